Source: an optimization exercise on an open RTL-to-GDS flow (aim: small area, a short achievable clock period and few clock cycles per item). Production flows keep margins and buffers that such runs may drop.
Where RTL was checked, it was by simulation tests only, not by an equivalence proof against the original.
Order is by start time. A run may have started before the one above it ended, and the first run may already hold edits.
Some runs may be left out. An edit can pass the tests and still lose a function that they never use.
For runs 2 to 5, 9 and 13, only the layout was checked, not whether the RTL still works.
Power is estimated from default activity; no workload was simulated.

===== design/flow/config.mk =====
export PLATFORM = sky130hd
export DESIGN_NAME = exec_unit_top
export DESIGN_NICKNAME = exec_unit_top
export VERILOG_FILES = /design/flow/design.v
export SDC_FILE = /design/flow/constraint.sdc
export NUM_CORES = 4
export LEC_CHECK = 0
export CAP_MARGIN = 20
export CORE_MARGIN = 2
export CORE_UTILIZATION = 40
export SETUP_SLACK_MARGIN = 0.5
export SLEW_MARGIN = 20

===== design/flow/constraint.sdc =====
create_clock -name core_clock -period 12.0 [get_ports {clk}]
set_input_delay 2.4000 -clock core_clock [delete_from_list [all_inputs] [get_ports {clk}]]
set_output_delay 2.4000 -clock core_clock [all_outputs]
set_load 0.01 [all_outputs]

===== design/flow/run.sh =====
#!/bin/bash
# synth_recipe.tcl (not shown) runs the flow's synth.tcl, then flattens the netlist and writes it again
# the make line also repeats each setting of config.mk as NAME=value (left out here)
make -C /OpenROAD-flow-scripts/flow DESIGN_CONFIG=/design/flow/config.mk WORK_HOME=/design/flow/orfs CLKGATE_MAP_FILE= SYNTH_SCRIPT=/design/flow/synth_recipe.tcl finish

===== design/flow/design.v =====
package rv32i_types;
    localparam  ROB_ID_SIZE = 4;
    localparam  EX_UNITS = 3;
    typedef enum logic [6:0] {
        op_b_lui   = 7'b0110111,  
        op_b_auipc = 7'b0010111,  
        op_b_jal   = 7'b1101111,  
        op_b_jalr  = 7'b1100111,  
        op_b_br    = 7'b1100011,  
        op_b_load  = 7'b0000011,  
        op_b_store = 7'b0100011,  
        op_b_imm   = 7'b0010011,  
        op_b_reg   = 7'b0110011,  
        op_b_csr   = 7'b1110011   
    } rv32i_op_b_t;
    typedef struct packed{
        logic                   ready;
        logic   [ROB_ID_SIZE-1:0] rob_id;
        logic   [31:0]          rd_data;
      } ex_data_bus_t;
    typedef enum bit [2:0] {
        alu_add = 3'b000,
        alu_sll = 3'b001,
        alu_sra = 3'b010,
        alu_sub = 3'b011,
        alu_xor = 3'b100,
        alu_srl = 3'b101,
        alu_or  = 3'b110,
        alu_and = 3'b111
    } alu_ops;
    typedef enum bit [2:0] {
        mul = 3'b000,
        mulh = 3'b001,
        mulhsu = 3'b010,
        mulhu = 3'b011,
        div = 3'b100,
        divu = 3'b101,
        rem  = 3'b110,
        remu = 3'b111
    } mult_ops;
    typedef enum bit {
        div_idle  = 1'b0,  
        div_compute  = 1'b1
    } div_state;
    typedef enum bit [2:0] {
        beq  = 3'b000,
        bne  = 3'b001,
        blt  = 3'b100,
        bge  = 3'b101,
        bltu = 3'b110,
        bgeu = 3'b111
    } branch_funct3_t;
    typedef struct packed{
        logic   [ROB_ID_SIZE-1:0]            rob_id;
        logic   [ROB_ID_SIZE-1:0]            rob_id2;
        logic   [ROB_ID_SIZE-1:0]            rob_id_dest;
        logic valid;
        logic   [6:0]    opcode;
        logic   [6:0]    funct7;
        logic   [2:0]    funct3;
        logic    alu_cmp;
        logic    [31:0] rs1_v;
        logic    [31:0] rs2_v;
        logic    [2:0]  aluop;
        logic    [2:0]  cmpop;
        logic    r1;
        logic    r2;
      } rs_d;
endpackage
module wallace_multiplier
#(
    parameter int OPERAND_WIDTH = 32, parameter MULT_SETS = 11, parameter int TOTAL_MULTS = 33, parameter STAGES = 8
)
(
    input logic clk,
    input logic rst,
    input logic branch_mispredict,
    input logic start,
    input logic [1:0] mul_type,
    input logic[OPERAND_WIDTH-1:0] a,
    input logic[OPERAND_WIDTH-1:0] b,
    output logic[2*OPERAND_WIDTH-1:0] p,
    output logic done
);
   typedef enum bit [1:0] {
        mult_idle  = 2'b00,
        partial_product = 2'b01,
        wallace_add  = 2'b10,
        sign_conversion = 2'b11
    } mult_controller_states;
    logic [1:0] state, next_state;
    localparam int OP_WIDTH_LOG = $clog2(OPERAND_WIDTH);
    logic [OPERAND_WIDTH - 1:0] counter;
    logic [OPERAND_WIDTH-1:0] a_reg, b_reg;
    logic [2*OPERAND_WIDTH-1:0] computation_stations[0:TOTAL_MULTS - 1];
    logic [2*OPERAND_WIDTH-1:0] final_sol, sol;
    logic [TOTAL_MULTS -1:0] early_finish_check;
    logic [OP_WIDTH_LOG-1:0] mult_indices[0:MULT_SETS - 1];
    logic [OP_WIDTH_LOG-1:0] zero_indices[0:7];
    logic early_finish_true, extremely_early_check, neg_result;
    assign mult_indices[0] = 5'd0;
    assign mult_indices[1] = 5'd3;
    assign mult_indices[2] = 5'd6;
    assign mult_indices[3] = 5'd9;
    assign mult_indices[4] = 5'd12;
    assign mult_indices[5] = 5'd15;
    assign mult_indices[6] = 5'd18;
    assign mult_indices[7] = 5'd21;
    assign mult_indices[8] = 5'd24;
    assign mult_indices[9] = 5'd27;
    assign mult_indices[10] = 5'd30;
    assign zero_indices[0] = 5'd22;
    assign zero_indices[1] = 5'd16;
    assign zero_indices[2] = 5'd12;
    assign zero_indices[3] = 5'd8;
    assign zero_indices[4] = 5'd6;
    assign zero_indices[5] = 5'd4;
    assign zero_indices[6] = 5'd3;
    assign zero_indices[7] = 5'd2;
    logic [OP_WIDTH_LOG-1:0] zero_idx;
    assign zero_idx = (counter < 8) ? zero_indices[counter[2:0]] : 5'd2;
    assign extremely_early_check = ((a_reg == 0)|| (a_reg == 1) || (a_reg ==2) || (b_reg == 0) || (b_reg==1) || (b_reg ==2)) && (state == partial_product);
    assign sol = computation_stations[0] + computation_stations[1];
    always_comb begin
        next_state = state;
        p = '0;
        done = '0;
        unique case (state)
            mult_idle: begin
             if(start) begin
             next_state = partial_product;
             end
             else next_state = mult_idle;
            end
            partial_product: begin
            if(extremely_early_check) next_state = sign_conversion;
            else next_state = wallace_add;
            end
            wallace_add: next_state =  branch_mispredict ? mult_idle : early_finish_true || (counter == 32'h9) ? sign_conversion : wallace_add;
            sign_conversion: begin 
                 done = 1'b1;
                unique case (mul_type)
                    2'b00: p = final_sol[2*OPERAND_WIDTH-1:0];
                    2'b01,
                    2'b10: p = neg_result ? (~final_sol[2*OPERAND_WIDTH-1-1:0])+1'b1 : final_sol;
                    default: ;
                endcase
                next_state = mult_idle;
            end
            default: ;
        endcase
    end
    always_comb begin
        for(int i=0; i<2; i++) begin
           early_finish_check[i] = '0; 
        end
        for(int i=2; i < TOTAL_MULTS; i++) begin
        early_finish_check[i] = |computation_stations[i];
        end
      early_finish_true = (~|early_finish_check) && (counter != '0);    
    end
    always_comb begin
    final_sol = sol;
    if((a_reg == 0) || (b_reg == 0)) final_sol = '0;
    if((a_reg == 1) || (a_reg == 2)) final_sol = {32'b0, b_reg} << {32'b0, (a_reg - 1)};
    if((b_reg == 1) || (b_reg == 2)) final_sol = {32'b0, a_reg} << {32'b0, (b_reg - 1)};
    end
    always_ff @(posedge clk) begin
        if(rst || done || branch_mispredict) begin
            state <= mult_idle;
            counter <= 'x;
            for(int i =0; i < TOTAL_MULTS; i++) begin
                computation_stations[i] <= 'x;
            end
        end
        else begin
            state <= next_state;
            unique case(state)
                mult_idle: begin
                    if(start) begin
                    counter <= '0;
                    for(int i = 0; i < TOTAL_MULTS; i++) begin
			    computation_stations[i] <= '0;
		    end
              unique case (mul_type)
                            2'b00:
                            begin
                                neg_result <= '0;    
                                a_reg <= a;
                                b_reg <= b;
                            end
                            2'b01:
                            begin
                                neg_result <= (a[OPERAND_WIDTH-1] ^ b[OPERAND_WIDTH-1]) && ((a != '0) && (b != '0));
                                a_reg <= (a[OPERAND_WIDTH-1]) ?  {(~a + 1'b1)} : a;
                                b_reg <= (b[OPERAND_WIDTH-1]) ? {(~b + 1'b1)} : b;
                            end
                            2'b10:
                            begin
                                neg_result <= a[OPERAND_WIDTH-1];
                                a_reg <= (a[OPERAND_WIDTH-1]) ? {(~a + 1'b1)} : a;
                                b_reg <= b;
                            end
                            default:;
                        endcase
                    end
                end
                partial_product: begin
                 for (int i = 0; i < 32; i++) begin 
			unique case (b_reg[i])
				1'b1: computation_stations[i] <= ({32'b0, a_reg} << i);
				1'b0: ;
				default:;
			endcase
		end                    
                end
                wallace_add: begin
                 for (int i = 0; i < MULT_SETS; i++) begin 
			         computation_stations[mult_indices[i] + 0 - unsigned'(i)]	<= computation_stations[mult_indices[i] + 0] ^ computation_stations[mult_indices[i] + 1] ^ computation_stations[mult_indices[i] + 2];
			          computation_stations[mult_indices[i] + 1 - unsigned'(i)]	<= ((computation_stations[mult_indices[i] + 0] & computation_stations[mult_indices[i] + 1]) | 
												(computation_stations[mult_indices[i] + 1] & computation_stations[mult_indices[i] + 2]) | 
												(computation_stations[mult_indices[i] + 0] & computation_stations[mult_indices[i] + 2])) << 1;
		         end 
		         for (int i = 0; i < TOTAL_MULTS; i++) begin
			         if (i >= int'(zero_idx)) computation_stations[i] <= '0;
		         end
		          counter <= counter + 1;
                end
                default: ;
            endcase
        end
    end
endmodule
module new_divider
(
	input logic inst_clk,
	input logic rst,
	input logic inst_start,
  input logic branch_mispredict,
	input logic [31:0] inst_a,
	input logic [31:0] inst_b,
	output logic [31:0] quotient_inst,
	output logic [31:0] remainder_inst,
	output logic complete_inst,
	output logic divide_by_0
);
	enum bit [1:0] {
		div_idle			= 2'b00,
		shift_sub		 = 2'b01,
		done			 = 2'b10
	} state, next_state;
	logic [31:0] local_numerator, local_denominator;
	logic [31:0] Q;
	logic [31:0] R;
	logic [31:0] R_SUB;
	logic [31:0] counter;
assign divide_by_0 = (inst_b == '0);
assign quotient_inst = Q;
assign remainder_inst = R;
assign R_SUB = R - inst_b;
always_comb begin
next_state = state;
complete_inst = 1'b0;
 case (state)
    div_idle: begin
        if(inst_start && !divide_by_0) next_state = shift_sub;
        else next_state = div_idle;
        if(inst_start && divide_by_0) complete_inst = 1'b1;
    end
    shift_sub: begin
            if(counter == '0) next_state = done;
            else next_state = shift_sub;
    end
    done: begin
    next_state = div_idle;
    complete_inst = 1'b1;
    end
endcase
end
always_ff @(posedge inst_clk) begin
    if(rst) begin
        counter <= '0;
        Q <= '0;
        R <= '0;
        state <= div_idle;
end
    else begin
    state <= next_state;
    case (state)
        div_idle: begin
            if(inst_start) begin
                Q <= '0;
                R <= '0;
                counter <= log2(inst_a);
            end   
            end
         shift_sub: begin
            if(branch_mispredict) begin
                counter <= '0;
                state <= div_idle;
            end
            else begin
            if (inst_b <= R) begin
							Q[31:0] <= {Q[30:0], 1'b1};
							if (counter != '0)
								R[31:0] <= {R_SUB[30:0], inst_a[counter - 1'b1]};
							else
								R[31:0] <= R_SUB;
					end else begin
							Q <= {Q[30:0], 1'b0};
							if (counter != '0)
								R[31:0] <= {R[30:0], inst_a[counter - 1'b1]};
							else
								R[31:0] <= R[31:0];
					end
					counter <= counter - 1'b1;
          end
         end
         done: begin
            Q <= '0;
            R <= '0;
            counter <= '0;
         end
    endcase
    end
end
function logic [31:0] log2(logic [31:0] data);
      log2 = '0;
      for (int i = 1; i < 32; i = i + 1) begin
        if (data[i] == 1'b1) log2 = unsigned'(i) + 1;
      end
	endfunction
endmodule
import rv32i_types::*;
module cmp
(
    input   logic   [2:0]   cmpop,
    input   logic   [31:0]  a, b,
    output  logic           br_en
);
    logic signed   [31:0] as;
    logic signed   [31:0] bs;
    logic unsigned [31:0] au;
    logic unsigned [31:0] bu;
    assign as =   signed'(a);
    assign bs =   signed'(b);
    assign au = unsigned'(a);
    assign bu = unsigned'(b);
    always_comb begin
        unique case (cmpop)
            beq:  br_en = (au == bu);
            bne:  br_en = (au != bu);
            blt:  br_en = (as <  bs);
            bge:  br_en = (as >=  bs);
            bltu: br_en = (au <  bu);
            bgeu: br_en = (au >=  bu);
            default: br_en = 1'bx;
        endcase
    end
endmodule: cmp
module alu
(
    input   logic   [2:0]   aluop,
    input   logic   [31:0]  a, b,
    output  logic   [31:0]  f
);
    logic signed   [31:0] as;
    logic signed   [31:0] bs;
    logic unsigned [31:0] au;
    logic unsigned [31:0] bu;
    assign as =   signed'(a);
    assign bs =   signed'(b);
    assign au = unsigned'(a);
    assign bu = unsigned'(b);
    always_comb begin
        unique case (aluop)
            alu_add: f = au +   bu;
            alu_sll: f = au <<  bu[4:0];
            alu_sra: f = unsigned'(as >>> bu[4:0]);
            alu_sub: f = au -   bu;
            alu_xor: f = au ^   bu;
            alu_srl: f = au >>  bu[4:0];
            alu_or:  f = au |   bu;
            alu_and: f = au &   bu;
            default: f = 'x;
        endcase
    end
endmodule : alu
module execution_unit
(   
    input logic clk,
    input logic rst,
    input rv32i_types::rs_d rs_data,
    input logic branch_mispredict,
    output logic mult_inst_bit,
    output logic done_inst,
    output logic start_inst,
    output rv32i_types::ex_data_bus_t data_bus
);
    logic   [2:0]   aluop;
    logic   [31:0]  alu_in_1;
    logic   [31:0]  alu_in_2;
    logic   [31:0]  alu_out;
    logic   [2:0]   cmpop;
    logic   [31:0]  cmp_in_1;
    logic   [31:0]  cmp_in_2;
    logic           cmp_out;
    logic   [31:0]  out;
    logic   [2:0]   funct3;
    logic           done;
    logic           start;
    logic   [63:0]  mul_out;
    logic           mult_inst;
    logic           mul_out_top;
    logic           ready;
    logic   [1:0]   mul_type;
    logic   [31:0]  mul_in_1;
    logic   [31:0]  mul_in_2;
    logic valid;
    logic div_inst, start_div, div_complete, state_div, state_div_next,complete, divide_by_zero, divider_bypass_check;
    logic [31:0] div_inp_a, div_inp_b, quotient, remainder, quotient2, remainder2;
    always_comb begin
        div_inp_a = rs_data.rs1_v;
        div_inp_b = rs_data.rs2_v;
        case (funct3)
            div: begin
                div_inp_a = is_neg(rs_data.rs1_v) ? negative(rs_data.rs1_v) : rs_data.rs1_v;
                div_inp_b = is_neg(rs_data.rs2_v) ? negative(rs_data.rs2_v) : rs_data.rs2_v;
            end
            rem: begin
                 div_inp_a = is_neg(rs_data.rs1_v) ? negative(rs_data.rs1_v) : rs_data.rs1_v;
                 div_inp_b = is_neg(rs_data.rs2_v) ? negative(rs_data.rs2_v) : rs_data.rs2_v;
            end
        endcase
    end
    assign divider_bypass_check = divider_bypass(div_inp_a, div_inp_b);
    assign div_complete = complete || divide_by_zero;
    assign done_inst = done;
    assign start_inst = start;
    assign funct3 = rs_data.funct3;
    assign aluop = rs_data.aluop;
    assign cmpop = rs_data.cmpop;
    assign alu_in_1 = rs_data.rs1_v;
    assign alu_in_2 = rs_data.rs2_v;
    assign cmp_in_1 = rs_data.rs1_v;
    assign cmp_in_2 = rs_data.rs2_v;
    assign mul_in_1 = rs_data.rs1_v;
    assign mul_in_2 = rs_data.rs2_v;
    assign data_bus.ready = ready;
    assign data_bus.rob_id = rs_data.rob_id_dest;
    assign data_bus.rd_data = out;
    assign mult_inst_bit = mult_inst;
    assign valid = rs_data.r1 && rs_data.r2;
    alu alu_inst(
        .aluop(aluop),
        .a(alu_in_1),
        .b(alu_in_2),
        .f(alu_out)
    );
    cmp cmp_inst(
        .cmpop(cmpop),
        .a(cmp_in_1),
        .b(cmp_in_2),
        .br_en(cmp_out)
    );
    wallace_multiplier wallace_multiplier(
        .clk(clk),
        .rst(rst),
        .start(start),
        .mul_type(mul_type),
        .branch_mispredict(branch_mispredict),
        .a(mul_in_1),
        .b(mul_in_2),
        .p(mul_out),
        .done(done)
    );
    new_divider new_divider(
    .inst_clk(clk),
    .rst(rst || branch_mispredict),
    .inst_start(start_div),
    .inst_a(div_inp_a),
    .inst_b(div_inp_b),
    .complete_inst(complete),
    .branch_mispredict(branch_mispredict),
    .divide_by_0(divide_by_zero),
    .quotient_inst(quotient),
    .remainder_inst(remainder)
    );
    always_ff @(posedge clk) begin
    if(rst || branch_mispredict) begin
        state_div <= div_idle;
    end
    else begin
        state_div <= state_div_next;
    end
    end
    always_comb begin
        state_div_next = state_div;
        start_div = 1'b0;
        case (state_div)
            div_idle: begin
                state_div_next = (div_inst && valid && rs_data.r1 && rs_data.r2 && ~divider_bypass_check) ? div_compute : div_idle;
                start_div = (div_inst && valid && rs_data.r1 && rs_data.r2 && ~divider_bypass_check) ? 1'b1: 1'b0;
            end
            div_compute: begin
                state_div_next = (div_inst && valid && rs_data.r1 && rs_data.r2 && div_complete) ? div_idle : div_compute;
                start_div = 1'b0;
            end
        endcase
    end
    always_comb begin
        mult_inst = 1'b0;
        div_inst = 1'b0;
        if (rs_data.opcode == op_b_reg && rs_data.funct7 == 7'b0000001 && valid && ((funct3 == mul) || (funct3 == mulh) || (funct3 ==mulhsu) || (funct3 == mulhu))) begin
            mult_inst = 1'b1;
        end
        if (rs_data.opcode == op_b_reg && rs_data.funct7 == 7'b0000001 && valid && ((funct3 == div) || (funct3 == divu) || (funct3 == rem) || (funct3 == remu))) begin
            div_inst = 1'b1;
        end
        if (mult_inst && valid) begin   
            ready = done && rs_data.r1 && rs_data.r2;
            start = (rs_data.r1 && rs_data.r2) || done;
        end
        else if(div_inst && valid) begin
            ready = ~divider_bypass_check && valid && rs_data.r1 && rs_data.r2 && div_complete && !start_div || divider_bypass_check && valid && rs_data.r1 && rs_data.r2;
            start = 1'b0;
        end
        else begin
            ready =  rs_data.r1 && rs_data.r2;
            start = 1'b0;      
        end
        unique case (funct3)
            mul : begin
                mul_type = 2'b01;
                mul_out_top = 1'b0;
            end
            mulh : begin
                mul_type = 2'b01;
                mul_out_top = 1'b1;
            end
            mulhsu : begin
                mul_type = 2'b10;
                mul_out_top = 1'b1;
            end
            mulhu : begin
                mul_type = 2'b00;
                mul_out_top = 1'b1;
            end
            default : begin
                mul_type = 2'bx;
                mul_out_top = 1'bx;
            end
        endcase
        if (rs_data.alu_cmp == 1'b1) begin
            out = {31'd0, cmp_out};
        end 
        else if (mult_inst) begin
            out = mul_out[31:0];
            if (mul_out_top) begin
                out = mul_out[63:32];
            end
            else begin
                out = mul_out[31:0];
            end
        end
        else if(div_inst) begin
            case (funct3)
              div: begin
                  if(divider_bypass_check) begin
                          out = ((is_neg(rs_data.rs1_v)) ^ (is_neg(rs_data.rs2_v))) ? negative(quotient2) : quotient2; 
                  end
                  else begin
                      case (divide_by_zero)
                          1'b1: begin
                            out = 32'hffffffff;
                          end
                          1'b0: begin
                          out = ((is_neg(rs_data.rs1_v)) ^ (is_neg(rs_data.rs2_v))) ? negative(quotient) : quotient;   
                          end
                      endcase
                  end
              end
              rem: begin
                   if(divider_bypass_check) begin
                        out = (is_neg(rs_data.rs1_v)) ? negative(remainder2) : remainder2;
                   end
                   else begin
                       case (divide_by_zero)
                          1'b1: begin
                            out = rs_data.rs1_v;
                          end
                          1'b0: begin
                          out = (is_neg(rs_data.rs1_v)) ? negative(remainder) : remainder;   
                          end
                      endcase
                  end
              end
               divu: begin
                   if(divider_bypass_check) begin
                       out = quotient2; 
                   end
                   else begin
                       case (divide_by_zero)
                          1'b1: begin
                            out = 32'hffffffff;
                          end
                          1'b0: begin
                          out = quotient;  
                          end
                      endcase
                  end
              end
              remu: begin
                   if(divider_bypass_check) begin
                        out = remainder2;
                   end
                   else begin
                       case (divide_by_zero)
                          1'b1: begin
                            out = div_inp_a;
                          end
                          1'b0: begin
                          out = remainder;  
                          end
                      endcase
                  end
              end
              default: begin
                  out = 'x;
              end
           endcase 
        end
        else begin
            out = alu_out;
        end
    end
    always_comb begin
        quotient2 = '0;
        remainder2 = '0;
        if(div_inp_a == '0) begin
            quotient2 = '0;
            remainder2 = '0;
        end
        else if(div_inp_b > div_inp_a) begin
            quotient2 = '0;
            remainder2 = div_inp_a;
        end
        else if(div_inp_a == div_inp_b) begin
            quotient2 = 1;
            remainder2 = 0;
        end
        else if(div_inp_b == 1) begin
            quotient2 = div_inp_a;
            remainder2 = '0;
        end
        else if((div_inp_a == 1) && (div_inp_b != 1)) begin
                quotient2 = 0;
                remainder2 = 1;
        end
    end
function logic is_neg(logic [31:0] data);
		is_neg = data[31];
endfunction
	function logic [31:0] negative(logic [31:0] data);
		negative = (~data) + 1;
	endfunction
function logic divider_bypass(logic [31:0] a, logic [31:0] b);
    if((b != 0) && ((a==b) || (a == 0) || ((a==1) || (b==1)) || (b > a))) begin
        divider_bypass = 1;
        end
     else divider_bypass = 0;
 endfunction
endmodule : execution_unit
import rv32i_types::*;
module exec_unit_top
(
    input  logic        clk,
    input  logic        rst,
    input  logic        branch_mispredict,
    input  logic        in_valid,
    input  logic [6:0]  opcode,
    input  logic [6:0]  funct7,
    input  logic [2:0]  funct3,
    input  logic        alu_cmp,
    input  logic [2:0]  aluop,
    input  logic [2:0]  cmpop,
    input  logic [31:0] rs1_v,
    input  logic [31:0] rs2_v,
    input  logic [3:0]  rob_id_dest,
    output logic        ready,
    output logic [3:0]  rob_id,
    output logic [31:0] rd_data
);
    rv32i_types::rs_d          rs_data;
    rv32i_types::ex_data_bus_t data_bus;
    logic         mult_inst_bit, done_inst, start_inst;
    always_comb begin
        rs_data             = '0;
        rs_data.rob_id_dest = rob_id_dest;
        rs_data.valid       = in_valid;
        rs_data.opcode      = opcode;
        rs_data.funct7      = funct7;
        rs_data.funct3      = funct3;
        rs_data.alu_cmp     = alu_cmp;
        rs_data.rs1_v       = rs1_v;
        rs_data.rs2_v       = rs2_v;
        rs_data.aluop       = aluop;
        rs_data.cmpop       = cmpop;
        rs_data.r1          = in_valid;
        rs_data.r2          = in_valid;
    end
    execution_unit exec_unit (
        .clk(clk),
        .rst(rst),
        .rs_data(rs_data),
        .branch_mispredict(branch_mispredict),
        .mult_inst_bit(mult_inst_bit),
        .done_inst(done_inst),
        .start_inst(start_inst),
        .data_bus(data_bus)
    );
    assign ready   = data_bus.ready;
    assign rob_id  = data_bus.rob_id;
    assign rd_data = data_bus.rd_data;
endmodule

==> results.sh, run 1 <==
export IMPL_status="complete, no violations"
export IMPL_largest_reg_flops=1449
export IMPL_start_kind="input pin"
export IMPL_fp_dieW_um=524
export IMPL_io_pins=133
export IMPL_ff_latch_area_mm2=0.0484
export IMPL_die_area_mm2=0.274
export IMPL_route_detailed_drc=0
export IMPL_netlist_top_cells_count="1,546 x edfxtp_1, 1,199 x nand2_1, 1,062 x a21oi_1, 791 x nor2_1, 715 x and2_1"
export IMPL_ys_flop_type="edfxtp_1"
export IMPL_tightest_slew_ns=1.24
export IMPL_hold_start="exec_unit.new_divider.counter[21]$_SDFFE_PP0P_"
export IMPL_power_density_mw_per_mm2=119
export IMPL_h_tree_depth=4
export IMPL_crit_slowest_cell="o21ai_0"
export IMPL_hold_class="flip-flop to flip-flop"
export IMPL_avgSynthCellArea_um2=10.2
export IMPL_place_hpwl_mm=405
export IMPL_yosys_top_cells_area="edfxtp_1 43%, fa_1 8.2%, a21oi_1 4.9%"
export IMPL_top_register="exec_unit.wallace_multiplier.computation_stations"
export IMPL_gp_congestion=1.08
export IMPL_dr_pass1_iters=10
export IMPL_crit_required_ns=9.60
export IMPL_pwr_share_comb_pct=15.8
export IMPL_grt_max_degree=129
export IMPL_max_cap_violations=0
export IMPL_multi_input_area_mm2=0.0567
export IMPL_clkTransAtPathRegs_ns=0.05
export IMPL_start_util_pct=40.3
export IMPL_synth_top_area_share_pct=43.0
export IMPL_period_minus_slack_ns=11.50
export IMPL_hold_viol_final=0
export IMPL_antenna_found_initial=27
export IMPL_max_freq_ghz=0.0870
export IMPL_p_switching_w=0.00426
export IMPL_fp_coreArea_mm2=0.268
export IMPL_via_per_inst=6.53
export IMPL_ant_nets=0
export IMPL_fin_crit_sh_pct=95.8
export IMPL_final_net_count=11773
export IMPL_syn_num_nets=11440
export IMPL_die_h_um=524
export IMPL_grt_overflow=0
export IMPL_crit_path_max_incr_delay_ns=0.83
export IMPL_ys_types=111
export IMPL_syn_inst=10604
export IMPL_yosys_warnings=8
export IMPL_pre_cts_ws_ns=-0.264
export IMPL_clock_path_buffers=4
export IMPL_num_rows=190
export IMPL_ir_worst_vdd_mv=0.116
export IMPL_critPathBufInv=10
export IMPL_grt_pass1_wl_mm=730
export IMPL_synthArstFlopShare_pct=0
export IMPL_internal_power_w=0.0105
export IMPL_grt_pass1_vias=90915
export IMPL_rsz0062_at_grt="true"
export IMPL_worst_slack_ns=0.502
export IMPL_cts_root_buffer_cell="clkbuf_16"
export IMPL_arrival_ns=9.10
export IMPL_synth_edf_count=1546
export IMPL_path_common_cell="buf_4"
export IMPL_io_buffer_count=124
export IMPL_routed_wl_mm=533
export IMPL_yosysMostFrequentCell="edfxtp_1"
export IMPL_path_delay_family="simple AND/OR/NAND/NOR gates"
export IMPL_p_total_w=0.0148
export IMPL_grt_use_total_pct=37.9
export IMPL_cts_tree="built"
export IMPL_slew_viol_final=0
export IMPL_synth_cell_area_mm2=0.108
export IMPL_clock_latency_ns=0.89
export IMPL_max_slew_margin_pct=16.8
export IMPL_crit_path_end_kind="output port"
export IMPL_finClkSkew_ns=0.0913
export IMPL_yosysTopAreaCell="edfxtp_1"
export IMPL_synth_seq_cells=1647
export IMPL_reg2reg_from="exec_unit.new_divider.R[0]$_SDFFE_PP0P_"
export IMPL_worstSetupStartpoint="rs1_v[28]"
export IMPL_clock_sinks=1647
export IMPL_setup_viol=0
export IMPL_p_sw_share_pct=28.8
export IMPL_pwr_share_seq_pct=45.8
export IMPL_worstPathMaxFanout=3
export IMPL_drive_gt1_share_pct=13.2
export IMPL_final_util_pct=46.1
export IMPL_numCtsBuffers=184
export IMPL_route_detailed_wl_per_inst_um=36.3
export IMPL_clkPwrFrac_pct=38.4
export IMPL_syn_to_final_growth_pct=14.5
export IMPL_setup_worst_path_class="input pin to output port"
export IMPL_p_leak_nw=47.4
export IMPL_drtIter0Drc=14647
export IMPL_vias=95618
export IMPL_ys_seq_area_share_pct=44.8
export IMPL_fillerInstances=25180
[power by group through the flow]
stage                     registers (W)  logic [W]  clock network (W)
after floorplan                 0.00675    0.00110                  0
after global placement          0.00687    0.00222                  0
after detailed placement        0.00687    0.00222                  0
after CTS                       0.00675    0.00224            0.00570
after global routing            0.00677    0.00243            0.00590
final                           0.00676    0.00234            0.00568
[worst reg2reg max path: stages, from the launching register on]
cell      delay, ns
dfxtp_1        0.40
inv_1          0.26
ha_1           0.23
inv_1          0.06
fa_1           0.43
a21o_1         0.20
a21oi_1        0.26
o211ai_1       0.19
a21oi_1        0.25
or4_1          0.23
nand3_1        0.18
a221o_1        0.40
a31o_2         0.34
a21oi_4        0.16
inv_1          0.32
o21bai_2       0.22
buf_4          0.38
nor2_1         0.25
a32o_1         0.27
[per-layer routing]
metal  vias to the layer above  part of all wire [%]  global-route usage [%]
met5                         -                 0.016                       0
met4                        14                   7.7                    23.9
met3                      1440                    10                    8.35
met2                      6562                    44                    57.5
met1                     47793                    38                    49.1
li1                      39809                     -                       -
[layout by cell type, fill, tap and decap left out, types with 32 or more instances in the layout]
master,instances
edfxtp_1,1546
nand2_1,1182
a21oi_1,1048
buf_4,771
nor2_1,770
and2_1,713
nor4_1,444
fa_1,441
o21ai_0,434
ha_1,294
xnor2_1,248
inv_1,234
nand3_1,206
clkbuf_16,188
nand4_1,174
nor3_1,146
mux2i_1,140
mux4_2,110
dfxtp_1,101
a21o_1,94
xor2_1,92
clkdlybuf4s50_1,90
a31oi_1,89
or3_1,76
o211ai_1,72
a22oi_1,70
o31ai_1,66
and3_1,62
a211oi_1,60
a221oi_1,59
nand2b_1,43
o221ai_1,41
clkinv_1,41
o22ai_1,34
or4_1,33
clkbuf_1,33
clkinv_2,32
[through the flow]
stage,area [um^2],instances,hold slack (ns),setup TNS [ns]
after floorplan,108000,10604,0.444,0
after global placement,117000,14282,0.461,-1.93
final,124000,14651,0.473,0
after detailed placement,117000,14282,0.469,-0.594
after global routing,124000,14634,0.508,0
after CTS,123000,14617,0.478,0
[worst paths after layout]
check | slack [ns] | end | cells after the start
setup / recovery | 0.50 | rd_data[9] | 27
hold / removal | 0.47 | exec_unit.new_divider.counter[21]$_SDFFE_PP0P_ | 2
setup reg to reg | 6.86 | exec_unit.new_divider.R[28]$_SDFFE_PP0P_ | 18
hold reg to reg | 0.47 | exec_unit.new_divider.counter[21]$_SDFFE_PP0P_ | 2
[kinds of logic after synthesis]
logic type / count (synthesis) / share of synthesized area [%]
muxes: 268 / 3.78
xor gates and xnor gates: 349 / 2.84
adders and majority gates: 740 / 11.6
buffers and inverters: 1014 / 3.61
AOI/OAI and AO/OA: 2492 / 14.3
and+or+nand+nor: 4094 / 19.0
DFF: 1647 / 44.8
[area by class of cell]
| cell class | count | area share [%] |
|---|---|---|
| well taps | 3552 | 3.59 |
| clock buffers | 223 | 3.92 |
| flip-flops and latches | 1647 | 39.2 |
| multi-input cells | 7943 | 45.8 |
| clock inverters | 104 | 0.791 |
| inverters | 247 | 0.750 |
| repair buffers | 914 | 5.96 |
| diodes | 21 | 0.0425 |
[what timing repair did]
action / CTS / global route
pin swaps: 13 / 32
hold buffers: 0 / 0
setup buffers: 8 / 10
setup endpoints to repair: 31 / 31
gates resized for setup: 66 / 66
Testbench counts, summed over its fixed seeds: cycles 21,221, items 5,600.
==> run 2, diff against run 1 <==
==> design/flow/design.v (replaced) <==
package rv32i_types;
    localparam  ROB_ID_SIZE = 4;
    typedef enum bit [2:0] {
        alu_add = 3'b000,
        alu_sll = 3'b001,
        alu_sra = 3'b010,
        alu_sub = 3'b011,
        alu_xor = 3'b100,
        alu_srl = 3'b101,
        alu_or  = 3'b110,
        alu_and = 3'b111
    } alu_ops;
endpackage
module booth_step
(
    input  logic [32:0] x,         
    input  logic [8:0]  ybits,
    input  logic [33:0] acc_in,    
    output logic [33:0] acc_out,   
    output logic [7:0]  lo_out
);
    localparam int W = 42;
    logic [W-1:0] row [0:3];
    logic [W-1:0] negv;
    logic [W-1:0] accx;
    logic [W-1:0] s1, c1, s2, c2, s3, c3, s4, c4;
    logic [W-1:0] total;
    always_comb begin
        negv = '0;
        for (int i = 0; i < 4; i++) begin
            logic b0, b1, b2, neg, one, two;
            logic [34:0] mag;
            b0 = ybits[2*i];
            b1 = ybits[2*i+1];
            b2 = ybits[2*i+2];
            neg = b2 & ~(b1 & b0);
            one = b1 ^ b0;
            two = (b2 & ~b1 & ~b0) | (~b2 & b1 & b0);
            mag = one ? {{2{x[32]}}, x} : (two ? {x[32], x, 1'b0} : 35'd0);
            if (neg) mag = ~mag;
            row[i] = {{(W-35){mag[34]}}, mag} << (2*i);
            negv[2*i] = neg;
        end
    end
    assign accx = {{(W-34){acc_in[33]}}, acc_in};
    function automatic logic [2*W-1:0] csa(input logic [W-1:0] p, q, r);
        logic [W-1:0] s, c;
        s = p ^ q ^ r;
        c = ((p & q) | (p & r) | (q & r)) << 1;
        csa = {c, s};
    endfunction
    assign {c1, s1} = csa(row[0], row[1], row[2]);
    assign {c2, s2} = csa(row[3], negv, accx);
    assign {c3, s3} = csa(s1, c1, s2);
    assign {c4, s4} = csa(s3, c3, c2);
    assign total = s4 + c4;
    assign lo_out  = total[7:0];
    assign acc_out = total[41:8];
endmodule : booth_step
module div_steps
(
    input  logic [31:0] r_in,
    input  logic [31:0] q_in,
    input  logic [31:0] b,
    output logic [31:0] r_out,
    output logic [31:0] q_out
);
    always_comb begin
        logic [31:0] r, q;
        logic [32:0] rp;
        logic [33:0] d;
        r = r_in;
        q = q_in;
        for (int i = 0; i < 4; i++) begin
            rp = {r, q[31]};
            q  = {q[30:0], 1'b0};
            d  = {1'b0, rp} - {2'b00, b};
            if (!d[33]) begin
                r    = d[31:0];
                q[0] = 1'b1;
            end else begin
                r    = rp[31:0];
            end
        end
        r_out = r;
        q_out = q;
    end
endmodule : div_steps
import rv32i_types::*;
module alu_cmp_unit
(
    input   logic           alu_cmp,
    input   logic   [2:0]   aluop,
    input   logic   [2:0]   cmpop,
    input   logic   [31:0]  a, b,
    output  logic   [31:0]  f
);
    logic        sub;
    logic [32:0] sum;
    logic        eq, lts, ltu, br_en;
    logic [31:0] sh_in, sh_out, a_rev;
    logic [32:0] sr;
    logic        sh_left;
    assign sub = alu_cmp | (aluop == alu_sub);
    assign sum = {1'b0, a} + {1'b0, b ^ {32{sub}}} + {32'd0, sub};
    assign eq  = (a == b);
    assign ltu = ~sum[32];
    assign lts = (a[31] ^ b[31]) ? a[31] : sum[31];
    assign br_en = (cmpop[2] ? (cmpop[1] ? ltu : lts) : eq) ^ cmpop[0];
    always_comb begin
        for (int i = 0; i < 32; i++) a_rev[i] = a[31-i];
    end
    assign sh_left = (aluop == alu_sll);
    assign sh_in   = sh_left ? a_rev : a;
    assign sr      = $signed({(aluop == alu_sra) & a[31], sh_in}) >>> b[4:0];
    always_comb begin
        for (int i = 0; i < 32; i++) sh_out[i] = sh_left ? sr[31-i] : sr[i];
    end
    always_comb begin
        if (alu_cmp) f = {31'd0, br_en};
        else begin
            case (aluop)
                alu_add, alu_sub: f = sum[31:0];
                alu_sll, alu_sra, alu_srl: f = sh_out;
                alu_xor: f = a ^ b;
                alu_or:  f = a | b;
                default: f = a & b;
            endcase
        end
    end
endmodule : alu_cmp_unit
import rv32i_types::*;
module exec_unit_top
(
    input  logic        clk,
    input  logic        rst,
    input  logic        branch_mispredict,
    input  logic        in_valid,
    input  logic [6:0]  opcode,
    input  logic [6:0]  funct7,
    input  logic [2:0]  funct3,
    input  logic        alu_cmp,
    input  logic [2:0]  aluop,
    input  logic [2:0]  cmpop,
    input  logic [31:0] rs1_v,
    input  logic [31:0] rs2_v,
    input  logic [3:0]  rob_id_dest,
    output logic        ready,
    output logic [3:0]  rob_id,
    output logic [31:0] rd_data
);
    logic is_m, is_mul, is_div;
    assign is_m   = (opcode == 7'b0110011) && (funct7 == 7'b0000001);
    assign is_mul = is_m & ~funct3[2];
    assign is_div = is_m &  funct3[2];
    logic        busy, done;
    logic [2:0]  cnt;
    logic [33:0] acc;      
    logic [31:0] lo;       
    logic [31:0] breg;     
    logic [31:0] alu_f;
    alu_cmp_unit u_alu (
        .alu_cmp(alu_cmp), .aluop(aluop), .cmpop(cmpop),
        .a(rs1_v), .b(rs2_v), .f(alu_f)
    );
    function automatic logic [2:0] nchunks(input logic [32:0] v);
        if      (v[32:7]  == {26{v[32]}}) nchunks = 3'd1;
        else if (v[32:15] == {18{v[32]}}) nchunks = 3'd2;
        else if (v[32:23] == {10{v[32]}}) nchunks = 3'd3;
        else if (v[32:31] == {2{v[32]}})  nchunks = 3'd4;
        else                              nchunks = 3'd5;
    endfunction
    logic        a_sg, b_sg, swap;
    logic [32:0] ax, bx, mx, my;
    logic [2:0]  ma, mb, mm, kk;
    logic [40:0] yext;
    logic [8:0]  ybits;
    logic [33:0] acc_in, acc_n;
    logic [7:0]  lo_n;
    assign a_sg = (funct3[1:0] != 2'b11);    
    assign b_sg = ~funct3[1];                
    assign ax   = {a_sg & rs1_v[31], rs1_v};
    assign bx   = {b_sg & rs2_v[31], rs2_v};
    assign ma   = nchunks(ax);
    assign mb   = nchunks(bx);
    assign swap = (ma < mb);
    assign mx   = swap ? bx : ax;
    assign my   = swap ? ax : bx;
    assign mm   = swap ? ma : mb;
    assign kk   = busy ? cnt : 3'd0;
    assign yext = {{7{my[32]}}, my, 1'b0};
    always_comb begin
        case (kk)
            3'd0:    ybits = yext[8:0];
            3'd1:    ybits = yext[16:8];
            3'd2:    ybits = yext[24:16];
            3'd3:    ybits = yext[32:24];
            default: ybits = yext[40:32];
        endcase
    end
    assign acc_in = busy ? acc : 34'd0;
    booth_step u_booth (
        .x(mx), .ybits(ybits), .acc_in(acc_in), .acc_out(acc_n), .lo_out(lo_n)
    );
    logic [31:0] p_hi, p_lo, mul_out;
    logic        s;
    assign s = acc[33];
    always_comb begin
        case (cnt)
            3'd1:    begin p_hi = {{22{s}}, acc[33:24]}; p_lo = {acc[23:0], lo[31:24]}; end
            3'd2:    begin p_hi = {{14{s}}, acc[33:16]}; p_lo = {acc[15:0], lo[31:16]}; end
            3'd3:    begin p_hi = {{6{s}},  acc[33:8]};  p_lo = {acc[7:0],  lo[31:8]};  end
            3'd4:    begin p_hi = acc[31:0];             p_lo = lo;                     end
            default: begin p_hi = {acc[23:0], lo[31:24]}; p_lo = lo;                   end
        endcase
    end
    assign mul_out = (funct3[1:0] == 2'b00) ? p_lo : p_hi;
    function automatic logic [5:0] clz32(input logic [31:0] v);
        clz32 = 6'd32;
        for (int i = 0; i < 32; i++) if (v[i]) clz32 = 6'(31 - i);
    endfunction
    logic        d_sg, d_rem, bz, bypass;
    logic [31:0] da, db;
    logic [5:0]  lza, lzb;
    logic [6:0]  nq;
    logic [3:0]  nc;           
    logic [63:0] dinit;
    logic [31:0] r_n, q_n, dval, dfix, dbyp, div_out;
    logic        dneg;
    assign d_sg  = ~funct3[0];               
    assign d_rem =  funct3[1];               
    assign da    = (d_sg & rs1_v[31]) ? (~rs1_v + 32'd1) : rs1_v;
    assign db    = (d_sg & rs2_v[31]) ? (~rs2_v + 32'd1) : rs2_v;
    assign bz    = (rs2_v == 32'd0);
    assign bypass = bz | (da < db);
    assign lza   = clz32(da);
    assign lzb   = clz32(db);
    assign nq    = {1'b0, lzb} - {1'b0, lza} + 7'd4;
    assign nc    = nq[5:2];
    assign dinit = {32'd0, da} << {(4'd8 - nc), 2'b00};
    div_steps u_div (
        .r_in(acc[31:0]), .q_in(lo), .b(breg), .r_out(r_n), .q_out(q_n)
    );
    assign dval = d_rem ? acc[31:0] : lo;
    assign dneg = d_sg & (d_rem ? rs1_v[31] : (rs1_v[31] ^ rs2_v[31]));
    assign dfix = dneg ? (~dval + 32'd1) : dval;
    assign dbyp = d_rem ? rs1_v : {32{bz}};
    assign div_out = done ? dfix : dbyp;
    always_ff @(posedge clk) begin
        if (rst || branch_mispredict) begin
            busy <= 1'b0;
            done <= 1'b0;
        end else if (done) begin
            busy <= 1'b0;
            done <= 1'b0;
        end else if (!busy) begin
            if (in_valid && is_mul) begin
                busy <= 1'b1;
                done <= (mm == 3'd1);
            end else if (in_valid && is_div && !bypass) begin
                busy <= 1'b1;
            end
        end else begin
            if (is_mul) done <= (cnt + 3'd1 == mm);
            else        done <= (cnt == 3'd0);
        end
    end
    always_ff @(posedge clk) begin
        if (!busy) begin
            if (is_div) begin
                cnt  <= 3'(nc - 4'd1);
                acc  <= {2'b00, dinit[63:32]};
                lo   <= dinit[31:0];
                breg <= db;
            end else begin
                cnt  <= 3'd1;
                acc  <= acc_n;
                lo   <= {lo_n, lo[31:8]};
            end
        end else if (!done) begin
            if (is_mul) begin
                cnt <= cnt + 3'd1;
                acc <= acc_n;
                lo  <= {lo_n, lo[31:8]};
            end else begin
                cnt <= cnt - 3'd1;
                acc <= {2'b00, r_n};
                lo  <= q_n;
            end
        end
    end
    assign ready   = in_valid & (~is_m | (is_mul & done) | (is_div & (done | bypass)));
    assign rob_id  = rob_id_dest;
    assign rd_data = is_m ? (is_div ? div_out : mul_out) : alu_f;
endmodule
--- a/design/flow/config.mk
+++ b/design/flow/config.mk
@@ -8,5 +8,5 @@
 export CAP_MARGIN = 20
 export CORE_MARGIN = 2
 export CORE_UTILIZATION = 40
-export SETUP_SLACK_MARGIN = 0.5
+export SETUP_SLACK_MARGIN = 4
 export SLEW_MARGIN = 20
==> results.sh, run 2 <==
export IMPL_numCtsBuffers=9
export IMPL_grt_max_degree=70
export IMPL_lastStage="global routing (5_1_grt)"
export IMPL_synth_top_area_share_pct=11.9
export IMPL_ys_flop_type="edfxtp_1"
export IMPL_num_rows=113
export IMPL_synthArstFlopShare_pct=0
export IMPL_error_line="[ERROR GRT-0232] Routing congestion too high. Check the congestion heatmap in the GUI."
export IMPL_ys_types=100
export IMPL_avgSynthCellArea_um2=7.18
export IMPL_yosysMostFrequentCell="a21oi_1"
export IMPL_synth_cell_area_mm2=0.0381
export IMPL_netlist_top_cells_count="568 x a21oi_1, 448 x inv_1, 418 x nor2_1, 382 x nand2_1, 362 x ha_1"
export IMPL_syn_num_nets=5878
export IMPL_pre_cts_ws_ns=-0.548
export IMPL_start_util_pct=40.2
export IMPL_grt_use_total_pct=44.0
export IMPL_clock_sinks=103
export IMPL_ys_seq_area_share_pct=8.07
export IMPL_clock_path_buffers=2
export IMPL_place_hpwl_mm=172
export IMPL_yosysTopAreaCell="ha_1"
export IMPL_yosys_top_cells_area="ha_1 12%, edfxtp_1 8.0%, a21oi_1 7.5%"
export IMPL_die_h_um=312
export IMPL_synth_seq_cells=103
export IMPL_gp_congestion=1.10
export IMPL_grt_overflow=1
export IMPL_syn_inst=5305
export IMPL_yosys_warnings=5
export IMPL_status="stopped before the end"
export IMPL_fp_dieW_um=312
export IMPL_h_tree_depth=3
export IMPL_synth_edf_count=101
export IMPL_cts_root_buffer_cell="clkbuf_16"
export IMPL_dpl_instance_area_mm2=0.0453
export IMPL_io_buffer_count=124
export IMPL_io_pins=133
run 2: cells by family after synthesis:
group | synth area share [%]
compound gates | 29.6
xor+xnor | 8.98
fa+ha+maj | 17.9
buf+inv | 8.62
flops | 8.07
mux | 7.87
simple gates | 18.9
run 2: worst max-delay path by stage:
stage | endpoint | slack (ns) | cells after the start
global placement | acc[1]$_DFFE_PP_ | -0.48 | 54
detailed placement | acc[1]$_DFFE_PP_ | -0.55 | 55
floorplan | acc[15]$_DFFE_PP_ | 0.78 | 53
CTS | acc[15]$_DFFE_PP_ | 0.04 | 55
run 2: through the flow:
step	hold WS (ns)	TNS (ns)	cells
floorplan	0.600	0	5305
global placement	0.704	-10.97	6942
detailed placement	0.680	-14.11	6942
CTS	0.700	0	7134
run 2: layer usage:
metal | global-route usage, % | GRT overflow
met1 | 54.3 | 0
met2 | 64.5 | 1
met4 | 33.8 | 0
met3 | 12.8 | 0
met5 | 0.338 | 0
run 2: timing repair:
item | 4_1_cts
hold buffers | 0
setup buffers | 169
pin swaps | 190
cloned | 7
gates resized for setup | 520
hold endpoints to repair | 0
endpoints found under the setup margin | 101
==> run 3, diff against run 2 <==
==> design/flow/design.v (replaced) <==
package rv32i_types;
    localparam  ROB_ID_SIZE = 4;
    typedef enum bit [2:0] {
        alu_add = 3'b000,
        alu_sll = 3'b001,
        alu_sra = 3'b010,
        alu_sub = 3'b011,
        alu_xor = 3'b100,
        alu_srl = 3'b101,
        alu_or  = 3'b110,
        alu_and = 3'b111
    } alu_ops;
endpackage
module booth_step
(
    input  logic [32:0] x,         
    input  logic [4:0]  ybits,
    input  logic [37:0] lo_in,
    input  logic [25:0] up_in,
    input  logic [1:0]  pend_in,
    output logic [37:0] lo_out,
    output logic [25:0] up_out,
    output logic [1:0]  pend_out
);
    localparam int W = 40;         
    logic [W-1:0] row [0:1];
    logic [W-1:0] op0;
    logic [W-1:0] s1, c1, total;
    logic [25:0]  up_fix;
    always_comb begin
        op0 = {2'b00, lo_in[33:0], 4'b0000};
        for (int i = 0; i < 2; i++) begin
            logic b0, b1, b2, neg, one, two;
            logic [34:0] mag;
            b0 = ybits[2*i];
            b1 = ybits[2*i+1];
            b2 = ybits[2*i+2];
            neg = b2 & ~(b1 & b0);
            one = b1 ^ b0;
            two = (b2 & ~b1 & ~b0) | (~b2 & b1 & b0);
            mag = one ? {{2{x[32]}}, x} : (two ? {x[32], x, 1'b0} : 35'd0);
            if (neg) mag = ~mag;
            row[i] = {{(W-35){mag[34]}}, mag} << (2*i);
            op0[2*i] = neg;
        end
    end
    assign s1 = op0 ^ row[0] ^ row[1];
    assign c1 = ((op0 & row[0]) | (op0 & row[1]) | (row[0] & row[1])) << 1;
    assign total = s1 + c1;
    assign up_fix   = up_in + {{25{pend_in[1]}}, pend_in[0]};
    assign up_out   = {up_fix[21:0], lo_in[37:34]};
    assign lo_out   = total[37:0];
    assign pend_out = total[39:38];
endmodule : booth_step
module div_steps
(
    input  logic [31:0] r_in,
    input  logic [31:0] q_in,
    input  logic [32:0] bal_in,
    output logic [31:0] r_out,
    output logic [31:0] q_out,
    output logic [32:0] bal_out
);
    always_comb begin
        logic [31:0] r, q;
        logic [32:0] bal;
        logic [33:0] d;
        r   = r_in;
        q   = q_in;
        bal = bal_in;
        for (int i = 0; i < 2; i++) begin
            d = {2'b00, r} - {1'b0, bal};
            q = {q[30:0], ~d[33]};
            if (!d[33]) r = d[31:0];
            bal = {1'b0, bal[32:1]};
        end
        r_out   = r;
        q_out   = q;
        bal_out = bal;
    end
endmodule : div_steps
import rv32i_types::*;
module alu_cmp_unit
(
    input   logic           alu_cmp,
    input   logic   [2:0]   aluop,
    input   logic   [2:0]   cmpop,
    input   logic   [31:0]  a, b,
    output  logic   [31:0]  f
);
    logic        sub;
    logic [31:0] bb, p, g, sum, lg;
    logic [32:0] c;
    logic        eq, lts, ltu, br_en;
    assign sub = alu_cmp | (aluop == alu_sub);
    assign bb  = b ^ {32{sub}};
    assign p   = a ^ bb;
    assign g   = a & bb;
    always_comb begin
        logic [31:0] gg, pp, gn, pn;
        gg = g; pp = p;
        gg[0] = g[0] | (p[0] & sub);
        for (int l = 0; l < 5; l++) begin
            gn = gg; pn = pp;
            for (int i = 0; i < 32; i++) begin
                if ((i >> l) & 1) begin
                    int j;
                    j = ((i >> l) << l) - 1;
                    gn[i] = gg[i] | (pp[i] & gg[j]);
                    pn[i] = pp[i] & pp[j];
                end
            end
            gg = gn; pp = pn;
        end
        c[0] = sub;
        for (int i = 0; i < 32; i++) c[i+1] = gg[i];
    end
    assign sum = p ^ c[31:0];
    assign eq  = &p;                  
    assign ltu = ~c[32];
    assign lts = (a[31] ^ b[31]) ? a[31] : sum[31];
    assign br_en = (cmpop[2] ? (cmpop[1] ? ltu : lts) : eq) ^ cmpop[0];
    always_comb begin
        case (aluop[1:0])
            2'b00:   lg = p;          
            2'b10:   lg = p | g;      
            default: lg = g;          
        endcase
    end
    logic [31:0] sh_out, sr_in;
    logic [32:0] sr;
    logic        sh_left;
    assign sh_left = (aluop == alu_sll);
    always_comb begin
        for (int i = 0; i < 32; i++) sr_in[i] = sh_left ? a[31-i] : a[i];
    end
    assign sr = $signed({(aluop == alu_sra) & a[31], sr_in}) >>> b[4:0];
    always_comb begin
        for (int i = 0; i < 32; i++) sh_out[i] = sh_left ? sr[31-i] : sr[i];
    end
    always_comb begin
        if (alu_cmp) f = {31'd0, br_en};
        else begin
            case (aluop)
                alu_add, alu_sub: f = sum;
                alu_sll, alu_sra, alu_srl: f = sh_out;
                default: f = lg;
            endcase
        end
    end
endmodule : alu_cmp_unit
import rv32i_types::*;
module exec_unit_top
(
    input  logic        clk,
    input  logic        rst,
    input  logic        branch_mispredict,
    input  logic        in_valid,
    input  logic [6:0]  opcode,
    input  logic [6:0]  funct7,
    input  logic [2:0]  funct3,
    input  logic        alu_cmp,
    input  logic [2:0]  aluop,
    input  logic [2:0]  cmpop,
    input  logic [31:0] rs1_v,
    input  logic [31:0] rs2_v,
    input  logic [3:0]  rob_id_dest,
    output logic        ready,
    output logic [3:0]  rob_id,
    output logic [31:0] rd_data
);
    logic is_m, is_mul, is_div;
    assign is_m   = (opcode == 7'b0110011) && (funct7 == 7'b0000001);
    assign is_mul = is_m & ~funct3[2];
    assign is_div = is_m &  funct3[2];
    logic        busy, done;
    logic [3:0]  cnt;
    logic [63:0] acc;      
    logic [1:0]  pend;     
    logic [32:0] bal;      
    logic [31:0] alu_f;
    alu_cmp_unit u_alu (
        .alu_cmp(alu_cmp), .aluop(aluop), .cmpop(cmpop),
        .a(rs1_v), .b(rs2_v), .f(alu_f)
    );
    function automatic logic [7:0] fits(input logic [32:0] v);
        logic [32:0] d;
        d = v ^ {33{v[32]}};       
        for (int k = 1; k <= 8; k++) fits[k-1] = ((d >> (4*k-1)) == 33'd0);
    endfunction
    function automatic logic [4:0] chunk(input logic [32:0] v, input logic [3:0] k);
        logic [36:0] e;
        e = {{3{v[32]}}, v, 1'b0};
        case (k)
            4'd0:    chunk = e[4:0];
            4'd1:    chunk = e[8:4];
            4'd2:    chunk = e[12:8];
            4'd3:    chunk = e[16:12];
            4'd4:    chunk = e[20:16];
            4'd5:    chunk = e[24:20];
            4'd6:    chunk = e[28:24];
            4'd7:    chunk = e[32:28];
            default: chunk = e[36:32];
        endcase
    endfunction
    function automatic logic [4:0] topchunk(input logic [32:0] v, input logic [7:0] f);
        logic [36:0] e;
        e = {{3{v[32]}}, v, 1'b0};
        topchunk = f[0] ? e[4:0] : 5'd0;
        for (int k = 1; k < 8; k++)
            if (f[k] & ~f[k-1]) topchunk = topchunk | e[4*k+4 -: 5];
        if (~f[7]) topchunk = topchunk | e[36:32];
    endfunction
    function automatic logic [3:0] nchunks(input logic [7:0] f);
        nchunks = 4'd9;
        for (int k = 8; k >= 1; k--) if (f[k-1]) nchunks = 4'(k);
    endfunction
    logic        a_sg, b_sg, swap;
    logic [32:0] ax, bx, mx;
    logic [7:0]  fa, fb;
    logic [3:0]  mm;
    logic [4:0]  ya, yb, ybits;
    logic [37:0] lo_n;
    logic [25:0] up_n;
    logic [1:0]  pend_n;
    assign a_sg = (funct3[1:0] != 2'b11);    
    assign b_sg = ~funct3[1];                
    assign ax   = {a_sg & rs1_v[31], rs1_v};
    assign bx   = {b_sg & rs2_v[31], rs2_v};
    assign fa   = fits(ax);
    assign fb   = fits(bx);
    assign swap = |(fa & ~fb);
    assign mx   = swap ? bx : ax;
    assign mm   = swap ? nchunks(fa) : nchunks(fb);
    assign ya    = busy ? chunk(ax, cnt) : topchunk(ax, fa);
    assign yb    = busy ? chunk(bx, cnt) : topchunk(bx, fb);
    assign ybits = swap ? ya : yb;
    booth_step u_booth (
        .x(mx), .ybits(ybits),
        .lo_in(busy ? acc[37:0] : 38'd0), .up_in(busy ? acc[63:38] : 26'd0),
        .pend_in(busy ? pend : 2'd0),
        .lo_out(lo_n), .up_out(up_n), .pend_out(pend_n)
    );
    logic [25:0] up_fin;
    logic [31:0] mul_out;
    assign up_fin  = acc[63:38] + {{25{pend[1]}}, pend[0]};
    assign mul_out = (funct3[1:0] == 2'b00) ? acc[31:0] : {up_fin, acc[37:32]};
    function automatic logic [5:0] clz32(input logic [31:0] v);
        clz32 = 6'd32;
        for (int i = 0; i < 32; i++) if (v[i]) clz32 = 6'(31 - i);
    endfunction
    logic        d_sg, d_rem, bz, bypass;
    logic [31:0] da, db;
    logic [5:0]  lza, lzb;
    logic [5:0]  nq;
    logic [3:0]  c1;           
    logic [32:0] bal0;
    logic [31:0] r_n, q_n, dval, dfix, dbyp, div_out;
    logic [32:0] bal_n;
    logic        dneg;
    assign d_sg  = ~funct3[0];               
    assign d_rem =  funct3[1];               
    assign da    = (d_sg & rs1_v[31]) ? (~rs1_v + 32'd1) : rs1_v;
    assign db    = (d_sg & rs2_v[31]) ? (~rs2_v + 32'd1) : rs2_v;
    assign bz    = (rs2_v == 32'd0);
    assign bypass = bz | (da < db);
    assign lza   = clz32(da);
    assign lzb   = clz32(db);
    assign nq    = lzb - lza;
    assign c1    = nq[4:1];
    assign bal0  = {1'b0, db} << {c1, 1'b1};
    div_steps u_div (
        .r_in(acc[31:0]), .q_in(acc[63:32]), .bal_in(bal),
        .r_out(r_n), .q_out(q_n), .bal_out(bal_n)
    );
    assign dval = d_rem ? acc[31:0] : acc[63:32];
    assign dneg = d_sg & (rs1_v[31] ^ (~d_rem & rs2_v[31]));
    assign dfix = dneg ? (~dval + 32'd1) : dval;
    assign dbyp = d_rem ? rs1_v : {32{bz}};
    assign div_out = done ? dfix : dbyp;
    always_ff @(posedge clk) begin
        if (rst || branch_mispredict) begin
            busy <= 1'b0;
            done <= 1'b0;
        end else if (done) begin
            busy <= 1'b0;
            done <= 1'b0;
        end else if (!busy) begin
            if (in_valid && is_mul) begin
                busy <= 1'b1;
                done <= swap ? fa[0] : fb[0];
            end else if (in_valid && is_div && !bypass) begin
                busy <= 1'b1;
            end
        end else begin
            done <= (cnt == 4'd0);
        end
    end
    always_ff @(posedge clk) begin
        if (!busy) begin
            if (is_div) begin
                cnt <= c1;
                acc <= {32'd0, da};
                bal <= bal0;
            end else begin
                cnt  <= mm - 4'd2;
                acc  <= {up_n, lo_n};
                pend <= pend_n;
            end
        end else if (!done) begin
            cnt <= cnt - 4'd1;
            if (is_mul) begin
                acc  <= {up_n, lo_n};
                pend <= pend_n;
            end else begin
                acc <= {q_n, r_n};
                bal <= bal_n;
            end
        end
    end
    assign ready   = in_valid & (~is_m | (is_mul & done) | (is_div & (done | bypass)));
    assign rob_id  = rob_id_dest;
    assign rd_data = is_m ? (is_div ? div_out : mul_out) : alu_f;
endmodule
--- a/design/flow/config.mk
+++ b/design/flow/config.mk
@@ -8,5 +8,5 @@
 export CAP_MARGIN = 20
 export CORE_MARGIN = 2
 export CORE_UTILIZATION = 40
-export SETUP_SLACK_MARGIN = 4
+export SETUP_SLACK_MARGIN = 0.5
 export SLEW_MARGIN = 20
==> results.sh, run 3 <==
export IMPL_status="complete, no violations"
export IMPL_setup_viol=0
export IMPL_internal_power_w=0.00240
export IMPL_crit_slowest_cell="clkdlybuf4s50_1"
export IMPL_worstPathMaxFanout=4
export IMPL_ant_nets=0
export IMPL_drive_gt1_share_pct=7.62
export IMPL_ctsHoldBuffers=0
export IMPL_syn_num_nets=4627
export IMPL_yosysTopAreaCell="ha_1"
export IMPL_route_detailed_wl_per_inst_um=26.0
export IMPL_final_cell_mix="430 x a21oi_1, 400 x nand2_1, 369 x nor2_1"
export IMPL_crit_required_ns=9.60
export IMPL_slew_viol_final=0
export IMPL_crit_path_end_kind="output port"
export IMPL_synth_cell_area_mm2=0.0298
export IMPL_arrival_ns=9.07
export IMPL_setup_worst_path_class="input pin to output port"
export IMPL_ys_flop_type="edfxtp_1"
export IMPL_finClkSkew_ns=0.0154
export IMPL_ir_worst_vdd_mv=0.133
export IMPL_pwr_share_comb_pct=79.5
export IMPL_hold_class="flip-flop to flip-flop"
export IMPL_yosys_warnings=5
export IMPL_tightest_slew_ns=1.12
export IMPL_multi_input_area_mm2=0.0246
export IMPL_clkTransAtPathRegs_ns=0.10
export IMPL_grt_pass1_wl_mm=196
export IMPL_syn_inst=4225
export IMPL_max_slew_margin_pct=24.6
export IMPL_clock_latency_ns=0.41
export IMPL_synthArstFlopShare_pct=0
export IMPL_route_detailed_drc=0
export IMPL_synth_top_family_by_area="compound AO/OA/AOI/OAI gates"
export IMPL_dr_pass1_iters=11
export IMPL_yosys_area_share_adder_pct=14.0
export IMPL_fillerInstances=7825
export IMPL_synth_mux_area_share_pct=9.08
export IMPL_cts_root_buffer_cell="clkbuf_16"
export IMPL_cts_tree="built"
export IMPL_top_register="acc"
export IMPL_num_rows=100
export IMPL_grt_use_total_pct=34.0
export IMPL_antennaDiodeCount=0
export IMPL_final_net_count=4650
export IMPL_synth_compound_area_share_pct=29.0
export IMPL_fp_dieW_um=277
export IMPL_power_density_mw_per_mm2=158
export IMPL_period_minus_slack_ns=11.47
export IMPL_gp_congestion=1.06
export IMPL_ys_types=97
export IMPL_start_kind="input pin"
export IMPL_crit_path_max_incr_delay_ns=0.72
export IMPL_vias=33030
export IMPL_pre_cts_ws_ns=0.210
export IMPL_max_freq_ghz=0.0872
export IMPL_path_cells="clkdlybuf4s50_1 -> inv_2 -> mux2i_1 -> fa_1 -> a21o_1 -> a21oi_1 -> o21ai_0 -> a21o_1 -> a21oi_2 -> o21bai_1 -> a221o_1 -> a221o_1 -> a221o_1 -> a2111oi_4 -> nor3_1 -> a211o_1 -> o41a_1 -> mux2_2 -> a21oi_1 -> o2111ai_1 -> a21oi_1 -> nor3b_1 -> clkdlybuf4s50_1"
export IMPL_hold_viol_final=0
export IMPL_via_per_inst=6.33
export IMPL_tns_ns=0
export IMPL_io_buffer_count=124
export IMPL_yosysMostFrequentCell="a21oi_1"
export IMPL_rsz0062_at_grt="false"
export IMPL_numCtsBuffers=9
export IMPL_syn_to_final_growth_pct=10.7
export IMPL_grt_max_degree=72
export IMPL_antenna_found_initial=3
export IMPL_start_util_pct=40.2
export IMPL_netlist_top_cells_count="434 x a21oi_1, 401 x nand2_1, 374 x nor2_1, 324 x o21ai_0, 301 x inv_1"
export IMPL_clkPwrFrac_pct=6.7
export IMPL_ys_seq_area_share_pct=10.5
export IMPL_synth_xor_xnor_area_share_pct=9.87
export IMPL_clock_sinks=105
export IMPL_pwr_share_seq_pct=13.8
export IMPL_io_pins=133
export IMPL_p_leak_nw=14.0
export IMPL_synth_top_area_share_pct=11.0
export IMPL_clock_path_buffers=2
export IMPL_avgSynthCellArea_um2=7.05
export IMPL_synth_edf_count=103
export IMPL_yosys_top_cells_area="ha_1 11%, edfxtp_1 10%, a21oi_1 7.3%"
export IMPL_p_switching_w=0.00280
export IMPL_synth_seq_cells=105
export IMPL_grt_overflow=0
export IMPL_place_hpwl_mm=107
export IMPL_fin_crit_sh_pct=95.6
export IMPL_drtIter0Drc=4569
export IMPL_worst_slack_ns=0.528
export IMPL_h_tree_depth=3
export IMPL_die_area_mm2=0.0767
export IMPL_die_h_um=277
export IMPL_grt_pass1_vias=30065
export IMPL_largest_reg_flops=64
export IMPL_synthSimpleGateAreaFrac_pct=19.9
export IMPL_final_common_cell="a21oi_1"
export IMPL_p_sw_share_pct=53.8
export IMPL_routed_wl_mm=136
export IMPL_ff_latch_area_mm2=0.00314
export IMPL_fp_coreArea_mm2=0.0741
export IMPL_max_cap_violations=0
export IMPL_largestRegisters="acc x64, bal x33, cnt x4"
## run 3: worst paths after layout
path	startpoint	end	slack (ns)	depth (start not counted)
min reg2reg	bal[5]$_DFFE_PP_	bal[3]$_DFFE_PP_	0.58	2
min	bal[5]$_DFFE_PP_	bal[3]$_DFFE_PP_	0.58	2
max	rs2_v[0]	rd_data[0]	0.53	23
max reg2reg	acc[1]$_DFFE_PP_	acc[12]$_DFFE_PP_	1.48	36
## run 3: worst max-delay path: cells and delay by family
family,cells,cell delay (ns)
fa+ha+maj,1,0.42
simple gates,2,0.45
mux,2,0.41
buf+inv,3,1.40
compound gates,15,3.96
## run 3: logic make-up (layout without fill, tap and decap cells)
logic type,count (synthesis),after routing
adder cells (fa/ha/maj),306,306
flip-flops,105,105
AND/OR/NAND/NOR,1272,1272
XOR/XNOR,336,336
multiplexers,236,236
AO/OA/AOI/OAI,1367,1367
buffers and inverters,603,631
## run 3: power by group through the flow
stage               combinational [W]  sequential, W  clock, W
global placement              0.00401       0.000721         0
CTS                           0.00405       0.000713  0.000354
floorplan                     0.00295       0.000650         0
detailed placement            0.00402       0.000722         0
global route                  0.00452       0.000723  0.000362
finish                        0.00413       0.000719  0.000349
## run 3: metrics by stage
| stage | util, % | hold WS (ns) | std cells | power, W | instance area, um^2 |
|---|---|---|---|---|---|
| after global routing | 44.5 | 0.607 | 5222 | 0.00560 | 33000 |
| after floorplan | - | 0.525 | 4225 | 0.00359 | 29800 |
| after CTS | 44.5 | 0.577 | 5221 | 0.00511 | 32900 |
| final | 44.5 | 0.579 | 5222 | 0.00520 | 33000 |
| after global placement | 44.0 | 0.546 | 5204 | 0.00473 | 32600 |
| after detailed placement | 44.0 | 0.554 | 5204 | 0.00474 | 32600 |
## run 3: layer usage
layer / vias up / global-route usage [%] / routed length [um]
met1: 15499 / 45.7 / 55400
met4: 0 / 14.2 / 6820
met5: - / 0 / 0
li1: 15290 / - / -
met3: 368 / 9.43 / 16900
met2: 1873 / 51.0 / 56700
## run 3: cell type report
cell class | instances | share of cell area (%)
timing repair buffer | 305 | 7.88
inverter | 310 | 3.53
multi-input combinational | 3517 | 74.4
clock buffer | 9 | 0.683
sequential | 105 | 9.51
tap | 969 | 3.68
clock inverter | 7 | 0.284
## run 3: repair_timing
item,4_1_cts,5_1_grt
resized for setup,3,6
setup endpoints to repair,3,5
cloned,0,0
setup buffers,1,0
==> run 4, diff against run 3 <==
--- a/design/flow/design.v
+++ b/design/flow/design.v
@@ -14,22 +14,22 @@
 module booth_step
 (
     input  logic [32:0] x,         
-    input  logic [4:0]  ybits,
-    input  logic [37:0] lo_in,
-    input  logic [25:0] up_in,
+    input  logic [6:0]  ybits,
+    input  logic [39:0] lo_in,
+    input  logic [23:0] up_in,
     input  logic [1:0]  pend_in,
-    output logic [37:0] lo_out,
-    output logic [25:0] up_out,
+    output logic [39:0] lo_out,
+    output logic [23:0] up_out,
     output logic [1:0]  pend_out
 );
-    localparam int W = 40;         
-    logic [W-1:0] row [0:1];
+    localparam int W = 42;         
+    logic [W-1:0] row [0:2];
     logic [W-1:0] op0;
-    logic [W-1:0] s1, c1, total;
-    logic [25:0]  up_fix;
+    logic [W-1:0] s1, c1, s2, c2, total;
+    logic [23:0]  up_fix;
     always_comb begin
-        op0 = {2'b00, lo_in[33:0], 4'b0000};
-        for (int i = 0; i < 2; i++) begin
+        op0 = {2'b00, lo_in[33:0], 6'b000000};
+        for (int i = 0; i < 3; i++) begin
             logic b0, b1, b2, neg, one, two;
             logic [34:0] mag;
             b0 = ybits[2*i];
@@ -46,11 +46,13 @@
     end
     assign s1 = op0 ^ row[0] ^ row[1];
     assign c1 = ((op0 & row[0]) | (op0 & row[1]) | (row[0] & row[1])) << 1;
-    assign total = s1 + c1;
-    assign up_fix   = up_in + {{25{pend_in[1]}}, pend_in[0]};
-    assign up_out   = {up_fix[21:0], lo_in[37:34]};
-    assign lo_out   = total[37:0];
-    assign pend_out = total[39:38];
+    assign s2 = s1 ^ c1 ^ row[2];
+    assign c2 = ((s1 & c1) | (s1 & row[2]) | (c1 & row[2])) << 1;
+    assign total = s2 + c2;
+    assign up_fix   = up_in + {{23{pend_in[1]}}, pend_in[0]};
+    assign up_out   = {up_fix[17:0], lo_in[39:34]};
+    assign lo_out   = total[39:0];
+    assign pend_out = total[41:40];
 endmodule : booth_step
 module div_steps
 (
@@ -183,45 +185,42 @@
         .alu_cmp(alu_cmp), .aluop(aluop), .cmpop(cmpop),
         .a(rs1_v), .b(rs2_v), .f(alu_f)
     );
-    function automatic logic [7:0] fits(input logic [32:0] v);
+    function automatic logic [4:0] fits(input logic [32:0] v);
         logic [32:0] d;
         d = v ^ {33{v[32]}};       
-        for (int k = 1; k <= 8; k++) fits[k-1] = ((d >> (4*k-1)) == 33'd0);
+        for (int k = 1; k <= 5; k++) fits[k-1] = ((d >> (6*k-1)) == 33'd0);
     endfunction
-    function automatic logic [4:0] chunk(input logic [32:0] v, input logic [3:0] k);
+    function automatic logic [6:0] chunk(input logic [32:0] v, input logic [3:0] k);
         logic [36:0] e;
         e = {{3{v[32]}}, v, 1'b0};
         case (k)
-            4'd0:    chunk = e[4:0];
-            4'd1:    chunk = e[8:4];
-            4'd2:    chunk = e[12:8];
-            4'd3:    chunk = e[16:12];
-            4'd4:    chunk = e[20:16];
-            4'd5:    chunk = e[24:20];
-            4'd6:    chunk = e[28:24];
-            4'd7:    chunk = e[32:28];
-            default: chunk = e[36:32];
+            4'd0:    chunk = e[6:0];
+            4'd1:    chunk = e[12:6];
+            4'd2:    chunk = e[18:12];
+            4'd3:    chunk = e[24:18];
+            4'd4:    chunk = e[30:24];
+            default: chunk = e[36:30];
         endcase
     endfunction
-    function automatic logic [4:0] topchunk(input logic [32:0] v, input logic [7:0] f);
+    function automatic logic [6:0] topchunk(input logic [32:0] v, input logic [4:0] f);
         logic [36:0] e;
         e = {{3{v[32]}}, v, 1'b0};
-        topchunk = f[0] ? e[4:0] : 5'd0;
-        for (int k = 1; k < 8; k++)
-            if (f[k] & ~f[k-1]) topchunk = topchunk | e[4*k+4 -: 5];
-        if (~f[7]) topchunk = topchunk | e[36:32];
+        topchunk = f[0] ? e[6:0] : 7'd0;
+        for (int k = 1; k < 5; k++)
+            if (f[k] & ~f[k-1]) topchunk = topchunk | e[6*k+6 -: 7];
+        if (~f[4]) topchunk = topchunk | e[36:30];
     endfunction
-    function automatic logic [3:0] nchunks(input logic [7:0] f);
-        nchunks = 4'd9;
-        for (int k = 8; k >= 1; k--) if (f[k-1]) nchunks = 4'(k);
+    function automatic logic [3:0] nchunks(input logic [4:0] f);
+        nchunks = 4'd6;
+        for (int k = 5; k >= 1; k--) if (f[k-1]) nchunks = 4'(k);
     endfunction
     logic        a_sg, b_sg, swap;
     logic [32:0] ax, bx, mx;
-    logic [7:0]  fa, fb;
+    logic [4:0]  fa, fb;
     logic [3:0]  mm;
-    logic [4:0]  ya, yb, ybits;
-    logic [37:0] lo_n;
-    logic [25:0] up_n;
+    logic [6:0]  ya, yb, ybits;
+    logic [39:0] lo_n;
+    logic [23:0] up_n;
     logic [1:0]  pend_n;
     assign a_sg = (funct3[1:0] != 2'b11);    
     assign b_sg = ~funct3[1];                
@@ -237,14 +236,14 @@
     assign ybits = swap ? ya : yb;
     booth_step u_booth (
         .x(mx), .ybits(ybits),
-        .lo_in(busy ? acc[37:0] : 38'd0), .up_in(busy ? acc[63:38] : 26'd0),
+        .lo_in(busy ? acc[39:0] : 40'd0), .up_in(busy ? acc[63:40] : 24'd0),
         .pend_in(busy ? pend : 2'd0),
         .lo_out(lo_n), .up_out(up_n), .pend_out(pend_n)
     );
-    logic [25:0] up_fin;
+    logic [23:0] up_fin;
     logic [31:0] mul_out;
-    assign up_fin  = acc[63:38] + {{25{pend[1]}}, pend[0]};
-    assign mul_out = (funct3[1:0] == 2'b00) ? acc[31:0] : {up_fin, acc[37:32]};
+    assign up_fin  = acc[63:40] + {{23{pend[1]}}, pend[0]};
+    assign mul_out = (funct3[1:0] == 2'b00) ? acc[31:0] : {up_fin, acc[39:32]};
     function automatic logic [5:0] clz32(input logic [31:0] v);
         clz32 = 6'd32;
         for (int i = 0; i < 32; i++) if (v[i]) clz32 = 6'(31 - i);
--- a/design/flow/config.mk
+++ b/design/flow/config.mk
@@ -8,5 +8,5 @@
 export CAP_MARGIN = 20
 export CORE_MARGIN = 2
 export CORE_UTILIZATION = 40
-export SETUP_SLACK_MARGIN = 0.5
+export SETUP_SLACK_MARGIN = 4
 export SLEW_MARGIN = 20
==> results.sh, run 4 <==
export IMPL_status="complete, no violations"
export IMPL_grt_pass1_wl_mm=233
export IMPL_crit_path_end_kind="flip-flop"
export IMPL_start_kind="input pin"
export IMPL_grt_busiest_layer="met2"
export IMPL_finClkSkew_ns=0.0215
export IMPL_ys_flop_type="edfxtp_1"
export IMPL_io_pins=133
export IMPL_grt_util_met2_pct=58.1
export IMPL_synth_top_area_share_pct=10.3
export IMPL_dpl_cell_count=5224
export IMPL_synth_cell_area_mm2=0.0314
export IMPL_antenna_found_initial=3
export IMPL_largest_reg_flops=64
export IMPL_yosysTopAreaCell="ha_1"
export IMPL_synth_edf_count=103
export IMPL_gp_congestion=1.11
export IMPL_finalNonFillerCells=5542
export IMPL_ys_seq_area_share_pct=9.97
export IMPL_routed_wl_mm=164
export IMPL_largestRegisters="acc x64, bal x33, cnt x4"
export IMPL_final_net_count=4929
export IMPL_route_detailed_wl_per_inst_um=29.7
export IMPL_synthArstFlopShare_pct=0
export IMPL_crit_required_ns=12.15
export IMPL_synth_mux_area_share_pct=8.48
export IMPL_yosys_warnings=5
export IMPL_drive_gt1_share_pct=27.1
export IMPL_tns_ns=0
export IMPL_syn_num_nets=4630
export IMPL_yosysMostFrequentCell="nand2_1"
export IMPL_crit_slowest_cell="fa_1"
export IMPL_cts_tree="built"
export IMPL_syn_to_final_growth_pct=31.0
export IMPL_fp_coreArea_mm2=0.0776
export IMPL_clock_sinks=105
export IMPL_final_common_cell="nand2_1"
export IMPL_yosys_area_share_adder_pct=15.5
export IMPL_max_freq_ghz=0.110
export IMPL_grtUsageMet1_pct=46.4
export IMPL_p_leak_nw=17.1
export IMPL_hold_ws_ns=0.576
export IMPL_grt_use_total_pct=38.3
export IMPL_avgSynthCellArea_um2=7.49
export IMPL_io_buffer_count=124
export IMPL_rsz0062_at_grt="true"
export IMPL_top_register="acc"
export IMPL_pre_cts_ws_ns=1.07
export IMPL_ant_nets=0
export IMPL_p_total_w=0.00833
export IMPL_grt_max_degree=84
export IMPL_synth_xor_xnor_area_share_pct=10.5
export IMPL_h_tree_depth=3
export IMPL_route_detailed_drc=0
export IMPL_yosys_top_cells_area="ha_1 10%, edfxtp_1 9.8%, xnor2_1 7.3%"
export IMPL_period_minus_slack_ns=9.07
export IMPL_ys_types=105
export IMPL_die_h_um=284
export IMPL_worst_slack_ns=2.93
export IMPL_dr_pass1_iters=11
export IMPL_max_cap_violations=0
export IMPL_clock_path_buffers=2
export IMPL_grt_met3_usage_pct=11.0
export IMPL_fp_dieW_um=284
export IMPL_worstPathMaxFanout=5
export IMPL_synth_top_family_by_area="compound AO/OA/AOI/OAI gates"
export IMPL_ir_worst_vdd_mv=0.182
export IMPL_num_rows=102
export IMPL_netlist_top_cells_count="370 x nand2_1, 332 x a21oi_1, 277 x nor2_1, 263 x xnor2_1, 260 x o21ai_0"
export IMPL_cts_root_buffer_cell="clkbuf_16"
export IMPL_place_hpwl_mm=119
export IMPL_fin_crit_sh_pct=75.6
export IMPL_start_util_pct=40.5
export IMPL_ctsHoldBuffers=0
export IMPL_synthSimpleGateAreaFrac_pct=18.5
export IMPL_slew_viol_final=0
export IMPL_drtIter0Drc=5686
export IMPL_grt_pass1_vias=34296
export IMPL_via_per_inst=6.71
export IMPL_setup_worst_path_class="input pin to flip-flop"
export IMPL_vias=37209
export IMPL_clkTransAtPathRegs_ns=0.08
export IMPL_synth_seq_cells=105
export IMPL_max_slew_margin_pct=25.6
export IMPL_arrival_ns=9.22
export IMPL_die_area_mm2=0.0808
export IMPL_hold_class="flip-flop to flip-flop"
export IMPL_setup_viol=0
export IMPL_numCtsBuffers=9
export IMPL_tightest_slew_ns=1.12
export IMPL_grt_overflow=0
export IMPL_final_cell_mix="356 x nand2_1, 350 x buf_4, 276 x a21oi_1"
export IMPL_power_density_mw_per_mm2=202
export IMPL_syn_inst=4193
export IMPL_hold_viol_final=0
export IMPL_crit_path_max_incr_delay_ns=0.53
export IMPL_clock_latency_ns=0.41
export IMPL_synth_compound_area_share_pct=30.1
-- run 4: cell types whose count changed in the layout (fill, tap and decap cells not counted), sizes merged, moves of 37 or more --
| cell | change |
|---|---|
| buf | +310 |
| o21ai | -52 |
| fa | +37 |
| nor2 | -98 |
| clkdlybuf4s50 | -92 |
| a22oi | +79 |
| a21oi | -102 |
| inv | -70 |
-- run 4: metal layers --
layer | up-vias | routed length (um) | part of all wire, %
li1 | 16123 | - | -
met1 | 17776 | 61100 | 37
met2 | 2573 | 69700 | 42
met3 | 735 | 19300 | 12
met4 | 2 | 14300 | 8.7
met5 | - | 11 | 0.0067
-- run 4: critical path: cells and delay by family --
kind	cells	cell delay, ns
buffers and inverters	4	0.79
AND/OR/NAND/NOR	7	1.60
AO/OA/AOI/OAI	14	2.51
multiplexers	2	0.43
XOR/XNOR	1	0.19
adder cells (fa/ha/maj)	3	1.29
-- run 4: repair_timing --
| item | CTS | global route |
|---|---|---|
| pin swaps | 184 | 165 |
| cloned | 15 | 1 |
| endpoints found under the setup margin | 108 | 105 |
| resized for setup | 721 | 345 |
| endpoints found under the hold margin | 0 | 0 |
| buffers inserted | 153 | 128 |
-- run 4: worst paths after layout --
check / startpoint / to / slack (ns) / cells after the start
worst max-delay path: rs1_v[7] / acc[37]$_DFFE_PP_ / 2.93 / 31
worst min-delay path: bal[20]$_DFFE_PP_ / bal[18]$_DFFE_PP_ / 0.58 / 2
worst max register to register: acc[1]$_DFFE_PP_ / acc[31]$_DFFE_PP_ / 4.08 / 26
worst min register to register: bal[20]$_DFFE_PP_ / bal[18]$_DFFE_PP_ / 0.58 / 2
-- run 4: kinds of logic after synthesis --
logic type / after synthesis
and+or+nand+nor: 1182
AOI/OAI and AO/OA: 1414
xor gates and xnor gates: 374
muxes: 232
DFF: 105
buffers and inverters: 545
adders and majority gates: 341
-- run 4: stage by stage --
step | instance area (um^2) | util [%]
6_report | 41200 | 53.0
5_1_grt | 41100 | 53.0
4_1_cts | 38700 | 49.8
3_5_place_dp | 34700 | 44.7
3_3_place_gp | 34600 | 44.6
2_1_floorplan | 32200 | -
-- run 4: cell type report --
cell class / count / area [um^2]
Fill cell: 7343 / 36400
Multi-Input combinational cell: 3547 / 29900
Timing Repair Buffer: 582 / 5470
Sequential cell: 105 / 3140
Tap cell: 1040 / 1300
Inverter: 246 / 1010
Clock buffer: 9 / 225
Clock inverter: 7 / 61.3
Antenna cell: 5 / 12.5
Timing Repair inverter: 1 / 8.76
-- run 4: where the power goes --
group          internal, W  total [W]  switching, W
Combinational      0.00320    0.00721       0.00401
Sequential        0.000624   0.000791      0.000167
Clock             0.000145   0.000322      0.000177
==> run 5, diff against run 4 <==
--- a/design/flow/config.mk
+++ b/design/flow/config.mk
@@ -8,5 +8,5 @@
 export CAP_MARGIN = 20
 export CORE_MARGIN = 2
 export CORE_UTILIZATION = 40
-export SETUP_SLACK_MARGIN = 4
+export SETUP_SLACK_MARGIN = 2
 export SLEW_MARGIN = 20
==> results.sh, run 5 <==
export IMPL_synth_top_area_share_pct=10.3
export IMPL_worstPathMaxFanout=11
export IMPL_routed_wl_mm=154
export IMPL_rsz0062_at_grt="true"
export IMPL_route_detailed_drc=0
export IMPL_crit_required_ns=9.60
export IMPL_crit_path_end_kind="output port"
export IMPL_slew_viol_final=0
export IMPL_synth_mux_area_share_pct=8.48
export IMPL_die_h_um=284
export IMPL_worst_slack_ns=2.03
export IMPL_path_cells="clkdlybuf4s50_1 -> a21oi_4 -> buf_4 -> buf_4 -> xnor2_1 -> inv_1 -> ha_1 -> a21o_1 -> a21oi_1 -> o21a_1 -> nor2_1 -> a2111oi_2 -> buf_4 -> nor2_1 -> o32a_1 -> o211ai_1 -> a21oi_1 -> o211ai_1 -> clkdlybuf4s50_1"
export IMPL_cts_root_buffer_cell="clkbuf_16"
export IMPL_grt_overflow=0
export IMPL_setup_viol=0
export IMPL_reg2reg_from="acc[1]$_DFFE_PP_"
export IMPL_start_kind="input pin"
export IMPL_h_tree_depth=3
export IMPL_status="complete, no violations"
export IMPL_avgSynthCellArea_um2=7.49
export IMPL_hold_class="flip-flop to flip-flop"
export IMPL_clock_sinks=105
export IMPL_crit_path_max_incr_delay_ns=0.71
export IMPL_top_register="acc"
export IMPL_via_per_inst=6.57
export IMPL_start_util_pct=40.5
export IMPL_gp_congestion=1.05
export IMPL_dr_pass1_iters=9
export IMPL_drive_gt1_share_pct=12.4
export IMPL_drtIter0Drc=4743
export IMPL_num_rows=102
export IMPL_max_slew_margin_pct=24.1
export IMPL_io_buffer_count=124
export IMPL_synth_cell_area_mm2=0.0314
export IMPL_clkTransAtPathRegs_ns=0.09
export IMPL_final_net_count=4697
export IMPL_final_cell_mix="366 x nand2_1, 318 x a21oi_1, 266 x nor2_1"
export IMPL_fin_crit_sh_pct=83.1
export IMPL_arrival_ns=7.57
export IMPL_io_pins=133
export IMPL_ir_worst_vdd_mv=0.151
export IMPL_grt_use_total_pct=36.5
export IMPL_tns_ns=0
export IMPL_ant_nets=0
export IMPL_synth_compound_area_share_pct=30.1
export IMPL_netlist_top_cells_count="370 x nand2_1, 332 x a21oi_1, 277 x nor2_1, 263 x xnor2_1, 260 x o21ai_0"
export IMPL_final_common_cell="nand2_1"
export IMPL_synth_edf_count=103
export IMPL_hold_viol_final=0
export IMPL_grt_max_degree=74
export IMPL_place_hpwl_mm=120
export IMPL_fp_coreArea_mm2=0.0776
export IMPL_hold_start="bal[19]$_DFFE_PP_"
export IMPL_clock_latency_ns=0.42
export IMPL_pre_cts_ws_ns=0.325
export IMPL_route_detailed_wl_per_inst_um=29.0
export IMPL_syn_to_final_growth_pct=13.7
export IMPL_largest_reg_flops=64
export IMPL_p_leak_nw=14.9
export IMPL_ys_seq_area_share_pct=9.97
export IMPL_yosys_top_cells_area="ha_1 10%, edfxtp_1 9.8%, xnor2_1 7.3%"
export IMPL_path_common_cell="buf_4"
export IMPL_tightest_slew_ns=1.13
export IMPL_min_delay_path_depth=2
export IMPL_numCtsBuffers=9
export IMPL_p_total_w=0.00730
export IMPL_setup_worst_path_class="input pin to output port"
export IMPL_reg2reg_depth=25
export IMPL_synth_top_family_by_area="compound AO/OA/AOI/OAI gates"
export IMPL_ctsHoldBuffers=0
export IMPL_synth_seq_cells=105
export IMPL_dpl_instance_area_mm2=0.0342
export IMPL_syn_inst=4193
export IMPL_syn_num_nets=4630
export IMPL_yosysMostFrequentCell="nand2_1"
export IMPL_cts_tree="built"
export IMPL_power_density_mw_per_mm2=204
export IMPL_finClkSkew_ns=0.0318
export IMPL_largestRegisters="acc x64, bal x33, cnt x4"
export IMPL_ys_flop_type="edfxtp_1"
export IMPL_grt_pass1_wl_mm=221
export IMPL_vias=34854
export IMPL_reg2reg_slack_ns=3.52
export IMPL_period_minus_slack_ns=9.97
export IMPL_min_to="bal[17]$_DFFE_PP_"
export IMPL_yosys_area_share_adder_pct=15.5
export IMPL_fp_dieW_um=284
export IMPL_yosysTopAreaCell="ha_1"
export IMPL_grt_pass1_vias=32826
export IMPL_r2r_end="acc[30]$_DFFE_PP_"
export IMPL_max_freq_ghz=0.100
export IMPL_synthArstFlopShare_pct=0
export IMPL_antenna_found_initial=3
export IMPL_ys_types=105
export IMPL_clock_path_buffers=2
export IMPL_fin_area_mm2=0.0357
export IMPL_yosys_warnings=5
export IMPL_synthSimpleGateAreaFrac_pct=18.5
export IMPL_max_cap_violations=0
export IMPL_die_area_mm2=0.0808
export IMPL_synth_xor_xnor_area_share_pct=10.5
export IMPL_crit_slowest_cell="xnor2_1"
[run 5: cell count changes in the layout (fill, tap and decap cells not counted), sizes merged, moves of 4 or more]
| cell | change |
|---|---|
| buf | -267 |
| clkdlybuf4s50 | +61 |
| clkdlybuf4s15 | -23 |
| dlymetal6s2s | +18 |
| bufbuf | -8 |
| clkbuf | -6 |
| diode | -4 |
| dlygate4sd2 | -4 |
[run 5: critical path: cells and delay by family]
| family | cells | cell delay, ns |
|---|---|---|
| XOR/XNOR | 1 | 0.71 |
| buffers and inverters | 6 | 1.82 |
| AO/OA/AOI/OAI | 9 | 2.08 |
| adder cells (fa/ha/maj) | 1 | 0.39 |
| AND/OR/NAND/NOR | 2 | 0.14 |
[run 5: metrics by stage]
step | hold slack [ns] | util, % | std cells
floorplan | 0.518 | - | 4193
global placement | 0.552 | 44.1 | 5236
detailed placement | 0.563 | 44.1 | 5236
CTS | 0.586 | 45.0 | 5277
global route | 0.623 | 46.0 | 5305
finish | 0.587 | 46.0 | 5306
[run 5: layout make-up]
cell class,instances,area (um^2)
multi-input combinational,3546,27000
antenna,1,2.50
timing repair buffer,352,3070
fill,7933,41900
clock inverter,7,86.3
sequential,105,3140
inverter,246,942
tap,1040,1300
clock buffer,9,225
[run 5: kinds of logic (layout without fill, tap and decap cells)]
family                     after synthesis  count (layout)
DFF                                    105             105
adders and majority gates              341             341
buffers and inverters                  545             614
AOI/OAI and AO/OA                     1414            1417
other                                    0               1
muxes                                  232             232
xor gates and xnor gates               374             374
and+or+nand+nor                       1182            1182
[run 5: how the worst max path moves through the flow]
stage | cells past startpoint | from | slack, ns | end
floorplan | 32 | rs1_v[21] | 2.34 | pend[1]$_DFFE_PP_
global placement | 27 | rs2_v[16] | 0.54 | pend[1]$_DFFE_PP_
detailed placement | 27 | rs2_v[16] | 0.32 | pend[1]$_DFFE_PP_
CTS | 29 | rs2_v[26] | 1.92 | pend[1]$_DFFE_PP_
global route | 30 | rs2_v[21] | 1.86 | acc[38]$_DFFE_PP_
finish | 19 | aluop[0] | 2.03 | rd_data[31]
[run 5: metal layers]
layer  vias to the layer above  wire (um)  global-route usage (%)
met5                         -         13                       0
met4                         2      12200                    24.1
met3                       535      14700                    6.77
met2                      2099      66600                    57.0
met1                     16600      60400                    45.8
li1                      15618          -                       -
[run 5: power by group]
part,total [W],internal (W),switching [W]
clock,0.000333,0.000150,0.000184
combinational,0.00618,0.00257,0.00361
sequential,0.000788,0.000624,0.000164
total,0.00730,0.00334,0.00396
[run 5: what timing repair did]
action                     in CTS  in global routing
setup buffers                  23                 26
setup endpoints to repair      47                 35
pin swaps                      11                 45
gates resized for setup        75                123
gates cloned                    2                  2
==> run 6, diff against run 5 <==
--- a/design/flow/design.v
+++ b/design/flow/design.v
@@ -136,7 +136,7 @@
     always_comb begin
         for (int i = 0; i < 32; i++) sr_in[i] = sh_left ? a[31-i] : a[i];
     end
-    assign sr = $signed({(aluop == alu_sra) & a[31], sr_in}) >>> b[4:0];
+    assign sr = signed'({(aluop == alu_sra) & a[31], sr_in}) >>> b[4:0];
     always_comb begin
         for (int i = 0; i < 32; i++) sh_out[i] = sh_left ? sr[31-i] : sr[i];
     end
@@ -272,11 +272,11 @@
         .r_in(acc[31:0]), .q_in(acc[63:32]), .bal_in(bal),
         .r_out(r_n), .q_out(q_n), .bal_out(bal_n)
     );
-    assign dval = d_rem ? acc[31:0] : acc[63:32];
+    assign dval = d_rem ? r_n : q_n;
     assign dneg = d_sg & (rs1_v[31] ^ (~d_rem & rs2_v[31]));
     assign dfix = dneg ? (~dval + 32'd1) : dval;
     assign dbyp = d_rem ? rs1_v : {32{bz}};
-    assign div_out = done ? dfix : dbyp;
+    assign div_out = busy ? dfix : dbyp;
     always_ff @(posedge clk) begin
         if (rst || branch_mispredict) begin
             busy <= 1'b0;
@@ -291,33 +291,22 @@
             end else if (in_valid && is_div && !bypass) begin
                 busy <= 1'b1;
             end
+        end else if (is_div) begin
+            if (cnt == 4'd0) busy <= 1'b0;
         end else begin
             done <= (cnt == 4'd0);
         end
     end
     always_ff @(posedge clk) begin
-        if (!busy) begin
-            if (is_div) begin
-                cnt <= c1;
-                acc <= {32'd0, da};
-                bal <= bal0;
-            end else begin
-                cnt  <= mm - 4'd2;
-                acc  <= {up_n, lo_n};
-                pend <= pend_n;
-            end
-        end else if (!done) begin
-            cnt <= cnt - 4'd1;
-            if (is_mul) begin
-                acc  <= {up_n, lo_n};
-                pend <= pend_n;
-            end else begin
-                acc <= {q_n, r_n};
-                bal <= bal_n;
-            end
-        end
+        if (!busy) cnt <= is_div ? c1 : (mm - 4'd2);
+        else       cnt <= cnt - 4'd1;
+        if (is_mul || (!busy && !is_div)) acc <= {up_n, lo_n};
+        else if (busy)                    acc <= {q_n, r_n};
+        else                              acc <= {32'd0, da};
+        pend <= pend_n;
+        bal  <= busy ? bal_n : bal0;
     end
-    assign ready   = in_valid & (~is_m | (is_mul & done) | (is_div & (done | bypass)));
+    assign ready   = in_valid & (~is_m | (is_mul & done) | (is_div & (bypass | (busy & (cnt == 4'd0)))));
     assign rob_id  = rob_id_dest;
     assign rd_data = is_m ? (is_div ? div_out : mul_out) : alu_f;
 endmodule
--- a/design/flow/config.mk
+++ b/design/flow/config.mk
@@ -8,5 +8,6 @@
 export CAP_MARGIN = 20
 export CORE_MARGIN = 2
 export CORE_UTILIZATION = 40
+export GPL_TIMING_DRIVEN = 0
 export SETUP_SLACK_MARGIN = 2
 export SLEW_MARGIN = 20
==> results.sh, run 6 <==
export IMPL_route_detailed_drc=0
export IMPL_path_common_cell="a221o_1"
export IMPL_top_register="acc"
export IMPL_ctsHoldBuffers=0
export IMPL_routed_wl_mm=187
export IMPL_reg2reg_from="cnt[0]$_DFF_P_"
export IMPL_cts_root_buffer_cell="clkbuf_16"
export IMPL_syn_num_nets=4788
export IMPL_via_per_inst=6.71
export IMPL_dpl_cell_count=5446
export IMPL_ff_latch_area_mm2=0.00216
export IMPL_vias=37827
export IMPL_crit_required_ns=12.30
export IMPL_ys_types=118
export IMPL_max_slew_margin_pct=8.52
export IMPL_num_rows=101
export IMPL_max_freq_ghz=0.0989
export IMPL_fp_dieW_um=280
export IMPL_crit_path_max_incr_delay_ns=0.66
export IMPL_final_cell_mix="558 x nand2_1, 299 x a21oi_1, 293 x nor2_1"
export IMPL_drive_gt1_share_pct=17.4
export IMPL_start_kind="input pin"
export IMPL_gp_congestion=1.08
export IMPL_yosysMostFrequentCell="nand2_1"
export IMPL_synth_cell_area_mm2=0.0304
export IMPL_status="complete, no violations"
export IMPL_grt_pass1_vias=35284
export IMPL_slew_viol_final=0
export IMPL_yosys_top_cells_area="ha_1 11%, nand2_1 7.0%, dfxtp_1 6.9%"
export IMPL_numCtsBuffers=9
export IMPL_grt_pass1_wl_mm=258
export IMPL_max_cap_violations=0
export IMPL_syn_inst=4351
export IMPL_die_h_um=280
export IMPL_final_common_cell="nand2_1"
export IMPL_finClkSkew_ns=0.0140
export IMPL_die_area_mm2=0.0783
export IMPL_ys_flop_type="dfxtp_1"
export IMPL_hold_start="bal[4]$_DFF_P_"
export IMPL_yosys_warnings=5
export IMPL_clock_latency_ns=0.42
export IMPL_hold_class="flip-flop to flip-flop"
export IMPL_dpl_instance_area_mm2=0.0329
export IMPL_drtIter0Drc=4695
export IMPL_period_minus_slack_ns=10.11
export IMPL_synth_edf_count=0
export IMPL_netlist_top_cells_count="564 x nand2_1, 355 x o21ai_0, 328 x a21oi_1, 307 x nor2_1, 259 x ha_1"
export IMPL_crit_path_end_kind="flip-flop"
export IMPL_synthArstFlopShare_pct=0
export IMPL_finalNonFillerCells=5637
export IMPL_synth_top_area_share_pct=10.7
export IMPL_crit_slowest_cell="clkdlybuf4s50_1"
export IMPL_ant_nets=0
export IMPL_h_tree_depth=3
export IMPL_clock_path_buffers=2
export IMPL_route_detailed_wl_per_inst_um=33.2
export IMPL_largestRegisters="acc x64, bal x33, cnt x4"
export IMPL_cts_tree="built"
export IMPL_antenna_found_initial=10
export IMPL_tightest_slew_ns=1.36
export IMPL_reg2reg_slack_ns=3.77
export IMPL_fin_area_mm2=0.0373
export IMPL_arrival_ns=10.41
export IMPL_setup_worst_path_class="input pin to flip-flop"
export IMPL_multi_input_area_mm2=0.0282
export IMPL_fp_coreArea_mm2=0.0756
export IMPL_fin_crit_sh_pct=84.3
export IMPL_start_util_pct=40.3
export IMPL_place_hpwl_mm=150
export IMPL_ys_seq_area_share_pct=6.91
export IMPL_pre_cts_ws_ns=-1.87
export IMPL_largest_reg_flops=64
export IMPL_setup_viol=0
export IMPL_final_net_count=5081
export IMPL_grt_use_total_pct=45.9
export IMPL_worstSetupStartpoint="rs1_v[30]"
export IMPL_hold_viol_final=0
export IMPL_fillerInstances=7793
export IMPL_io_pins=133
export IMPL_rsz0062_at_grt="true"
export IMPL_worst_slack_ns=1.89
export IMPL_grt_max_degree=27
export IMPL_grt_overflow=0
export IMPL_dr_pass1_iters=6
export IMPL_worstPathMaxFanout=10
export IMPL_syn_to_final_growth_pct=22.7
export IMPL_yosysTopAreaCell="ha_1"
export IMPL_synth_seq_cells=105
export IMPL_clkTransAtPathRegs_ns=0.10
export IMPL_io_buffer_count=104
export IMPL_clock_sinks=105
export IMPL_avgSynthCellArea_um2=6.99
## run 6: cell types whose count changed in the layout (fill, tap and decap cells not counted), moves of 41 or more
| cell | delta |
|---|---|
| clkbuf_1 | +148 |
| xnor2_1 | -76 |
| a22oi_1 | -53 |
| nand2_1 | +192 |
| edfxtp_1 | -103 |
| o22ai_1 | -41 |
| dfxtp_1 | +74 |
| mux2_2 | -42 |
## run 6: layer usage
layer	vias to the layer above	routed length, um	GRT usage, %
li1	16343	-	-
met1	18166	72200	57.1
met2	2563	78300	68.9
met3	749	19100	9.81
met4	6	17600	35.2
met5	-	138	1.06
## run 6: area by class of cell
class / count / area share (%)
clock inverter: 7 / 0.201
inverter: 247 / 2.60
sequential: 105 / 5.79
buffer: 310 / 5.17
multi-input combinational: 3690 / 75.6
clock buffer: 9 / 0.603
timing repair buffer: 281 / 6.64
tap: 978 / 3.28
antenna: 10 / 0.0670
## run 6: timing repair
action / 4_1_cts / 5_1_grt
pin swaps: 94 / 90
endpoints found under the setup margin: 104 / 47
buffers inserted: 113 / 49
cloned: 2 / 1
endpoints found under the hold margin: 0 / 0
gates resized for setup: 531 / 306
## run 6: kinds of logic after synthesis
logic type      share of synthesized area [%]
flops                                    6.91
simple gates                             21.2
fa+ha+maj                                16.0
compound gates                           30.6
mux                                      7.84
xor+xnor                                 10.1
buf+inv                                  7.30
## run 6: through the flow
step / hold slack (ns) / utilization (%) / setup TNS, ns
3_3_place_gp: 0.443 / 43.3 / -31.06
4_1_cts: 0.467 / 47.6 / 0
2_1_floorplan: 0.428 / - / 0
5_1_grt: 0.527 / 49.4 / 0
6_report: 0.472 / 49.4 / 0
3_5_place_dp: 0.447 / 43.5 / -24.02
## run 6: worst paths after layout
path / endpoint / cells past startpoint
setup / recovery: pend[0]$_DFF_P_ / 31
hold / removal: bal[2]$_DFF_P_ / 2
setup reg to reg: pend[0]$_DFF_P_ / 31
hold reg to reg: bal[2]$_DFF_P_ / 2
## run 6: worst max-delay path: cells and delay by family
| kind | cells | cell delay (ns) |
|---|---|---|
| buffers and inverters | 5 | 1.74 |
| AO/OA/AOI/OAI | 19 | 4.11 |
| AND/OR/NAND/NOR | 2 | 0.56 |
| adder cells (fa/ha/maj) | 3 | 1.19 |
| XOR/XNOR | 2 | 0.38 |
Testbench counts for the RTL of run 6, summed over its fixed seeds: cycles 10,517, items 5,600.
Power of run 6 is not shown: the default activity estimate is doubtful for this run.
==> run 7, diff against run 6 <==
--- a/design/flow/config.mk
+++ b/design/flow/config.mk
@@ -5,9 +5,9 @@
 export SDC_FILE = /design/flow/constraint.sdc
 export NUM_CORES = 4
 export LEC_CHECK = 0
+export ABC_AREA = 1
 export CAP_MARGIN = 20
 export CORE_MARGIN = 2
 export CORE_UTILIZATION = 40
-export GPL_TIMING_DRIVEN = 0
 export SETUP_SLACK_MARGIN = 2
 export SLEW_MARGIN = 20
==> results.sh, run 7 <==
export IMPL_grt_max_degree=81
export IMPL_grt_pass1_vias=33607
export IMPL_max_slew_margin_pct=21.7
export IMPL_clock_sinks=105
export IMPL_final_common_cell="nand2_1"
export IMPL_cts_root_buffer_cell="clkbuf_16"
export IMPL_route_detailed_drc=0
export IMPL_critPathBufInv=7
export IMPL_io_buffer_count=124
export IMPL_clkTransAtPathRegs_ns=0.10
export IMPL_status="complete, no violations"
export IMPL_top_register="acc"
export IMPL_crit_path_end_kind="output port"
export IMPL_largestRegisters="acc x64, bal x33, cnt x4"
export IMPL_synthArstFlopShare_pct=0
export IMPL_max_freq_ghz=0.100
export IMPL_path_cells="clkdlybuf4s50_1 -> clkinvlp_4 -> ha_1 -> nand2_2 -> inv_2 -> nand3_2 -> nor3_4 -> buf_4 -> buf_4 -> buf_4 -> nand4_1 -> nor4_1 -> nand2_1 -> o21ai_0 -> nand2_1 -> a31oi_1 -> o21ai_1 -> o21ai_0 -> clkdlybuf4s50_1"
export IMPL_arrival_ns=7.56
export IMPL_hold_class="flip-flop to flip-flop"
export IMPL_ys_types=67
export IMPL_ys_seq_area_share_pct=7.17
export IMPL_cts_tree="built"
export IMPL_place_hpwl_mm=124
export IMPL_synth_seq_cells=105
export IMPL_die_area_mm2=0.0755
export IMPL_num_rows=99
export IMPL_fillerInstances=7859
export IMPL_rsz0062_at_grt="false"
export IMPL_slew_viol_final=0
export IMPL_tns_ns=0
export IMPL_ff_latch_area_mm2=0.00217
export IMPL_netlist_top_cells_count="1,161 x nand2_1, 752 x o21ai_0, 613 x inv_1, 424 x nor2_1, 358 x a21oi_1"
export IMPL_multi_input_area_mm2=0.0251
export IMPL_fp_coreArea_mm2=0.0728
export IMPL_grt_overflow=0
export IMPL_ys_flop_type="dfxtp_1"
export IMPL_crit_slowest_cell="nand2_1"
export IMPL_numCtsBuffers=9
export IMPL_gp_congestion=1.09
export IMPL_largest_reg_flops=64
export IMPL_ant_nets=0
export IMPL_dr_pass1_iters=7
export IMPL_start_kind="input pin"
export IMPL_crit_path_max_incr_delay_ns=0.85
export IMPL_crit_required_ns=9.60
export IMPL_fin_crit_sh_pct=83.0
export IMPL_period_minus_slack_ns=9.96
export IMPL_syn_to_final_growth_pct=16.9
export IMPL_yosys_top_cells_area="nand2_1 15%, o21ai_0 13%, ha_1 11%"
export IMPL_route_detailed_wl_per_inst_um=25.1
export IMPL_drive_gt1_share_pct=11.7
export IMPL_setup_viol=0
export IMPL_start_util_pct=40.3
export IMPL_yosysTopAreaCell="nand2_1"
export IMPL_yosys_warnings=5
export IMPL_avgSynthCellArea_um2=5.80
export IMPL_grt_pass1_wl_mm=221
export IMPL_clock_latency_ns=0.42
export IMPL_setup_worst_path_class="input pin to output port"
export IMPL_syn_num_nets=5493
export IMPL_grt_use_total_pct=39.5
export IMPL_path_delay_family="simple AND/OR/NAND/NOR gates"
export IMPL_vias=37045
export IMPL_yosysMostFrequentCell="nand2_1"
export IMPL_synth_cell_area_mm2=0.0293
export IMPL_hold_viol_final=0
export IMPL_io_pins=133
export IMPL_synth_edf_count=0
export IMPL_worstPathMaxFanout=26
export IMPL_clock_path_buffers=2
export IMPL_antenna_found_initial=3
export IMPL_path_common_cell="buf_4"
export IMPL_synth_top_area_share_pct=14.9
export IMPL_tightest_slew_ns=1.16
export IMPL_syn_inst=5056
export IMPL_final_cell_mix="1,139 x nand2_1, 684 x o21ai_0, 587 x inv_1"
export IMPL_routed_wl_mm=154
export IMPL_via_per_inst=6.02
export IMPL_reg2reg_slack_ns=4.00
export IMPL_h_tree_depth=3
export IMPL_finClkSkew_ns=0.0270
export IMPL_max_cap_violations=0
export IMPL_drtIter0Drc=4393
export IMPL_final_net_count=5627
export IMPL_fp_dieW_um=275
export IMPL_die_h_um=275
==> run 7: changes by cell type after synthesis, sizes merged, moves of 66 or more <==
cell,delta
mux2i,-161
o21ai,+408
inv,+388
a21o,-85
nand2,+602
and2,-68
nor2,+135
nand3,+139
o22ai,+66
xnor2,-130
==> run 7: area by class of cell <==
class                      count  area share (%)
clock inverter                 7           0.215
multi-input combinational   4069            73.1
clock buffer                   9           0.657
timing repair buffer         359            9.06
antenna                        1         0.00730
inverter                     646            7.16
tap                          959            3.50
sequential                   105            6.33
==> run 7: what timing repair did <==
| item | in CTS | in global routing |
|---|---|---|
| pin swaps | 22 | 54 |
| setup buffers | 37 | 48 |
| hold buffers | 0 | 0 |
| gates resized for setup | 205 | 290 |
| cloned | 0 | 1 |
| setup endpoints to repair | 48 | 47 |
==> run 7: cells by family after synthesis <==
kind of cell | share of synthesized area [%]
XOR/XNOR | 8.40
flip-flops | 7.17
adder cells (fa/ha/maj) | 16.6
multiplexers | 0.410
AO/OA/AOI/OAI | 28.6
AND/OR/NAND/NOR | 27.2
buffers and inverters | 11.6
==> run 7: routing by layer <==
metal	vias to the layer above	wire length, um	part of all wire, %	GRT usage, %
met5	-	22	0.014	0
met1	17224	62900	41	51.9
met3	477	16100	10	8.06
met4	4	13000	8.4	28.3
met2	2139	62300	40	57.3
li1	17201	-	-	-
==> run 7: path summary, 6_finish.rpt <==
kind                  startpoint           endpoint  cells after the start
setup / recovery        rs2_v[1]         rd_data[3]                     19
hold reg to reg   bal[2]$_DFF_P_  bal[0]$_SDFF_PN0_                      2
setup reg to reg  cnt[1]$_DFF_P_    acc[38]$_DFF_P_                     44
hold / removal    bal[2]$_DFF_P_  bal[0]$_SDFF_PN0_                      2
==> run 7: per-stage QoR <==
stage	std cells	setup slack [ns]	area (um^2)	util, %	hold WS, ns
floorplan	5056	2.01	29300	-	0.426
global placement	6052	0.626	32000	43.9	0.506
detailed placement	6052	0.583	32000	43.9	0.518
CTS	6105	1.93	33000	45.3	0.516
global route	6154	1.92	34300	47.1	0.495
finish	6155	2.04	34300	47.1	0.485
==> run 7: worst reg2reg max path, delay by kind of cell (launching register included) <==
kind            cells  cell delay, ns
compound gates     20            3.15
fa+ha+maj           5            1.86
simple gates       12            1.54
buf+inv             6            0.78
flops               1            0.40
xor+xnor            1            0.14
Power of run 7 is not shown: the default activity estimate is doubtful for this run.
==> run 8, diff against run 7 <==
--- a/design/flow/config.mk
+++ b/design/flow/config.mk
@@ -9,5 +9,5 @@
 export CAP_MARGIN = 20
 export CORE_MARGIN = 2
 export CORE_UTILIZATION = 40
-export SETUP_SLACK_MARGIN = 2
+export SETUP_SLACK_MARGIN = 3
 export SLEW_MARGIN = 20
==> results.sh, run 8 <==
export IMPL_max_cap_violations=0
export IMPL_vias=39028
export IMPL_synth_compound_area_share_pct=28.6
export IMPL_synth_seq_cells=105
export IMPL_ant_nets=0
export IMPL_yosysTopAreaCell="nand2_1"
export IMPL_synth_cell_area_mm2=0.0293
export IMPL_synth_edf_count=0
export IMPL_final_common_cell="nand2_1"
export IMPL_yosys_warnings=5
export IMPL_yosysMostFrequentCell="nand2_1"
export IMPL_ys_flop_type="dfxtp_1"
export IMPL_reg2reg_slack_ns=4.00
export IMPL_fp_coreArea_mm2=0.0728
export IMPL_grt_pass1_wl_mm=228
export IMPL_syn_to_final_growth_pct=34.1
export IMPL_grt_overflow=0
export IMPL_setup_worst_path_class="input pin to flip-flop"
export IMPL_drive_gt1_share_pct=25.2
export IMPL_crit_path_end_kind="flip-flop"
export IMPL_largest_reg_flops=64
export IMPL_max_slew_margin_pct=20.1
export IMPL_setup_viol=0
export IMPL_ys_seq_area_share_pct=7.17
export IMPL_slew_viol_final=0
export IMPL_antenna_found_initial=2
export IMPL_clock_path_buffers=2
export IMPL_syn_inst=5056
export IMPL_worstPathMaxFanout=10
export IMPL_crit_required_ns=12.32
export IMPL_finClkSkew_ns=0.0355
export IMPL_ys_types=67
export IMPL_reg2reg_from="cnt[1]$_DFF_P_"
export IMPL_route_detailed_wl_per_inst_um=25.4
export IMPL_synth_mux_area_share_pct=0.410
export IMPL_largestRegisters="acc x64, bal x33, cnt x4"
export IMPL_via_per_inst=6.08
export IMPL_io_buffer_count=124
export IMPL_avgSynthCellArea_um2=5.80
export IMPL_tns_ns=0
export IMPL_crit_path_max_incr_delay_ns=0.59
export IMPL_cts_tree="built"
export IMPL_crit_slowest_cell="fa_1"
export IMPL_pre_cts_ws_ns=0.728
export IMPL_hold_viol_final=0
export IMPL_period_minus_slack_ns=9.29
export IMPL_tightest_slew_ns=1.19
export IMPL_final_net_count=5893
export IMPL_final_cell_mix="1,023 x nand2_1, 585 x o21ai_0, 525 x inv_1"
export IMPL_worstSetupStartpoint="rs2_v[31]"
export IMPL_clock_latency_ns=0.43
export IMPL_place_hpwl_mm=122
export IMPL_yosys_top_cells_area="nand2_1 15%, o21ai_0 13%, ha_1 11%"
export IMPL_top_register="acc"
export IMPL_synthSimpleGateAreaFrac_pct=27.2
export IMPL_hold_start="bal[27]$_DFF_P_"
export IMPL_route_detailed_drc=0
export IMPL_grt_max_degree=73
export IMPL_gp_congestion=1.09
export IMPL_worst_slack_ns=2.71
export IMPL_routed_wl_mm=163
export IMPL_hold_ws_ns=0.510
export IMPL_synth_top_family_by_area="compound AO/OA/AOI/OAI gates"
export IMPL_netlist_top_cells_count="1,161 x nand2_1, 752 x o21ai_0, 613 x inv_1, 424 x nor2_1, 358 x a21oi_1"
export IMPL_die_h_um=275
export IMPL_h_tree_depth=3
export IMPL_synthArstFlopShare_pct=0
export IMPL_path_common_cell="buf_6"
export IMPL_arrival_ns=9.62
export IMPL_fp_dieW_um=275
export IMPL_ctsHoldBuffers=0
export IMPL_clock_sinks=105
export IMPL_rsz0062_at_grt="true"
export IMPL_clkTransAtPathRegs_ns=0.08
export IMPL_grt_use_total_pct=40.6
export IMPL_grt_pass1_vias=34812
export IMPL_status="complete, no violations"
export IMPL_synth_xor_xnor_area_share_pct=8.40
export IMPL_num_rows=99
export IMPL_numCtsBuffers=9
export IMPL_synth_top_area_share_pct=14.9
export IMPL_final_util_pct=54.0
export IMPL_start_kind="input pin"
export IMPL_dr_pass1_iters=6
export IMPL_start_util_pct=40.3
export IMPL_syn_num_nets=5493
export IMPL_fin_crit_sh_pct=77.4
export IMPL_max_freq_ghz=0.108
export IMPL_io_pins=133
export IMPL_hold_class="flip-flop to flip-flop"
export IMPL_cts_root_buffer_cell="clkbuf_16"
export IMPL_yosys_area_share_adder_pct=16.6
export IMPL_die_area_mm2=0.0755
export IMPL_drtIter0Drc=5039
[run 8: cell counts after synthesis]
Identical to the previous run, type by type.
[run 8: area by class of cell]
cell class	instances	area (um^2)
Inverter	646	2570
Multi-Input combinational cell	4072	27400
Fill cell	7291	33500
Timing Repair inverter	7	53.8
Clock buffer	9	225
Sequential cell	105	2210
Clock inverter	7	81.3
Timing Repair Buffer	615	5580
Antenna cell	4	10.0
Tap cell	959	1200
[run 8: logic make-up (layout without fill, tap and decap cells)]
logic type                 count (synthesis)  after routing
other                                      0              4
xor gates and xnor gates                 278            278
AOI/OAI and AO/OA                       1495           1496
adders and majority gates                341            341
muxes                                     12             12
DFF                                      105            105
buffers and inverters                    882           1284
and+or+nand+nor                         1943           1945
[run 8: worst paths after layout]
check / endpoint / depth (start not counted)
setup / recovery: acc[29]$_DFF_P_ / 52
hold / removal: bal[25]$_DFF_P_ / 2
setup reg to reg: acc[29]$_DFF_P_ / 45
hold reg to reg: bal[25]$_DFF_P_ / 2
[run 8: timing repair]
action	CTS	global route
pin swaps	169	279
endpoints found under the setup margin	77	53
gates resized for setup	857	637
cloned	11	13
buffers inserted	212	130
[run 8: per-layer routing]
| layer | GRT usage [%] | part of all wire, % | routed length (um) | vias to the layer above |
|---|---|---|---|---|
| li1 | - | - | - | 17741 |
| met1 | 54.2 | 39 | 64400 | 18110 |
| met2 | 59.3 | 41 | 66400 | 2592 |
| met3 | 8.08 | 12 | 18900 | 585 |
| met4 | 26.5 | 8.3 | 13600 | 0 |
| met5 | 0 | 0 | 0 | - |
[run 8: critical path, delay by kind of cell]
family	cells	cell delay [ns]
AND/OR/NAND/NOR	13	1.35
AO/OA/AOI/OAI	15	2.09
adder cells (fa/ha/maj)	3	1.30
buffers and inverters	20	2.20
XOR/XNOR	1	0.24
[run 8: through the flow]
| stage | instances | instance area (um^2) |
|---|---|---|
| after floorplan | 5056 | 29500 |
| after global placement | 6038 | 32000 |
| after detailed placement | 6038 | 32000 |
| after CTS | 6277 | 36100 |
| after global routing | 6420 | 39300 |
| final | 6424 | 39300 |
Power of run 8 is not shown: the default activity estimate is doubtful for this run.
==> run 9, diff against run 8 <==
--- a/design/flow/design.v
+++ b/design/flow/design.v
@@ -14,22 +14,22 @@
 module booth_step
 (
     input  logic [32:0] x,         
-    input  logic [6:0]  ybits,
-    input  logic [39:0] lo_in,
-    input  logic [23:0] up_in,
+    input  logic [8:0]  ybits,
+    input  logic [41:0] lo_in,
+    input  logic [21:0] up_in,
     input  logic [1:0]  pend_in,
-    output logic [39:0] lo_out,
-    output logic [23:0] up_out,
+    output logic [41:0] lo_out,
+    output logic [21:0] up_out,
     output logic [1:0]  pend_out
 );
-    localparam int W = 42;         
-    logic [W-1:0] row [0:2];
+    localparam int W = 44;         
+    logic [W-1:0] row [0:3];
     logic [W-1:0] op0;
-    logic [W-1:0] s1, c1, s2, c2, total;
-    logic [23:0]  up_fix;
+    logic [W-1:0] s1, c1, s2, c2, s3, c3, total;
+    logic [21:0]  up_fix;
     always_comb begin
-        op0 = {2'b00, lo_in[33:0], 6'b000000};
-        for (int i = 0; i < 3; i++) begin
+        op0 = {2'b00, lo_in[33:0], 8'b00000000};
+        for (int i = 0; i < 4; i++) begin
             logic b0, b1, b2, neg, one, two;
             logic [34:0] mag;
             b0 = ybits[2*i];
@@ -46,13 +46,15 @@
     end
     assign s1 = op0 ^ row[0] ^ row[1];
     assign c1 = ((op0 & row[0]) | (op0 & row[1]) | (row[0] & row[1])) << 1;
-    assign s2 = s1 ^ c1 ^ row[2];
-    assign c2 = ((s1 & c1) | (s1 & row[2]) | (c1 & row[2])) << 1;
-    assign total = s2 + c2;
-    assign up_fix   = up_in + {{23{pend_in[1]}}, pend_in[0]};
-    assign up_out   = {up_fix[17:0], lo_in[39:34]};
-    assign lo_out   = total[39:0];
-    assign pend_out = total[41:40];
+    assign s2 = row[2] ^ row[3] ^ s1;
+    assign c2 = ((row[2] & row[3]) | (row[2] & s1) | (row[3] & s1)) << 1;
+    assign s3 = s2 ^ c2 ^ c1;
+    assign c3 = ((s2 & c2) | (s2 & c1) | (c2 & c1)) << 1;
+    assign total = s3 + c3;
+    assign up_fix   = up_in + {{21{pend_in[1]}}, pend_in[0]};
+    assign up_out   = {up_fix[13:0], lo_in[41:34]};
+    assign lo_out   = total[41:0];
+    assign pend_out = total[43:42];
 endmodule : booth_step
 module div_steps
 (
@@ -185,42 +187,41 @@
         .alu_cmp(alu_cmp), .aluop(aluop), .cmpop(cmpop),
         .a(rs1_v), .b(rs2_v), .f(alu_f)
     );
-    function automatic logic [4:0] fits(input logic [32:0] v);
+    function automatic logic [3:0] fits(input logic [32:0] v);
         logic [32:0] d;
         d = v ^ {33{v[32]}};       
-        for (int k = 1; k <= 5; k++) fits[k-1] = ((d >> (6*k-1)) == 33'd0);
+        for (int k = 1; k <= 4; k++) fits[k-1] = ((d >> (8*k-1)) == 33'd0);
     endfunction
-    function automatic logic [6:0] chunk(input logic [32:0] v, input logic [3:0] k);
-        logic [36:0] e;
-        e = {{3{v[32]}}, v, 1'b0};
+    function automatic logic [8:0] chunk(input logic [32:0] v, input logic [3:0] k);
+        logic [40:0] e;
+        e = {{7{v[32]}}, v, 1'b0};
         case (k)
-            4'd0:    chunk = e[6:0];
-            4'd1:    chunk = e[12:6];
-            4'd2:    chunk = e[18:12];
-            4'd3:    chunk = e[24:18];
-            4'd4:    chunk = e[30:24];
-            default: chunk = e[36:30];
+            4'd0:    chunk = e[8:0];
+            4'd1:    chunk = e[16:8];
+            4'd2:    chunk = e[24:16];
+            4'd3:    chunk = e[32:24];
+            default: chunk = e[40:32];
         endcase
     endfunction
-    function automatic logic [6:0] topchunk(input logic [32:0] v, input logic [4:0] f);
-        logic [36:0] e;
-        e = {{3{v[32]}}, v, 1'b0};
-        topchunk = f[0] ? e[6:0] : 7'd0;
-        for (int k = 1; k < 5; k++)
-            if (f[k] & ~f[k-1]) topchunk = topchunk | e[6*k+6 -: 7];
-        if (~f[4]) topchunk = topchunk | e[36:30];
+    function automatic logic [8:0] topchunk(input logic [32:0] v, input logic [3:0] f);
+        logic [40:0] e;
+        e = {{7{v[32]}}, v, 1'b0};
+        topchunk = f[0] ? e[8:0] : 9'd0;
+        for (int k = 1; k < 4; k++)
+            if (f[k] & ~f[k-1]) topchunk = topchunk | e[8*k+8 -: 9];
+        if (~f[3]) topchunk = topchunk | e[40:32];
     endfunction
-    function automatic logic [3:0] nchunks(input logic [4:0] f);
-        nchunks = 4'd6;
-        for (int k = 5; k >= 1; k--) if (f[k-1]) nchunks = 4'(k);
+    function automatic logic [3:0] nchunks(input logic [3:0] f);
+        nchunks = 4'd5;
+        for (int k = 4; k >= 1; k--) if (f[k-1]) nchunks = 4'(k);
     endfunction
     logic        a_sg, b_sg, swap;
     logic [32:0] ax, bx, mx;
-    logic [4:0]  fa, fb;
+    logic [3:0]  fa, fb;
     logic [3:0]  mm;
-    logic [6:0]  ya, yb, ybits;
-    logic [39:0] lo_n;
-    logic [23:0] up_n;
+    logic [8:0]  ya, yb, ybits;
+    logic [41:0] lo_n;
+    logic [21:0] up_n;
     logic [1:0]  pend_n;
     assign a_sg = (funct3[1:0] != 2'b11);    
     assign b_sg = ~funct3[1];                
@@ -236,14 +237,14 @@
     assign ybits = swap ? ya : yb;
     booth_step u_booth (
         .x(mx), .ybits(ybits),
-        .lo_in(busy ? acc[39:0] : 40'd0), .up_in(busy ? acc[63:40] : 24'd0),
+        .lo_in(busy ? acc[41:0] : 42'd0), .up_in(busy ? acc[63:42] : 22'd0),
         .pend_in(busy ? pend : 2'd0),
         .lo_out(lo_n), .up_out(up_n), .pend_out(pend_n)
     );
-    logic [23:0] up_fin;
+    logic [21:0] up_fin;
     logic [31:0] mul_out;
-    assign up_fin  = acc[63:40] + {{23{pend[1]}}, pend[0]};
-    assign mul_out = (funct3[1:0] == 2'b00) ? acc[31:0] : {up_fin, acc[39:32]};
+    assign up_fin  = acc[63:42] + {{21{pend[1]}}, pend[0]};
+    assign mul_out = (funct3[1:0] == 2'b00) ? acc[31:0] : {up_fin, acc[41:32]};
     function automatic logic [5:0] clz32(input logic [31:0] v);
         clz32 = 6'd32;
         for (int i = 0; i < 32; i++) if (v[i]) clz32 = 6'(31 - i);
--- a/design/flow/config.mk
+++ b/design/flow/config.mk
@@ -9,5 +9,5 @@
 export CAP_MARGIN = 20
 export CORE_MARGIN = 2
 export CORE_UTILIZATION = 40
-export SETUP_SLACK_MARGIN = 3
+export SETUP_SLACK_MARGIN = 2
 export SLEW_MARGIN = 20
==> results.sh, run 9 <==
export IMPL_antenna_found_initial=11
export IMPL_arrival_ns=7.60
export IMPL_top_register="acc"
export IMPL_synth_edf_count=0
export IMPL_route_detailed_drc=0
export IMPL_min_to="bal[29]$_DFF_P_"
export IMPL_period_minus_slack_ns=10.0
export IMPL_vias=38467
export IMPL_start_util_pct=40.2
export IMPL_slew_viol_final=0
export IMPL_yosys_warnings=5
export IMPL_status="complete, no violations"
export IMPL_drive_gt1_share_pct=14.5
export IMPL_tightest_slew_ns=1.15
export IMPL_ys_types=74
export IMPL_start_kind="input pin"
export IMPL_yosysTopAreaCell="nand2_1"
export IMPL_syn_to_final_growth_pct=19.6
export IMPL_yosysMostFrequentCell="nand2_1"
export IMPL_setup_viol=0
export IMPL_clock_path_buffers=2
export IMPL_reg2reg_depth=44
export IMPL_synthArstFlopShare_pct=0
export IMPL_clkTransAtPathRegs_ns=0.10
export IMPL_grt_pass1_vias=34337
export IMPL_synth_top_area_share_pct=13.0
export IMPL_numCtsBuffers=9
export IMPL_num_rows=101
export IMPL_max_cap_violations=0
export IMPL_via_per_inst=6.14
export IMPL_rsz0062_at_grt="true"
export IMPL_grt_max_degree=61
export IMPL_hold_viol_final=0
export IMPL_hold_class="flip-flop to flip-flop"
export IMPL_synth_seq_cells=105
export IMPL_synth_cell_area_mm2=0.0305
export IMPL_h_tree_depth=3
export IMPL_final_common_cell="nand2_1"
export IMPL_place_hpwl_mm=142
export IMPL_final_cell_mix="1,032 x nand2_1, 694 x o21ai_0, 558 x inv_1"
export IMPL_cts_tree="built"
export IMPL_ys_flop_type="dfxtp_1"
export IMPL_setup_worst_path_class="input pin to output port"
export IMPL_netlist_top_cells_count="1,057 x nand2_1, 772 x o21ai_0, 593 x inv_1, 370 x a21oi_1, 329 x nor2_1"
export IMPL_avgSynthCellArea_um2=6.03
export IMPL_reg2reg_from="cnt[2]$_DFF_P_"
export IMPL_grt_use_total_pct=43.2
export IMPL_crit_slowest_cell="clkdlybuf4s50_1"
export IMPL_crit_required_ns=9.60
export IMPL_reg2reg_slack_ns=3.78
export IMPL_ant_nets=0
export IMPL_die_area_mm2=0.0784
export IMPL_fp_coreArea_mm2=0.0757
export IMPL_finClkSkew_ns=0.0180
export IMPL_crit_path_max_incr_delay_ns=0.54
export IMPL_syn_inst=5051
export IMPL_yosys_top_cells_area="nand2_1 13%, o21ai_0 13%, ha_1 11%"
export IMPL_fillerInstances=8047
export IMPL_die_h_um=280
export IMPL_fin_crit_sh_pct=83.3
export IMPL_largestRegisters="acc x64, bal x33, cnt x4"
export IMPL_ys_seq_area_share_pct=6.90
export IMPL_worstPathMaxFanout=11
export IMPL_max_slew_margin_pct=23.1
export IMPL_worstSetupStartpoint="alu_cmp"
export IMPL_clock_latency_ns=0.41
export IMPL_dpl_instance_area_mm2=0.0337
export IMPL_io_buffer_count=124
export IMPL_syn_num_nets=5529
export IMPL_tns_ns=0
export IMPL_gp_congestion=1.09
export IMPL_cts_root_buffer_cell="clkbuf_16"
export IMPL_routed_wl_mm=175
export IMPL_hold_start="bal[31]$_SDFF_PP0_"
export IMPL_io_pins=133
export IMPL_min_delay_path_depth=2
export IMPL_fp_dieW_um=280
export IMPL_dr_pass1_iters=8
export IMPL_largest_reg_flops=64
export IMPL_r2r_end="acc[37]$_DFF_P_"
export IMPL_grt_overflow=0
export IMPL_route_detailed_wl_per_inst_um=28.0
export IMPL_drtIter0Drc=5810
export IMPL_fin_area_mm2=0.0364
export IMPL_final_net_count=5758
export IMPL_max_freq_ghz=0.100
export IMPL_grt_pass1_wl_mm=246
export IMPL_crit_path_end_kind="output port"
export IMPL_clock_sinks=105
[run 9: cell count changes in the layout (fill, tap and decap cells not counted), sizes merged, moves of 39 or more]
cell           before   now
buf               525   341
clkdlybuf4s50      22    66
fa                 82   121
nand2            1169  1071
nor2              443   347
o21ai             792   863
[run 9: layout make-up]
cell class / count / area [um^2] / share of cell area, %
clock inverter: 7 / 75.1 / 0.206
tap: 978 / 1220 / 3.36
antenna: 5 / 12.5 / 0.0344
inverter: 641 / 2470 / 6.77
clock buffer: 9 / 225 / 0.618
multi-input combinational: 4062 / 26300 / 72.2
sequential: 105 / 2140 / 5.88
timing repair buffer: 461 / 3980 / 10.9
[run 9: kinds of logic after synthesis]
group / after synthesis / share of synthesized area [%]
DFF: 105 / 6.90
xor gates and xnor gates: 317 / 9.21
and+or+nand+nor: 1786 / 24.7
adders and majority gates: 382 / 18.7
buffers and inverters: 885 / 11.4
AOI/OAI and AO/OA: 1557 / 28.5
muxes: 19 / 0.624
[run 9: critical path: cells and delay by family]
family / cells / cell delay [ns]
xor gates and xnor gates: 2 / 0.45
AOI/OAI and AO/OA: 8 / 1.45
and+or+nand+nor: 8 / 0.97
buffers and inverters: 10 / 1.96
adders and majority gates: 1 / 0.35
[run 9: metrics by stage]
| step | hold WS, ns | instances | setup WS, ns | utilization, % |
|---|---|---|---|---|
| after detailed placement | 0.441 | 6140 | 0.462 | 44.5 |
| final | 0.449 | 6268 | 2.00 | 48.1 |
| after CTS | 0.448 | 6207 | 1.93 | 46.3 |
| after floorplan | 0.426 | 5051 | 2.11 | - |
| after global placement | 0.435 | 6140 | 0.508 | 44.5 |
| after global routing | 0.460 | 6263 | 1.79 | 48.1 |
[run 9: what timing repair did]
| item | 4_1_cts | 5_1_grt |
|---|---|---|
| endpoints found under the setup margin | 50 | 47 |
| hold buffers | 0 | 0 |
| gates resized for setup | 220 | 345 |
| hold endpoints to repair | 0 | 0 |
| buffers inserted | 49 | 54 |
| cloned | 2 | 2 |
| pin swaps | 34 | 94 |
[run 9: how the worst max path moves through the flow]
stage                                 end  slack [ns]  depth (start not counted)
after detailed placement  acc[41]$_DFF_P_        0.46                         45
after CTS                 acc[40]$_DFF_P_        1.93                         56
final                         rd_data[31]        2.00                         29
after floorplan           acc[40]$_DFF_P_        2.11                         57
after global placement    acc[41]$_DFF_P_        0.51                         44
after global routing      acc[40]$_DFF_P_        1.79                         54
[run 9: metal layers]
layer	global-route usage, %	part of all wire [%]	vias to the layer above
li1	-	-	17452
met1	59.1	41	18069
met2	61.4	40	2426
met3	11.9	13	512
met4	22.3	6.3	8
met5	0.750	0.035	-
Power of run 9 is not shown: the default activity estimate is doubtful for this run.
==> run 10, diff against run 9 <==
==> design/flow/design.v: back to that of run 6 <==
--- a/design/flow/config.mk
+++ b/design/flow/config.mk
@@ -9,5 +9,5 @@
 export CAP_MARGIN = 20
 export CORE_MARGIN = 2
 export CORE_UTILIZATION = 40
-export SETUP_SLACK_MARGIN = 2
+export SETUP_SLACK_MARGIN = 1
 export SLEW_MARGIN = 20
==> results.sh, run 10 <==
export IMPL_status="complete, no violations"
export IMPL_max_cap_violations=0
export IMPL_routed_wl_mm=152
export IMPL_crit_slowest_cell="dfxtp_1"
export IMPL_setup_worst_path_class="flip-flop to output port"
export IMPL_arrival_ns=8.27
export IMPL_path_delay_family="compound AO/OA/AOI/OAI gates"
export IMPL_ys_flop_type="dfxtp_1"
export IMPL_crit_path_end_kind="output port"
export IMPL_yosysMostFrequentCell="nand2_1"
export IMPL_period_minus_slack_ns=10.67
export IMPL_num_rows=99
export IMPL_grt_pass1_wl_mm=220
export IMPL_fillerInstances=8008
export IMPL_place_hpwl_mm=124
export IMPL_final_net_count=5569
export IMPL_crit_required_ns=9.60
export IMPL_worstPathMaxFanout=13
export IMPL_ant_nets=0
export IMPL_hold_class="flip-flop to flip-flop"
export IMPL_final_common_cell="nand2_1"
export IMPL_numCtsBuffers=9
export IMPL_synthArstFlopShare_pct=0
export IMPL_grt_pass1_vias=33249
export IMPL_max_freq_ghz=0.0937
export IMPL_cts_tree="built"
export IMPL_slew_viol_final=0
export IMPL_ys_types=67
export IMPL_gp_congestion=1.09
export IMPL_syn_to_final_growth_pct=11.7
export IMPL_avgSynthCellArea_um2=5.80
export IMPL_clock_latency_ns=0.42
export IMPL_clkTransAtPathRegs_ns=0.10
export IMPL_clock_path_buffers=2
export IMPL_cts_root_buffer_cell="clkbuf_16"
export IMPL_antennaDiodeCount=0
export IMPL_grt_overflow=0
export IMPL_drtIter0Drc=4850
export IMPL_io_pins=133
export IMPL_antenna_found_initial=3
export IMPL_hold_viol_final=0
export IMPL_fp_dieW_um=275
export IMPL_dr_pass1_iters=6
export IMPL_max_slew_margin_pct=18.5
export IMPL_synth_cell_area_mm2=0.0293
export IMPL_fp_coreArea_mm2=0.0728
export IMPL_netlist_top_cells_count="1,161 x nand2_1, 752 x o21ai_0, 613 x inv_1, 424 x nor2_1, 358 x a21oi_1"
export IMPL_tns_ns=0
export IMPL_final_cell_mix="1,156 x nand2_1, 730 x o21ai_0, 608 x inv_1"
export IMPL_die_area_mm2=0.0755
export IMPL_largestRegisters="acc x64, bal x33, cnt x4"
export IMPL_rsz0062_at_grt="false"
export IMPL_pre_cts_ws_ns=0.583
export IMPL_setup_viol=0
export IMPL_path_common_cell="nand2_1"
export IMPL_grt_use_total_pct=39.3
export IMPL_route_detailed_drc=0
export IMPL_io_buffer_count=124
export IMPL_vias=36469
export IMPL_die_h_um=275
export IMPL_syn_num_nets=5493
export IMPL_crit_path_max_incr_delay_ns=0.58
export IMPL_tightest_slew_ns=1.22
export IMPL_via_per_inst=5.98
export IMPL_fin_crit_sh_pct=88.9
export IMPL_grt_max_degree=81
export IMPL_synth_seq_cells=105
export IMPL_yosys_warnings=5
export IMPL_critPathBufInv=3
export IMPL_synth_top_area_share_pct=14.9
export IMPL_drive_gt1_share_pct=6.60
export IMPL_clock_sinks=105
export IMPL_route_detailed_wl_per_inst_um=24.9
export IMPL_start_kind="flip-flop"
export IMPL_finClkSkew_ns=0.0304
export IMPL_yosysTopAreaCell="nand2_1"
export IMPL_largest_reg_flops=64
export IMPL_syn_inst=5056
export IMPL_h_tree_depth=3
export IMPL_top_register="acc"
export IMPL_start_util_pct=40.3
export IMPL_synth_edf_count=0
export IMPL_worst_slack_ns=1.33
export IMPL_yosys_top_cells_area="nand2_1 15%, o21ai_0 13%, ha_1 11%"
export IMPL_ys_seq_area_share_pct=7.17
run 10: cell count changes after synthesis, sizes merged, moves of 12 or more:
| cell | delta |
|---|---|
| nand2 | +97 |
| nor2 | +96 |
| o21ai | -72 |
| fa | -39 |
| xor2 | -30 |
| nand3 | -26 |
| buf | -20 |
| a21oi | -14 |
| a21boi | +13 |
| o211ai | -13 |
| clkbuf | +12 |
run 10: per-stage QoR:
step / hold slack, ns / cell area, um^2 / utilization, % / cells
global placement: 0.506 / 32000 / 43.9 / 6052
finish: 0.517 / 32800 / 45.0 / 6096
detailed placement: 0.518 / 32000 / 43.9 / 6052
global route: 0.543 / 32800 / 45.0 / 6096
CTS: 0.528 / 32400 / 44.5 / 6079
floorplan: 0.426 / 29300 / - / 5056
run 10: final cells by class:
type                       instances  area (um^2)  area share [%]
multi-input combinational       4069        24100            73.6
timing repair buffer             301         2620            7.98
inverter                         646         2430            7.43
sequential                       105         2110            6.45
tap                              959         1200            3.66
clock buffer                       9          225           0.687
clock inverter                     7         73.8           0.225
run 10: cells by family after synthesis:
kind of cell	share of synthesized area, %
simple gates	27.2
compound gates	28.6
buf+inv	11.6
fa+ha+maj	16.6
xor+xnor	8.40
flops	7.17
mux	0.410
run 10: what timing repair did:
action / in CTS / in global routing
pin swaps: 3 / 3
resized for setup: 10 / 80
hold buffers: 0 / 0
setup endpoints to repair: 31 / 44
buffers inserted: 11 / 16
run 10: routing by layer:
metal,track usage (%),share of wire [%],vias to the layer above
li1,-,-,17056
met1,51.8,41,16829
met2,57.0,40,2120
met3,8.11,10,458
met4,27.2,8.4,6
met5,0,0.024,-
run 10: path summary, 6_finish.rpt:
check	cells past startpoint	slack, ns	startpoint	end
hold reg to reg	2	0.52	bal[2]$_DFF_P_	bal[0]$_SDFF_PN0_
setup / recovery	37	1.33	acc[18]$_DFF_P_	rd_data[16]
setup reg to reg	44	3.68	cnt[1]$_DFF_P_	acc[38]$_DFF_P_
hold / removal	2	0.52	bal[2]$_DFF_P_	bal[0]$_SDFF_PN0_
run 10: worst min-delay path, cell delays in order (launching register included):
cell and delay [ns]:
dfxtp_1 0.37, nand2_1 0.09, inv_1 0.04
Testbench counts for the RTL of run 10, summed over its fixed seeds: cycles 10,517, items 5,600.
Power of run 10 is not shown: the default activity estimate is doubtful for this run.
==> run 11, diff against run 10 <==
--- a/design/flow/config.mk
+++ b/design/flow/config.mk
@@ -9,5 +9,5 @@
 export CAP_MARGIN = 20
 export CORE_MARGIN = 2
 export CORE_UTILIZATION = 40
-export SETUP_SLACK_MARGIN = 1
+export SETUP_SLACK_MARGIN = 1.5
 export SLEW_MARGIN = 20
==> results.sh, run 11 <==
export IMPL_status="complete, no violations"
export IMPL_via_per_inst=5.98
export IMPL_crit_slowest_cell="clkdlybuf4s50_1"
export IMPL_routed_wl_mm=153
export IMPL_final_cell_mix="1,149 x nand2_1, 707 x o21ai_0, 602 x inv_1"
export IMPL_crit_path_end_kind="output port"
export IMPL_tns_ns=0
export IMPL_yosys_warnings=5
export IMPL_fp_dieW_um=275
export IMPL_route_detailed_drc=0
export IMPL_route_detailed_wl_per_inst_um=25.0
export IMPL_place_hpwl_mm=124
export IMPL_dr_pass1_iters=6
export IMPL_largest_reg_flops=64
export IMPL_grt_pass1_wl_mm=220
export IMPL_dpl_instance_area_mm2=0.0320
export IMPL_ant_nets=0
export IMPL_path_delay_family="buffers and inverters"
export IMPL_start_util_pct=40.3
export IMPL_clkTransAtPathRegs_ns=0.10
export IMPL_avgSynthCellArea_um2=5.80
export IMPL_min_delay_path_depth=2
export IMPL_ys_flop_type="dfxtp_1"
export IMPL_vias=36503
export IMPL_slew_viol_final=0
export IMPL_final_net_count=5576
export IMPL_cts_tree="built"
export IMPL_rsz0062_at_grt="true"
export IMPL_route_met2_wl_mm=61.5
export IMPL_die_area_mm2=0.0755
export IMPL_synth_edf_count=0
export IMPL_max_freq_ghz=0.0969
export IMPL_start_kind="input pin"
export IMPL_netlist_top_cells_count="1,161 x nand2_1, 752 x o21ai_0, 613 x inv_1, 424 x nor2_1, 358 x a21oi_1"
export IMPL_setup_viol=0
export IMPL_top_register="acc"
export IMPL_grt_overflow=0
export IMPL_critPathBufInv=7
export IMPL_drive_gt1_share_pct=8.18
export IMPL_syn_to_final_growth_pct=13.1
export IMPL_yosysTopAreaCell="nand2_1"
export IMPL_path_common_cell="inv_1"
export IMPL_path_cells="clkdlybuf4s50_1 -> clkinvlp_4 -> ha_1 -> nand4_1 -> nor3_1 -> inv_1 -> nor2_1 -> a21oi_1 -> a21oi_1 -> nand2_1 -> xor2_1 -> inv_1 -> ha_1 -> nand4_1 -> o41ai_1 -> buf_4 -> nand2_1 -> o31ai_1 -> inv_1 -> clkdlybuf4s50_1"
export IMPL_arrival_ns=7.92
export IMPL_setup_worst_path_class="input pin to output port"
export IMPL_cts_root_buffer_cell="clkbuf_16"
export IMPL_die_h_um=275
export IMPL_antenna_found_initial=5
export IMPL_clock_path_buffers=2
export IMPL_clock_sinks=105
export IMPL_ys_types=67
export IMPL_max_slew_margin_pct=19.5
export IMPL_grt_max_degree=81
export IMPL_synth_top_area_share_pct=14.9
export IMPL_largestRegisters="acc x64, bal x33, cnt x4"
export IMPL_ys_seq_area_share_pct=7.17
export IMPL_synthArstFlopShare_pct=0
export IMPL_hold_start="bal[2]$_DFF_P_"
export IMPL_crit_cells=20
export IMPL_m1WireLength_mm=62.0
export IMPL_dr_wl_met3_mm=16.5
export IMPL_final_common_cell="nand2_1"
export IMPL_worstSetupStartpoint="rs1_v[0]"
export IMPL_tightest_slew_ns=1.20
export IMPL_maxUsedRoutingLayer="met5"
export IMPL_io_buffer_count=124
export IMPL_crit_path_max_incr_delay_ns=0.82
export IMPL_crit_required_ns=9.60
export IMPL_drtIter0Drc=4455
export IMPL_fin_area_mm2=0.0332
export IMPL_hold_viol_final=0
export IMPL_period_minus_slack_ns=10.32
export IMPL_h_tree_depth=3
export IMPL_numCtsBuffers=9
export IMPL_syn_num_nets=5493
export IMPL_reg2reg_from="cnt[1]$_DFF_P_"
export IMPL_clock_latency_ns=0.42
export IMPL_grt_use_total_pct=39.3
export IMPL_yosys_top_cells_area="nand2_1 15%, o21ai_0 13%, ha_1 11%"
export IMPL_grt_pass1_vias=33304
export IMPL_max_cap_violations=0
export IMPL_reg2reg_depth=44
export IMPL_yosysMostFrequentCell="nand2_1"
export IMPL_synth_cell_area_mm2=0.0293
export IMPL_gp_congestion=1.09
export IMPL_num_rows=99
export IMPL_synth_seq_cells=105
export IMPL_hold_class="flip-flop to flip-flop"
export IMPL_fin_crit_sh_pct=86.0
export IMPL_syn_inst=5056
export IMPL_io_pins=133
export IMPL_worstPathMaxFanout=7
export IMPL_finClkSkew_ns=0.0289
export IMPL_reg2reg_slack_ns=3.81
export IMPL_fp_coreArea_mm2=0.0728
run 11: per-stage QoR:
step                      hold WS [ns]  cells  setup slack, ns  util [%]
final                            0.522   6104             1.68      45.5
after CTS                        0.528   6089             1.51      44.8
after global routing             0.543   6103             1.32      45.5
after detailed placement         0.518   6052            0.583      43.9
after floorplan                  0.426   5056             2.01         -
after global placement           0.506   6052            0.626      43.9
run 11: worst paths after layout:
kind / end
setup / recovery: ready
hold reg to reg: bal[0]$_SDFF_PN0_
setup reg to reg: acc[38]$_DFF_P_
hold / removal: bal[0]$_SDFF_PN0_
run 11: worst reg2reg max path: cells and delay by family (launching register included):
family,cells,cell delay (ns)
xor+xnor,1,0.14
simple gates,12,1.55
buf+inv,6,0.81
fa+ha+maj,5,1.86
compound gates,20,3.31
flops,1,0.40
run 11: area by class of cell:
cell class,count,area (um^2)
Fill cell,7983,39700
Multi-Input combinational cell,4069,24400
Timing Repair Buffer,308,2720
Inverter,646,2440
Sequential cell,105,2120
Tap cell,959,1200
Clock buffer,9,225
Clock inverter,7,73.8
Antenna cell,1,2.50
run 11: kinds of logic after synthesis:
group / after synthesis / share of synthesized area (%)
and+or+nand+nor: 1943 / 27.2
AOI/OAI and AO/OA: 1495 / 28.6
buffers and inverters: 882 / 11.6
adders and majority gates: 341 / 16.6
xor gates and xnor gates: 278 / 8.40
DFF: 105 / 7.17
muxes: 12 / 0.410
run 11: what timing repair did:
action,4_1_cts,5_1_grt
hold buffers,0,0
gates resized for setup,64,160
setup buffers,21,14
pin swaps,9,26
setup endpoints to repair,43,46
run 11: layer usage:
| metal | track usage (%) | up-vias |
|---|---|---|
| met3 | 8.27 | 472 |
| met2 | 57.2 | 2140 |
| met5 | 0 | - |
| met1 | 51.8 | 16800 |
| li1 | - | 17085 |
| met4 | 27.4 | 6 |
Power of run 11 is not shown: the default activity estimate is doubtful for this run.
==> run 12, diff against run 11 <==
--- a/design/flow/config.mk
+++ b/design/flow/config.mk
@@ -9,5 +9,5 @@
 export CAP_MARGIN = 20
 export CORE_MARGIN = 2
 export CORE_UTILIZATION = 40
-export SETUP_SLACK_MARGIN = 1.5
+export SETUP_SLACK_MARGIN = 2.5
 export SLEW_MARGIN = 20
==> results.sh, run 12 <==
export IMPL_reg2reg_from="cnt[1]$_DFF_P_"
export IMPL_fp_dieW_um=275
export IMPL_yosysMostFrequentCell="nand2_1"
export IMPL_crit_path_end_kind="output port"
export IMPL_ys_types=67
export IMPL_routed_wl_mm=156
export IMPL_period_minus_slack_ns=9.39
export IMPL_worstSetupStartpoint="aluop[1]"
export IMPL_fin_crit_sh_pct=78.3
export IMPL_cts_root_buffer_cell="clkbuf_16"
export IMPL_crit_required_ns=9.60
export IMPL_final_net_count=5695
export IMPL_final_common_cell="nand2_1"
export IMPL_cts_tree="built"
export IMPL_finClkSkew_ns=0.0320
export IMPL_largestRegisters="acc x64, bal x33, cnt x4"
export IMPL_hold_class="flip-flop to flip-flop"
export IMPL_syn_to_final_growth_pct=21.4
export IMPL_ant_nets=0
export IMPL_grt_pass1_wl_mm=222
export IMPL_via_per_inst=6.02
export IMPL_path_common_cell="a21oi_1"
export IMPL_top_register="acc"
export IMPL_io_buffer_count=124
export IMPL_num_rows=99
export IMPL_synth_edf_count=0
export IMPL_die_h_um=275
export IMPL_fp_coreArea_mm2=0.0728
export IMPL_io_pins=133
export IMPL_max_cap_violations=0
export IMPL_clkTransAtPathRegs_ns=0.09
export IMPL_path_cells="clkdlybuf4s50_1 -> a31oi_4 -> buf_12 -> buf_8 -> xor2_1 -> inv_1 -> ha_1 -> a21oi_1 -> o31ai_1 -> a211oi_1 -> o21ai_2 -> a21oi_1 -> o21ai_0 -> xor2_1 -> buf_4 -> o21ai_1 -> nand3_1 -> o41ai_1 -> xnor2_1 -> a21oi_1 -> nand2_1 -> o21ai_0 -> dlygate4sd2_1"
export IMPL_clock_sinks=105
export IMPL_path_delay_family="compound AO/OA/AOI/OAI gates"
export IMPL_rsz0062_at_grt="true"
export IMPL_ys_flop_type="dfxtp_1"
export IMPL_route_detailed_wl_per_inst_um=25.1
export IMPL_die_area_mm2=0.0755
export IMPL_synth_top_area_share_pct=14.9
export IMPL_ys_seq_area_share_pct=7.17
export IMPL_fin_area_mm2=0.0356
export IMPL_status="complete, no violations"
export IMPL_syn_inst=5056
export IMPL_grt_overflow=0
export IMPL_netlist_top_cells_count="1,161 x nand2_1, 752 x o21ai_0, 613 x inv_1, 424 x nor2_1, 358 x a21oi_1"
export IMPL_max_freq_ghz=0.106
export IMPL_tightest_slew_ns=1.12
export IMPL_arrival_ns=6.99
export IMPL_hold_start="bal[2]$_DFF_P_"
export IMPL_synthArstFlopShare_pct=0
export IMPL_clock_latency_ns=0.43
export IMPL_start_util_pct=40.3
export IMPL_tns_ns=0
export IMPL_largest_reg_flops=64
export IMPL_slew_viol_final=0
export IMPL_start_kind="input pin"
export IMPL_synth_cell_area_mm2=0.0293
export IMPL_antenna_found_initial=4
export IMPL_grt_use_total_pct=39.7
export IMPL_grt_pass1_vias=33878
export IMPL_critPathBufInv=6
export IMPL_dr_pass1_iters=9
export IMPL_yosys_warnings=5
export IMPL_h_tree_depth=3
export IMPL_syn_num_nets=5493
export IMPL_gp_congestion=1.10
export IMPL_drive_gt1_share_pct=16.1
export IMPL_avgSynthCellArea_um2=5.80
export IMPL_setup_viol=0
export IMPL_place_hpwl_mm=124
export IMPL_grt_max_degree=77
export IMPL_ctsHoldBuffers=0
export IMPL_drtIter0Drc=4429
export IMPL_worstPathMaxFanout=22
export IMPL_yosysTopAreaCell="nand2_1"
export IMPL_final_cell_mix="1,122 x nand2_1, 627 x o21ai_0, 569 x inv_1"
export IMPL_fillerInstances=7837
export IMPL_synth_seq_cells=105
export IMPL_yosys_top_cells_area="nand2_1 15%, o21ai_0 13%, ha_1 11%"
export IMPL_route_detailed_drc=0
export IMPL_setup_worst_path_class="input pin to output port"
export IMPL_max_slew_margin_pct=24.8
export IMPL_dpl_instance_area_mm2=0.0321
export IMPL_clock_path_buffers=2
export IMPL_crit_path_max_incr_delay_ns=0.48
export IMPL_crit_slowest_cell="clkdlybuf4s50_1"
export IMPL_numCtsBuffers=9
export IMPL_hold_viol_final=0
export IMPL_reg2reg_slack_ns=3.77
export IMPL_vias=37483
-- run 12: cell counts after synthesis --
No cell type changed its count.
-- run 12: worst paths after layout --
check        cells past startpoint                 to
max reg2reg                     43    pend[1]$_DFF_P_
min                              2  bal[0]$_SDFF_PN0_
min reg2reg                      2  bal[0]$_SDFF_PN0_
max                             23         rd_data[0]
-- run 12: area by class of cell --
cell class / count / area [um^2] / area share [%]
diodes: 2 / 5.00 / 0.0141
multi-input cells: 4070 / 25800 / 72.4
clock buffers: 9 / 225 / 0.633
repair inverters: 2 / 15.0 / 0.0422
flip-flops and latches: 105 / 2180 / 6.12
repair buffers: 424 / 3620 / 10.2
inverters: 646 / 2510 / 7.06
well taps: 959 / 1200 / 3.37
clock inverters: 7 / 81.3 / 0.228
-- run 12: kinds of logic after synthesis --
group / synth area share [%]
compound gates: 28.6
simple gates: 27.2
xor+xnor: 8.40
fa+ha+maj: 16.6
mux: 0.410
buf+inv: 11.6
flops: 7.17
-- run 12: worst min-delay path: cells and delay by family, from the launching register on --
family	cells	cell delay, ns
flip-flops	1	0.38
buffers and inverters	1	0.04
AND/OR/NAND/NOR	1	0.06
-- run 12: repair_timing --
action | 4_1_cts | 5_1_grt
resized for setup | 380 | 474
setup endpoints to repair | 54 | 49
pin swaps | 75 | 147
cloned | 2 | 5
setup buffers | 68 | 80
-- run 12: through the flow --
stage	utilization, %	worst slack, ns	instances	hold WS (ns)
after global placement	44.0	0.782	6051	0.490
after CTS	46.4	2.33	6137	0.521
after floorplan	-	2.52	5056	0.426
after detailed placement	44.0	0.698	6051	0.501
after global routing	48.9	2.24	6223	0.525
final	48.9	2.61	6224	0.509
-- run 12: per-layer routing --
metal  wire (um)  track usage (%)  part of all wire, %  vias to the layer above
met5          36                0                0.023                        -
met4       12900             27.3                  8.3                        4
met3       16900             8.00                   11                      494
met2       64300             58.6                   41                     2182
met1       62300             51.8                   40                    17489
li1            -                -                    -                    17314
Power of run 12 is not shown: the default activity estimate is doubtful for this run.
==> run 13, diff against run 12 <==
--- a/design/flow/design.v
+++ b/design/flow/design.v
@@ -81,6 +81,31 @@
         bal_out = bal;
     end
 endmodule : div_steps
+module div_steps_small
+(
+    input  logic [3:0]  r_in,
+    input  logic [31:0] q_in,
+    input  logic [3:0]  b,
+    output logic [3:0]  r_out,
+    output logic [31:0] q_out
+);
+    always_comb begin
+        logic [3:0]  r;
+        logic [31:0] q;
+        logic [4:0]  rp;
+        logic [5:0]  d;
+        r = r_in;
+        q = q_in;
+        for (int i = 0; i < 4; i++) begin
+            rp = {r, q[31]};
+            d  = {1'b0, rp} - {2'b00, b};
+            q  = {q[30:0], ~d[5]};
+            r  = d[5] ? rp[3:0] : d[3:0];
+        end
+        r_out = r;
+        q_out = q;
+    end
+endmodule : div_steps_small
 import rv32i_types::*;
 module alu_cmp_unit
 (
@@ -180,6 +205,7 @@
     logic [63:0] acc;      
     logic [1:0]  pend;     
     logic [32:0] bal;      
+    logic        dsmall;   
     logic [31:0] alu_f;
     alu_cmp_unit u_alu (
         .alu_cmp(alu_cmp), .aluop(aluop), .cmpop(cmpop),
@@ -268,11 +294,18 @@
     assign nq    = lzb - lza;
     assign c1    = nq[4:1];
     assign bal0  = {1'b0, db} << {c1, 1'b1};
+    logic        use_small;
+    logic [3:0]  r_s;
+    logic [31:0] q_s;
+    assign use_small = (db[31:4] == 28'd0) & nq[4];
+    div_steps_small u_div_small (
+        .r_in(acc[3:0]), .q_in(acc[63:32]), .b(bal[3:0]), .r_out(r_s), .q_out(q_s)
+    );
     div_steps u_div (
         .r_in(acc[31:0]), .q_in(acc[63:32]), .bal_in(bal),
         .r_out(r_n), .q_out(q_n), .bal_out(bal_n)
     );
-    assign dval = d_rem ? r_n : q_n;
+    assign dval = dsmall ? (d_rem ? {28'd0, r_s} : q_s) : (d_rem ? r_n : q_n);
     assign dneg = d_sg & (rs1_v[31] ^ (~d_rem & rs2_v[31]));
     assign dfix = dneg ? (~dval + 32'd1) : dval;
     assign dbyp = d_rem ? rs1_v : {32{bz}};
@@ -298,13 +331,14 @@
         end
     end
     always_ff @(posedge clk) begin
-        if (!busy) cnt <= is_div ? c1 : (mm - 4'd2);
+        if (!busy) cnt <= is_div ? (use_small ? 4'd7 : c1) : (mm - 4'd2);
         else       cnt <= cnt - 4'd1;
         if (is_mul || (!busy && !is_div)) acc <= {up_n, lo_n};
-        else if (busy)                    acc <= {q_n, r_n};
-        else                              acc <= {32'd0, da};
+        else if (busy)                    acc <= dsmall ? {q_s, 28'd0, r_s} : {q_n, r_n};
+        else                              acc <= use_small ? {da, 32'd0} : {32'd0, da};
         pend <= pend_n;
-        bal  <= busy ? bal_n : bal0;
+        if (!busy) dsmall <= use_small;
+        bal  <= busy ? (dsmall ? bal : bal_n) : (use_small ? {29'd0, db[3:0]} : bal0);
     end
     assign ready   = in_valid & (~is_m | (is_mul & done) | (is_div & (bypass | (busy & (cnt == 4'd0)))));
     assign rob_id  = rob_id_dest;
--- a/design/flow/config.mk
+++ b/design/flow/config.mk
@@ -9,5 +9,5 @@
 export CAP_MARGIN = 20
 export CORE_MARGIN = 2
 export CORE_UTILIZATION = 40
-export SETUP_SLACK_MARGIN = 2.5
+export SETUP_SLACK_MARGIN = 2
 export SLEW_MARGIN = 20
==> results.sh, run 13 <==
export IMPL_largestRegisters="acc x64, bal x33, cnt x4"
export IMPL_tightest_slew_ns=1.21
export IMPL_netlist_top_cells_count="1,200 x nand2_1, 667 x o21ai_0, 627 x inv_1, 401 x a21oi_1, 399 x nor2_1"
export IMPL_clock_sinks=106
export IMPL_cts_tree="built"
export IMPL_syn_inst=5280
export IMPL_yosysMostFrequentCell="nand2_1"
export IMPL_dr_pass1_iters=9
export IMPL_yosysTopAreaCell="nand2_1"
export IMPL_worstPathMaxFanout=9
export IMPL_ys_flop_type="dfxtp_1"
export IMPL_grt_pass1_wl_mm=245
export IMPL_synth_edf_count=34
export IMPL_hold_viol_final=0
export IMPL_final_net_count=5879
export IMPL_grt_pass1_vias=35864
export IMPL_crit_required_ns=9.60
export IMPL_max_slew_margin_pct=19.0
export IMPL_fp_dieW_um=284
export IMPL_cts_root_buffer_cell="clkbuf_16"
export IMPL_drive_gt1_share_pct=12.5
export IMPL_synth_seq_cells=106
export IMPL_place_hpwl_mm=139
export IMPL_start_kind="input pin"
export IMPL_worst_slack_ns=2.03
export IMPL_setup_worst_path_class="input pin to output port"
export IMPL_ant_nets=0
export IMPL_arrival_ns=7.57
export IMPL_ys_seq_area_share_pct=7.87
export IMPL_fp_coreArea_mm2=0.0775
export IMPL_synth_cell_area_mm2=0.0313
export IMPL_clock_path_buffers=2
export IMPL_max_cap_violations=0
export IMPL_status="complete, no violations"
export IMPL_period_minus_slack_ns=9.97
export IMPL_hold_class="flip-flop to flip-flop"
export IMPL_largest_reg_flops=64
export IMPL_die_h_um=284
export IMPL_gp_congestion=1.14
export IMPL_syn_to_final_growth_pct=16.5
export IMPL_fin_crit_sh_pct=83.1
export IMPL_crit_path_end_kind="output port"
export IMPL_clkTransAtPathRegs_ns=0.09
export IMPL_route_detailed_drc=0
export IMPL_num_rows=102
export IMPL_grt_max_degree=64
export IMPL_numCtsBuffers=9
export IMPL_syn_num_nets=5737
export IMPL_ys_types=78
export IMPL_route_detailed_wl_per_inst_um=26.9
export IMPL_routed_wl_mm=174
export IMPL_io_buffer_count=124
export IMPL_yosys_warnings=6
export IMPL_fillerInstances=8379
export IMPL_max_freq_ghz=0.100
export IMPL_via_per_inst=6.15
export IMPL_synth_top_area_share_pct=14.4
export IMPL_setup_viol=0
export IMPL_rsz0062_at_grt="true"
export IMPL_drtIter0Drc=5514
export IMPL_pre_cts_ws_ns=0.289
export IMPL_slew_viol_final=0
export IMPL_io_pins=133
export IMPL_die_area_mm2=0.0805
export IMPL_avgSynthCellArea_um2=5.93
export IMPL_grt_use_total_pct=41.1
export IMPL_yosys_top_cells_area="nand2_1 14%, ha_1 11%, o21ai_0 11%"
export IMPL_final_common_cell="nand2_1"
export IMPL_tns_ns=0
export IMPL_finClkSkew_ns=0.0189
export IMPL_h_tree_depth=3
export IMPL_top_register="acc"
export IMPL_grt_overflow=0
export IMPL_synthArstFlopShare_pct=0
export IMPL_vias=39777
export IMPL_antenna_found_initial=6
export IMPL_clock_latency_ns=0.39
export IMPL_start_util_pct=40.4
export IMPL_final_cell_mix="1,159 x nand2_1, 623 x o21ai_0, 603 x inv_1"
-- run 13: cell types whose count changed after synthesis, sizes merged, moves of 29 or more --
cell and delta:
nand3 +82, o21ai -74, nand2 +48, a21oi +40, edfxtp +34, dfxtp -33
a31oi +29
-- run 13: cell type report --
cell class | count | area, um^2 | share of cell area [%]
antenna | 5 | 12.5 | 0.0343
sequential | 106 | 2480 | 6.80
clock buffer | 9 | 225 | 0.617
timing repair buffer | 370 | 3210 | 8.81
multi-input combinational | 4253 | 26600 | 72.8
clock inverter | 7 | 68.8 | 0.189
tap | 1040 | 1300 | 3.57
timing repair inverter | 1 | 7.51 | 0.0206
inverter | 681 | 2610 | 7.14
-- run 13: timing repair --
action | 4_1_cts | 5_1_grt
resized for setup | 213 | 274
hold buffers | 0 | 0
pin swaps | 23 | 75
setup endpoints to repair | 51 | 74
cloned | 0 | 1
setup buffers | 29 | 56
-- run 13: path summary, 6_finish.rpt --
check / from / endpoint / slack (ns) / cells past startpoint
worst max-delay path: rs1_v[0] / ready / 2.03 / 24
worst min-delay path: cnt[0]$_DFF_P_ / cnt[0]$_DFF_P_ / 0.54 / 1
worst max register to register: cnt[0]$_DFF_P_ / pend[1]$_DFF_P_ / 3.37 / 43
worst min register to register: cnt[0]$_DFF_P_ / cnt[0]$_DFF_P_ / 0.54 / 1
-- run 13: kinds of logic after synthesis --
logic type      count (synthesis)  share of synthesized area [%]
xor+xnor                      274                           7.92
flops                         106                           7.87
compound gates               1519                           27.5
mux                            17                          0.544
fa+ha+maj                     361                           16.5
simple gates                 2082                           28.0
buf+inv                       921                           11.6
-- run 13: per-layer routing --
layer,share of wire [%],global-route usage [%],vias up
met2,41,61.1,2518
met5,0.015,0,-
met1,38,52.1,18493
met3,11,8.83,666
li1,-,-,18096
met4,9.5,30.6,4
-- run 13: critical path, stage by stage --
cell and delay [ns]:
clkdlybuf4s50_1 0.40, buf_4 0.22, inv_2 0.24, ha_1 0.21
inv_1 0.06, nor2_2 0.28, nand2_1 0.09, nor2_1 0.18
nand3_1 0.18, nor3_2 0.18, nand3_1 0.13, o21ai_2 0.21
o21ai_0 0.20, xor2_2 0.26, clkinvlp_4 0.25, ha_1 0.33
nand2_1 0.06, inv_1 0.05, nand3_1 0.10, o41ai_4 0.44
nand2_1 0.17, o31ai_4 0.31, inv_1 0.08, clkdlybuf4s50_1 0.51
-- run 13: metrics by stage --
step	cell area (um^2)	utilization, %	cells	hold WS (ns)
3_5_place_dp	34100	44.0	6365	0.510
3_3_place_gp	34100	44.0	6365	0.487
4_1_cts	35200	45.4	6410	0.515
2_1_floorplan	31300	-	5280	0.460
6_report	36500	47.1	6472	0.537
5_1_grt	36500	47.1	6467	0.570
Power of run 13 is not shown: the default activity estimate is doubtful for this run.
==> run 14, diff against run 13 <==
==> design/flow/design.v: back to that of run 6 <==
--- a/design/flow/config.mk
+++ b/design/flow/config.mk
@@ -8,6 +8,6 @@
 export ABC_AREA = 1
 export CAP_MARGIN = 20
 export CORE_MARGIN = 2
-export CORE_UTILIZATION = 40
+export CORE_UTILIZATION = 50
 export SETUP_SLACK_MARGIN = 2
 export SLEW_MARGIN = 20
==> results.sh, run 14 <==
export IMPL_place_hpwl_mm=119
export IMPL_final_common_cell="nand2_1"
export IMPL_worst_slack_ns=1.90
export IMPL_crit_required_ns=9.60
export IMPL_io_buffer_count=124
export IMPL_io_pins=133
export IMPL_synthArstFlopShare_pct=0
export IMPL_route_detailed_drc=0
export IMPL_fillerInstances=5818
export IMPL_slew_viol_final=0
export IMPL_hold_start="bal[2]$_DFF_P_"
export IMPL_antenna_found_initial=7
export IMPL_ant_nets=0
export IMPL_yosys_top_cells_area="nand2_1 15%, o21ai_0 13%, ha_1 11%"
export IMPL_pre_cts_ws_ns=0.541
export IMPL_yosysTopAreaCell="nand2_1"
export IMPL_rsz0062_at_grt="true"
export IMPL_path_cells="clkdlybuf4s50_1 -> inv_1 -> nor2_1 -> inv_1 -> nor2_2 -> nand2_1 -> o21ai_0 -> inv_1 -> nand2_1 -> o21ai_0 -> o21ai_0 -> o21ai_0 -> mux2i_1 -> a211oi_2 -> o22ai_1 -> a311oi_1 -> a211oi_1 -> a21oi_1 -> nand2_1 -> clkdlybuf4s50_1"
export IMPL_tns_ns=0
export IMPL_ys_types=67
export IMPL_syn_to_final_growth_pct=17.3
export IMPL_ys_seq_area_share_pct=7.17
export IMPL_die_h_um=246
export IMPL_largest_reg_flops=64
export IMPL_clkTransAtPathRegs_ns=0.09
export IMPL_ys_flop_type="dfxtp_1"
export IMPL_min_to="bal[0]$_SDFF_PN0_"
export IMPL_min_delay_path_depth=2
export IMPL_setup_worst_path_class="input pin to output port"
export IMPL_drive_gt1_share_pct=12.2
export IMPL_start_kind="input pin"
export IMPL_worstPathMaxFanout=15
export IMPL_max_slew_margin_pct=16.9
export IMPL_num_rows=88
export IMPL_synth_cell_area_mm2=0.0293
export IMPL_die_area_mm2=0.0606
export IMPL_grt_max_degree=69
export IMPL_via_per_inst=6.34
export IMPL_crit_slowest_cell="nor2_2"
export IMPL_hold_ws_ns=0.468
export IMPL_clock_sinks=105
export IMPL_path_common_cell="o21ai_0"
export IMPL_syn_inst=5056
export IMPL_clock_latency_ns=0.40
export IMPL_grt_pass1_wl_mm=217
export IMPL_start_util_pct=50.7
export IMPL_tightest_slew_ns=1.23
export IMPL_fin_crit_sh_pct=84.2
export IMPL_reg2reg_depth=41
export IMPL_synth_seq_cells=105
export IMPL_yosysMostFrequentCell="nand2_1"
export IMPL_dr_pass1_iters=9
export IMPL_synth_edf_count=0
export IMPL_cts_root_buffer_cell="clkbuf_16"
export IMPL_arrival_ns=7.70
export IMPL_drtIter0Drc=5019
export IMPL_status="complete, no violations"
export IMPL_final_net_count=5622
export IMPL_ctsHoldBuffers=0
export IMPL_numCtsBuffers=9
export IMPL_hold_class="flip-flop to flip-flop"
export IMPL_final_cell_mix="1,131 x nand2_1, 660 x o21ai_0, 577 x inv_1"
export IMPL_reg2reg_from="cnt[1]$_DFF_P_"
export IMPL_h_tree_depth=3
export IMPL_gp_congestion=1.13
export IMPL_synth_top_area_share_pct=14.9
export IMPL_final_util_pct=59.5
export IMPL_reg2reg_slack_ns=3.60
export IMPL_route_detailed_wl_per_inst_um=25.8
export IMPL_avgSynthCellArea_um2=5.80
export IMPL_path_delay_family="compound AO/OA/AOI/OAI gates"
export IMPL_crit_path_max_incr_delay_ns=0.65
export IMPL_fp_coreArea_mm2=0.0578
export IMPL_largestRegisters="acc x64, bal x33, cnt x4"
export IMPL_cts_tree="built"
export IMPL_syn_num_nets=5493
export IMPL_max_freq_ghz=0.0990
export IMPL_netlist_top_cells_count="1,161 x nand2_1, 752 x o21ai_0, 613 x inv_1, 424 x nor2_1, 358 x a21oi_1"
export IMPL_clock_path_buffers=2
export IMPL_critPathBufInv=5
export IMPL_crit_path_end_kind="output port"
export IMPL_vias=37761
export IMPL_yosys_warnings=5
export IMPL_grt_pass1_vias=33778
export IMPL_routed_wl_mm=154
export IMPL_setup_viol=0
export IMPL_r2r_end="pend[1]$_DFF_P_"
export IMPL_max_cap_violations=0
export IMPL_grt_overflow=0
export IMPL_fp_dieW_um=246
export IMPL_grt_use_total_pct=48.5
export IMPL_top_register="acc"
export IMPL_finClkSkew_ns=0.0216
export IMPL_hold_viol_final=0
export IMPL_period_minus_slack_ns=10.10
[run 14: logic make-up after synthesis]
logic type / count (synthesis) / synth area share [%]
multiplexers: 12 / 0.410
buffers and inverters: 882 / 11.6
AND/OR/NAND/NOR: 1943 / 27.2
XOR/XNOR: 278 / 8.40
flip-flops: 105 / 7.17
AO/OA/AOI/OAI: 1495 / 28.6
adder cells (fa/ha/maj): 341 / 16.6
[run 14: timing repair]
action,in CTS,in global routing
cloned,4,3
gates resized for setup,220,327
setup buffers,37,50
endpoints found under the hold margin,0,0
pin swaps,28,53
endpoints found under the setup margin,49,48
[run 14: worst reg2reg max path, delay by kind of cell, from the launching register on]
kind,cells,cell delay (ns)
compound gates,19,3.01
xor+xnor,3,0.55
flops,1,0.40
buf+inv,8,1.22
fa+ha+maj,5,1.76
simple gates,6,1.36
[run 14: worst max-delay path by stage]
stage / from / end / slack, ns / cells after the start
floorplan: funct3[1] / acc[38]$_DFF_P_ / 2.01 / 47
global placement: funct3[0] / pend[1]$_DFF_P_ / 0.56 / 48
detailed placement: rs1_v[31] / pend[1]$_DFF_P_ / 0.54 / 47
CTS: bal[30]$_DFF_P_ / rd_data[20] / 1.97 / 43
global route: bal[29]$_DFF_P_ / rd_data[4] / 1.65 / 40
finish: aluop[0] / rd_data[26] / 1.90 / 20
[run 14: area by class of cell]
cell class,count,area (um^2),area share (%)
multi-input cells,4071,25300,73.5
repair buffers,350,3210,9.33
inverters,646,2470,7.17
flip-flops and latches,105,2150,6.25
well taps,765,957,2.78
clock buffers,9,225,0.655
clock inverters,7,87.6,0.255
repair inverters,2,12.5,0.0364
diodes,2,5.00,0.0146
[run 14: routing by layer]
layer | global-route usage (%) | vias up | share of wire [%]
met1 | 58.9 | 17206 | 36
met3 | 13.6 | 703 | 13
met5 | 0 | - | 0.047
met2 | 70.3 | 2679 | 40
met4 | 41.1 | 12 | 10
li1 | - | 17161 | -
[run 14: stage by stage]
| step | cells | instance area (um^2) |
|---|---|---|
| CTS | 5902 | 33000 |
| detailed placement | 5845 | 31700 |
| global route | 5956 | 34400 |
| finish | 5957 | 34400 |
| floorplan | 5056 | 29300 |
| global placement | 5845 | 31700 |
Testbench counts for the RTL of run 14, summed over its fixed seeds: cycles 10,517, items 5,600.
Power of run 14 is not shown: the default activity estimate is doubtful for this run.
==> run 15, diff against run 14 <==
--- a/design/flow/config.mk
+++ b/design/flow/config.mk
@@ -8,6 +8,6 @@
 export ABC_AREA = 1
 export CAP_MARGIN = 20
 export CORE_MARGIN = 2
-export CORE_UTILIZATION = 50
+export CORE_UTILIZATION = 30
 export SETUP_SLACK_MARGIN = 2
 export SLEW_MARGIN = 20
==> results.sh, run 15 <==
export IMPL_status="complete, no violations"
export IMPL_reg2reg_from="cnt[1]$_DFF_P_"
export IMPL_gp_congestion=1.09
export IMPL_grt_overflow=0
export IMPL_largest_reg_flops=64
export IMPL_final_net_count=5639
export IMPL_setup_worst_path_class="flip-flop to output port"
export IMPL_r2r_end="pend[1]$_DFF_P_"
export IMPL_route_detailed_wl_per_inst_um=24.0
export IMPL_synth_top_area_share_pct=14.9
export IMPL_period_minus_slack_ns=9.89
export IMPL_place_hpwl_mm=124
export IMPL_synth_seq_cells=105
export IMPL_grt_met3_usage_pct=5.30
export IMPL_ys_flop_type="dfxtp_1"
export IMPL_clock_latency_ns=0.41
export IMPL_grt_max_degree=103
export IMPL_fp_dieW_um=317
export IMPL_route_detailed_drc=0
export IMPL_worstPathMaxFanout=14
export IMPL_setup_viol=0
export IMPL_yosys_area_share_adder_pct=16.6
export IMPL_fillerInstances=10598
export IMPL_crit_path_max_incr_delay_ns=0.60
export IMPL_synth_cell_area_mm2=0.0293
export IMPL_synth_top_family_by_area="compound AO/OA/AOI/OAI gates"
export IMPL_cts_tree="built"
export IMPL_path_common_cell="nand2_1"
export IMPL_grt_pass1_vias=34104
export IMPL_yosys_warnings=5
export IMPL_io_pins=133
export IMPL_crit_required_ns=9.60
export IMPL_hold_ws_ns=0.497
export IMPL_syn_inst=5056
export IMPL_slew_viol_final=0
export IMPL_io_buffer_count=124
export IMPL_via_per_inst=5.69
export IMPL_tns_ns=0
export IMPL_netlist_top_cells_count="1,161 x nand2_1, 752 x o21ai_0, 613 x inv_1, 424 x nor2_1, 358 x a21oi_1"
export IMPL_clock_path_buffers=2
export IMPL_grt_pass1_wl_mm=223
export IMPL_ctsHoldBuffers=0
export IMPL_die_h_um=317
export IMPL_largestRegisters="acc x64, bal x33, cnt x4"
export IMPL_synth_compound_area_share_pct=28.6
export IMPL_max_freq_ghz=0.101
export IMPL_synth_xor_xnor_area_share_pct=8.40
export IMPL_fp_coreArea_mm2=0.0969
export IMPL_h_tree_depth=3
export IMPL_num_rows=114
export IMPL_reg2reg_slack_ns=3.86
export IMPL_multi_input_area_mm2=0.0254
export IMPL_reg2reg_depth=45
export IMPL_yosys_top_cells_area="nand2_1 15%, o21ai_0 13%, ha_1 11%"
export IMPL_drtIter0Drc=4620
export IMPL_antenna_found_initial=5
export IMPL_crit_path_end_kind="output port"
export IMPL_syn_to_final_growth_pct=20.6
export IMPL_ys_seq_area_share_pct=7.17
export IMPL_grt_use_total_pct=29.9
export IMPL_cts_root_buffer_cell="clkbuf_16"
export IMPL_final_util_pct=36.5
export IMPL_grt_busiest_layer="met2"
export IMPL_grtUsageMet1_pct=38.3
export IMPL_synth_mux_area_share_pct=0.410
export IMPL_dr_pass1_iters=8
export IMPL_clock_sinks=105
export IMPL_ys_types=67
export IMPL_tightest_slew_ns=1.19
export IMPL_max_slew_margin_pct=20.8
export IMPL_hold_class="flip-flop to flip-flop"
export IMPL_top_register="acc"
export IMPL_synthArstFlopShare_pct=0
export IMPL_rsz0062_at_grt="true"
export IMPL_ant_nets=0
export IMPL_clkTransAtPathRegs_ns=0.09
export IMPL_synthSimpleGateAreaFrac_pct=27.2
export IMPL_numCtsBuffers=9
export IMPL_die_area_mm2=0.100
export IMPL_final_common_cell="nand2_1"
export IMPL_crit_path_end="rd_data[31]"
export IMPL_finClkSkew_ns=0.0304
export IMPL_synth_edf_count=0
export IMPL_final_cell_mix="1,135 x nand2_1, 672 x o21ai_0, 584 x inv_1"
export IMPL_vias=36894
export IMPL_arrival_ns=7.49
export IMPL_start_util_pct=30.3
export IMPL_grt_util_met2_pct=45.1
export IMPL_yosysTopAreaCell="nand2_1"
export IMPL_fin_crit_sh_pct=82.4
export IMPL_avgSynthCellArea_um2=5.80
export IMPL_drive_gt1_share_pct=12.7
export IMPL_yosysMostFrequentCell="nand2_1"
export IMPL_crit_slowest_cell="clkdlybuf4s50_1"
export IMPL_worstSetupStartpoint="bal[31]$_SDFF_PP0_"
export IMPL_ff_latch_area_mm2=0.00215
export IMPL_syn_num_nets=5493
export IMPL_start_kind="flip-flop"
export IMPL_max_cap_violations=0
export IMPL_hold_viol_final=0
export IMPL_routed_wl_mm=155
==> run 15: cell counts after synthesis <==
Identical to the previous run, type by type.
==> run 15: timing repair <==
action	in CTS	in global routing
setup buffers	30	51
setup endpoints to repair	49	46
pin swaps	25	87
resized for setup	203	377
gates cloned	6	4
==> run 15: final cells by class <==
| type | count | area share (%) |
|---|---|---|
| multi-input combinational | 4073 | 71.8 |
| inverter | 646 | 7.02 |
| clock buffer | 9 | 0.637 |
| clock inverter | 7 | 0.244 |
| timing repair buffer | 365 | 9.66 |
| sequential | 105 | 6.07 |
| timing repair inverter | 2 | 0.0424 |
| tap | 1276 | 4.51 |
| antenna | 1 | 0.00707 |
==> run 15: how the worst min path moves through the flow <==
stage | slack [ns] | start | to | cells past startpoint
floorplan | 0.43 | bal[27]$_DFF_P_ | bal[25]$_DFF_P_ | 2
global placement | 0.50 | bal[2]$_DFF_P_ | bal[0]$_SDFF_PN0_ | 2
detailed placement | 0.49 | bal[2]$_DFF_P_ | bal[0]$_SDFF_PN0_ | 2
CTS | 0.52 | bal[2]$_DFF_P_ | bal[0]$_SDFF_PN0_ | 2
global route | 0.52 | bal[2]$_DFF_P_ | bal[0]$_SDFF_PN0_ | 2
finish | 0.50 | bal[2]$_DFF_P_ | bal[0]$_SDFF_PN0_ | 2
==> run 15: kinds of logic after synthesis <==
group / Yosys count
DFF: 105
and+or+nand+nor: 1943
AOI/OAI and AO/OA: 1495
buffers and inverters: 882
adders and majority gates: 341
muxes: 12
xor gates and xnor gates: 278
==> run 15: per-stage QoR <==
stage | area (um^2) | std cells | setup slack (ns)
after detailed placement | 32500 | 6375 | 0.505
after floorplan | 29300 | 5056 | 2.01
final | 35400 | 6484 | 2.11
after CTS | 33600 | 6427 | 1.99
after global placement | 32500 | 6375 | 0.566
after global routing | 35400 | 6483 | 1.79
==> run 15: layer usage <==
metal	share of wire [%]	vias to the layer above	wire length, um
li1	-	17226	-
met1	40	16997	61500
met4	8.8	4	13700
met2	41	2159	64400
met5	0.017	-	26
met3	10	508	15700
==> run 15: worst max-delay path: cells and delay by family (launching register included) <==
kind            cells  cell delay [ns]
compound gates     12             1.90
simple gates       20             2.48
buf+inv             7             1.63
fa+ha+maj           2             0.69
flops               1             0.36
Power of run 15 is not shown: the default activity estimate is doubtful for this run.

==> afterwards: timing with drivers on the ports <==
Ports are ideal in the flow. The routed layouts listed here were re-timed in OpenROAD. Step 1, drivers: a clkbuf_16 drives clk and a buf_2 each remaining input, both assumed. Step 2 times the ports against the registers' clock, not the clock port: input delays grow and output delays shrink by t, the midpoint of the rising clock arrivals with the driver on. a / b / c = ideal ports / drivers / drivers and shift; a / b = the first two.
run	t (ns)	setup slack, ns	worst slew at a driven data input, ns	cell pins on the clock port's net
run 1	0.951	0.502 / 0.478 / 0.478	0.11	1
run 3	0.465	0.528 / 0.506 / 0.463	0.07	1
run 4	0.466	2.927 / 2.951 / 2.485	0.07	1
run 5	0.471	2.030 / 2.002 / 1.629	0.08	1
run 6	0.469	1.889 / 1.906 / 1.437	0.05	1
run 7	0.476	2.036 / 2.012 / 1.904	0.06	1
run 8	0.469	2.709 / 2.677 / 2.237	0.07	1
run 9	0.457	2.000 / 1.982 / 1.791	0.08	1
run 10	0.474	1.332 / 1.266 / 1.042	0.06	1
run 11	0.474	1.680 / 1.657 / 1.475	0.06	1
run 12	0.471	2.608 / 2.586 / 2.197	0.13	1
run 13	0.450	2.031 / 2.006 / 1.792	0.07	1
run 14	0.454	1.895 / 1.872 / 1.854	0.07	1
run 15	0.465	2.107 / 2.041 / 1.892	0.16	1
After both steps every run listed still meets setup and hold. For run 8, which loses most, drivers alone change the setup slack by -0.032 ns; drivers and shift together by -0.472 ns.
